From an optimization exercise on the open Yosys and OpenROAD flow, aimed at small area; shortcuts taken in it are not production practice.
At most, simulation tests tie the RTL to the original design; equivalence was not proved.
Runs are listed by start time; runs that overlapped did not see each other's results, and the first one shown may already differ from the original design.
Some runs may be left out. An edit can pass the tests and still lose a function that they never use.
For run 2, only the layout was checked, not whether the RTL still works.
Power figures rest on the tool's default switching activity, not on a simulated workload.

==> flow/design.v <==
module pause_manager(
    input      clk_in,
    input      rst_in,
    input      pause_0_in,
    input      unpause_0_in,
    input      pause_unpause_0_in,
    output     inject_pause_out
);
    reg  pause_0_reg;
    reg  unpause_0_reg;
    wire set_pause_0;
    wire reset_pause_0;
    reg  pause_unpause_0_gen;
    reg  pause_unpause_0_reg;
    assign set_pause_0   = !pause_0_reg && pause_0_in;
    assign reset_pause_0 = !unpause_0_reg && unpause_0_in;
    always @(posedge clk_in) begin
        if(rst_in) begin
            pause_unpause_0_gen <= 1'b0;
            pause_0_reg         <= 1'b0;
            unpause_0_reg       <= 1'b0;
            pause_unpause_0_reg <= 1'b0;
        end
        else begin
            pause_0_reg   <= pause_0_in;
            unpause_0_reg <= unpause_0_in;
            case({set_pause_0,reset_pause_0})
                2'b00: pause_unpause_0_gen <= pause_unpause_0_gen;
                2'b01: pause_unpause_0_gen <= 1'b0;
                2'b10: pause_unpause_0_gen <= 1'b1;
                2'b11: pause_unpause_0_gen <= pause_unpause_0_gen;
            endcase
            pause_unpause_0_reg <= pause_unpause_0_in;
        end
    end
    assign inject_pause_out = pause_unpause_0_gen ||
                              pause_unpause_0_reg;
endmodule
module payload_encoder(
    input             clk_in,
    input             rst_in,
    input      [63:0] s_axis_tdata,
    input       [7:0] s_axis_tkeep,
    input       [7:0] s_axis_tuser,
    input       [7:0] s_axis_tdest,
    input             s_axis_tlast,
    input             s_axis_tvalid,
    output            s_axis_tready,
    input             inject_pause_in,
    input             pause_in,
    output reg [63:0] payload_out,
    output reg  [1:0] header_out
);
    localparam T_S1    = 8'h1e;
    localparam T_S2    = 8'h2d;
    localparam T_S3    = 8'h33;
    localparam T_S4    = 8'h4b;
    localparam T_S5    = 8'h55;
    localparam T_T0    = 8'h66;
    localparam T_T1    = 8'h78;
    localparam T_T2    = 8'h87;
    localparam T_T3    = 8'h99;
    localparam T_T4    = 8'haa;
    localparam T_T5    = 8'hb4;
    localparam T_T6    = 8'hcc;
    localparam T_T7    = 8'hd2;
    localparam T_IDLE  = 8'h00;
    localparam T_ERROR = 8'he1;
    localparam T_PAUSE = 8'hff;
    localparam H_DATA  = 2'b01;
    localparam H_CTRL  = 2'b10;
    wire [63:0] PAUSE   = {T_PAUSE,s_axis_tuser,{8{1'b0}},{32{1'b1}},{8{1'b0}}};
    wire [63:0] UNPAUSE = {T_PAUSE,s_axis_tuser,{8{1'b0}},{32{1'b0}},{8{1'b0}}};
    wire [63:0] IDLE    = {T_IDLE,{56{1'b0}}};
    wire       load_buf;
    wire       load_from_buf;
    reg [63:0] s_axis_tdata_reg;
    reg  [7:0] s_axis_tkeep_reg;
    reg  [7:0] s_axis_tuser_reg;
    reg  [7:0] s_axis_tdest_reg;
    reg        s_axis_tlast_reg;
    reg        s_axis_tvalid_reg;
    reg        s_axis_tready_reg;
    reg [63:0] s_axis_tdata_buf;
    reg  [7:0] s_axis_tkeep_buf;
    reg  [7:0] s_axis_tuser_buf;
    reg  [7:0] s_axis_tdest_buf;
    reg        s_axis_tlast_buf;
    reg        s_axis_tvalid_buf;
    reg        s_axis_tready_int;
    reg        inject_pause_reg;
    reg        pause_reg;
    wire       inject_pause;
    wire       inject_unpause;
    reg [23:0] tdata_temp;
    reg  [2:0] tkeep_temp;
    localparam START       = 3'b001;
    localparam SEND_MIDDLE = 3'b010;
    localparam SEND_LAST   = 3'b100;
    reg  [2:0] state;
    reg  [2:0] next_state;
    function [63:0] start_payload;
        input  [7:0] tkeep;
        input  [7:0] tuser;
        input  [7:0] tdest;
        input [63:0] tdata;
            case(tkeep)
                8'h80: start_payload = {T_S1,tuser,tdest,tdata[63:56],{32{1'b0}}};
                8'hc0: start_payload = {T_S2,tuser,tdest,tdata[63:48],{24{1'b0}}};
                8'he0: start_payload = {T_S3,tuser,tdest,tdata[63:40],{16{1'b0}}};
                8'hf0: start_payload = {T_S4,tuser,tdest,tdata[63:32],{8{1'b0}}};
                8'hf8: start_payload = {T_S5,tuser,tdest,tdata[63:24]};
                8'hfc: start_payload = {T_S5,tuser,tdest,tdata[63:24]};
                8'hfe: start_payload = {T_S5,tuser,tdest,tdata[63:24]};
                8'hff: start_payload = {T_S5,tuser,tdest,tdata[63:24]};
                default: start_payload = {T_ERROR,{56{1'b0}}};
            endcase
    endfunction
    function [63:0] end_payload;
        input  [7:0] tkeep;
        input [63:0] tdata;
            case(tkeep)
                8'h00: end_payload = {T_T0,{56{1'b0}}};
                8'h80: end_payload = {T_T1,tdata[63:56],{48{1'b0}}};
                8'hc0: end_payload = {T_T2,tdata[63:48],{40{1'b0}}};
                8'he0: end_payload = {T_T3,tdata[63:40],{32{1'b0}}};
                8'hf0: end_payload = {T_T4,tdata[63:32],{24{1'b0}}};
                8'hf8: end_payload = {T_T5,tdata[63:24],{16{1'b0}}};
                8'hfc: end_payload = {T_T6,tdata[63:16],{8{1'b0}}};
                8'hfe: end_payload = {T_T7,tdata[63:8]};
                default: end_payload = {T_ERROR,{56{1'b0}}};
            endcase
    endfunction
    assign s_axis_tready  = s_axis_tready_reg;
    assign inject_pause   = !inject_pause_reg && inject_pause_in;
    assign inject_unpause = inject_pause_reg && !inject_pause_in;
    assign load_buf       = s_axis_tready_reg && !s_axis_tready_int;
    assign load_from_buf  = !s_axis_tready_reg && s_axis_tready_int;
    always @(*) begin
        s_axis_tready_int = 1'b1;
        header_out        = H_CTRL;
        payload_out       = IDLE;
        next_state        = state;
        if(inject_pause || inject_unpause) begin
            s_axis_tready_int = 1'b0;
            header_out        = H_CTRL;
            payload_out       = inject_pause_in ? PAUSE : UNPAUSE;
        end
        else if(pause_in) begin
            s_axis_tready_int = 1'b0;
            header_out        = H_CTRL;
            payload_out       = IDLE;
        end
        else begin
            case(state)
                START: begin
                    if(s_axis_tvalid_reg) begin
                        header_out  = H_CTRL;
                        payload_out = start_payload(s_axis_tkeep_reg,s_axis_tuser_reg,s_axis_tdest_reg,s_axis_tdata_reg);
                        next_state  = s_axis_tkeep_reg[3] ? (s_axis_tlast_reg ? SEND_LAST : SEND_MIDDLE) : START;
                    end
                    else begin
                        header_out  = H_CTRL;
                        payload_out = IDLE;
                        next_state  = START;
                    end
                end
                SEND_MIDDLE: begin
                    if(s_axis_tvalid_reg) begin
                        if(s_axis_tlast_reg) begin
                            if(s_axis_tkeep_reg[3]) begin
                                header_out  = H_DATA;
                                payload_out = {tdata_temp,s_axis_tdata_reg[63:24]};
                                next_state  = SEND_LAST;
                            end
                            else begin
                                header_out  = H_CTRL;
                                payload_out = end_payload({tkeep_temp,s_axis_tkeep_reg[7:3]},{tdata_temp,s_axis_tdata_reg[63:24]});
                                next_state  = s_axis_tkeep_reg[4] ? SEND_LAST : START;
                            end
                        end
                        else begin
                            header_out  = H_DATA;
                            payload_out = {tdata_temp,s_axis_tdata_reg[63:24]};
                            next_state  = SEND_MIDDLE;
                        end
                    end
                    else begin
                        header_out  = H_CTRL;
                        payload_out = IDLE;
                        next_state  = SEND_MIDDLE;
                    end
                end
                SEND_LAST: begin
                    s_axis_tready_int = 1'b0;
                    header_out        = H_CTRL;
                    payload_out       = end_payload({tkeep_temp,{5{1'b0}}},{tdata_temp,{40{1'b0}}});
                    next_state        = START;
                end
            endcase
        end
    end
    always @(posedge clk_in) begin
        if(load_from_buf)begin
            s_axis_tdata_reg  <= s_axis_tdata_buf;
            s_axis_tkeep_reg  <= s_axis_tkeep_buf;
            s_axis_tuser_reg  <= s_axis_tuser_buf;
            s_axis_tdest_reg  <= s_axis_tdest_buf;
            s_axis_tlast_reg  <= s_axis_tlast_buf;
            s_axis_tvalid_reg <= s_axis_tvalid_buf;
        end
        else if(!s_axis_tready_int) begin
            s_axis_tdata_reg  <= s_axis_tdata_reg;
            s_axis_tkeep_reg  <= s_axis_tkeep_reg;
            s_axis_tuser_reg  <= s_axis_tuser_reg;
            s_axis_tdest_reg  <= s_axis_tdest_reg;
            s_axis_tlast_reg  <= s_axis_tlast_reg;
            s_axis_tvalid_reg <= s_axis_tvalid_reg;
        end
        else begin
            s_axis_tdata_reg  <= s_axis_tdata;
            s_axis_tkeep_reg  <= s_axis_tkeep;
            s_axis_tuser_reg  <= s_axis_tuser;
            s_axis_tdest_reg  <= s_axis_tdest;
            s_axis_tlast_reg  <= s_axis_tlast;
            s_axis_tvalid_reg <= s_axis_tvalid;
        end
        s_axis_tready_reg <= s_axis_tready_int;
    end
    always @(posedge clk_in) begin
        if(rst_in) begin
            s_axis_tdata_buf  <= {64{1'b0}};
            s_axis_tkeep_buf  <= {8{1'b0}};
            s_axis_tuser_buf  <= {8{1'b0}};
            s_axis_tdest_buf  <= {8{1'b0}};
            s_axis_tlast_buf  <= {8{1'b0}};
            s_axis_tvalid_buf <= 1'b0;
        end
        else if(load_buf)begin
            s_axis_tdata_buf  <= s_axis_tdata;
            s_axis_tkeep_buf  <= s_axis_tkeep;
            s_axis_tuser_buf  <= s_axis_tuser;
            s_axis_tdest_buf  <= s_axis_tdest;
            s_axis_tlast_buf  <= s_axis_tlast;
            s_axis_tvalid_buf <= s_axis_tvalid;
        end
    end
    always @(posedge clk_in) begin
        if(rst_in) begin
            inject_pause_reg <= 1'b0;
            pause_reg        <= 1'b0;
        end
        else begin
            inject_pause_reg <= inject_pause_in;
            pause_reg        <= pause_in;
        end
    end
    always @(posedge clk_in) begin
        if(rst_in) begin
            tdata_temp <= {24{1'b0}};
            tkeep_temp <= {3{1'b0}};
        end
        else if(s_axis_tvalid_reg) begin
            tdata_temp <= s_axis_tdata_reg[23:0];
            tkeep_temp <= s_axis_tkeep_reg[2:0];
        end
    end
    always @(posedge clk_in) begin
        if(rst_in) state <= START;
        else    state <= next_state;
    end
endmodule
module payload_manager(
    input  [63:0] payload_in,
    input   [1:0] header_in,
    output [63:0] payload_out,
    output  [1:0] header_out,
    output        valid_out
);
    localparam H_CTRL = 2'b10;
    localparam T_IDLE = 8'h00;
    assign valid_out = !(header_in == H_CTRL && payload_in[63:56] == T_IDLE);
    assign header_out = header_in;
    assign payload_out = payload_in;
endmodule
module payload_decoder(
    input             clk_in,
    input             rst_in,
    input      [63:0] payload_in,
    input       [1:0] header_in,
    input             valid_in,
    output     [63:0] m_axis_tdata,
    output      [7:0] m_axis_tkeep,
    output      [7:0] m_axis_tuser,
    output      [7:0] m_axis_tdest,
    output            m_axis_tlast,
    output            m_axis_tvalid,
    output            m_error,
    output            pause_out,
    output            unpause_out,
    output      [7:0] pause_src_out
);
    reg [63:0] payload_reg;
    reg  [1:0] header_reg;
    reg        valid_reg;
    reg [63:0] m_axis_tdata_reg;
    reg  [7:0] m_axis_tkeep_reg;
    reg  [7:0] m_axis_tuser_reg;
    reg  [7:0] m_axis_tdest_reg;
    reg        m_axis_tlast_reg;
    reg        m_axis_tvalid_reg;
    reg        m_error_reg;
    reg        pause_reg;
    reg        unpause_reg;
    reg  [7:0] pause_src_reg;
    reg [63:0] m_axis_tdata_int;
    reg  [7:0] m_axis_tkeep_int;
    reg  [7:0] m_axis_tuser_int;
    reg  [7:0] m_axis_tdest_int;
    reg        m_axis_tlast_int;
    reg        m_axis_tvalid_int;
    reg        m_error_int;
    reg        pause_int;
    reg        unpause_int;
    reg  [7:0] pause_src_int;
    reg        load_buf;
    localparam T_S1    = 8'h1e;
    localparam T_S2    = 8'h2d;
    localparam T_S3    = 8'h33;
    localparam T_S4    = 8'h4b;
    localparam T_S5    = 8'h55;
    localparam T_T0    = 8'h66;
    localparam T_T1    = 8'h78;
    localparam T_T2    = 8'h87;
    localparam T_T3    = 8'h99;
    localparam T_T4    = 8'haa;
    localparam T_T5    = 8'hb4;
    localparam T_T6    = 8'hcc;
    localparam T_T7    = 8'hd2;
    localparam T_IDLE  = 8'h00;
    localparam T_ERROR = 8'he1;
    localparam T_PAUSE = 8'hff;
    localparam H_DATA  = 2'b01;
    localparam H_CTRL  = 2'b10;
    localparam START       = 4'b0001;
    localparam SEND_MIDDLE = 4'b0010;
    localparam SEND_LAST   = 4'b0100;
    localparam END         = 4'b1000;
    reg  [3:0] state;
    reg  [3:0] next_state;
    assign m_axis_tdata  = m_axis_tdata_reg;
    assign m_axis_tkeep  = m_axis_tkeep_reg;
    assign m_axis_tuser  = m_axis_tuser_reg;
    assign m_axis_tdest  = m_axis_tdest_reg;
    assign m_axis_tlast  = m_axis_tlast_reg;
    assign m_axis_tvalid = m_axis_tvalid_reg;
    assign m_error       = m_error_reg;
    assign pause_out     = pause_reg;
    assign unpause_out   = unpause_reg;
    assign pause_src_out = pause_src_reg;
    always @(*) begin
        load_buf          = 1'b1;
        m_axis_tdata_int  = {64{1'b0}};
        m_axis_tkeep_int  = {8{1'b0}};
        m_axis_tuser_int  = m_axis_tuser_reg;
        m_axis_tdest_int  = m_axis_tdest_reg;
        m_axis_tlast_int  = 1'b0;
        m_axis_tvalid_int = 1'b0;
        m_error_int       = 1'b0;
        pause_int         = 1'b0;
        unpause_int       = 1'b0;
        pause_src_int     = {8{1'b0}};
        next_state        = state;
        if(valid_reg) begin
            if(header_reg == H_CTRL && (payload_reg[63:56] == T_PAUSE || payload_reg[63:56] == T_IDLE)) begin
                case(payload_reg[63:56])
                    T_PAUSE: begin
                        pause_int     = &payload_reg[39:8];
                        unpause_int   = !(&payload_reg[39:8]);
                        pause_src_int = payload_reg[55:48];
                    end
                    T_IDLE: begin
                        ;  
                    end
                endcase
            end
            else begin
                case(state)
                    START: begin
                        case({header_reg,payload_reg[63:56]})
                            {H_CTRL,T_ERROR}: begin
                                m_error_int       = 1'b1;
                                next_state        = START;
                            end
                            {H_CTRL,T_S1}: begin
                                m_axis_tdata_int  = {payload_reg[39:32],{56{1'b0}}};
                                m_axis_tkeep_int  = 8'h80;
                                m_axis_tuser_int  = payload_reg[55:48];
                                m_axis_tdest_int  = payload_reg[47:40];
                                m_axis_tlast_int  = 1'b1;
                                m_axis_tvalid_int = 1'b1;
                                next_state        = START;
                            end
                            {H_CTRL,T_S2}: begin
                                m_axis_tdata_int  = {payload_reg[39:24],{48{1'b0}}};
                                m_axis_tkeep_int  = 8'hc0;
                                m_axis_tuser_int  = payload_reg[55:48];
                                m_axis_tdest_int  = payload_reg[47:40];
                                m_axis_tlast_int  = 1'b1;
                                m_axis_tvalid_int = 1'b1;
                                next_state        = START;
                            end
                            {H_CTRL,T_S3}: begin
                                m_axis_tdata_int  = {payload_reg[39:16],{40{1'b0}}};
                                m_axis_tkeep_int  = 8'he0;
                                m_axis_tuser_int  = payload_reg[55:48];
                                m_axis_tdest_int  = payload_reg[47:40];
                                m_axis_tlast_int  = 1'b1;
                                m_axis_tvalid_int = 1'b1;
                                next_state        = START;
                            end
                            {H_CTRL,T_S4}: begin
                                m_axis_tdata_int  = {payload_reg[39:8],{32{1'b0}}};
                                m_axis_tkeep_int  = 8'hf0;
                                m_axis_tuser_int  = payload_reg[55:48];
                                m_axis_tdest_int  = payload_reg[47:40];
                                m_axis_tlast_int  = 1'b1;
                                m_axis_tvalid_int = 1'b1;
                                next_state        = START;
                            end
                            {H_CTRL,T_S5}: begin
                                if(valid_in) begin
                                    if(header_in == H_DATA) begin
                                        m_axis_tdata_int  = {payload_reg[39:0],payload_in[63:40]};
                                        m_axis_tkeep_int  = 8'hff;
                                        m_axis_tuser_int  = payload_reg[55:48];
                                        m_axis_tdest_int  = payload_reg[47:40];
                                        m_axis_tlast_int  = 1'b0;
                                        m_axis_tvalid_int = 1'b1;
                                        next_state        = SEND_MIDDLE;
                                    end
                                    else begin
                                        case({header_in,payload_in[63:56]})
                                            {H_CTRL,T_ERROR}: begin
                                                m_error_int       = 1'b1;
                                                next_state        = START;
                                            end
                                            {H_CTRL,T_PAUSE}: begin
                                                load_buf          = 1'b0;
                                                pause_int         = &payload_in[39:8];
                                                unpause_int       = !(&payload_in[39:8]);
                                                pause_src_int     = payload_in[55:48];
                                                next_state        = START;
                                            end
                                            {H_CTRL,T_IDLE}: begin
                                                load_buf          = 1'b0;
                                                next_state        = START;
                                            end
                                            {H_CTRL,T_T0}: begin
                                                m_axis_tdata_int  = {payload_reg[39:0],{24{1'b0}}};
                                                m_axis_tkeep_int  = 8'hf8;
                                                m_axis_tuser_int  = payload_reg[55:48];
                                                m_axis_tdest_int  = payload_reg[47:40];
                                                m_axis_tlast_int  = 1'b1;
                                                m_axis_tvalid_int = 1'b1;
                                                next_state        = END;
                                            end
                                            {H_CTRL,T_T1}: begin
                                                m_axis_tdata_int  = {payload_reg[39:0],payload_in[55:48],{16{1'b0}}};
                                                m_axis_tkeep_int  = 8'hfc;
                                                m_axis_tuser_int  = payload_reg[55:48];
                                                m_axis_tdest_int  = payload_reg[47:40];
                                                m_axis_tlast_int  = 1'b1;
                                                m_axis_tvalid_int = 1'b1;
                                                next_state        = END;
                                            end
                                            {H_CTRL,T_T2}: begin
                                                m_axis_tdata_int  = {payload_reg[39:0],payload_in[55:40],{8{1'b0}}};
                                                m_axis_tkeep_int  = 8'hfe;
                                                m_axis_tuser_int  = payload_reg[55:48];
                                                m_axis_tdest_int  = payload_reg[47:40];
                                                m_axis_tlast_int  = 1'b1;
                                                m_axis_tvalid_int = 1'b1;
                                                next_state        = END;
                                            end
                                            {H_CTRL,T_T3}: begin
                                                m_axis_tdata_int  = {payload_reg[39:0],payload_in[55:32]};
                                                m_axis_tkeep_int  = 8'hff;
                                                m_axis_tuser_int  = payload_reg[55:48];
                                                m_axis_tdest_int  = payload_reg[47:40];
                                                m_axis_tlast_int  = 1'b1;
                                                m_axis_tvalid_int = 1'b1;
                                                next_state        = END;
                                            end
                                            {H_CTRL,T_T4}: begin
                                                m_axis_tdata_int  = {payload_reg[39:0],payload_in[55:32]};
                                                m_axis_tkeep_int  = 8'hff;
                                                m_axis_tuser_int  = payload_reg[55:48];
                                                m_axis_tdest_int  = payload_reg[47:40];
                                                m_axis_tlast_int  = 1'b0;
                                                m_axis_tvalid_int = 1'b1;
                                                next_state        = SEND_LAST;
                                            end
                                            {H_CTRL,T_T5}: begin
                                                m_axis_tdata_int  = {payload_reg[39:0],payload_in[55:32]};
                                                m_axis_tkeep_int  = 8'hff;
                                                m_axis_tuser_int  = payload_reg[55:48];
                                                m_axis_tdest_int  = payload_reg[47:40];
                                                m_axis_tlast_int  = 1'b0;
                                                m_axis_tvalid_int = 1'b1;
                                                next_state        = SEND_LAST;
                                            end
                                            {H_CTRL,T_T6}: begin
                                                m_axis_tdata_int  = {payload_reg[39:0],payload_in[55:32]};
                                                m_axis_tkeep_int  = 8'hff;
                                                m_axis_tuser_int  = payload_reg[55:48];
                                                m_axis_tdest_int  = payload_reg[47:40];
                                                m_axis_tlast_int  = 1'b0;
                                                m_axis_tvalid_int = 1'b1;
                                                next_state        = SEND_LAST;
                                            end
                                            {H_CTRL,T_T7}: begin
                                                m_axis_tdata_int  = {payload_reg[39:0],payload_in[55:32]};
                                                m_axis_tkeep_int  = 8'hff;
                                                m_axis_tuser_int  = payload_reg[55:48];
                                                m_axis_tdest_int  = payload_reg[47:40];
                                                m_axis_tlast_int  = 1'b0;
                                                m_axis_tvalid_int = 1'b1;
                                                next_state        = SEND_LAST;
                                            end
                                            default: begin
                                                m_error_int = 1'b1;
                                                next_state  = START;
                                            end
                                        endcase
                                    end
                                end
                                else begin
                                    load_buf   = 1'b0;
                                    next_state = START;
                                end
                            end
                            default: begin
                                m_error_int = 1'b1;
                                next_state  = START;
                            end
                        endcase
                    end
                    SEND_MIDDLE: begin
                        if(valid_in) begin
                            if(header_in == H_DATA) begin
                                m_axis_tdata_int  = {payload_reg[39:0],payload_in[63:40]};
                                m_axis_tkeep_int  = 8'hff;
                                m_axis_tuser_int  = payload_reg[55:48];
                                m_axis_tdest_int  = payload_reg[47:40];
                                m_axis_tlast_int  = 1'b0;
                                m_axis_tvalid_int = 1'b1;
                                next_state        = SEND_MIDDLE;
                            end
                            else begin
                                case({header_in,payload_in[63:56]})
                                    {H_CTRL,T_ERROR}: begin
                                        m_error_int       = 1'b1;
                                        next_state        = START;
                                    end
                                    {H_CTRL,T_PAUSE}: begin
                                        load_buf          = 1'b0;
                                        pause_int         = &payload_in[39:8];
                                        unpause_int       = !(&payload_in[39:8]);
                                        pause_src_int     = payload_in[55:48];
                                        next_state        = SEND_MIDDLE;
                                    end
                                    {H_CTRL,T_IDLE}: begin
                                        load_buf          = 1'b0;
                                        next_state        = SEND_MIDDLE;
                                    end
                                    {H_CTRL,T_T0}: begin
                                        m_axis_tdata_int  = {payload_reg[39:0],{24{1'b0}}};
                                        m_axis_tkeep_int  = 8'hf8;
                                        m_axis_tlast_int  = 1'b1;
                                        m_axis_tvalid_int = 1'b1;
                                        next_state        = END;
                                    end
                                    {H_CTRL,T_T1}: begin
                                        m_axis_tdata_int  = {payload_reg[39:0],payload_in[55:48],{16{1'b0}}};
                                        m_axis_tkeep_int  = 8'hfc;
                                        m_axis_tlast_int  = 1'b1;
                                        m_axis_tvalid_int = 1'b1;
                                        next_state        = END;
                                    end
                                    {H_CTRL,T_T2}: begin
                                        m_axis_tdata_int  = {payload_reg[39:0],payload_in[55:40],{8{1'b0}}};
                                        m_axis_tkeep_int  = 8'hfe;
                                        m_axis_tlast_int  = 1'b1;
                                        m_axis_tvalid_int = 1'b1;
                                        next_state        = END;
                                    end
                                    {H_CTRL,T_T3}: begin
                                        m_axis_tdata_int  = {payload_reg[39:0],payload_in[55:32]};
                                        m_axis_tkeep_int  = 8'hff;
                                        m_axis_tlast_int  = 1'b1;
                                        m_axis_tvalid_int = 1'b1;
                                        next_state        = END;
                                    end
                                    {H_CTRL,T_T4}: begin
                                        m_axis_tdata_int  = {payload_reg[39:0],payload_in[55:32]};
                                        m_axis_tkeep_int  = 8'hff;
                                        m_axis_tlast_int  = 1'b0;
                                        m_axis_tvalid_int = 1'b1;
                                        next_state        = SEND_LAST;
                                    end
                                    {H_CTRL,T_T5}: begin
                                        m_axis_tdata_int  = {payload_reg[39:0],payload_in[55:32]};
                                        m_axis_tkeep_int  = 8'hff;
                                        m_axis_tlast_int  = 1'b0;
                                        m_axis_tvalid_int = 1'b1;
                                        next_state        = SEND_LAST;
                                    end
                                    {H_CTRL,T_T6}: begin
                                        m_axis_tdata_int  = {payload_reg[39:0],payload_in[55:32]};
                                        m_axis_tkeep_int  = 8'hff;
                                        m_axis_tlast_int  = 1'b0;
                                        m_axis_tvalid_int = 1'b1;
                                        next_state        = SEND_LAST;
                                    end
                                    {H_CTRL,T_T7}: begin
                                        m_axis_tdata_int  = {payload_reg[39:0],payload_in[55:32]};
                                        m_axis_tkeep_int  = 8'hff;
                                        m_axis_tlast_int  = 1'b0;
                                        m_axis_tvalid_int = 1'b1;
                                        next_state        = SEND_LAST;
                                    end
                                    default: begin
                                        m_error_int = 1'b1;
                                        next_state  = START;
                                    end
                                endcase
                            end
                        end
                        else begin
                            load_buf   = 1'b0;
                            next_state = SEND_MIDDLE;
                        end
                    end
                    SEND_LAST: begin
                        case({header_reg,payload_reg[63:56]})
                            {H_CTRL,T_T4}: begin
                                m_axis_tdata_int  = {payload_reg[31:24],{56{1'b0}}};
                                m_axis_tkeep_int  = 8'h80;
                                m_axis_tlast_int  = 1'b1;
                                m_axis_tvalid_int = 1'b1;
                                next_state        = START;
                            end
                            {H_CTRL,T_T5}: begin
                                m_axis_tdata_int  = {payload_reg[31:16],{48{1'b0}}};
                                m_axis_tkeep_int  = 8'hc0;
                                m_axis_tlast_int  = 1'b1;
                                m_axis_tvalid_int = 1'b1;
                                next_state        = START;
                            end
                            {H_CTRL,T_T6}: begin
                                m_axis_tdata_int  = {payload_reg[31:8],{40{1'b0}}};
                                m_axis_tkeep_int  = 8'he0;
                                m_axis_tlast_int  = 1'b1;
                                m_axis_tvalid_int = 1'b1;
                                next_state        = START;
                            end
                            {H_CTRL,T_T7}: begin
                                if(valid_in) begin
                                    case({header_in,payload_in[63:56]})
                                        {H_CTRL,T_ERROR}: begin
                                            m_error_int       = 1'b1;
                                            next_state        = START;
                                        end
                                        {H_CTRL,T_PAUSE}: begin
                                            load_buf          = 1'b0;
                                            pause_int         = &payload_in[39:8];
                                            unpause_int       = !(&payload_in[39:8]);
                                            pause_src_int     = payload_in[55:48];
                                            next_state        = SEND_LAST;
                                        end
                                        {H_CTRL,T_IDLE}: begin
                                            load_buf          = 1'b0;
                                            next_state        = SEND_LAST;
                                        end
                                        {H_CTRL,T_T0}: begin
                                            m_axis_tdata_int  = {payload_reg[31:0],{32{1'b0}}};
                                            m_axis_tkeep_int  = 8'hf0;
                                            m_axis_tlast_int  = 1'b1;
                                            m_axis_tvalid_int = 1'b1;
                                            next_state        = END;
                                        end
                                        default: begin
                                            m_error_int = 1'b1;
                                            next_state  = START;
                                        end
                                    endcase
                                end
                                else begin
                                    load_buf   = 1'b0;
                                    next_state = SEND_LAST;
                                end
                            end
                            default: begin
                                m_error_int = 1'b1;
                                next_state  = START;
                            end
                        endcase
                    end
                    END: begin
                        m_axis_tvalid_int = 1'b0;
                        next_state        = START;
                    end
                endcase
            end
        end
    end
    always @(posedge clk_in) begin
        if(rst_in) begin
            m_axis_tdata_reg  <= {64{1'b0}};
            m_axis_tkeep_reg  <= {8{1'b0}};
            m_axis_tuser_reg  <= {8{1'b0}};
            m_axis_tdest_reg  <= {8{1'b0}};
            m_axis_tlast_reg  <= {8{1'b0}};
            m_axis_tvalid_reg <= 1'b0;
            m_error_reg       <= 1'b0;
        end
        else begin
            m_axis_tdata_reg  <= m_axis_tdata_int;
            m_axis_tkeep_reg  <= m_axis_tkeep_int;
            m_axis_tuser_reg  <= m_axis_tuser_int;
            m_axis_tdest_reg  <= m_axis_tdest_int;
            m_axis_tlast_reg  <= m_axis_tlast_int;
            m_axis_tvalid_reg <= m_axis_tvalid_int;
            m_error_reg       <= m_error_int;
        end
    end
    always @(posedge clk_in) begin
        if(rst_in) begin
            payload_reg <= {64{1'b0}};
            header_reg  <= {2{1'b0}};
            valid_reg   <= 1'b0;
        end
        else if(load_buf) begin
            payload_reg <= payload_in;
            header_reg  <= header_in;
            valid_reg   <= valid_in;
        end
    end
    always @(posedge clk_in) begin
        if(rst_in) begin
            pause_reg     <= 1'b0;
            unpause_reg   <= 1'b0;
            pause_src_reg <= {8{1'b0}};
        end
        else begin
            pause_reg     <= pause_int;
            unpause_reg   <= unpause_int;
            pause_src_reg <= pause_src_int;
        end
    end
    always @(posedge clk_in) begin
        if(rst_in) state <= START;
        else       state <= next_state;
    end
endmodule
module aqueduct_codec(
    input         clk,
    input         rst,
    input  [63:0] s_axis_tdata,
    input   [7:0] s_axis_tkeep,
    input   [7:0] s_axis_tuser,
    input   [7:0] s_axis_tdest,
    input         s_axis_tlast,
    input         s_axis_tvalid,
    output        s_axis_tready,
    input         s_pause,
    input         s_send_pause,
    input         rx_almost_full,
    input         rx_almost_empty,
    output [63:0] tx_payload,
    output  [1:0] tx_header,
    input  [63:0] rx_payload,
    input   [1:0] rx_header,
    input         rx_valid,
    output [63:0] m_axis_tdata,
    output  [7:0] m_axis_tkeep,
    output  [7:0] m_axis_tuser,
    output  [7:0] m_axis_tdest,
    output        m_axis_tlast,
    output        m_axis_tvalid,
    output        m_error,
    output        m_pause,
    output        m_unpause,
    output  [7:0] m_pause_src
);
    wire        inject_pause;
    wire [63:0] rx_pm_payload;
    wire  [1:0] rx_pm_header;
    wire        rx_pm_valid;
    pause_manager pause_manager_inst(
        .clk_in(clk),
        .rst_in(rst),
        .pause_0_in(rx_almost_full),
        .unpause_0_in(rx_almost_empty),
        .pause_unpause_0_in(s_send_pause),
        .inject_pause_out(inject_pause)
    );
    payload_encoder payload_encoder_inst(
        .clk_in(clk),
        .rst_in(rst),
        .s_axis_tdata(s_axis_tdata),
        .s_axis_tkeep(s_axis_tkeep),
        .s_axis_tuser(s_axis_tuser),
        .s_axis_tdest(s_axis_tdest),
        .s_axis_tlast(s_axis_tlast),
        .s_axis_tvalid(s_axis_tvalid),
        .s_axis_tready(s_axis_tready),
        .inject_pause_in(inject_pause),
        .pause_in(s_pause),
        .payload_out(tx_payload),
        .header_out(tx_header)
    );
    payload_manager payload_manager_inst(
        .payload_in(rx_payload),
        .header_in(rx_header),
        .payload_out(rx_pm_payload),
        .header_out(rx_pm_header),
        .valid_out(rx_pm_valid)
    );
    payload_decoder payload_decoder_inst(
        .clk_in(clk),
        .rst_in(rst),
        .payload_in(rx_pm_payload),
        .header_in(rx_pm_header),
        .valid_in(rx_valid && rx_pm_valid),
        .m_axis_tdata(m_axis_tdata),
        .m_axis_tkeep(m_axis_tkeep),
        .m_axis_tuser(m_axis_tuser),
        .m_axis_tdest(m_axis_tdest),
        .m_axis_tlast(m_axis_tlast),
        .m_axis_tvalid(m_axis_tvalid),
        .m_error(m_error),
        .pause_out(m_pause),
        .unpause_out(m_unpause),
        .pause_src_out(m_pause_src)
    );
endmodule
==> flow/run.sh <==
#!/bin/bash
# synth_recipe.tcl (not shown) runs the flow's synth.tcl, then flattens the netlist and writes it again
# the make line also repeats each setting of config.mk as NAME=value (left out here)
make -C /OpenROAD-flow-scripts/flow DESIGN_CONFIG=/design/flow/config.mk WORK_HOME=/design/flow/orfs CLKGATE_MAP_FILE= SYNTH_SCRIPT=/design/flow/synth_recipe.tcl finish
==> flow/config.mk <==
export PLATFORM = sky130hd
export DESIGN_NAME = aqueduct_codec
export DESIGN_NICKNAME = aqueduct_codec
export VERILOG_FILES = /design/flow/design.v
export SDC_FILE = /design/flow/constraint.sdc
export NUM_CORES = 4
export LEC_CHECK = 0
export CAP_MARGIN = 20
export CORE_MARGIN = 2
export CORE_UTILIZATION = 40
export SLEW_MARGIN = 20
==> flow/constraint.sdc <==
create_clock -name core_clock -period 4.5 [get_ports {clk}]
set_input_delay 0.9000 -clock core_clock [delete_from_list [all_inputs] [get_ports {clk}]]
set_output_delay 0.9000 -clock core_clock [all_outputs]
set_load 0.01 [all_outputs]
==> impl_results.md, run 1 <==
* Cell Rows at 74
* Area Growth Syn to Fin at 32.3%
* CTS tree: built
* Number of global-route vias before repair at ~14000
* Arrival @ worst endpoint at between 3 and 4 ns
* Worst Max-Slew Pin Slew at between 1 and 1.5 ns
* Starting DRT DRC Count at 1248
* Io pins at 331
* Worst Clk Skew at about 0.022 ns
* Sink Count at between 300 and 400
* Leakage at roughly 8.1 nW
* Total negative slack at 0 ns
* H-tree depth at 2
* # Max-Cap Violations at 0
* Distinct cells, synth at 73
* Type of the tightest min-delay check: flip-flop to flip-flop
* Routed WL at ~57 mm
* Largest net degree at the start of global routing at ~210
* IO Port Bufs at 330
* Residual DRC count at 0
* Critical path peak fanout at 9
* Met1 WL at around 26 mm
* Global router's overall resource usage at between 20% and 30%
* Minimum clock period at roughly 4.4 ns
* Non-Filler Instances at 2656
* Power Density at about 400 mW/mm^2
* Startpoint types: flip-flop
* Placed insts at approximately 2600
* CP endpoint kind: primary output
* Vias at between 10000 and 15000
* Grt ovf at 0
* Register area share after synthesis at between 50% and 60%
* Final setup fails at 0
* Critical path type: flip-flop to primary output
* Final GP Congestion at 0.973
* Reg2Reg Depth at 6
* Ys flop type: dfxtp_1
* Reg-to-reg setup timing slack at 1.46 ns
* Initial antenna violation count at 3
* Die area at 0.0435 mm^2
* Final Hold Fails at 0
* Final worst path period share at a little over nine tenths
* Metal3 WL at 4.52 mm
* Die H at ~210 um
* Clk root buf: clkbuf_16
* Layout cell share with drive strength beyond 1 at between 10% and 20%
* Hold depth at 2
* Top layer in use: met5
* Via/cell ratio at around 5.6
* Total power at around 8.6 mW
* Worst-path clk slew at 0.06 ns
* Fmax at ~230 MHz
* FF-to-FF End: payload_decoder_inst.m_axis_tdest_reg[1]
* TritonCTS Buffers at 44
* EDFF count, synth at 90
* Synth Instances at between 1500 and 2000
* Crit Reg-Reg Startpoint: payload_decoder_inst.state[0]
* Slew HR at between 30% and 40%
* Starting Density at 40.7%
* Met2 WL at 25.0 mm
* Total core area at between 0.04 and 0.05 mm^2
* RSZ-0062 raised after global routing: no
* Slew Viols, Final at 0
* Status: no timing/DRC/antenna violations
* HP Start: payload_decoder_inst.payload_reg[44]
* FFs w/ async S/R, synth at 0%
* Yosys reg bits at 388
* Syn Area/Cell at about 9.4 um^2
* DRT Pass-1 Iters at 6
* Worst Path Required at ~3.6 ns
* Layout net count at around 2300
* Synth Net Count at 1948
* DPL Wire Length at between 30 and 40 mm
* Yosys warnings at 3
* Cts-stage hold buffer count at 0
* Die extent in x at ~210 um
* Cell area after synthesis at 0.0167 mm^2
* Worst IR drop on VDD at 250 uV
* First-pass GRT wire length at a little under 90 mm
* Remaining antenna violation count at 0
* WHS Endpoint: payload_decoder_inst.payload_reg[44]
* Bufs on Longest Clock Path at 3
* Wirelength per Cell at about 21 um
* Worst-skew pair later-pin latency at between 0.5 and 0.6 ns
-- power breakdown --
group | switching [mW] | internal [mW] | leakage, nW
Clock | 1.47 | 2.12 | 0.714
Combinational | 0.561 | 0.503 | 4.13
Sequential | 0.180 | 3.79 | 3.30
Total | 2.22 | 6.42 | 8.15
-- cells in the mapped netlist (3+ instances only) --
cell       instances  area (um^2)
nor3b_1            5         37.5
or3_1              6         37.5
nand3b_1           3         22.5
edfxtp_1          90         2700
nor3_1            12         60.1
a22oi_1           18          135
nand2_1          399         1500
o31ai_1            3         22.5
nor2b_1            9         56.3
o21ai_0           38          190
nor4_1            15         93.8
and3_1            14         87.6
dfxtp_1          298         5970
nor4bb_1           6         60.1
or4_1              6         45.0
nor2_1           113          424
mux2_2            90         1010
o211ai_1           3         22.5
or3b_2             4         35.0
o21a_1             4         30.0
buf_2             13         65.1
a32o_1             8         80.1
or4bb_1            6         67.6
a21oi_2            3         26.3
o21bai_1           5         37.5
a211oi_1           8         60.1
clkbuf_1          96          360
nand4_1           22          138
a22o_1            33          289
xor2_1             3         26.3
and2_1            17          106
nor4b_1            3         26.3
a221o_1           48          480
a31oi_1           15         93.8
mux2i_1           45          450
buf_1              3         11.3
a21oi_1          221         1110
inv_1             12         45.0
nand3_1           24          120
or2_2              6         37.5
buf_6              7         78.8
nand2b_1           9         56.3
o2111ai_1          3         26.3
-- worst max-delay path, stage by stage (launching register included) --
cell and delay [ns]:
edfxtp_1 0.60, and3_1 0.36, nand2_1 0.13, nor3b_1 0.50, nor3_1 0.11, or3_1 0.37
a31oi_1 0.23, clkdlybuf4s50_1 0.59
-- final cells by class --
class                           instances  area [um^2]
Timing Repair Buffer                  378         3700
Sequential cell                       388         8670
Antenna cell                            2         5.00
Clock buffer                           59         1240
Clock inverter                         21          218
Multi-Input combinational cell       1264         7600
Tap cell                              532          666
Fill cell                            3785        19000
Inverter                               12         46.3
-- cell families after synthesis --
| family | share of synthesized area (%) |
|---|---|
| simple gates | 18.9 |
| fa+ha+maj | 0.0747 |
| xor+xnor | 0.209 |
| flops | 51.8 |
| buf+inv | 3.38 |
| compound gates | 16.9 |
| mux | 8.74 |
-- per-stage QoR --
stage          setup WS [ns]  hold slack, ns  area (um^2)  utilization, %
3_5_place_dp           0.108           0.443        20500            49.9
4_1_cts              -0.0229           0.453        22000            53.5
6_report               0.129           0.450        22100            53.9
2_1_floorplan           1.13           0.431        16700               -
3_3_place_gp           0.244           0.438        20500            49.9
5_1_grt              0.00398           0.466        22100            53.9
-- placed cells by master (no fill, tap or decap), types with 14 or more instances in the layout --
cell               n
a22oi_1           17
nor4_1            14
mux2i_1           45
and2_1            16
and3_1            14
nor2_1           109
o21ai_0           37
mux2_2            90
a21oi_1          220
nand4_1           22
nand3_1           24
a31oi_1           14
nand2_1          398
edfxtp_1          90
clkbuf_16         45
clkdlybuf4s50_1  328
a22o_1            33
buf_4             45
dfxtp_1          298
a221o_1           48
-- metal layers --
layer / vias up / track usage (%)
li1: 7042 / -
met1: 7180 / 35.2
met2: 518 / 38.9
met3: 99 / 6.82
met4: 2 / 6.87
met5: - / 0
-- worst max path at each step --
stage                                             startpoint        endpoint  slack (ns)  cells after the start
floorplan                                            s_pause  tx_payload[10]        1.13                      7
global placement                                     s_pause  tx_payload[54]        0.24                      8
detailed placement                                   s_pause  tx_payload[54]        0.11                      8
CTS                 payload_encoder_inst.s_axis_tkeep_reg[2]  tx_payload[35]       -0.02                      7
global route                   payload_encoder_inst.state[1]   tx_payload[9]       0.004                      9
finish              payload_encoder_inst.s_axis_tkeep_reg[6]  tx_payload[60]        0.13                      7
-- repair_timing --
| item | 4_1_cts | 5_1_grt |
|---|---|---|
| setup endpoints to repair | 26 | 41 |
| setup buffers | 4 | 8 |
| endpoints found under the hold margin | 0 | 0 |
| pin swaps | 2 | 3 |
| resized for setup | 6 | 8 |
==> inputs of run 2 (changes only) <==
==> flow/design.v (replaced) <==
module pause_manager(
    input      clk_in,
    input      rst_in,
    input      pause_0_in,
    input      unpause_0_in,
    input      pause_unpause_0_in,
    output     inject_pause_out
);
    reg  pause_0_reg;
    reg  unpause_0_reg;
    wire set_pause_0;
    wire reset_pause_0;
    reg  pause_unpause_0_gen;
    reg  pause_unpause_0_reg;
    assign set_pause_0   = !pause_0_reg && pause_0_in;
    assign reset_pause_0 = !unpause_0_reg && unpause_0_in;
    always @(posedge clk_in) begin
        if(rst_in) begin
            pause_unpause_0_gen <= 1'b0;
            pause_0_reg         <= 1'b0;
            unpause_0_reg       <= 1'b0;
            pause_unpause_0_reg <= 1'b0;
        end
        else begin
            pause_0_reg   <= pause_0_in;
            unpause_0_reg <= unpause_0_in;
            case({set_pause_0,reset_pause_0})
                2'b00: pause_unpause_0_gen <= pause_unpause_0_gen;
                2'b01: pause_unpause_0_gen <= 1'b0;
                2'b10: pause_unpause_0_gen <= 1'b1;
                2'b11: pause_unpause_0_gen <= pause_unpause_0_gen;
            endcase
            pause_unpause_0_reg <= pause_unpause_0_in;
        end
    end
    assign inject_pause_out = pause_unpause_0_gen ||
                              pause_unpause_0_reg;
endmodule
module payload_encoder(
    input             clk_in,
    input             rst_in,
    input      [63:0] s_axis_tdata,
    input       [7:0] s_axis_tkeep,
    input       [7:0] s_axis_tuser,
    input       [7:0] s_axis_tdest,
    input             s_axis_tlast,
    input             s_axis_tvalid,
    output            s_axis_tready,
    input             inject_pause_in,
    input             pause_in,
    output reg [63:0] payload_out,
    output reg  [1:0] header_out
);
    localparam T_S1    = 8'h1e;
    localparam T_S2    = 8'h2d;
    localparam T_S3    = 8'h33;
    localparam T_S4    = 8'h4b;
    localparam T_S5    = 8'h55;
    localparam T_T0    = 8'h66;
    localparam T_T1    = 8'h78;
    localparam T_T2    = 8'h87;
    localparam T_T3    = 8'h99;
    localparam T_T4    = 8'haa;
    localparam T_T5    = 8'hb4;
    localparam T_T6    = 8'hcc;
    localparam T_T7    = 8'hd2;
    localparam T_IDLE  = 8'h00;
    localparam T_ERROR = 8'he1;
    localparam T_PAUSE = 8'hff;
    localparam H_DATA  = 2'b01;
    localparam H_CTRL  = 2'b10;
    localparam START       = 2'd0;
    localparam SEND_MIDDLE = 2'd1;
    localparam SEND_LAST   = 2'd2;
    reg        tready_reg;
    reg [63:0] b_data;
    reg  [7:0] b_keep;
    reg  [7:0] b_user;
    reg  [7:0] b_dest;
    reg        b_last;
    reg        b_valid;
    reg [63:0] h_data;
    reg  [7:0] h_keep;
    reg  [7:0] h_user;
    reg  [7:0] h_dest;
    reg        h_last;
    reg        h_valid;
    wire [63:0] c_data  = tready_reg ? b_data  : h_data;
    wire  [7:0] c_keep  = tready_reg ? b_keep  : h_keep;
    wire  [7:0] c_user  = tready_reg ? b_user  : h_user;
    wire  [7:0] c_dest  = tready_reg ? b_dest  : h_dest;
    wire        c_last  = tready_reg ? b_last  : h_last;
    wire        c_valid = tready_reg ? b_valid : h_valid;
    reg        inject_pause_reg;
    reg [23:0] tdata_temp;
    reg  [2:0] tkeep_temp;
    reg  [1:0] state;
    reg  [1:0] next_state;
    reg        tready_int;
    function [63:0] start_payload;
        input  [7:0] tkeep;
        input  [7:0] tuser;
        input  [7:0] tdest;
        input [63:0] tdata;
            case(tkeep)
                8'h80: start_payload = {T_S1,tuser,tdest,tdata[63:56],{32{1'b0}}};
                8'hc0: start_payload = {T_S2,tuser,tdest,tdata[63:48],{24{1'b0}}};
                8'he0: start_payload = {T_S3,tuser,tdest,tdata[63:40],{16{1'b0}}};
                8'hf0: start_payload = {T_S4,tuser,tdest,tdata[63:32],{8{1'b0}}};
                8'hf8: start_payload = {T_S5,tuser,tdest,tdata[63:24]};
                8'hfc: start_payload = {T_S5,tuser,tdest,tdata[63:24]};
                8'hfe: start_payload = {T_S5,tuser,tdest,tdata[63:24]};
                8'hff: start_payload = {T_S5,tuser,tdest,tdata[63:24]};
                default: start_payload = {T_ERROR,{56{1'b0}}};
            endcase
    endfunction
    function [63:0] end_payload;
        input  [7:0] tkeep;
        input [63:0] tdata;
            case(tkeep)
                8'h00: end_payload = {T_T0,{56{1'b0}}};
                8'h80: end_payload = {T_T1,tdata[63:56],{48{1'b0}}};
                8'hc0: end_payload = {T_T2,tdata[63:48],{40{1'b0}}};
                8'he0: end_payload = {T_T3,tdata[63:40],{32{1'b0}}};
                8'hf0: end_payload = {T_T4,tdata[63:32],{24{1'b0}}};
                8'hf8: end_payload = {T_T5,tdata[63:24],{16{1'b0}}};
                8'hfc: end_payload = {T_T6,tdata[63:16],{8{1'b0}}};
                8'hfe: end_payload = {T_T7,tdata[63:8]};
                default: end_payload = {T_ERROR,{56{1'b0}}};
            endcase
    endfunction
    assign s_axis_tready = tready_reg;
    wire inject = inject_pause_reg ^ inject_pause_in;
    always @(*) begin
        tready_int  = 1'b1;
        header_out  = H_CTRL;
        payload_out = {T_IDLE,{56{1'b0}}};
        next_state  = state;
        if(inject) begin
            tready_int  = 1'b0;
            payload_out = {T_PAUSE,s_axis_tuser,{8{1'b0}},{32{inject_pause_in}},{8{1'b0}}};
        end
        else if(pause_in) begin
            tready_int  = 1'b0;
        end
        else begin
            case(state)
                START: begin
                    if(c_valid) begin
                        payload_out = start_payload(c_keep,c_user,c_dest,c_data);
                        next_state  = c_keep[3] ? (c_last ? SEND_LAST : SEND_MIDDLE) : START;
                    end
                end
                SEND_MIDDLE: begin
                    if(c_valid) begin
                        if(c_last && !c_keep[3]) begin
                            payload_out = end_payload({tkeep_temp,c_keep[7:3]},{tdata_temp,c_data[63:24]});
                            next_state  = c_keep[4] ? SEND_LAST : START;
                        end
                        else begin
                            header_out  = H_DATA;
                            payload_out = {tdata_temp,c_data[63:24]};
                            next_state  = c_last ? SEND_LAST : SEND_MIDDLE;
                        end
                    end
                end
                default: begin
                    tready_int  = 1'b0;
                    payload_out = end_payload({tkeep_temp,{5{1'b0}}},{tdata_temp,{40{1'b0}}});
                    next_state  = START;
                end
            endcase
        end
    end
    always @(posedge clk_in) begin
        if(tready_reg) begin
            b_data <= s_axis_tdata;
            b_keep <= s_axis_tkeep;
            b_user <= s_axis_tuser;
            b_dest <= s_axis_tdest;
            b_last <= s_axis_tlast;
        end
        h_data  <= c_data;
        h_keep  <= c_keep;
        h_user  <= c_user;
        h_dest  <= c_dest;
        h_last  <= c_last;
        h_valid <= c_valid;
        if(c_valid) begin
            tdata_temp <= c_data[23:0];
            tkeep_temp <= c_keep[2:0];
        end
    end
    always @(posedge clk_in) begin
        if(rst_in) begin
            tready_reg       <= 1'b1;
            b_valid          <= 1'b0;
            inject_pause_reg <= 1'b0;
            state            <= START;
        end
        else begin
            tready_reg       <= tready_int;
            if(tready_reg)
                b_valid      <= s_axis_tvalid;
            inject_pause_reg <= inject_pause_in;
            state            <= next_state;
        end
    end
endmodule
module payload_manager(
    input  [63:0] payload_in,
    input   [1:0] header_in,
    output [63:0] payload_out,
    output  [1:0] header_out,
    output        valid_out
);
    localparam H_CTRL = 2'b10;
    localparam T_IDLE = 8'h00;
    assign valid_out = !(header_in == H_CTRL && payload_in[63:56] == T_IDLE);
    assign header_out = header_in;
    assign payload_out = payload_in;
endmodule
module payload_decoder(
    input             clk_in,
    input             rst_in,
    input      [63:0] payload_in,
    input       [1:0] header_in,
    input             valid_in,
    output reg [63:0] m_axis_tdata,
    output reg  [7:0] m_axis_tkeep,
    output      [7:0] m_axis_tuser,
    output      [7:0] m_axis_tdest,
    output reg        m_axis_tlast,
    output            m_axis_tvalid,
    output            m_error,
    output            pause_out,
    output            unpause_out,
    output      [7:0] pause_src_out
);
    localparam T_S1    = 8'h1e;
    localparam T_S2    = 8'h2d;
    localparam T_S3    = 8'h33;
    localparam T_S4    = 8'h4b;
    localparam T_S5    = 8'h55;
    localparam T_T0    = 8'h66;
    localparam T_T1    = 8'h78;
    localparam T_T2    = 8'h87;
    localparam T_T3    = 8'h99;
    localparam T_T4    = 8'haa;
    localparam T_T5    = 8'hb4;
    localparam T_T6    = 8'hcc;
    localparam T_T7    = 8'hd2;
    localparam T_IDLE  = 8'h00;
    localparam T_ERROR = 8'he1;
    localparam T_PAUSE = 8'hff;
    localparam H_DATA  = 2'b01;
    localparam H_CTRL  = 2'b10;
    localparam START       = 2'd0;
    localparam SEND_MIDDLE = 2'd1;
    localparam SEND_LAST   = 2'd2;
    localparam END         = 2'd3;
    localparam O_NONE = 4'd0;
    localparam O_ERR  = 4'd1;
    localparam O_S1   = 4'd2;
    localparam O_S2   = 4'd3;
    localparam O_S3   = 4'd4;
    localparam O_S4   = 4'd5;
    localparam O_DATA = 4'd6;
    localparam O_T0   = 4'd7;
    localparam O_T1   = 4'd8;
    localparam O_T2   = 4'd9;
    localparam O_T3   = 4'd10;
    localparam O_T47  = 4'd11;
    localparam O_L4   = 4'd12;
    localparam O_L5   = 4'd13;
    localparam O_L6   = 4'd14;
    localparam O_L70  = 4'd15;
    reg [63:0] payload_reg;
    reg        ctrl_reg;
    reg        valid_reg;
    reg [39:0] prev_data;
    reg  [3:0] out_code;
    reg  [7:0] m_axis_tuser_reg;
    reg  [7:0] m_axis_tdest_reg;
    reg        pause_reg;
    reg        unpause_reg;
    reg  [7:0] pause_src_reg;
    reg  [1:0] state;
    reg  [3:0] code_int;
    reg        load_buf;
    reg        load_ud;
    reg  [1:0] pause_sel;    
    reg  [1:0] next_state;
    wire [7:0] r_type = payload_reg[63:56];
    wire [7:0] i_type = payload_in[63:56];
    wire       i_data = header_in == H_DATA;
    wire       i_ctrl = header_in == H_CTRL;
    function [7:0] dec_in;
        input       ctrl;
        input [7:0] itype;
        input [1:0] stay;
            if(ctrl) begin
                case(itype)
                    T_PAUSE: dec_in = {O_NONE,stay,1'b0,1'b1};
                    T_IDLE:  dec_in = {O_NONE,stay,1'b0,1'b0};
                    T_T0:    dec_in = {O_T0,END,1'b1,1'b0};
                    T_T1:    dec_in = {O_T1,END,1'b1,1'b0};
                    T_T2:    dec_in = {O_T2,END,1'b1,1'b0};
                    T_T3:    dec_in = {O_T3,END,1'b1,1'b0};
                    T_T4, T_T5, T_T6, T_T7:
                             dec_in = {O_T47,SEND_LAST,1'b1,1'b0};
                    default: dec_in = {O_ERR,START,1'b1,1'b0};
                endcase
            end
            else dec_in = {O_ERR,START,1'b1,1'b0};
    endfunction
    wire [7:0] dec_start  = dec_in(i_ctrl,i_type,START);
    wire [7:0] dec_middle = dec_in(i_ctrl,i_type,SEND_MIDDLE);
    always @(*) begin
        code_int   = O_NONE;
        load_buf   = 1'b1;
        load_ud    = 1'b0;
        pause_sel  = 2'd0;
        next_state = state;
        if(valid_reg) begin
            if(ctrl_reg && r_type == T_PAUSE) begin
                pause_sel = 2'd1;
            end
            else if(ctrl_reg && r_type == T_IDLE) begin
                ;
            end
            else begin
                case(state)
                    START: begin
                        next_state = START;
                        if(ctrl_reg && r_type == T_S1) begin code_int = O_S1; load_ud = 1'b1; end
                        else if(ctrl_reg && r_type == T_S2) begin code_int = O_S2; load_ud = 1'b1; end
                        else if(ctrl_reg && r_type == T_S3) begin code_int = O_S3; load_ud = 1'b1; end
                        else if(ctrl_reg && r_type == T_S4) begin code_int = O_S4; load_ud = 1'b1; end
                        else if(ctrl_reg && r_type == T_S5) begin
                            if(valid_in) begin
                                if(i_data) begin
                                    code_int   = O_DATA;
                                    load_ud    = 1'b1;
                                    next_state = SEND_MIDDLE;
                                end
                                else begin
                                    {code_int,next_state,load_buf} = dec_start[7:1];
                                    pause_sel = {dec_start[0],1'b0};
                                    load_ud   = dec_start[7:4] != O_NONE && dec_start[7:4] != O_ERR;
                                end
                            end
                            else load_buf = 1'b0;
                        end
                        else code_int = O_ERR;
                    end
                    SEND_MIDDLE: begin
                        if(valid_in) begin
                            if(i_data) begin
                                code_int = O_DATA;
                                load_ud  = 1'b1;
                            end
                            else begin
                                {code_int,next_state,load_buf} = dec_middle[7:1];
                                pause_sel = {dec_middle[0],1'b0};
                            end
                        end
                        else load_buf = 1'b0;
                    end
                    SEND_LAST: begin
                        next_state = START;
                        if(ctrl_reg && r_type == T_T4) code_int = O_L4;
                        else if(ctrl_reg && r_type == T_T5) code_int = O_L5;
                        else if(ctrl_reg && r_type == T_T6) code_int = O_L6;
                        else if(ctrl_reg && r_type == T_T7) begin
                            next_state = SEND_LAST;
                            if(valid_in) begin
                                if(i_ctrl && i_type == T_PAUSE) begin
                                    load_buf = 1'b0; pause_sel = 2'd2;
                                end
                                else if(i_ctrl && i_type == T_IDLE) begin
                                    load_buf = 1'b0;
                                end
                                else if(i_ctrl && i_type == T_T0) begin
                                    code_int = O_L70; next_state = END;
                                end
                                else begin
                                    code_int = O_ERR; next_state = START;
                                end
                            end
                            else load_buf = 1'b0;
                        end
                        else code_int = O_ERR;
                    end
                    default: next_state = START;
                endcase
            end
        end
    end
    always @(posedge clk_in) begin
        if(load_buf) begin
            payload_reg <= payload_in;
            ctrl_reg    <= header_in == H_CTRL;
        end
        prev_data <= payload_reg[39:0];
    end
    always @(posedge clk_in) begin
        if(rst_in) begin
            valid_reg        <= 1'b0;
            out_code         <= O_NONE;
            m_axis_tuser_reg <= 8'd0;
            m_axis_tdest_reg <= 8'd0;
            pause_reg        <= 1'b0;
            unpause_reg      <= 1'b0;
            pause_src_reg    <= 8'd0;
            state            <= START;
        end
        else begin
            if(load_buf)
                valid_reg    <= valid_in;
            out_code         <= code_int;
            if(load_ud) begin
                m_axis_tuser_reg <= payload_reg[55:48];
                m_axis_tdest_reg <= payload_reg[47:40];
            end
            case(pause_sel)
                2'd1: begin
                    pause_reg     <= &payload_reg[39:8];
                    unpause_reg   <= !(&payload_reg[39:8]);
                    pause_src_reg <= payload_reg[55:48];
                end
                2'd2: begin
                    pause_reg     <= &payload_in[39:8];
                    unpause_reg   <= !(&payload_in[39:8]);
                    pause_src_reg <= payload_in[55:48];
                end
                default: begin
                    pause_reg     <= 1'b0;
                    unpause_reg   <= 1'b0;
                    pause_src_reg <= 8'd0;
                end
            endcase
            state            <= next_state;
        end
    end
    assign m_axis_tuser  = m_axis_tuser_reg;
    assign m_axis_tdest  = m_axis_tdest_reg;
    assign m_axis_tvalid = out_code[3:1] != 3'd0;
    assign m_error       = out_code == O_ERR;
    assign pause_out     = pause_reg;
    assign unpause_out   = unpause_reg;
    assign pause_src_out = pause_src_reg;
    always @(*) begin
        m_axis_tdata = {64{1'b0}};
        m_axis_tkeep = 8'h00;
        m_axis_tlast = 1'b1;
        case(out_code)
            O_NONE: m_axis_tlast = 1'b0;
            O_ERR:  m_axis_tlast = 1'b0;
            O_S1:   begin m_axis_tdata = {prev_data[39:32],{56{1'b0}}}; m_axis_tkeep = 8'h80; end
            O_S2:   begin m_axis_tdata = {prev_data[39:24],{48{1'b0}}}; m_axis_tkeep = 8'hc0; end
            O_S3:   begin m_axis_tdata = {prev_data[39:16],{40{1'b0}}}; m_axis_tkeep = 8'he0; end
            O_S4:   begin m_axis_tdata = {prev_data[39:8],{32{1'b0}}};  m_axis_tkeep = 8'hf0; end
            O_DATA: begin m_axis_tdata = {prev_data,payload_reg[63:40]}; m_axis_tkeep = 8'hff; m_axis_tlast = 1'b0; end
            O_T0:   begin m_axis_tdata = {prev_data,{24{1'b0}}}; m_axis_tkeep = 8'hf8; end
            O_T1:   begin m_axis_tdata = {prev_data,payload_reg[55:48],{16{1'b0}}}; m_axis_tkeep = 8'hfc; end
            O_T2:   begin m_axis_tdata = {prev_data,payload_reg[55:40],{8{1'b0}}}; m_axis_tkeep = 8'hfe; end
            O_T3:   begin m_axis_tdata = {prev_data,payload_reg[55:32]}; m_axis_tkeep = 8'hff; end
            O_T47:  begin m_axis_tdata = {prev_data,payload_reg[55:32]}; m_axis_tkeep = 8'hff; m_axis_tlast = 1'b0; end
            O_L4:   begin m_axis_tdata = {prev_data[31:24],{56{1'b0}}}; m_axis_tkeep = 8'h80; end
            O_L5:   begin m_axis_tdata = {prev_data[31:16],{48{1'b0}}}; m_axis_tkeep = 8'hc0; end
            O_L6:   begin m_axis_tdata = {prev_data[31:8],{40{1'b0}}};  m_axis_tkeep = 8'he0; end
            default: begin m_axis_tdata = {prev_data[31:0],{32{1'b0}}}; m_axis_tkeep = 8'hf0; end
        endcase
    end
endmodule
module aqueduct_codec(
    input         clk,
    input         rst,
    input  [63:0] s_axis_tdata,
    input   [7:0] s_axis_tkeep,
    input   [7:0] s_axis_tuser,
    input   [7:0] s_axis_tdest,
    input         s_axis_tlast,
    input         s_axis_tvalid,
    output        s_axis_tready,
    input         s_pause,
    input         s_send_pause,
    input         rx_almost_full,
    input         rx_almost_empty,
    output [63:0] tx_payload,
    output  [1:0] tx_header,
    input  [63:0] rx_payload,
    input   [1:0] rx_header,
    input         rx_valid,
    output [63:0] m_axis_tdata,
    output  [7:0] m_axis_tkeep,
    output  [7:0] m_axis_tuser,
    output  [7:0] m_axis_tdest,
    output        m_axis_tlast,
    output        m_axis_tvalid,
    output        m_error,
    output        m_pause,
    output        m_unpause,
    output  [7:0] m_pause_src
);
    wire        inject_pause;
    wire [63:0] rx_pm_payload;
    wire  [1:0] rx_pm_header;
    wire        rx_pm_valid;
    pause_manager pause_manager_inst(
        .clk_in(clk),
        .rst_in(rst),
        .pause_0_in(rx_almost_full),
        .unpause_0_in(rx_almost_empty),
        .pause_unpause_0_in(s_send_pause),
        .inject_pause_out(inject_pause)
    );
    payload_encoder payload_encoder_inst(
        .clk_in(clk),
        .rst_in(rst),
        .s_axis_tdata(s_axis_tdata),
        .s_axis_tkeep(s_axis_tkeep),
        .s_axis_tuser(s_axis_tuser),
        .s_axis_tdest(s_axis_tdest),
        .s_axis_tlast(s_axis_tlast),
        .s_axis_tvalid(s_axis_tvalid),
        .s_axis_tready(s_axis_tready),
        .inject_pause_in(inject_pause),
        .pause_in(s_pause),
        .payload_out(tx_payload),
        .header_out(tx_header)
    );
    payload_manager payload_manager_inst(
        .payload_in(rx_payload),
        .header_in(rx_header),
        .payload_out(rx_pm_payload),
        .header_out(rx_pm_header),
        .valid_out(rx_pm_valid)
    );
    payload_decoder payload_decoder_inst(
        .clk_in(clk),
        .rst_in(rst),
        .payload_in(rx_pm_payload),
        .header_in(rx_pm_header),
        .valid_in(rx_valid && rx_pm_valid),
        .m_axis_tdata(m_axis_tdata),
        .m_axis_tkeep(m_axis_tkeep),
        .m_axis_tuser(m_axis_tuser),
        .m_axis_tdest(m_axis_tdest),
        .m_axis_tlast(m_axis_tlast),
        .m_axis_tvalid(m_axis_tvalid),
        .m_error(m_error),
        .pause_out(m_pause),
        .unpause_out(m_unpause),
        .pause_src_out(m_pause_src)
    );
endmodule
==> impl_results.md, run 2 <==
* Vias at 12792 (-14%)
* Cell area after synthesis at 0.0156 mm^2 (-6.5%)
* Minimum clock period at 4.32 ns (-0.0509 ns)
* IO Port Bufs at 330 (unchanged)
* Arrival @ worst endpoint at 3.42 ns (-0.05 ns)
* Startpoint types: flip-flop
* TritonCTS Buffers at 40 (-9.1%)
* # Max-Cap Violations at 0 (unchanged)
* Layout net count at 1939 (-14%)
* CP startpoint: payload_encoder_inst.tready_reg
* Leading cell types in the layout, fill and taps excluded: clkdlybuf4s50_1, edfxtp_1, dfxtp_1
* Worst-skew pair later-pin latency at 0.55 ns (-0.03 ns)
* Clock power frac at 41.2% (-0.4 points)
* FFs w/ async S/R, synth at 0% (unchanged)
* Final GP Congestion at 0.918 (-5.6%)
* Worst Clk Skew at 0.0178 ns (-0.00377 ns)
* Top cells by count, synth: edfxtp_1, dfxtp_1, nor2_1, o21ai_0
* Critical path type: flip-flop to primary output
* Bufs on Longest Clock Path at 3 (unchanged)
* Total core area at 0.0386 mm^2 (-6.0%)
* Clk root buf: clkbuf_16
* Global router's overall resource usage at 22.9% (-2.4 points)
* Slew Viols, Final at 0 (unchanged)
* Top cells by area, synth: edfxtp_1, dfxtp_1, mux2_2
* Logic pwr share at 11.1% (-1.2 points)
* Area Growth Syn to Fin at 33.5%
* Crit Reg-Reg Startpoint: payload_decoder_inst.payload_reg[61]
* Worst-path clk slew at 0.06 ns (about the same)
* Final setup fails at 0 (unchanged)
* Routed WL at 48.3 mm (-15%)
* DPL Wire Length at 35.6 mm (-11%)
* Critical path peak fanout at 20 (+11)
* Cell with the most instances after synthesis: edfxtp_1
* Distinct cells, synth at 85 (+16%)
* RSZ-0062 raised after global routing: no
* Worst Path Required at 3.60 ns (about the same)
* Power Density at 382 mW/mm^2 (-1.9%)
* Starting DRT DRC Count at 1013 (-19%)
* Final-layout fill cell count at 3364 (-11%)
* Leakage at 7.95 nW (-2.4%)
* Synth Net Count at 1616 (-17%)
* Number of global-route vias before repair at 12386 (-14%)
* Die H at 202 um (-3.3%)
* Cell Rows at 72 (-2.7%)
* Type of the tightest min-delay check: flip-flop to flip-flop
* Reg2Reg Depth at 5 (-1)
* Final worst path period share at 96.0% (-1.1 points)
* Yosys reg bits at 353 (-9.0%)
* HP Start: payload_decoder_inst.payload_reg[2]
* Status: no timing/DRC/antenna violations
* Die area at 0.0407 mm^2 (-6.4%)
* Die extent in x at 202 um (-3.3%)
* Hold depth at 0 (-2)
* Starting Density at 40.5% (-0.23 points)
* Slew HR at 38.5% (+5.7 points)
* Worst Max-Slew Pin Slew at 0.923 ns (-0.0848 ns)
* Grt ovf at 0 (unchanged)
* Area of placed instances at 0.0195 mm^2 (-4.8%)
* EDFF count, synth at 181 (+100%)
* Syn Area/Cell at 10.8 um^2 (+15%)
* Dominant cell type by area after synthesis: edfxtp_1
* Most common cell after layout, fill and taps aside: clkdlybuf4s50_1
* Cell Int Power at 6.10 mW (-4.9%)
* CP endpoint kind: primary output
* Wirelength per Cell at 20.8 um (-2.4%)
* Cts-stage hold buffer count at 0 (unchanged)
* Largest net degree at the start of global routing at 110 (-48%)
* Fmax at 231 MHz (+1.2%)
* CTS tree: built
* Initial antenna violation count at 1 (-2)
* Sequential share of power at 47.7% (+1.7 points)
* Reg-to-reg setup timing slack at 1.64 ns (+0.18 ns)
* Final Hold Fails at 0 (unchanged)
* Sink Count at 353 (-9.0%)
* Yosys warnings at 3 (unchanged)
* Synth Instances at 1452 (-19%)
* Sw Pwr at 1.89 mW (-15%)
* Total negative slack at 0 ns (unchanged)
* Switching Share at 23.6% (-2.0 points)
* H-tree depth at 2 (unchanged)
* Via/cell ratio at 5.50 (-1.5%)
* DRT Pass-1 Iters at 5 (-1)
* Fin area at 0.0209 mm^2 (-5.6%)
* Area share of the largest cell type after synthesis at 34.7% (-0.90 points)
* Remaining antenna violation count at 0 (unchanged)
* Layout cell share with drive strength beyond 1 at 10.5% (-1.4 points)
* Register area share after synthesis at 56.7% (+5.0 points)
* Io pins at 331 (unchanged)
* Post-place setup slack at 0.179 ns (+0.0713 ns)
* Residual DRC count at 0 (unchanged)
* Ys flop type: edfxtp_1
* First-pass GRT wire length at 72.3 mm (-17%)
* PnR worst setup slack at 0.180 ns (+0.0509 ns)
* Worst IR drop on VDD at 259 uV (+3.6%)
-- run 2: changes by cell type in the layout (fill, tap and decap cells not counted), sizes merged, moves of 18 or more --
cell    before  now
edfxtp      90  181
nand2      399   91
dfxtp      298  172
o21ai       38  120
nand2b       9   28
a21oi      224   95
o221ai       1   19
inv         15   95
mux2        90   53
a221o       48    8
-- run 2: timing repair --
action / 4_1_cts / 5_1_grt
buffers inserted: 0 / 1
endpoints found under the setup margin: 0 / 53
gates resized for setup: 0 / 9
-- run 2: per-layer routing --
metal | wire (um) | vias up | GRT usage (%)
li1 | - | 6062 | -
met1 | 20700 | 6151 | 30.0
met2 | 23200 | 528 | 38.1
met3 | 3590 | 51 | 5.16
met4 | 849 | 0 | 6.43
met5 | 0 | - | 0
-- run 2: power groups by stage --
stage	Combinational, mW	Clock (mW)	Sequential, mW
2_1_floorplan	0.456	0	3.83
3_3_place_gp	0.865	0	3.87
3_5_place_dp	0.873	0	3.88
4_1_cts	0.880	3.38	3.81
5_1_grt	0.964	3.50	3.83
6_report	0.889	3.29	3.81
-- run 2: layout make-up --
class                           count  area (um^2)  share of cell area (%)
Inverter                           95          357                    1.71
Clock inverter                     20          231                    1.11
Multi-Input combinational cell    922         6090                    29.2
Timing Repair Buffer              363         3580                    17.1
Sequential cell                   353         8880                    42.5
Tap cell                          518          648                    3.10
Clock buffer                       52         1100                    5.25
Antenna cell                        1         2.50                  0.0120
-- run 2: worst paths after layout --
| check | end |
|---|---|
| setup / recovery | tx_payload[53] |
| hold / removal | payload_decoder_inst.prev_data[2] |
| setup reg to reg | payload_decoder_inst.m_axis_tdest_reg[3] |
| hold reg to reg | payload_decoder_inst.prev_data[2] |
-- run 2: cell families after synthesis --
group	count (synthesis)	synth area share, %
compound gates	439	19.3
xor+xnor	3	0.168
fa+ha+maj	1	0.0799
buf+inv	177	4.62
flops	353	56.7
mux	93	6.45
simple gates	386	12.7
-- run 2: worst max-delay path, stage by stage (launching register included) --
cell and delay [ns]:
dfxtp_4 0.53, mux2_2 0.41, mux2i_1 0.22, a32o_2 0.30, and2_1 0.41, a21o_4 0.22, a32o_1 0.23, clkdlybuf4s50_1 0.56
-- run 2: through the flow --
step	util, %	power [mW]	hold WS (ns)	cells
2_1_floorplan	-	4.28	0.323	1452
3_3_place_gp	50.5	4.73	0.324	2250
3_5_place_dp	50.5	4.75	0.327	2250
4_1_cts	53.9	8.07	0.340	2322
5_1_grt	54.1	8.30	0.346	2324
6_report	54.1	7.99	0.340	2324
==> inputs of run 3 (changes only) <==
--- a/flow/design.v
+++ b/flow/design.v
@@ -87,8 +87,11 @@
     reg        h_valid;
-    wire [63:0] c_data  = tready_reg ? b_data  : h_data;
-    wire  [7:0] c_keep  = tready_reg ? b_keep  : h_keep;
-    wire  [7:0] c_user  = tready_reg ? b_user  : h_user;
-    wire  [7:0] c_dest  = tready_reg ? b_dest  : h_dest;
-    wire        c_last  = tready_reg ? b_last  : h_last;
-    wire        c_valid = tready_reg ? b_valid : h_valid;
+    wire [89:0] b_beat = {b_data,b_keep,b_user,b_dest,b_last,b_valid};
+    wire [89:0] h_beat = {h_data,h_keep,h_user,h_dest,h_last,h_valid};
+    wire [89:0] c_beat = ({90{tready_reg}} & b_beat) | ({90{!tready_reg}} & h_beat);
+    wire [63:0] c_data  = c_beat[89:26];
+    wire  [7:0] c_keep  = c_beat[25:18];
+    wire  [7:0] c_user  = c_beat[17:10];
+    wire  [7:0] c_dest  = c_beat[9:2];
+    wire        c_last  = c_beat[1];
+    wire        c_valid = c_beat[0];
     reg        inject_pause_reg;
==> flow/flow/run.sh (new file) <==
#!/bin/bash
cp standard.sh standard_sh.log 2>/dev/null
export BUFFER_PORTS_ARGS="-buffer_cell sky130_fd_sc_hd__buf_1"
bash standard.sh > standard_run.log 2>&1
==> flow/standard.sh (new file) <==
#!/bin/bash
# synth_recipe.tcl (not shown) runs the flow's synth.tcl, then flattens the netlist and writes it again
# the make line also repeats each setting of config.mk as NAME=value (left out here)
make -C /OpenROAD-flow-scripts/flow DESIGN_CONFIG=/design/flow/config.mk WORK_HOME=/design/flow/orfs CLKGATE_MAP_FILE= SYNTH_SCRIPT=/design/flow/synth_recipe.tcl "${@:-finish}"
removed: flow/run.sh
==> impl_results.md, run 3 <==
* Die area at 0.0401 mm^2 (-1.6%)
* Bufs on Longest Clock Path at 3 (unchanged)
* DPL Wire Length at 33.6 mm (-5.5%)
* Total negative slack at 0 ns (unchanged)
* Die H at 200 um (-0.80%)
* Grt ovf at 0 (unchanged)
* Yosys reg bits at 353 (unchanged)
* Worst IR drop on VDD at 359 uV (+39%)
* First-pass GRT wire length at 69.6 mm (-3.8%)
* Area Growth Syn to Fin at 20.4%
* Sink Count at 353 (unchanged)
* CP endpoint kind: primary output
* # Max-Cap Violations at 0 (unchanged)
* Starting Density at 40.8% (+0.28 points)
* Number of global-route vias before repair at 11796 (-4.8%)
* TritonCTS Buffers at 40 (unchanged)
* Cell with the most instances after synthesis: edfxtp_1
* Critical path peak fanout at 33 (+65%)
* Area share of the largest cell type after synthesis at 35.3% (+0.58 points)
* Slew Viols, Final at 0 (unchanged)
* Remaining antenna violation count at 0 (unchanged)
* Global router's overall resource usage at 22.1% (-0.82 points)
* Worst-path cell chain: mux2i_1 -> nor2_1 -> o211ai_2 -> a21oi_2 -> a221oi_1 -> o31ai_1 -> buf_1
* Residual DRC count at 0 (unchanged)
* Starting DRT DRC Count at 792 (-22%)
* Critical path type: flip-flop to primary output
* Ys flop type: edfxtp_1
* Synth Net Count at 1555 (-3.8%)
* Wirelength per Cell at 20.3 um (-2.6%)
* Layout net count at 1887 (-2.7%)
* Crit path buffers/inverters at 1 (unchanged)
* Dominant cell type by area after synthesis: edfxtp_1
* Final worst path period share at 95.2% (-0.80 points)
* Worst-skew pair later-pin latency at 0.55 ns (about the same)
* Top cells by count, synth: edfxtp_1, dfxtp_1, nand2_1, o21ai_0, a21oi_1
* Vias at 12537 (-2.0%)
* IO Port Bufs at 330 (unchanged)
* CP peak stage delay at 0.58 ns (+0.02 ns)
* CP delay by family, top: compound AO/OA/AOI/OAI gates
* Via/cell ratio at 5.53 (+0.47%)
* Final Hold Fails at 0 (unchanged)
* Cts-stage hold buffer count at 0 (unchanged)
* Status: no timing/DRC/antenna violations
* Largest net degree at the start of global routing at 66 (-40%)
* Routed WL at 46.0 mm (-4.9%)
* Initial antenna violation count at 3 (+2)
* Register area share after synthesis at 57.7% (+0.94 points)
* Worst-path clk slew at 0.06 ns (about the same)
* EDFF count, synth at 181 (unchanged)
* Power Density at 417 mW/mm^2 (+9.0%)
* Clk root buf: clkbuf_16
* Worst Max-Slew Pin Slew at 0.987 ns (+0.0643 ns)
* H-tree depth at 2 (unchanged)
* CTS tree: built
* Top cells by area, synth: edfxtp_1, dfxtp_1, mux2_2
* Type of the tightest min-delay check: flip-flop to flip-flop
* Final setup fails at 0 (unchanged)
* Slew HR at 34.2% (-4.3 points)
* Cell area after synthesis at 0.0154 mm^2 (-1.6%)
* DRT Pass-1 Iters at 5 (unchanged)
* Syn Area/Cell at 11.1 um^2 (+2.7%)
* Synth Instances at 1391 (-4.2%)
* Die extent in x at 200 um (-0.80%)
* Startpoint types: flip-flop
* Yosys warnings at 3 (unchanged)
* Worst Path Required at 3.60 ns (about the same)
* Fmax at 233 MHz (+0.84%)
* Final GP Congestion at 0.973 (+6.0%)
* Worst Clk Skew at 0.0159 ns (-0.00188 ns)
* Distinct cells, synth at 81 (-4.7%)
* RSZ-0062 raised after global routing: no
* Total core area at 0.0378 mm^2 (-2.3%)
* Most common cell after layout, fill and taps aside: buf_1
* Final-layout fill cell count at 3516 (+4.5%)
* FFs w/ async S/R, synth at 0% (unchanged)
* Arrival @ worst endpoint at 3.38 ns (-0.04 ns)
* Leading cell types in the layout, fill and taps excluded: buf_1, edfxtp_1, dfxtp_1
* Leakage at 6.84 nW (-14%)
* Cell Rows at 71 (-1.4%)
* Critical Path Slowest Stage Cell: dfxtp_4
* Hold slack at 0.339 ns (-0.000915 ns)
* Layout cell share with drive strength beyond 1 at 10.9% (+0.42 points)
* Io pins at 331 (unchanged)
* Minimum clock period at 4.28 ns (-0.0360 ns)
-- run 3: cell count changes after synthesis, sizes merged, moves of 7 or more --
cell / before / now
o211a: 10 / 1
nand2b: 28 / 9
inv: 94 / 69
o21ai: 120 / 89
o31ai: 4 / 20
a32o: 18 / 10
a21o: 3 / 15
a211oi: 1 / 13
a21oi: 95 / 86
o32ai: 7 / 0
mux2: 53 / 62
nor2: 117 / 80
nand2: 91 / 126
nand3: 21 / 30
-- run 3: worst register-to-register path, stage by stage, from the launching register on --
cell and delay (ns):
edfxtp_1 0.51, and4bb_2 0.36, nand3_1 0.21, nor4_1 0.36, o311ai_1 0.26, a21oi_4 0.69
mux2i_1 0.28
-- run 3: power breakdown --
group	total [mW]	internal, mW	leakage [nW]	switching [mW]
Combinational	0.723	0.267	2.92	0.456
Clock	3.20	1.91	0.646	1.29
Sequential	3.80	3.66	3.27	0.139
Total	7.73	5.84	6.84	1.89
-- run 3: logic make-up (layout without fill, tap and decap cells) --
kind of cell	after synthesis	count (layout)	synth area share (%)
buffers and inverters	145	508	3.80
DFF	353	353	57.7
and+or+nand+nor	372	372	12.2
other	0	2	0
xor gates and xnor gates	1	1	0.0569
AOI/OAI and AO/OA	411	411	18.6
adders and majority gates	1	1	0.0813
muxes	108	108	7.53
-- run 3: repair_timing --
| action | CTS | global route |
|---|---|---|
| resized for setup | 0 | 2 |
| setup buffers | 0 | 1 |
| endpoints found under the setup margin | 0 | 6 |
-- run 3: path summary, 6_finish.rpt --
| path | startpoint | to | slack (ns) | depth (start not counted) |
|---|---|---|---|---|
| worst max-delay path | payload_encoder_inst.tready_reg | tx_payload[54] | 0.22 | 7 |
| worst min register to register | payload_decoder_inst.payload_reg[1] | payload_decoder_inst.prev_data[1] | 0.34 | 0 |
| worst min-delay path | payload_decoder_inst.payload_reg[1] | payload_decoder_inst.prev_data[1] | 0.34 | 0 |
| worst max register to register | payload_decoder_inst.payload_reg[59] | payload_decoder_inst.m_axis_tuser_reg[0] | 1.75 | 6 |
-- run 3: cell type report --
| type | instances | area (um^2) | area share [%] |
|---|---|---|---|
| clock buffers | 49 | 1100 | 5.92 |
| diodes | 2 | 5.00 | 0.0270 |
| flip-flops and latches | 353 | 8880 | 47.9 |
| clock inverters | 24 | 201 | 1.09 |
| inverters | 72 | 270 | 1.46 |
| repair buffers | 363 | 1510 | 8.13 |
| multi-input cells | 893 | 5930 | 32.0 |
| well taps | 511 | 639 | 3.45 |
-- run 3: per-layer routing --
metal | track usage [%] | routed length (um) | vias to the layer above
met5 | 0 | 13 | -
met4 | 6.93 | 1320 | 2
met3 | 4.70 | 2700 | 89
met2 | 34.7 | 21100 | 426
met1 | 30.5 | 20800 | 6115
li1 | - | - | 5905
-- run 3: through the flow --
stage | utilization, % | power, mW | cells | setup slack (ns) | instance area, um^2
global route | 49.1 | 8.03 | 2265 | 0.00480 | 18500
global placement | 45.6 | 4.57 | 2191 | 0.811 | 17200
finish | 49.1 | 7.73 | 2267 | 0.216 | 18500
floorplan | - | 4.27 | 1391 | 0.395 | 15400
CTS | 49.0 | 7.81 | 2264 | 0.178 | 18500
detailed placement | 45.6 | 4.58 | 2191 | 0.773 | 17200
==> inputs of run 4 (changes only) <==
--- a/flow/config.mk
+++ b/flow/config.mk
@@ -10,2 +10,4 @@
 export CORE_UTILIZATION = 40
+export CTS_BUF_LIST = sky130_fd_sc_hd__clkbuf_8
+export CTS_CLUSTER_SIZE = 30
 export SLEW_MARGIN = 20
==> impl_results.md, run 4 <==
* EDFF count, synth at 181 (unchanged)
* Syn Area/Cell at 11.1 um^2 (unchanged)
* Minimum clock period at 4.42 ns (+0.138 ns)
* Global router's overall resource usage at 22.3% (+0.23 points)
* Layout cell share with drive strength beyond 1 at 12.5% (+1.7 points)
* Wirelength per Cell at 20.1 um (-0.71%)
* Distinct cells, synth at 81 (unchanged)
* Cell Rows at 71 (unchanged)
* Cell Int Power at 5.62 mW (-3.8%)
* Sink Count at 353 (unchanged)
* Switching Share at 25.4% (+0.99 points)
* Starting Density at 40.8% (unchanged)
* Worst-path cell chain: or4_1 -> nor3_1 -> o21ai_1 -> buf_4 -> a21oi_1 -> o21ai_1 -> buf_4 -> o31ai_1 -> buf_1
* Arrival @ worst endpoint at 3.52 ns (+0.14 ns)
* Synth Net Count at 1555 (unchanged)
* Fmax at 226 MHz (-3.1%)
* Starting DRT DRC Count at 863 (+9.0%)
* Vias at 12559 (+0.18%)
* Top cells by count, synth: edfxtp_1, dfxtp_1, nand2_1, o21ai_0, a21oi_1
* Leading cell types in the layout, fill and taps excluded: buf_1, edfxtp_1, dfxtp_1
* Sequential share of power at 50.5% (+1.3 points)
* Via/cell ratio at 5.44 (-1.6%)
* Final core occ at 49.1% (unchanged)
* Die area at 0.0401 mm^2 (unchanged)
* Worst-skew pair later-pin latency at 0.66 ns (+0.11 ns)
* Critical Path Slowest Stage Cell: or4_1
* Synth Instances at 1391 (unchanged)
* Cell area after synthesis at 0.0154 mm^2 (unchanged)
* Critical path peak fanout at 14 (-58%)
* Yosys warnings at 3 (unchanged)
* Io pins at 331 (unchanged)
* Worst IR drop on VDD at 299 uV (-17%)
* Placed insts at 2191 (unchanged)
* IO Port Bufs at 330 (unchanged)
* Area Growth Syn to Fin at 20.4% (unchanged)
* Clk root buf: clkbuf_8
* Cell with the most instances after synthesis: edfxtp_1
* Critical path type: flip-flop to primary output
* Slew HR at 34.1% (-0.080 points)
* H-tree depth at 2 (unchanged)
* Grt ovf at 0 (unchanged)
* # Max-Cap Violations at 0 (unchanged)
* Status: no timing/DRC/antenna violations
* Die H at 200 um (unchanged)
* Area of placed instances at 0.0172 mm^2 (unchanged)
* Worst Path Required at 3.60 ns (about the same)
* Final Hold Fails at 0 (unchanged)
* Hold slack at 0.340 ns (+0.000752 ns)
* Cts-stage hold buffer count at 0 (unchanged)
* Worst Clk Skew at 0.0349 ns (+0.0190 ns)
* Final setup fails at 0 (unchanged)
* Area share of the largest cell type after synthesis at 35.3% (unchanged)
* Sw Pwr at 1.92 mW (+1.5%)
* Worst-path clk slew at 0.06 ns (about the same)
* Remaining antenna violation count at 0 (unchanged)
* Yosys reg bits at 353 (unchanged)
* Leakage at 6.93 nW (+1.3%)
* Startpoint types: flip-flop
* Non-Filler Instances at 2308 (+1.8%)
* First-pass GRT wire length at 70.4 mm (+1.1%)
* CP peak stage delay at 0.59 ns (about the same)
* DPL Wire Length at 33.6 mm (unchanged)
* Power Density at 406 mW/mm^2 (-2.5%)
* Total core area at 0.0378 mm^2 (unchanged)
* Final-layout fill cell count at 3564 (+1.4%)
* Largest net degree at the start of global routing at 66 (unchanged)
* Register area share after synthesis at 57.7% (unchanged)
* Initial antenna violation count at 3 (unchanged)
* Clock power frac at 39.9% (-1.5 points)
* DRT Pass-1 Iters at 5 (unchanged)
* FFs w/ async S/R, synth at 0% (unchanged)
* Final GP Congestion at 0.973 (unchanged)
* Routed WL at 46.5 mm (+1.1%)
* Total power at 7.53 mW (-2.5%)
* CTS tree: built
* Final worst path period share at 98.3% (+3.1 points)
* RSZ-0062 raised after global routing: yes
* CP endpoint kind: primary output
* Worst Max-Slew Pin Slew at 0.989 ns (+0.00120 ns)
* TritonCTS Buffers at 60 (+50%)
* Most common cell after layout, fill and taps aside: buf_1
* Bufs on Longest Clock Path at 3 (unchanged)
* Ys flop type: edfxtp_1
* Slew Viols, Final at 0 (unchanged)
* Dominant cell type by area after synthesis: edfxtp_1
* Layout net count at 1907 (+1.1%)
* Top cells by area, synth: edfxtp_1, dfxtp_1, mux2_2
* Fin area at 0.0185 mm^2 (unchanged)
* Type of the tightest min-delay check: flip-flop to flip-flop
* Logic pwr share at 9.6% (+0.2 points)
* Residual DRC count at 0 (unchanged)
* Die extent in x at 200 um (unchanged)
* Number of global-route vias before repair at 12006 (+1.8%)
-- run 4: changes by cell type in the layout (fill, tap and decap cells not counted), moves of 5 or more --
cell	change
clkinv_1	-6
inv_1	+18
clkbuf_16	-42
clkbuf_1	-5
clkbuf_8	+77
-- run 4: timing repair --
| action | CTS | global route |
|---|---|---|
| endpoints found under the setup margin | 0 | 27 |
| setup buffers | 0 | 1 |
| hold endpoints to repair | 0 | 0 |
| resized for setup | 0 | 3 |
-- run 4: per-stage QoR --
step                      setup slack [ns]  setup TNS, ns
after floorplan                      0.395              0
after global placement               0.811              0
after detailed placement             0.773              0
after CTS                           0.0629              0
after global routing               -0.0650         -0.203
final                               0.0782              0
-- run 4: cells by family (layout without fill, tap and decap cells) --
group,after synthesis,after routing,share of synthesized area [%]
compound gates,411,411,18.6
simple gates,372,372,12.2
flops,353,353,57.7
buf+inv,145,548,3.80
mux,108,108,7.53
fa+ha+maj,1,1,0.0813
xor+xnor,1,1,0.0569
other cells,0,3,0
-- run 4: power groups by stage --
| stage | Combinational [mW] | Clock [mW] | Sequential (mW) |
|---|---|---|---|
| final | 0.725 | 3.01 | 3.80 |
| after global routing | 0.793 | 3.23 | 3.83 |
| after CTS | 0.720 | 3.10 | 3.80 |
| after detailed placement | 0.716 | 0 | 3.87 |
| after global placement | 0.707 | 0 | 3.86 |
| after floorplan | 0.450 | 0 | 3.82 |
-- run 4: cell type report --
type                       instances  area, um^2  area share (%)
sequential                       353        8880            47.9
antenna                            3        7.51          0.0405
clock buffer                      79        1090            5.87
timing repair buffer             363        1510            8.13
tap                              511         639            3.45
clock inverter                    34         205            1.11
multi-input combinational        893        5940            32.0
inverter                          72         270            1.46
-- run 4: worst paths after layout --
path | start | to | slack, ns | depth (start not counted)
worst max-delay path | payload_encoder_inst.b_keep[3] | tx_payload[51] | 0.08 | 9
worst min-delay path | payload_decoder_inst.payload_reg[1] | payload_decoder_inst.prev_data[1] | 0.34 | 0
worst max register to register | payload_decoder_inst.payload_reg[59] | payload_decoder_inst.m_axis_tuser_reg[1] | 1.77 | 6
worst min register to register | payload_decoder_inst.payload_reg[1] | payload_decoder_inst.prev_data[1] | 0.34 | 0
-- run 4: worst max-delay path, delay by kind of cell, from the launching register on --
family,cells,cell delay (ns)
compound gates,4,0.83
buf+inv,3,0.66
flops,1,0.50
simple gates,2,0.91
-- run 4: layer usage --
layer | up-vias | track usage (%) | part of all wire, %
met2 | 425 | 35.0 | 46
met5 | - | 0 | 0
met4 | 0 | 8.64 | 2.8
li1 | 5970 | - | -
met3 | 81 | 4.13 | 6.1
met1 | 6083 | 30.6 | 45
==> inputs of run 5 (changes only) <==
--- a/flow/config.mk
+++ b/flow/config.mk
@@ -10,4 +10,3 @@
 export CORE_UTILIZATION = 40
-export CTS_BUF_LIST = sky130_fd_sc_hd__clkbuf_8
-export CTS_CLUSTER_SIZE = 30
+export CTS_BUF_LIST = sky130_fd_sc_hd__clkbuf_4
 export SLEW_MARGIN = 20
==> impl_results.md, run 5 <==
* Total power at 7.22 mW (-4.1%)
* Grt ovf at 0 (unchanged)
* Via/cell ratio at 5.41 (-0.59%)
* Initial antenna violation count at 4 (+1)
* TritonCTS Buffers at 92 (+53%)
* Io pins at 331 (unchanged)
* Worst Path Required at 3.60 ns (about the same)
* Routed WL at 46.2 mm (-0.51%)
* RSZ-0062 raised after global routing: yes
* Bufs on Longest Clock Path at 3 (unchanged)
* FFs w/ async S/R, synth at 0% (unchanged)
* Placed insts at 2191 (unchanged)
* Worst Clk Skew at 0.0492 ns (+0.0143 ns)
* Total core area at 0.0378 mm^2 (unchanged)
* Arrival @ worst endpoint at 3.48 ns (-0.04 ns)
* Cts-stage hold buffer count at 0 (unchanged)
* Leakage at 6.89 nW (-0.55%)
* Die H at 200 um (unchanged)
* Final GP Congestion at 0.973 (unchanged)
* Slew HR at 33.9% (-0.20 points)
* # Max-Cap Violations at 0 (unchanged)
* Vias at 12804 (+2.0%)
* DRT Pass-1 Iters at 7 (+2)
* Area of placed instances at 0.0172 mm^2 (unchanged)
* Register area share after synthesis at 57.7% (unchanged)
* Cell with the most instances after synthesis: edfxtp_1
* Worst Max-Slew Pin Slew at 0.992 ns (+0.00306 ns)
* HP Start: s_axis_tdest[5]
* Synth Instances at 1391 (unchanged)
* Minimum clock period at 4.38 ns (-0.0370 ns)
* Worst-path clk slew at 0.07 ns (about the same)
* Area occupied by multi-input gates at 0.00601 mm^2 (+1.3%)
* Critical Path Slowest Stage Cell: dfxtp_4
* Slew Viols, Final at 0 (unchanged)
* Cell area after synthesis at 0.0154 mm^2 (unchanged)
* CP endpoint kind: primary output
* Hold depth at 1 (+1)
* Startpoint types: flip-flop
* Final-layout fill cell count at 3599 (+0.98%)
* Starting Density at 40.8% (unchanged)
* Worst IR drop on VDD at 264 uV (-12%)
* Area Growth Syn to Fin at 20.2%
* Power Density at 390 mW/mm^2 (-3.9%)
* Top cells by area, synth: edfxtp_1, dfxtp_1, mux2_2
* Cell Rows at 71 (unchanged)
* Die extent in x at 200 um (unchanged)
* EDFF count, synth at 181 (unchanged)
* Final Hold Fails at 0 (unchanged)
* Yosys warnings at 3 (unchanged)
* Clk root buf: clkbuf_4
* H-tree depth at 3 (+1)
* Die area at 0.0401 mm^2 (unchanged)
* Worst-path cell chain: mux2i_1 -> inv_1 -> nor2_1 -> o211ai_4 -> a2111oi_4 -> buf_4 -> o31ai_1 -> a21oi_1 -> buf_1
* Reg area at 0.00888 mm^2 (unchanged)
* Synth Net Count at 1555 (unchanged)
* Reg2Reg Depth at 6 (unchanged)
* Layout net count at 1939 (+1.7%)
* Dominant cell type by area after synthesis: edfxtp_1
* Starting DRT DRC Count at 808 (-6.4%)
* Sink Count at 353 (unchanged)
* CP peak stage delay at 0.57 ns (-0.02 ns)
* Critical path peak fanout at 33 (+19)
* First-pass GRT wire length at 70.2 mm (-0.27%)
* Non-Filler Instances at 2367 (+2.6%)
* Largest net degree at the start of global routing at 66 (unchanged)
* Wirelength per Cell at 19.5 um (-3.0%)
* IO Port Bufs at 330 (unchanged)
* Residual DRC count at 0 (unchanged)
* Number of global-route vias before repair at 12279 (+2.3%)
* Status: no timing/DRC/antenna violations
* Distinct cells, synth at 81 (unchanged)
* Crit Reg-Reg Startpoint: payload_decoder_inst.payload_reg[59]
* Syn Area/Cell at 11.1 um^2 (unchanged)
* Critical path type: flip-flop to primary output
* Area share of the largest cell type after synthesis at 35.3% (unchanged)
* Final core occ at 49.0% (-0.096 points)
* CTS tree: built
* Yosys reg bits at 353 (unchanged)
* Fin area at 0.0185 mm^2 (-0.20%)
* Final worst path period share at 97.4% (-0.82 points)
* Layout cell share with drive strength beyond 1 at 15.3% (+2.8 points)
* Global router's overall resource usage at 22.3% (-0.049 points)
* Worst-skew pair later-pin latency at 0.77 ns (+0.11 ns)
* Fmax at 228 MHz (+0.84%)
* Leading cell types in the layout, fill and taps excluded: buf_1, edfxtp_1, dfxtp_1
* Final setup fails at 0 (unchanged)
* Type of the tightest min-delay check: input port to flip-flop
* Top cells by count, synth: edfxtp_1, dfxtp_1, nand2_1, o21ai_0, a21oi_1
* Remaining antenna violation count at 0 (unchanged)
* Most common cell after layout, fill and taps aside: buf_1
* CP startpoint: payload_encoder_inst.tready_reg
* DPL Wire Length at 33.6 mm (unchanged)
* Ys flop type: edfxtp_1
* Total negative slack at 0 ns (unchanged)
-- run 5: timing repair --
action | 4_1_cts | 5_1_grt
endpoints found under the hold margin | 0 | 0
setup buffers | 1 | 0
gates resized for setup | 7 | 11
pin swaps | 1 | 0
setup endpoints to repair | 22 | 40
-- run 5: power by group --
group	total, mW	switching [mW]	leakage (nW)	internal [mW]
sequential	3.80	0.139	3.27	3.66
combinational	0.733	0.463	2.93	0.270
clock	2.69	1.31	0.685	1.38
total	7.22	1.91	6.89	5.31
-- run 5: path summary, 6_finish.rpt --
path / to / slack [ns]
min: payload_encoder_inst.b_dest[5] / 0.29
min reg2reg: payload_decoder_inst.prev_data[2] / 0.34
max: tx_payload[46] / 0.12
max reg2reg: payload_decoder_inst.m_axis_tuser_reg[1] / 1.78
-- run 5: per-stage QoR --
stage / setup WS (ns) / hold WS [ns]
finish: 0.115 / 0.285
global route: -0.119 / 0.218
CTS: 0.0176 / 0.200
detailed placement: 0.773 / 0.328
global placement: 0.811 / 0.324
floorplan: 0.395 / 0.323
-- run 5: logic make-up (layout without fill, tap and decap cells) --
kind of cell,Yosys count,count (layout),synth area share (%)
fa+ha+maj,1,1,0.0813
simple gates,372,372,12.2
other cells,0,4,0
mux,108,108,7.53
flops,353,353,57.7
compound gates,411,411,18.6
xor+xnor,1,1,0.0569
buf+inv,145,606,3.80
-- run 5: cell type report --
class | count | area share [%]
Antenna cell | 4 | 0.0541
Clock buffer | 134 | 5.44
Clock inverter | 37 | 0.906
Inverter | 72 | 1.46
Multi-Input combinational cell | 893 | 32.5
Sequential cell | 353 | 48.0
Tap cell | 511 | 3.46
Timing Repair Buffer | 363 | 8.16
-- run 5: routing by layer --
metal,share of wire [%],vias up,GRT usage [%]
met4,3.1,0,8.66
met1,44,6132,30.2
li1,-,6079,-
met2,46,487,34.5
met5,0,-,0
met3,6.6,106,5.21
-- run 5: worst max-delay path, delay by kind of cell, from the launching register on --
| kind | cells | cell delay (ns) |
|---|---|---|
| simple gates | 1 | 0.22 |
| buf+inv | 3 | 0.61 |
| flops | 1 | 0.57 |
| mux | 1 | 0.35 |
| compound gates | 4 | 0.93 |
==> inputs of run 6 (changes only) <==
--- a/flow/config.mk
+++ b/flow/config.mk
@@ -9,4 +9,6 @@
 export CORE_MARGIN = 2
-export CORE_UTILIZATION = 40
-export CTS_BUF_LIST = sky130_fd_sc_hd__clkbuf_4
+export CORE_UTILIZATION = 65
+export CTS_BUF_LIST = sky130_fd_sc_hd__clkbuf_16
+export CTS_CLUSTER_DIAMETER = 150
+export CTS_CLUSTER_SIZE = 30
 export SLEW_MARGIN = 20
==> impl_results.md, run 6 <==
* Area share of the largest cell type after synthesis at 35.3% (unchanged)
* Grt ovf at 0 (unchanged)
* Cell with the most instances after synthesis: edfxtp_1
* FFs w/ async S/R, synth at 0% (unchanged)
* Slew Viols, Final at 0 (unchanged)
* Vias at 12704 (-0.78%)
* Type of the tightest min-delay check: flip-flop to flip-flop
* RSZ-0062 raised after global routing: no
* Synth Instances at 1391 (unchanged)
* Initial antenna violation count at 2 (-2)
* Area Growth Syn to Fin at 12.6%
* IO Port Bufs at 330 (unchanged)
* Bufs on Longest Clock Path at 3 (unchanged)
* Status: no timing/DRC/antenna violations
* Worst-skew pair later-pin latency at 0.51 ns (-0.26 ns)
* Yosys warnings at 3 (unchanged)
* Via/cell ratio at 6.30 (+17%)
* DPL Wire Length at 30.8 mm (-8.3%)
* Sink Count at 353 (unchanged)
* Distinct cells, synth at 81 (unchanged)
* Reg area at 0.00888 mm^2 (unchanged)
* Die extent in x at 158 um (-21%)
* Setup bufs post-CTS at 0 (-1)
* Wirelength per Cell at 20.9 um (+7.0%)
* Worst Max-Slew Pin Slew at 0.957 ns (-0.0344 ns)
* Worst IR drop on VDD at 349 uV (+32%)
* # Max-Cap Violations at 0 (unchanged)
* Total negative slack at 0 ns (unchanged)
* Post-place setup slack at 0.802 ns (+0.0293 ns)
* Slew HR at 36.2% (+2.3 points)
* Cell Rows at 56 (-21%)
* Final Hold Fails at 0 (unchanged)
* Register area share after synthesis at 57.7% (unchanged)
* Starting Density at 66.0% (+25 points)
* First-pass GRT wire length at 62.8 mm (-10%)
* Layout net count at 1851 (-4.5%)
* Critical path type: flip-flop to primary output
* Fmax at 234 MHz (+2.8%)
* Worst Path Required at 3.60 ns (about the same)
* Clk root buf: clkbuf_16
* Syn Area/Cell at 11.1 um^2 (unchanged)
* Die H at 158 um (-21%)
* Most common cell after layout, fill and taps aside: buf_1
* Ys flop type: edfxtp_1
* Arrival @ worst endpoint at 3.37 ns (-0.11 ns)
* EDFF count, synth at 181 (unchanged)
* DRT Pass-1 Iters at 6 (-1)
* Startpoint types: flip-flop
* Cell area after synthesis at 0.0154 mm^2 (unchanged)
* Final-layout fill cell count at 1684 (-53%)
* Layout cell share with drive strength beyond 1 at 7.97% (-7.4 points)
* Total core area at 0.0233 mm^2 (-38%)
* Top cells by area, synth: edfxtp_1, dfxtp_1, mux2_2
* Leading cell types in the layout, fill and taps excluded: buf_1, edfxtp_1, dfxtp_1
* Top cells by count, synth: edfxtp_1, dfxtp_1, nand2_1, o21ai_0, a21oi_1
* Power Density at 350 mW/mm^2 (-10%)
* Leakage at 6.37 nW (-7.5%)
* Remaining antenna violation count at 0 (unchanged)
* Worst Clk Skew at 0.0188 ns (-0.0305 ns)
* Dominant cell type by area after synthesis: edfxtp_1
* Critical path peak fanout at 14 (-58%)
* H-tree depth at 1 (-2)
* Die area at 0.0249 mm^2 (-38%)
* Synth Net Count at 1555 (unchanged)
* Cts-stage hold buffer count at 0 (unchanged)
* Routed WL at 42.1 mm (-8.9%)
* Final worst path period share at 94.8% (-2.6 points)
* PnR worst setup slack at 0.233 ns (+0.118 ns)
* Final setup fails at 0 (unchanged)
* Final GP Congestion at 0.984 (+1.1%)
* Io pins at 331 (unchanged)
* Number of global-route vias before repair at 11632 (-5.3%)
* Largest net degree at the start of global routing at 64 (-3.0%)
* Global router's overall resource usage at 32.3% (+10 points)
* CP endpoint kind: primary output
* Post_cts resized at 0 (-7)
* Worst-path clk slew at 0.11 ns (+0.04 ns)
* Minimum clock period at 4.27 ns (-0.118 ns)
* TritonCTS Buffers at 15 (-84%)
* Area occupied by multi-input gates at 0.00593 mm^2 (-1.3%)
* Yosys reg bits at 353 (unchanged)
* Residual DRC count at 0 (unchanged)
* CTS tree: built
* Starting DRT DRC Count at 1438 (+78%)
[run 6: cell counts after synthesis]
Identical to the previous run, type by type.
[run 6: cell type report]
type | instances | share of cell area [%]
Clock inverter | 9 | 0.224
Clock buffer | 15 | 2.17
Sequential cell | 353 | 51.2
Multi-Input combinational cell | 893 | 34.2
Timing Repair Buffer | 352 | 8.24
Tap cell | 319 | 2.30
Antenna cell | 2 | 0.0289
Inverter | 72 | 1.56
[run 6: report_power, final]
| part | switching (mW) | internal [mW] | total (mW) |
|---|---|---|---|
| clock network | 0.944 | 0.621 | 1.57 |
| logic | 0.443 | 0.259 | 0.702 |
| registers | 0.147 | 3.66 | 3.80 |
[run 6: critical path, stage by stage, from the launching register on]
cell      delay [ns]
edfxtp_1        0.52
or4_1           0.58
nor3_1          0.29
o21ai_1         0.13
buf_4           0.22
a21oi_1         0.14
o21ai_1         0.26
o31ai_1         0.49
buf_1           0.20
[run 6: worst paths after layout]
kind / from / endpoint / slack, ns / depth (start not counted)
worst max-delay path: payload_encoder_inst.b_keep[3] / tx_payload[49] / 0.23 / 8
worst min-delay path: payload_decoder_inst.payload_reg[7] / payload_decoder_inst.prev_data[7] / 0.35 / 0
worst max register to register: payload_decoder_inst.payload_reg[56] / payload_decoder_inst.payload_reg[7] / 1.63 / 6
worst min register to register: payload_decoder_inst.payload_reg[7] / payload_decoder_inst.prev_data[7] / 0.35 / 0
[run 6: cells by family (layout without fill, tap and decap cells)]
kind of cell	after synthesis	in the layout	share of synthesized area (%)
adder cells (fa/ha/maj)	1	1	0.0813
AND/OR/NAND/NOR	372	372	12.2
XOR/XNOR	1	1	0.0569
buffers and inverters	145	448	3.80
flip-flops	353	353	57.7
other	0	2	0
AO/OA/AOI/OAI	411	411	18.6
multiplexers	108	108	7.53
[run 6: stage by stage]
stage	utilization, %	cells	hold WS, ns	area [um^2]	total power, mW
global route	74.3	2015	0.359	17300	6.27
detailed placement	72.5	1989	0.329	16900	4.56
finish	74.3	2015	0.352	17300	6.07
CTS	74.3	2013	0.352	17300	6.08
floorplan	-	1391	0.323	15400	4.27
global placement	72.5	1989	0.324	16900	4.53
[run 6: metal layers]
metal  up-vias  GRT usage (%)  part of all wire, %
li1       5815              -                    -
met4         0           9.00                  2.5
met5         -              0                    0
met3        77           3.81                  8.7
met1      6106           46.7                   42
met2       706           51.8                   47
==> inputs of run 7 (changes only) <==
--- a/flow/config.mk
+++ b/flow/config.mk
@@ -12,3 +12,3 @@
 export CTS_CLUSTER_DIAMETER = 150
-export CTS_CLUSTER_SIZE = 30
+export CTS_CLUSTER_SIZE = 24
 export SLEW_MARGIN = 20
==> impl_results.md, run 7 <==
* Number of global-route vias before repair at 11688 (+0.48%)
* Final-layout fill cell count at 1675 (-0.53%)
* Critical path type: flip-flop to primary output
* Fmax at 230 MHz (-1.9%)
* Largest net degree at the start of global routing at 64 (unchanged)
* Leakage at 6.44 nW (+1.0%)
* Slew HR at 36.8% (+0.61 points)
* Io pins at 331 (unchanged)
* Area share of the largest cell type after synthesis at 35.3% (unchanged)
* Slew Viols, Final at 0 (unchanged)
* Remaining antenna violation count at 0 (unchanged)
* CP most frequent cell: o21ai_1
* Sequential share of power at 60.6% (-2.1 points)
* Die H at 158 um (unchanged)
* Final core occ at 74.8% (+0.49 points)
* Clock power frac at 28.2% (+2.4 points)
* Placed insts at 1989 (unchanged)
* Clk root buf: clkbuf_16
* Global router's overall resource usage at 32.4% (+0.12 points)
* Power Density at 360 mW/mm^2 (+2.6%)
* Reg area at 0.00888 mm^2 (unchanged)
* FFs w/ async S/R, synth at 0% (unchanged)
* Synth Area in Adders at 0.0813% (unchanged)
* Final GP Congestion at 0.984 (unchanged)
* Worst-skew pair later-pin latency at 0.52 ns (about the same)
* CP delay by family, top: compound AO/OA/AOI/OAI gates
* Sw Pwr at 1.58 mW (+3.2%)
* Status: no timing/DRC/antenna violations
* Leading cell types in the layout, fill and taps excluded: buf_1, edfxtp_1, dfxtp_1
* Cell area after synthesis at 0.0154 mm^2 (unchanged)
* Fin area at 0.0175 mm^2 (+0.66%)
* Top cells by count, synth: edfxtp_1, dfxtp_1, nand2_1, o21ai_0, a21oi_1
* Worst-path cell chain: or4_1 -> nor3_1 -> o21ai_1 -> buf_4 -> a21oi_1 -> o21ai_1 -> o31ai_1 -> buf_1
* CP peak stage delay at 0.59 ns (about the same)
* H-tree depth at 1 (unchanged)
* IO Port Bufs at 330 (unchanged)
* Largest family of logic cells by synthesized area: compound AO/OA/AOI/OAI gates
* Total negative slack at 0 ns (unchanged)
* Met2 Resource Use GR at 52.3% (+0.43 points)
* Final worst path period share at 96.6% (+1.8 points)
* Cell with the most instances after synthesis: edfxtp_1
* Non-Filler Instances at 2022 (+0.35%)
* Yosys warnings at 3 (unchanged)
* CTS tree: built
* Compound-Gate Fraction of Synth Area at 18.6% (unchanged)
* Residual DRC count at 0 (unchanged)
* Crit Reg-Reg Startpoint: payload_decoder_inst.payload_reg[56]
* Ys flop type: edfxtp_1
* Syn Area/Cell at 11.1 um^2 (unchanged)
* Critical Path Slowest Stage Cell: or4_1
* Starting Density at 66.0% (unchanged)
* Dominant cell type by area after synthesis: edfxtp_1
* Switching Share at 25.2% (-0.034 points)
* Critical path peak fanout at 14 (unchanged)
* Met1 usage in global routing at 46.2% (-0.55 points)
* Hold slack at 0.352 ns (+0.000255 ns)
* Minimum clock period at 4.35 ns (+0.0819 ns)
* Worst Path Required at 3.60 ns (about the same)
* Most common cell after layout, fill and taps aside: buf_1
* Arrival @ worst endpoint at 3.45 ns (+0.08 ns)
* Synth Net Count at 1555 (unchanged)
* Bufs on Longest Clock Path at 3 (unchanged)
* RSZ-0062 raised after global routing: no
* Setup bufs post-CTS at 0 (unchanged)
* Logic pwr share at 11.2% (-0.4 points)
* Routed WL at 42.2 mm (+0.29%)
* Worst IR drop on VDD at 331 uV (-5.2%)
* Post_cts resized at 0 (unchanged)
* Mux cell area share after synthesis at 7.53% (unchanged)
* Sink Count at 353 (unchanged)
* Layout cell share with drive strength beyond 1 at 8.17% (+0.20 points)
* CP endpoint kind: primary output
* Register area share after synthesis at 57.7% (unchanged)
* DPL Wire Length at 30.8 mm (unchanged)
* Worst-path clk slew at 0.10 ns (about the same)
* Grt ovf at 0 (unchanged)
* Wirelength per Cell at 20.9 um (about the same)
* Die area at 0.0249 mm^2 (unchanged)
* First-pass GRT wire length at 63.0 mm (+0.33%)
* Distinct cells, synth at 81 (unchanged)
* Die extent in x at 158 um (unchanged)
* Final setup fails at 0 (unchanged)
* EDFF count, synth at 181 (unchanged)
* Area of placed instances at 0.0169 mm^2 (unchanged)
* Starting DRT DRC Count at 1364 (-5.1%)
* Final Hold Fails at 0 (unchanged)
* Area Growth Syn to Fin at 13.4%
* Cts-stage hold buffer count at 0 (unchanged)
* Worst Clk Skew at 0.00964 ns (-0.00911 ns)
* Via/cell ratio at 6.27 (-0.50%)
* # Max-Cap Violations at 0 (unchanged)
* Simple-gate share of the synthesized area at 12.2% (unchanged)
* Met3 Track Usage GR at 4.49% (+0.68 points)
* Crit path buffers/inverters at 2 (unchanged)
* Busiest grt layer: met2
* Initial antenna violation count at 2 (unchanged)
* Top cells by area, synth: edfxtp_1, dfxtp_1, mux2_2
* TritonCTS Buffers at 18 (+3)
* Cell Rows at 56 (unchanged)
* Startpoint types: flip-flop
* Vias at 12684 (-0.16%)
* Type of the tightest min-delay check: flip-flop to flip-flop
* HP Start: payload_decoder_inst.payload_reg[7]
* Total core area at 0.0233 mm^2 (unchanged)
* CP startpoint: payload_encoder_inst.b_keep[3]
* Area occupied by multi-input gates at 0.00593 mm^2 (unchanged)
* Yosys reg bits at 353 (unchanged)
* Cell Int Power at 4.69 mW (+3.4%)
* DRT Pass-1 Iters at 6 (unchanged)
* Layout net count at 1854 (+0.16%)
* Synth Instances at 1391 (unchanged)
* Worst Max-Slew Pin Slew at 0.948 ns (-0.00915 ns)
* XOR/XNOR Fraction of Synth Area at 0.0569% (unchanged)
-- run 7: cell counts after synthesis --
Identical to the previous run, type by type.
-- run 7: kinds of logic (layout without fill, tap and decap cells) --
family | Yosys count | count (layout)
adder cells (fa/ha/maj) | 1 | 1
AO/OA/AOI/OAI | 411 | 411
XOR/XNOR | 1 | 1
AND/OR/NAND/NOR | 372 | 372
other | 0 | 2
flip-flops | 353 | 353
buffers and inverters | 145 | 455
multiplexers | 108 | 108
-- run 7: cell type report --
class                      count  area share (%)
sequential                   353            50.9
multi-input combinational    893            34.0
timing repair buffer         352            8.21
clock buffer                  19            2.72
tap                          319            2.29
inverter                      72            1.55
clock inverter                12           0.287
antenna                        2          0.0287
-- run 7: worst paths after layout --
kind                                    endpoint  slack [ns]  depth (start not counted)
max                               tx_payload[49]        0.15                          8
min            payload_decoder_inst.prev_data[7]        0.35                          0
max reg2reg  payload_decoder_inst.payload_reg[7]        1.63                          6
min reg2reg    payload_decoder_inst.prev_data[7]        0.35                          0
-- run 7: metrics by stage --
step / power (mW) / worst slack, ns
after floorplan: 4.27 / 0.395
after global placement: 4.53 / 0.815
after detailed placement: 4.56 / 0.802
after CTS: 6.28 / 0.199
after global routing: 6.47 / 0.0296
final: 6.27 / 0.151
-- run 7: per-layer routing --
metal	routed length, um	up-vias	share of wire [%]
li1	-	5817	-
met3	3730	86	8.8
met4	1110	0	2.6
met1	17500	6094	41
met5	0	-	0
met2	19900	687	47
-- run 7: power by group through the flow --
stage	logic, mW	clock network, mW	registers (mW)
6_report	0.703	1.77	3.80
2_1_floorplan	0.450	0	3.82
3_3_place_gp	0.669	0	3.86
5_1_grt	0.763	1.88	3.83
4_1_cts	0.695	1.79	3.80
3_5_place_dp	0.689	0	3.87
==> inputs of run 8 (changes only) <==
--- a/flow/config.mk
+++ b/flow/config.mk
@@ -7,2 +7,3 @@
 export LEC_CHECK = 0
+export ABC_AREA = 1
 export CAP_MARGIN = 20
==> impl_results.md, run 8 <==
* Status: no timing/DRC/antenna violations
* XOR/XNOR Fraction of Synth Area at 0.0572% (+0.00026 points)
* Area of placed instances at 0.0168 mm^2 (-0.58%)
* Initial antenna violation count at 0 (-2)
* Inserted Diodes at 0 (-2)
* Ys flop type: edfxtp_1
* Type of the tightest min-delay check: flip-flop to flip-flop
* Final-layout fill cell count at 1741 (+3.9%)
* FFs w/ async S/R, synth at 0% (unchanged)
* Critical path type: flip-flop to primary output
* Final core occ at 74.4% (-0.43 points)
* Syn Area/Cell at 8.61 um^2 (-22%)
* Layout net count at 2239 (+21%)
* EDFF count, synth at 181 (unchanged)
* Global router's overall resource usage at 33.4% (+1.0 points)
* Minimum clock period at 4.15 ns (-0.200 ns)
* CP endpoint kind: primary output
* Cell Rows at 56 (unchanged)
* Startpoint types: flip-flop
* CTS tree: built
* Leading cell types in the layout, fill and taps excluded: nand2_1, buf_1, inv_1
* RSZ-0062 raised after global routing: no
* Clk root buf: clkbuf_16
* Area Growth Syn to Fin at 13.2%
* Bufs on Longest Clock Path at 3 (unchanged)
* Routed WL at 43.2 mm (+2.3%)
* Mux cell area share after synthesis at 0% (-7.5 points)
* Starting DRT DRC Count at 1509 (+11%)
* Cts-stage hold buffer count at 0 (unchanged)
* Yosys warnings at 3 (unchanged)
* Crit Reg-Reg Startpoint: payload_decoder_inst.payload_reg[58]
* Via/cell ratio at 5.81 (-7.4%)
* Compound-Gate Fraction of Synth Area at 13.4% (-5.2 points)
* Number of global-route vias before repair at 12422 (+6.3%)
* Sink Count at 353 (unchanged)
* Synth Instances at 1780 (+28%)
* Top cells by count, synth: nand2_1, edfxtp_1, inv_1, dfxtp_1, o21ai_0
* Largest family of logic cells by synthesized area: simple AND/OR/NAND/NOR gates
* Fmax at 241 MHz (+4.8%)
* Reg-to-reg setup timing slack at 1.61 ns (-0.02 ns)
* End of the critical path: tx_payload[18]
* TritonCTS Buffers at 18 (unchanged)
* Final worst path period share at 92.2% (-4.4 points)
* Wirelength per Cell at 18.0 um (-14%)
* Area share of the largest cell type after synthesis at 35.5% (+0.16 points)
* DPL Wire Length at 31.6 mm (+2.5%)
* Worst IR drop on VDD at 423 uV (+28%)
* Die H at 158 um (-0.22%)
* Arrival @ worst endpoint at 3.25 ns (-0.20 ns)
* Slew HR at 29.0% (-7.8 points)
* Final GP Congestion at 0.979 (-0.49%)
* Total power at 6.50 mW (+3.6%)
* Cell with the most instances after synthesis: nand2_1
* Die area at 0.0248 mm^2 (-0.44%)
* Vias at 13971 (+10%)
* CP startpoint: payload_encoder_inst.tkeep_temp[1]
* DRT Pass-1 Iters at 6 (unchanged)
* Leakage at 7.05 nW (+9.5%)
* # Max-Cap Violations at 0 (unchanged)
* Die extent in x at 158 um (-0.22%)
* Synth Net Count at 1944 (+25%)
* Synth Area in Adders at 0.0816% (+0.00036 points)
* Power Density at 375 mW/mm^2 (+4.2%)
* Layout cell share with drive strength beyond 1 at 4.98% (-3.2 points)
* Io pins at 331 (unchanged)
* Sw Pwr at 1.78 mW (+13%)
* H-tree depth at 1 (unchanged)
* Remaining antenna violation count at 0 (unchanged)
* Fin area at 0.0174 mm^2 (-0.57%)
* Final Hold Fails at 0 (unchanged)
* IO Port Bufs at 330 (unchanged)
* Worst-path clk slew at 0.09 ns (about the same)
* Total negative slack at 0 ns (unchanged)
* First-pass GRT wire length at 65.1 mm (+3.3%)
* Setup bufs post-CTS at 0 (unchanged)
* Switching Share at 27.4% (+2.2 points)
* Sequential share of power at 58.7% (-1.9 points)
* FF-to-FF End: payload_decoder_inst.m_axis_tuser_reg[1]
* Worst-skew pair later-pin latency at 0.52 ns (about the same)
* Worst Path Required at 3.60 ns (about the same)
* Cell Int Power at 4.72 mW (+0.54%)
* Final setup fails at 0 (unchanged)
* Hold slack at 0.348 ns (-0.00408 ns)
* Critical path peak fanout at 11 (-3)
* Clock power frac at 26.8% (-1.4 points)
* Logic pwr share at 14.5% (+3.3 points)
* Total core area at 0.0233 mm^2 (unchanged)
* Worst Clk Skew at 0.0203 ns (+0.0106 ns)
* Distinct cells, synth at 46 (-43%)
* Worst Max-Slew Pin Slew at 1.06 ns (+0.115 ns)
* Cell area after synthesis at 0.0153 mm^2 (-0.45%)
* Largest net degree at the start of global routing at 66 (+3.1%)
* Top cells by area, synth: edfxtp_1, dfxtp_1, nand2_1
* Slew Viols, Final at 0 (unchanged)
* Residual DRC count at 0 (unchanged)
* Simple-gate share of the synthesized area at 21.9% (+9.7 points)
* Dominant cell type by area after synthesis: edfxtp_1
* Yosys reg bits at 353 (unchanged)
* Register area share after synthesis at 57.9% (+0.26 points)
* Starting Density at 65.7% (-0.29 points)
* Reg2Reg Depth at 13 (+7)
* Most common cell after layout, fill and taps aside: nand2_1
* Grt ovf at 0 (unchanged)
==> run 8: power by group through the flow <==
stage,Clock [mW],Sequential [mW],Combinational [mW]
after global routing,1.85,3.83,1.04
after floorplan,0,3.85,0.593
after CTS,1.76,3.81,0.923
after global placement,0,3.86,0.892
final,1.74,3.81,0.942
after detailed placement,0,3.88,0.915
==> run 8: worst min path at each step <==
stage / startpoint / to / slack (ns) / depth (start not counted)
after floorplan: payload_decoder_inst.payload_reg[0] / payload_decoder_inst.prev_data[0] / 0.32 / 0
after global placement: payload_decoder_inst.payload_reg[2] / payload_decoder_inst.prev_data[2] / 0.33 / 0
after detailed placement: payload_decoder_inst.payload_reg[0] / payload_decoder_inst.prev_data[0] / 0.33 / 0
after CTS: payload_decoder_inst.payload_reg[0] / payload_decoder_inst.prev_data[0] / 0.35 / 0
after global routing: payload_decoder_inst.payload_reg[5] / payload_decoder_inst.prev_data[5] / 0.36 / 0
final: payload_decoder_inst.payload_reg[0] / payload_decoder_inst.prev_data[0] / 0.35 / 0
==> run 8: cells by family after synthesis <==
logic type,after synthesis
fa+ha+maj,1
buf+inv,261
simple gates,783
xor+xnor,1
flops,353
compound gates,381
==> run 8: layer usage <==
metal	wire [um]	up-vias	global-route usage, %
met5	0	-	0
met4	1700	0	11.4
met3	3770	125	3.83
met2	20300	808	55.1
met1	17500	6483	46.3
li1	-	6555	-
==> run 8: worst max-delay path: stages (launching register included) <==
cell	delay [ns]
edfxtp_1	0.41
nand2_2	0.17
inv_1	0.31
nand2_1	0.22
nor2_2	0.23
nand3_2	0.19
nand2_2	0.18
inv_2	0.11
nand2_1	0.10
inv_2	0.08
o21ai_0	0.21
o211ai_1	0.12
o21ai_1	0.11
nand2_1	0.08
nand2_1	0.07
buf_1	0.15
==> run 8: cell type report <==
class	instances	area, um^2	area share [%]
Clock inverter	13	53.8	0.310
Inverter	188	708	4.08
Timing Repair Buffer	348	1390	7.99
Clock buffer	19	475	2.74
Multi-Input combinational cell	1166	5450	31.4
Sequential cell	353	8880	51.2
Tap cell	319	399	2.30
==> run 8: per-stage QoR <==
step / std cells / setup slack [ns]
2_1_floorplan: 1780 / 0.0978
3_3_place_gp: 2374 / 0.863
3_5_place_dp: 2374 / 0.843
4_1_cts: 2406 / 0.281
5_1_grt: 2406 / 0.0888
6_report: 2406 / 0.351
==> run 8: what timing repair did <==
action	CTS	global route
hold endpoints to repair	0	0
gates resized for setup	0	1
endpoints found under the setup margin	0	1
==> inputs of run 9 (changes only) <==
==> flow/flow/run.sh (replaced) <==
#!/bin/bash
# The standard layout with two changes:
#  - synthesis maps the logic with an area-oriented ABC script (flow/area.abc);
#    everything else in synthesis (registers, flattening, renaming) is the standard flow's own
#  - port buffers are made of the smallest buffer cell
set -euo pipefail
HERE=$(pwd)
FLOWDIR=$(cd "$(dirname "$0")" && pwd)
cp "$FLOWDIR/area.abc" "$HERE/area.abc"
{
  echo "proc abc {args} {"
  echo "  set i [lsearch -exact \$args -script]"
  echo "  if {\$i >= 0} { lset args [expr {\$i + 1}] $HERE/area.abc }"
  echo "  yosys abc {*}\$args"
  echo "}"
  cat "$HERE/synth_recipe.tcl"
} > "$HERE/area_synth.tcl"
sed "s#SYNTH_SCRIPT=[^ ]*#SYNTH_SCRIPT=$HERE/area_synth.tcl#" standard.sh > my_standard.sh
grep -q "SYNTH_SCRIPT=$HERE/area_synth.tcl" my_standard.sh
export BUFFER_PORTS_ARGS="-buffer_cell sky130_fd_sc_hd__buf_1"
bash my_standard.sh > flow_run.log 2>&1
==> flow/flow/area.abc (new file) <==
strash
&get -n
&fraig -x
&put
scorr
dc2
dretime
strash
&get -n
&dch -f
&nf -R 1000
&put
strash
&get -n
&dch -f
&nf -R 1000
&put
--- a/flow/config.mk
+++ b/flow/config.mk
@@ -7,3 +7,2 @@
 export LEC_CHECK = 0
-export ABC_AREA = 1
 export CAP_MARGIN = 20
==> impl_results.md, run 9 <==
* Io pins at 331 (unchanged)
* Startpoint types: flip-flop
* Cell Int Power at 4.73 mW (+0.35%)
* Largest net degree at the start of global routing at 51 (-23%)
* DRT Pass-1 Iters at 5 (-1)
* Final core occ at 78.6% (+4.2 points)
* Arrival @ worst endpoint at 3.48 ns (+0.23 ns)
* Synth Instances at 1154 (-35%)
* CP delay by family, top: simple AND/OR/NAND/NOR gates
* Worst IR drop on VDD at 406 uV (-4.1%)
* Sw Pwr at 1.63 mW (-8.5%)
* Slew Viols, Final at 0 (unchanged)
* Bufs on Longest Clock Path at 3 (unchanged)
* Register area share after synthesis at 63.9% (+5.9 points)
* Status: no timing/DRC/antenna violations
* Total power at 6.36 mW (-2.1%)
* Final setup fails at 0 (unchanged)
* H-tree depth at 1 (unchanged)
* Die extent in x at 150 um (-4.6%)
* Cell area after synthesis at 0.0139 mm^2 (-9.3%)
* Ys flop type: edfxtp_1
* RSZ-0062 raised after global routing: yes
* Vias at 11192 (-20%)
* Via/cell ratio at 6.16 (+6.1%)
* Sink Count at 353 (unchanged)
* Sequential share of power at 60.5% (+1.8 points)
* Synth Net Count at 1318 (-32%)
* DPL Wire Length at 27.7 mm (-12%)
* Final Hold Fails at 0 (unchanged)
* FFs w/ async S/R, synth at 0% (unchanged)
* Final GP Congestion at 0.939 (-4.1%)
* Top cells by area, synth: edfxtp_1, dfxtp_1, mux2_1
* Logic pwr share at 12.0% (-2.5 points)
* Dominant cell type by area after synthesis: edfxtp_1
* Top cells by count, synth: edfxtp_1, dfxtp_1, nand2_1, nor2_1, o21ai_0
* Worst-path clk slew at 0.09 ns (about the same)
* Remaining antenna violation count at 0 (unchanged)
* Minimum clock period at 4.38 ns (+0.232 ns)
* EDFF count, synth at 181 (unchanged)
* Worst Max-Slew Pin Slew at 0.942 ns (-0.121 ns)
* Initial antenna violation count at 2 (+2)
* Residual DRC count at 0 (unchanged)
* First-pass GRT wire length at 57.2 mm (-12%)
* Cell Rows at 53 (-5.4%)
* Area of placed instances at 0.0159 mm^2 (-5.5%)
* Syn Area/Cell at 12.0 um^2 (+40%)
* CTS tree: built
* Clk root buf: clkbuf_16
* Area share of the largest cell type after synthesis at 39.1% (+3.6 points)
* Yosys reg bits at 353 (unchanged)
* Final worst path period share at 97.4% (+5.2 points)
* Global router's overall resource usage at 32.8% (-0.60 points)
* Switching Share at 25.6% (-1.8 points)
* Leading cell types in the layout, fill and taps excluded: buf_1, edfxtp_1, dfxtp_1
* Clock power frac at 27.5% (+0.7 points)
* Total core area at 0.0210 mm^2 (-9.9%)
* CP endpoint kind: primary output
* Number of global-route vias before repair at 10560 (-15%)
* IO Port Bufs at 330 (unchanged)
* Die area at 0.0226 mm^2 (-9.1%)
* Routed WL at 38.4 mm (-11%)
* Yosys warnings at 3 (unchanged)
* Final-layout fill cell count at 1350 (-22%)
* Most common cell after layout, fill and taps aside: buf_1
* CP peak stage delay at 0.54 ns (+0.13 ns)
* Hold slack at 0.348 ns (+0.000679 ns)
* Die H at 150 um (-4.6%)
* Worst-skew pair later-pin latency at 0.52 ns (about the same)
* Cell with the most instances after synthesis: edfxtp_1
* Grt ovf at 0 (unchanged)
* Critical path type: flip-flop to primary output
* Layout cell share with drive strength beyond 1 at 5.84% (+0.86 points)
* Crit path buffers/inverters at 2 (-2)
* Layout net count at 1693 (-24%)
* Worst-path cell chain: mux2i_4 -> clkinv_1 -> nor3_1 -> nand3_1 -> nor2_2 -> nor2_1 -> nor2_4 -> a22o_1 -> a21oi_1 -> a2111oi_4 -> buf_1
* Starting DRT DRC Count at 1118 (-26%)
* Distinct cells, synth at 49 (+6.5%)
* Worst Clk Skew at 0.0147 ns (-0.00554 ns)
* Type of the tightest min-delay check: flip-flop to flip-flop
* TritonCTS Buffers at 18 (unchanged)
* Worst Path Required at 3.60 ns (about the same)
* Wirelength per Cell at 21.1 um (+17%)
* Starting Density at 66.1% (+0.44 points)
* Area Growth Syn to Fin at 18.8%
* # Max-Cap Violations at 0 (unchanged)
* Fin area at 0.0165 mm^2 (-4.8%)
* Power Density at 385 mW/mm^2 (+2.9%)
* Critical path peak fanout at 16 (+5)
* Leakage at 6.01 nW (-15%)
* Fmax at 228 MHz (-5.3%)
* Critical Path Slowest Stage Cell: dfxtp_4
* Slew HR at 36.6% (+7.6 points)
## run 9: changes by cell type after synthesis, sizes merged, moves of 29 or more
cell and change:
nand2 -376, inv -184, o21ai -111, a22o +65
mux2 +61, clkbuf -50, nand3 -49, a21oi -48
mux2i +47, clkinv +35, nor3 -31, nor2 -29
## run 9: worst register-to-register path: cells and delay by family, from the launching register on
family	cells	cell delay (ns)
buf+inv	3	1.07
flops	1	0.54
simple gates	3	0.23
mux	1	0.24
compound gates	1	0.47
## run 9: what timing repair did
action                     in CTS  in global routing
hold endpoints to repair        0                  0
setup endpoints to repair      10                 32
setup buffers                   0                  2
hold buffers                    0                  0
pin swaps                       0                  2
resized for setup               3                 10
## run 9: power by group through the flow
stage	registers (mW)	logic (mW)	clock network [mW]
floorplan	3.89	0.430	0
global placement	3.89	0.718	0
detailed placement	3.91	0.736	0
CTS	3.84	0.746	1.76
global route	3.87	0.828	1.88
finish	3.85	0.761	1.75
## run 9: layout make-up
cell class	count	area (um^2)	share of cell area (%)
tap	275	344	2.08
sequential	353	8880	53.8
clock buffer	19	475	2.88
inverter	39	154	0.932
timing repair buffer	355	1440	8.74
multi-input combinational	762	5160	31.3
antenna	2	5.00	0.0303
clock inverter	12	50.0	0.303
## run 9: worst paths after layout
check / startpoint / to / slack [ns] / cells past startpoint
min reg2reg: payload_decoder_inst.payload_reg[5] / payload_decoder_inst.prev_data[5] / 0.35 / 0
max reg2reg: payload_encoder_inst.tready_reg / payload_encoder_inst.state[0] / 1.81 / 8
min: payload_decoder_inst.payload_reg[5] / payload_decoder_inst.prev_data[5] / 0.35 / 0
max: payload_encoder_inst.tready_reg / tx_payload[41] / 0.12 / 11
## run 9: through the flow
step                      setup TNS (ns)  setup slack, ns  std cells
after floorplan                    -2.38           -0.101       1154
after global placement                 0            0.441       1782
after detailed placement               0            0.411       1782
after CTS                              0           0.0110       1813
after global routing              -0.172          -0.0743       1815
final                                  0            0.119       1817
## run 9: cells by family (layout without fill, tap and decap cells)
logic type / Yosys count / after routing / synth area share, %
buffers and inverters: 39 / 425 / 1.05
AND/OR/NAND/NOR: 344 / 344 / 11.6
other: 0 / 2 / 0
adder cells (fa/ha/maj): 1 / 1 / 0.0900
multiplexers: 108 / 108 / 8.33
flip-flops: 353 / 353 / 63.9
AO/OA/AOI/OAI: 309 / 309 / 15.0
## run 9: metal layers
layer / GRT usage, % / part of all wire [%] / vias up
met5: 0 / 0.037 / -
met2: 53.5 / 47 / 621
met4: 9.10 / 2.6 / 2
li1: - / - / 5154
met1: 45.9 / 41 / 5329
met3: 5.67 / 9.2 / 86
==> inputs of run 10 (changes only) <==
--- a/flow/design.v
+++ b/flow/design.v
@@ -198,3 +198,2 @@
         if(rst_in) begin
-            tready_reg       <= 1'b1;
             b_valid          <= 1'b0;
@@ -204,3 +203,2 @@
         else begin
-            tready_reg       <= tready_int;
             if(tready_reg)
@@ -211,2 +209,4 @@
     end
+    always @(posedge clk_in)
+        tready_reg <= tready_int;
 endmodule
@@ -412,8 +412,4 @@
             valid_reg        <= 1'b0;
-            out_code         <= O_NONE;
             m_axis_tuser_reg <= 8'd0;
             m_axis_tdest_reg <= 8'd0;
-            pause_reg        <= 1'b0;
-            unpause_reg      <= 1'b0;
-            pause_src_reg    <= 8'd0;
             state            <= START;
@@ -423,3 +419,2 @@
                 valid_reg    <= valid_in;
-            out_code         <= code_int;
             if(load_ud) begin
@@ -428,2 +423,7 @@
             end
+            state            <= next_state;
+        end
+    end
+    always @(posedge clk_in) begin
+            out_code         <= code_int;
             case(pause_sel)
@@ -445,4 +445,2 @@
             endcase
-            state            <= next_state;
-        end
     end
==> impl_results.md, run 10 <==
* Hold slack at 0.343 ns (-0.00565 ns)
* Top cells by count, synth: edfxtp_1, dfxtp_1, nor2_1, a21oi_1, mux2_1
* Residual DRC count at 0 (unchanged)
* Routed WL at 39.7 mm (+3.4%)
* Total negative slack at 0 ns (unchanged)
* Area share of the largest cell type after synthesis at 39.2% (+0.10 points)
* DPL Wire Length at 29.4 mm (+5.9%)
* Fin area at 0.0165 mm^2 (+0.11%)
* Worst IR drop on VDD at 331 uV (-19%)
* Reg area at 0.00888 mm^2 (unchanged)
* Wirelength per Cell at 21.8 um (+3.3%)
* Post-place setup slack at 0.617 ns (+0.205 ns)
* Worst Max-Slew Pin Slew at 1.06 ns (+0.116 ns)
* Area occupied by multi-input gates at 0.00515 mm^2 (-0.17%)
* Worst-skew pair later-pin latency at 0.52 ns (about the same)
* Type of the tightest min-delay check: flip-flop to flip-flop
* CP endpoint kind: primary output
* Total core area at 0.0210 mm^2 (-0.32%)
* Minimum clock period at 4.30 ns (-0.0859 ns)
* First-pass GRT wire length at 60.0 mm (+4.8%)
* Met2 Resource Use GR at 61.0% (+7.5 points)
* Worst-path clk slew at 0.10 ns (about the same)
* Area of placed instances at 0.0160 mm^2 (+0.59%)
* Vias at 11426 (+2.1%)
* Final GP Congestion at 0.958 (+2.0%)
* Critical path peak fanout at 15 (-1)
* Via/cell ratio at 6.28 (+2.0%)
* Register area share after synthesis at 64.0% (+0.17 points)
* Dominant cell type by area after synthesis: edfxtp_1
* Slew Viols, Final at 0 (unchanged)
* RSZ-0062 raised after global routing: no
* # Max-Cap Violations at 0 (unchanged)
* Worst Clk Skew at 0.0197 ns (+0.00497 ns)
* Leakage at 5.78 nW (-3.9%)
* Crit Reg-Reg Startpoint: payload_decoder_inst.payload_reg[61]
* Yosys warnings at 3 (unchanged)
* Starting DRT DRC Count at 1202 (+7.5%)
* Distinct cells, synth at 47 (-4.1%)
* Met3 Track Usage GR at 6.40% (+0.74 points)
* CP startpoint: payload_encoder_inst.tready_reg
* DRT Pass-1 Iters at 8 (+3)
* FFs w/ async S/R, synth at 0% (unchanged)
* Final setup fails at 0 (unchanged)
* Layout cell share with drive strength beyond 1 at 7.19% (+1.3 points)
* Cell with the most instances after synthesis: edfxtp_1
* Final Hold Fails at 0 (unchanged)
* Sink Count at 353 (unchanged)
* Final-layout fill cell count at 1298 (-3.9%)
* Startpoint types: flip-flop
* Die H at 150 um (-0.13%)
* Status: no timing/DRC/antenna violations
* Layout net count at 1699 (+0.35%)
* CTS tree: built
* Synth Net Count at 1312 (-0.46%)
* Slew HR at 28.7% (-7.8 points)
* Cell Rows at 53 (unchanged)
* HP Start: payload_decoder_inst.payload_reg[2]
* PnR worst setup slack at 0.204 ns (+0.0859 ns)
* Reg-to-reg setup timing slack at 1.76 ns (-0.05 ns)
* Die area at 0.0225 mm^2 (-0.25%)
* Worst Path Required at 3.60 ns (about the same)
* Power Density at 396 mW/mm^2 (+2.8%)
* Largest net degree at the start of global routing at 76 (+49%)
* EDFF count, synth at 181 (unchanged)
* Initial antenna violation count at 0 (-2)
* Fmax at 233 MHz (+2.0%)
* Cell area after synthesis at 0.0139 mm^2 (-0.26%)
* Area Growth Syn to Fin at 19.3%
* Hold depth at 0 (unchanged)
* Cts-stage hold buffer count at 0 (unchanged)
* Grt ovf at 0 (unchanged)
* Reg2Reg Depth at 6 (-2)
* Die extent in x at 150 um (-0.13%)
* Most common cell after layout, fill and taps aside: buf_1
* Number of global-route vias before repair at 11190 (+6.0%)
* Io pins at 331 (unchanged)
* Met1 usage in global routing at 41.8% (-4.1 points)
* Syn Area/Cell at 12.1 um^2 (+0.44%)
* WHS Endpoint: payload_decoder_inst.prev_data[2]
* Yosys reg bits at 353 (unchanged)
* Ys flop type: edfxtp_1
* Arrival @ worst endpoint at 3.40 ns (-0.08 ns)
* Top cells by area, synth: edfxtp_1, dfxtp_1, mux2_1
* Starting Density at 66.2% (about the same)
* Critical path type: flip-flop to primary output
* FF-to-FF End: payload_decoder_inst.payload_reg[12]
* Synth Instances at 1146 (-0.69%)
* H-tree depth at 1 (unchanged)
* Leading cell types in the layout, fill and taps excluded: buf_1, edfxtp_1, dfxtp_1
* TritonCTS Buffers at 18 (unchanged)
* Final worst path period share at 95.5% (-1.9 points)
* Clk root buf: clkbuf_16
* Global router's overall resource usage at 34.3% (+1.5 points)
* Remaining antenna violation count at 0 (unchanged)
* Busiest grt layer: met2
* Bufs on Longest Clock Path at 3 (unchanged)
* IO Port Bufs at 330 (unchanged)
## run 10: changes by cell type in the layout (fill, tap and decap cells not counted), moves of 25 or more
cell	change
o21ai_0	-35
o21ai_1	+25
nor2_1	+28
nand2_1	-29
## run 10: cell type report
type                            count  share of cell area [%]
Multi-Input combinational cell    769                    31.2
Timing Repair Buffer              367                    9.32
Tap cell                          275                    2.08
Sequential cell                   353                    53.7
Clock inverter                     12                   0.378
Inverter                           24                   0.598
Antenna cell                        1                  0.0151
Clock buffer                       18                    2.72
## run 10: worst max path at each step
stage	slack [ns]	to
global placement	0.71	tx_payload[11]
floorplan	-0.47	payload_decoder_inst.ctrl_reg
global route	0.004	tx_payload[12]
CTS	0.05	tx_payload[11]
detailed placement	0.62	tx_payload[11]
finish	0.20	tx_payload[28]
## run 10: critical path, stage by stage, from the launching register on
cell,delay [ns]
dfxtp_4,0.50
mux2_1,0.44
nor2_1,0.13
a21oi_1,0.05
or4_4,0.50
nand2b_4,0.18
nand2_4,0.20
a21oi_2,0.05
clkinv_2,0.17
a21oi_2,0.05
clkinv_2,0.15
a32oi_1,0.07
o21ai_1,0.16
buf_1,0.22
## run 10: timing repair
action,CTS,global route
endpoints found under the hold margin,0,0
setup endpoints to repair,0,25
gates resized for setup,0,3
buffers inserted,0,2
## run 10: where the power goes
part	internal, mW	switching, mW	total (mW)	leakage (nW)
combinational	0.330	0.600	0.929	2.27
clock	0.742	0.965	1.71	0.287
sequential	3.76	0.153	3.91	3.22
total	4.83	1.72	6.55	5.78
## run 10: logic make-up (layout without fill, tap and decap cells)
logic type      Yosys count  after routing  share of synthesized area, %
mux                     108            108                          8.50
flops                   353            353                          64.0
buf+inv                  24            421                         0.650
compound gates          306            306                          14.5
other cells               0              1                             0
simple gates            352            352                          12.1
fa+ha+maj                 3              3                         0.271
## run 10: routing by layer
metal	part of all wire, %	wire length [um]	vias to the layer above
li1	-	-	5158
met1	36	14500	5475
met2	51	20200	676
met3	8.8	3510	117
met4	3.8	1530	0
met5	0	0	-
## run 10: stage by stage
stage                     std cells  util (%)  total power, mW
after floorplan                1146         -             4.49
after global placement         1786      76.3             4.84
after detailed placement       1786      76.3             4.88
after CTS                      1816      78.7             6.54
after global routing           1818      78.9             6.78
final                          1819      78.9             6.55
==> inputs of run 11 (changes only) <==
--- a/flow/config.mk
+++ b/flow/config.mk
@@ -12,3 +12,3 @@
 export CTS_CLUSTER_DIAMETER = 150
-export CTS_CLUSTER_SIZE = 24
+export CTS_CLUSTER_SIZE = 28
 export SLEW_MARGIN = 20
==> impl_results.md, run 11 <==
* Final core occ at 78.7% (-0.22 points)
* TritonCTS Buffers at 16 (-2)
* XOR/XNOR Fraction of Synth Area at 0% (unchanged)
* DPL Wire Length at 29.4 mm (unchanged)
* Worst Path Required at 3.60 ns (about the same)
* Distinct cells, synth at 47 (unchanged)
* # Max-Cap Violations at 0 (unchanged)
* Synth Instances at 1146 (unchanged)
* Power Density at 393 mW/mm^2 (-0.70%)
* Final Hold Fails at 0 (unchanged)
* Synth Net Count at 1312 (unchanged)
* Via/cell ratio at 6.26 (-0.27%)
* CP endpoint kind: primary output
* Mux cell area share after synthesis at 8.50% (unchanged)
* Ys flop type: edfxtp_1
* Worst-skew pair later-pin latency at 0.53 ns (about the same)
* Number of global-route vias before repair at 11098 (-0.82%)
* Critical Path Slowest Stage Cell: dfxtp_4
* Total power at 6.49 mW (-0.98%)
* Minimum clock period at 4.29 ns (-0.00838 ns)
* EDFF count, synth at 181 (unchanged)
* Remaining antenna violation count at 0 (unchanged)
* Largest family of logic cells by synthesized area: compound AO/OA/AOI/OAI gates
* Clk root buf: clkbuf_16
* CP peak stage delay at 0.50 ns (about the same)
* Sink Count at 353 (unchanged)
* Starting DRT DRC Count at 1089 (-9.4%)
* Top cells by area, synth: edfxtp_1, dfxtp_1, mux2_1
* First-pass GRT wire length at 60.2 mm (+0.40%)
* Cell Rows at 53 (unchanged)
* Cts-stage hold buffer count at 0 (unchanged)
* IO Port Bufs at 330 (unchanged)
* CTS tree: built
* Cell with the most instances after synthesis: edfxtp_1
* Area Growth Syn to Fin at 19.0%
* Type of the tightest min-delay check: flip-flop to flip-flop
* Slew HR at 29.5% (+0.78 points)
* Compound-Gate Fraction of Synth Area at 14.5% (unchanged)
* Cell area after synthesis at 0.0139 mm^2 (unchanged)
* FFs w/ async S/R, synth at 0% (unchanged)
* Bufs on Longest Clock Path at 3 (unchanged)
* Worst Max-Slew Pin Slew at 1.05 ns (-0.0116 ns)
* Layout net count at 1696 (-0.18%)
* Yosys warnings at 3 (unchanged)
* Wirelength per Cell at 22.0 um (+0.73%)
* Simple-gate share of the synthesized area at 12.1% (unchanged)
* Top cells by count, synth: edfxtp_1, dfxtp_1, nor2_1, a21oi_1, mux2_1
* Vias at 11376 (-0.44%)
* Final worst path period share at 95.3% (-0.19 points)
* Total core area at 0.0210 mm^2 (unchanged)
* RSZ-0062 raised after global routing: no
* H-tree depth at 1 (unchanged)
* Area share of the largest cell type after synthesis at 39.2% (unchanged)
* Worst IR drop on VDD at 319 uV (-3.6%)
* Yosys reg bits at 353 (unchanged)
* Io pins at 331 (unchanged)
* Worst-path cell chain: mux2_1 -> nor2_1 -> a21oi_1 -> or4_4 -> nand2b_4 -> nand2_4 -> a21oi_2 -> clkinv_2 -> a21oi_2 -> clkinv_2 -> a32oi_1 -> o21ai_1 -> buf_1
* Final setup fails at 0 (unchanged)
* Initial antenna violation count at 1 (+1)
* Layout cell share with drive strength beyond 1 at 7.02% (-0.18 points)
* Leakage at 5.74 nW (-0.57%)
* Slew Viols, Final at 0 (unchanged)
* Syn Area/Cell at 12.1 um^2 (unchanged)
* Synth Area in Adders at 0.271% (unchanged)
* Fmax at 233 MHz (+0.20%)
* Die area at 0.0225 mm^2 (unchanged)
* Leading cell types in the layout, fill and taps excluded: buf_1, edfxtp_1, dfxtp_1
* Most common cell after layout, fill and taps aside: buf_1
* Final GP Congestion at 0.958 (unchanged)
* Register area share after synthesis at 64.0% (unchanged)
* Critical path peak fanout at 15 (unchanged)
* Fin area at 0.0165 mm^2 (-0.28%)
* Grt ovf at 0 (unchanged)
* Die H at 150 um (unchanged)
* Worst-path clk slew at 0.11 ns (about the same)
* DRT Pass-1 Iters at 7 (-1)
* Final-layout fill cell count at 1307 (+0.69%)
* Arrival @ worst endpoint at 3.39 ns (about the same)
* CP delay by family, top: simple AND/OR/NAND/NOR gates
* Status: no timing/DRC/antenna violations
* Global router's overall resource usage at 34.5% (+0.21 points)
* Largest net degree at the start of global routing at 76 (unchanged)
* Routed WL at 39.9 mm (+0.57%)
* Starting Density at 66.2% (unchanged)
* Total negative slack at 0 ns (unchanged)
* Critical path type: flip-flop to primary output
* Area of placed instances at 0.0160 mm^2 (unchanged)
* Startpoint types: flip-flop
* Dominant cell type by area after synthesis: edfxtp_1
* Worst Clk Skew at 0.0145 ns (-0.00521 ns)
* Residual DRC count at 0 (unchanged)
* Die extent in x at 150 um (unchanged)
* Crit path buffers/inverters at 3 (unchanged)
[run 11: cell counts after synthesis]
Identical to the previous run, type by type.
[run 11: kinds of logic after synthesis]
kind of cell               count (synthesis)
AOI/OAI and AO/OA                        306
adders and majority gates                  3
muxes                                    108
and+or+nand+nor                          352
DFF                                      353
buffers and inverters                     24
[run 11: timing repair]
action	4_1_cts	5_1_grt
buffers inserted	0	1
endpoints found under the hold margin	0	0
setup endpoints to repair	0	29
gates resized for setup	0	4
[run 11: final cells by class]
class	instances	area [um^2]	share of cell area, %
flip-flops and latches	353	8880	53.9
multi-input cells	769	5160	31.3
repair buffers	366	1530	9.30
clock buffers	16	400	2.43
well taps	275	344	2.09
inverters	24	98.8	0.599
clock inverters	11	66.3	0.402
diodes	2	5.00	0.0303
[run 11: metrics by stage]
step	instances	hold slack, ns	setup WS (ns)
finish	1816	0.351	0.213
global route	1815	0.356	0.0308
CTS	1813	0.350	0.0447
detailed placement	1786	0.328	0.617
global placement	1786	0.325	0.707
floorplan	1146	0.323	-0.472
[run 11: worst paths after layout]
kind                                        startpoint                                   end  slack [ns]  depth (start not counted)
setup reg to reg  payload_decoder_inst.payload_reg[60]  payload_decoder_inst.payload_reg[12]        1.76                          6
setup / recovery       payload_encoder_inst.tready_reg                        tx_payload[28]        0.21                         13
hold / removal     payload_decoder_inst.payload_reg[4]     payload_decoder_inst.prev_data[4]        0.35                          0
hold reg to reg    payload_decoder_inst.payload_reg[4]     payload_decoder_inst.prev_data[4]        0.35                          0
[run 11: per-layer routing]
layer	up-vias	routed length [um]	global-route usage, %
li1	5162	-	-
met1	5493	15000	42.9
met2	623	20200	60.6
met3	98	3280	6.22
met4	0	1420	12.5
met5	-	0	0
[run 11: power by group]
part | internal (mW) | switching [mW]
Combinational | 0.329 | 0.600
Sequential | 3.76 | 0.155
Clock | 0.669 | 0.971
==> inputs of run 12 (changes only) <==
--- a/flow/flow/area.abc
+++ b/flow/flow/area.abc
@@ -9,4 +9,3 @@
 &get -n
-&dch -f
-&nf -R 1000
+&deepsyn -T 60
 &put
==> impl_results.md, run 12 <==
* Status: no timing/DRC/antenna violations
* Worst-path clk slew at 0.10 ns (about the same)
* H-tree depth at 1 (unchanged)
* Area share of the largest cell type after synthesis at 41.9% (+2.7 points)
* Area Growth Syn to Fin at 17.7%
* Fmax at 233 MHz (-0.14%)
* Bufs on Longest Clock Path at 3 (unchanged)
* Layout net count at 1474 (-13%)
* Worst IR drop on VDD at 294 uV (-7.7%)
* Minimum clock period at 4.29 ns (+0.00580 ns)
* Global router's overall resource usage at 30.9% (-3.6 points)
* Cts-stage hold buffer count at 0 (unchanged)
* Layout cell share with drive strength beyond 1 at 4.63% (-2.4 points)
* Synth Net Count at 1111 (-15%)
* PnR worst setup slack at 0.207 ns (-0.00581 ns)
* Vias at 9531 (-16%)
* Dominant cell type by area after synthesis: edfxtp_1
* Final worst path period share at 95.4% (+0.13 points)
* Number of global-route vias before repair at 9505 (-14%)
* First-pass GRT wire length at 51.4 mm (-15%)
* XOR/XNOR Fraction of Synth Area at 0.0675% (+0.067 points)
* Starting Density at 66.5% (+0.31 points)
* Type of the tightest min-delay check: flip-flop to flip-flop
* Ys flop type: edfxtp_1
* Via/cell ratio at 6.02 (-3.9%)
* CP endpoint kind: primary output
* Syn Area/Cell at 13.7 um^2 (+14%)
* Reg2Reg Depth at 9 (+3)
* Total core area at 0.0195 mm^2 (-6.8%)
* Die area at 0.0211 mm^2 (-6.2%)
* Starting DRT DRC Count at 751 (-31%)
* Hold slack at 0.351 ns (+0.000739 ns)
* Final-layout fill cell count at 1307 (unchanged)
* Top cells by area, synth: edfxtp_1, dfxtp_1, mux2_1
* Placed insts at 1552 (-13%)
* Worst Max-Slew Pin Slew at 1.17 ns (+0.122 ns)
* Crit Reg-Reg Startpoint: payload_decoder_inst.payload_reg[56]
* Die H at 145 um (-3.2%)
* CTS tree: built
* Area of placed instances at 0.0147 mm^2 (-7.9%)
* Largest net degree at the start of global routing at 55 (-28%)
* Register area share after synthesis at 68.4% (+4.4 points)
* Clk root buf: clkbuf_16
* Grt ovf at 0 (unchanged)
* Distinct cells, synth at 41 (-13%)
* Cell area after synthesis at 0.0130 mm^2 (-6.4%)
* Final Hold Fails at 0 (unchanged)
* Simple-gate share of the synthesized area at 9.25% (-2.8 points)
* Power Density at 403 mW/mm^2 (+2.5%)
* Yosys warnings at 3 (unchanged)
* Top cells by count, synth: edfxtp_1, dfxtp_1, mux2_1, a22o_1, nand2_1
* Sink Count at 353 (unchanged)
* Slew HR at 21.8% (-7.7 points)
* Hold depth at 0 (unchanged)
* Die extent in x at 145 um (-3.2%)
* Leakage at 5.41 nW (-5.8%)
* Cell with the most instances after synthesis: edfxtp_1
* Io pins at 331 (unchanged)
* Initial antenna violation count at 1 (unchanged)
* FFs w/ async S/R, synth at 0% (unchanged)
* Worst-skew pair later-pin latency at 0.52 ns (about the same)
* Most common cell after layout, fill and taps aside: buf_1
* FF-to-FF End: payload_decoder_inst.payload_reg[49]
* Remaining antenna violation count at 0 (unchanged)
* Post-place setup slack at 0.352 ns (-0.265 ns)
* Final setup fails at 0 (unchanged)
* Worst Path Required at 3.60 ns (about the same)
* Final GP Congestion at 0.936 (-2.2%)
* Cell Rows at 51 (-3.8%)
* Fin area at 0.0153 mm^2 (-7.3%)
* Residual DRC count at 0 (unchanged)
* CP startpoint: pause_manager_inst.pause_unpause_0_gen
* Startpoint types: flip-flop
* Synth Instances at 945 (-18%)
* Leading cell types in the layout, fill and taps excluded: buf_1, edfxtp_1, dfxtp_1
* Largest family of logic cells by synthesized area: compound AO/OA/AOI/OAI gates
* DRT Pass-1 Iters at 7 (unchanged)
* DPL Wire Length at 24.6 mm (-16%)
* HP Start: payload_decoder_inst.payload_reg[7]
* Slew Viols, Final at 0 (unchanged)
* Compound-Gate Fraction of Synth Area at 13.1% (-1.4 points)
* Mux cell area share after synthesis at 8.05% (-0.45 points)
* WHS Endpoint: payload_decoder_inst.prev_data[7]
* Routed WL at 33.6 mm (-16%)
* Wirelength per Cell at 21.2 um (-3.6%)
* Non-Filler Instances at 1584 (-13%)
* Synth Area in Adders at 0.289% (+0.018 points)
* Worst Clk Skew at 0.0214 ns (+0.00693 ns)
* Critical path type: flip-flop to primary output
* RSZ-0062 raised after global routing: no
* Critical path peak fanout at 10 (-5)
* Reg-to-reg setup timing slack at 0.94 ns (-0.82 ns)
* Yosys reg bits at 353 (unchanged)
* IO Port Bufs at 330 (unchanged)
* TritonCTS Buffers at 16 (unchanged)
* EDFF count, synth at 181 (unchanged)
* Arrival @ worst endpoint at 3.39 ns (about the same)
* # Max-Cap Violations at 0 (unchanged)
-- run 12: cell types whose count changed in the layout (fill, tap and decap cells not counted), moves of 21 or more --
cell	change
a21oi_1	-58
a22oi_1	-24
nor2_1	-73
a221o_1	+21
o21ai_1	-34
a22o_1	+24
-- run 12: final cells by class --
cell class,count,area [um^2],area share [%]
sequential,353,8880,58.1
multi-input combinational,563,4120,27.0
timing repair buffer,345,1360,8.87
clock buffer,16,400,2.62
tap,265,332,2.17
inverter,29,116,0.761
clock inverter,12,70.1,0.458
antenna,1,2.50,0.0164
-- run 12: logic make-up (layout without fill, tap and decap cells) --
logic type | Yosys count | after routing
xor+xnor | 1 | 1
fa+ha+maj | 3 | 3
other cells | 0 | 1
flops | 353 | 353
compound gates | 220 | 220
mux | 94 | 94
simple gates | 245 | 245
buf+inv | 29 | 402
-- run 12: worst max-delay path by stage --
| stage | cells after the start | to |
|---|---|---|
| global placement | 8 | tx_payload[15] |
| CTS | 11 | tx_payload[47] |
| finish | 11 | tx_payload[19] |
| global route | 11 | tx_payload[17] |
| detailed placement | 8 | tx_payload[13] |
| floorplan | 8 | tx_payload[10] |
-- run 12: power by group --
group	total [mW]	internal, mW	switching, mW
Sequential	3.87	3.73	0.136
Clock	1.62	0.670	0.948
Combinational	0.674	0.249	0.425
Total	6.16	4.65	1.51
-- run 12: critical path, cell delays in order (launching register included) --
cell and delay [ns]:
dfxtp_1 0.33, nor2_1 0.20, or2_0 0.14, buf_4 0.19, nand2_1 0.28, nor3_1 0.24
buf_4 0.18, nand2_1 0.23, o21ai_4 0.39, o21bai_2 0.30, a221o_1 0.25, buf_1 0.15
-- run 12: timing repair --
action                                  4_1_cts  5_1_grt
pin swaps                                     1        0
endpoints found under the setup margin       16       48
gates resized for setup                       2       10
buffers inserted                              2        1
-- run 12: layer usage --
metal,up-vias,global-route usage [%],part of all wire (%)
met3,73,7.11,8.9
met2,486,54.3,50
met1,4575,38.4,38
met5,-,0,0
met4,0,9.17,2.9
li1,4397,-,-
-- run 12: metrics by stage --
stage,setup TNS [ns],power [mW],util [%]
2_1_floorplan,-0.947,4.30,-
3_3_place_gp,0,4.56,75.4
3_5_place_dp,0,4.60,75.4
4_1_cts,-0.0386,6.17,77.9
5_1_grt,0,6.38,78.3
6_report,0,6.16,78.3
==> inputs of run 13 (changes only) <==
--- a/flow/flow/area.abc
+++ b/flow/flow/area.abc
@@ -16 +16,9 @@
 &put
+&get -n
+&deepsyn -T 60
+&put
+strash
+&get -n
+&dch -f
+&nf -R 1000
+&put
--- a/flow/config.mk
+++ b/flow/config.mk
@@ -12,3 +12,3 @@
 export CTS_CLUSTER_DIAMETER = 150
-export CTS_CLUSTER_SIZE = 28
+export CTS_CLUSTER_SIZE = 32
 export SLEW_MARGIN = 20
==> impl_results.md, run 13 <==
* Status: no timing/DRC/antenna violations
* Worst Max-Slew Pin Slew at 1.10 ns (-0.0716 ns)
* Final Hold Fails at 0 (unchanged)
* XOR/XNOR Fraction of Synth Area at 0% (-0.067 points)
* Layout net count at 1484 (+0.68%)
* FFs w/ async S/R, synth at 0% (unchanged)
* Starting Density at 66.4% (-0.083 points)
* Yosys reg bits at 353 (unchanged)
* Slew HR at 26.6% (+4.8 points)
* Fmax at 229 MHz (-1.5%)
* Die extent in x at 145 um (about the same)
* Routed WL at 32.9 mm (-2.1%)
* Type of the tightest min-delay check: flip-flop to flip-flop
* Final worst path period share at 96.9% (+1.5 points)
* PnR worst setup slack at 0.141 ns (-0.0658 ns)
* Syn Area/Cell at 13.6 um^2 (-0.65%)
* Yosys warnings at 3 (unchanged)
* Sink Count at 353 (unchanged)
* Top cells by area, synth: edfxtp_1, dfxtp_1, mux2_1
* Residual DRC count at 0 (unchanged)
* Top cells by count, synth: edfxtp_1, dfxtp_1, a22o_1, nand2_1, mux2_1
* Grt ovf at 0 (unchanged)
* CP startpoint: payload_encoder_inst.tready_reg
* Critical path type: flip-flop to primary output
* Largest net degree at the start of global routing at 74 (+35%)
* FF-to-FF End: payload_decoder_inst.m_axis_tdest_reg[4]
* Mux cell area share after synthesis at 7.79% (-0.26 points)
* Remaining antenna violation count at 0 (unchanged)
* Compound-Gate Fraction of Synth Area at 12.7% (-0.38 points)
* HP Start: payload_decoder_inst.payload_reg[5]
* Initial antenna violation count at 2 (+1)
* Area Growth Syn to Fin at 18.0%
* Global router's overall resource usage at 30.3% (-0.60 points)
* Final setup fails at 0 (unchanged)
* CP endpoint kind: primary output
* Starting DRT DRC Count at 754 (+0.40%)
* CTS tree: built
* Reg area at 0.00888 mm^2 (unchanged)
* DPL Wire Length at 24.8 mm (+0.51%)
* Cell area after synthesis at 0.0130 mm^2 (-0.13%)
* Worst-path clk slew at 0.12 ns (+0.02 ns)
* Largest family of logic cells by synthesized area: compound AO/OA/AOI/OAI gates
* Minimum clock period at 4.36 ns (+0.0658 ns)
* Synth Instances at 950 (+0.53%)
* Register area share after synthesis at 68.5% (+0.086 points)
* Final-layout fill cell count at 1259 (-3.7%)
* Number of global-route vias before repair at 9456 (-0.52%)
* Most common cell after layout, fill and taps aside: buf_1
* Cts-stage hold buffer count at 0 (unchanged)
* Distinct cells, synth at 45 (+9.8%)
* Simple-gate share of the synthesized area at 9.55% (+0.30 points)
* Worst Clk Skew at 0.0510 ns (+0.0295 ns)
* H-tree depth at 1 (unchanged)
* Ys flop type: edfxtp_1
* Layout cell share with drive strength beyond 1 at 5.35% (+0.73 points)
* Die H at 145 um (about the same)
* Startpoint types: flip-flop
* Slew Viols, Final at 0 (unchanged)
* WHS Endpoint: payload_decoder_inst.prev_data[5]
* Synth Net Count at 1116 (+0.45%)
* Area occupied by multi-input gates at 0.00409 mm^2 (-0.88%)
* Cell Rows at 51 (unchanged)
* Crit Reg-Reg Startpoint: payload_decoder_inst.payload_reg[57]
* Area share of the largest cell type after synthesis at 41.9% (+0.053 points)
* Bufs on Longest Clock Path at 3 (unchanged)
* DRT Pass-1 Iters at 5 (-2)
* Final GP Congestion at 0.914 (-2.3%)
* Hold slack at 0.356 ns (+0.00508 ns)
* Leading cell types in the layout, fill and taps excluded: buf_1, edfxtp_1, dfxtp_1
* Die area at 0.0211 mm^2 (-0.12%)
* Via/cell ratio at 5.99 (-0.38%)
* IO Port Bufs at 330 (unchanged)
* Total core area at 0.0195 mm^2 (unchanged)
* Cell with the most instances after synthesis: edfxtp_1
* Io pins at 331 (unchanged)
* Worst IR drop on VDD at 409 uV (+39%)
* Vias at 9549 (+0.19%)
* Leakage at 5.52 nW (+2.0%)
* Reg-to-reg setup timing slack at 1.49 ns (+0.55 ns)
* # Max-Cap Violations at 0 (unchanged)
* Critical path peak fanout at 13 (+3)
* Worst-skew pair later-pin latency at 0.50 ns (-0.02 ns)
* Reg2Reg Depth at 13 (+4)
* Wirelength per Cell at 20.6 um (-2.6%)
* Hold depth at 0 (unchanged)
* Post-place setup slack at 0.389 ns (+0.0374 ns)
* Clk root buf: clkbuf_16
* RSZ-0062 raised after global routing: no
* First-pass GRT wire length at 50.6 mm (-1.5%)
* Arrival @ worst endpoint at 3.46 ns (+0.07 ns)
* Worst Path Required at 3.60 ns (about the same)
* TritonCTS Buffers at 15 (-1)
* EDFF count, synth at 181 (unchanged)
* Synth Area in Adders at 0.290% (+0.00036 points)
* Dominant cell type by area after synthesis: edfxtp_1
* Power Density at 397 mW/mm^2 (-1.4%)
[run 13: changes by cell type after synthesis, sizes merged, moves of 8 or more]
cell / before / now
mux2: 83 / 71
nor2: 46 / 56
mux2i: 11 / 21
clkinv: 29 / 40
o21ai: 30 / 21
a221o: 24 / 16
nand3: 9 / 17
[run 13: stage by stage]
step | std cells | setup TNS [ns] | area, um^2 | total power [mW] | utilization, %
final | 1593 | 0 | 15300 | 6.08 | 78.3
after global placement | 1562 | 0 | 14800 | 4.53 | 75.7
after CTS | 1587 | 0 | 15200 | 6.09 | 78.0
after floorplan | 950 | -4.97 | 13100 | 4.29 | -
after global routing | 1593 | 0 | 15300 | 6.30 | 78.3
after detailed placement | 1562 | 0 | 14800 | 4.57 | 75.7
[run 13: how the worst max path moves through the flow]
| stage | slack (ns) | cells after the start | end |
|---|---|---|---|
| 6_report | 0.14 | 11 | tx_payload[38] |
| 2_1_floorplan | -0.17 | 8 | tx_payload[19] |
| 4_1_cts | 0.02 | 11 | tx_payload[38] |
| 3_5_place_dp | 0.39 | 10 | tx_payload[50] |
| 3_3_place_gp | 0.54 | 10 | tx_payload[49] |
| 5_1_grt | 0.01 | 11 | tx_payload[38] |
[run 13: kinds of logic (layout without fill, tap and decap cells)]
family,after synthesis,after routing
flip-flops,353,353
adder cells (fa/ha/maj),3,3
other,0,2
AND/OR/NAND/NOR,255,255
AO/OA/AOI/OAI,207,207
buffers and inverters,40,416
multiplexers,92,92
[run 13: critical path: stages, from the launching register on]
cell      delay, ns
dfxtp_4        0.48
mux2i_2        0.32
clkinv_1       0.22
nand2_1        0.14
a21oi_2        0.09
or3_4          0.40
a21o_1         0.18
a31oi_1        0.27
nor2_1         0.16
and3_4         0.21
a221o_1        0.35
buf_1          0.14
[run 13: routing by layer]
metal  up-vias  share of wire [%]  GRT usage (%)
met2       433                 50           53.4
met3        69                8.3           4.94
met4         0                3.2           10.8
li1       4407                  -              -
met5         -                  0              0
met1      4640                 38           38.0
[run 13: final cells by class]
cell class / instances / area share (%)
flip-flops and latches: 353 / 58.1
inverters: 40 / 1.02
well taps: 265 / 2.17
clock inverters: 10 / 0.417
multi-input cells: 557 / 26.7
repair buffers: 351 / 9.13
diodes: 2 / 0.0327
clock buffers: 15 / 2.45
[run 13: report_power, final]
group          total, mW  internal, mW  switching (mW)
Sequential          3.86          3.73           0.132
Clock               1.56         0.631           0.930
Combinational      0.662         0.245           0.417
[run 13: timing repair]
| item | in CTS | in global routing |
|---|---|---|
| pin swaps | 0 | 1 |
| buffers inserted | 0 | 4 |
| endpoints found under the setup margin | 16 | 47 |
| resized for setup | 2 | 7 |
==> inputs of run 14 (changes only) <==
--- a/flow/design.v
+++ b/flow/design.v
@@ -97,4 +97,4 @@
     reg        inject_pause_reg;
-    reg [23:0] tdata_temp;
-    reg  [2:0] tkeep_temp;
+    wire [23:0] tdata_temp = h_data[23:0];
+    wire  [2:0] tkeep_temp = h_keep[2:0];
     reg  [1:0] state;
@@ -185,12 +185,12 @@
         end
-        h_data  <= c_data;
-        h_keep  <= c_keep;
-        h_user  <= c_user;
-        h_dest  <= c_dest;
-        h_last  <= c_last;
-        h_valid <= c_valid;
-        if(c_valid) begin
-            tdata_temp <= c_data[23:0];
-            tkeep_temp <= c_keep[2:0];
-        end
+        h_data[63:24] <= c_data[63:24];
+        h_keep[7:3]   <= c_keep[7:3];
+        h_user        <= c_user;
+        h_dest        <= c_dest;
+        h_last        <= c_last;
+        h_valid       <= c_valid;
+        if(c_valid && tready_reg)
+            h_data[23:0] <= b_data[23:0];
+        if(c_valid)
+            h_keep[2:0]  <= c_keep[2:0];
     end
==> flow/flow/area.abc (replaced) <==
strash
&get -n
&fraig -x
&put
scorr
dc2
dretime
strash
&get -n
&deepsyn -T 60
&put
strash
&get -n
&dch -f
&nf -R 1000
&put
--- a/flow/config.mk
+++ b/flow/config.mk
@@ -12,3 +12,3 @@
 export CTS_CLUSTER_DIAMETER = 150
-export CTS_CLUSTER_SIZE = 32
+export CTS_CLUSTER_SIZE = 28
 export SLEW_MARGIN = 20
==> impl_results.md, run 14 <==
* EDFF count, synth at 181 (unchanged)
* Dominant cell type by area after synthesis: edfxtp_1
* Largest net degree at the start of global routing at 66 (-11%)
* Vias at 9257 (-3.1%)
* Worst Max-Slew Pin Slew at 1.04 ns (-0.0541 ns)
* Status: no timing/DRC/antenna violations
* HP Start: payload_decoder_inst.payload_reg[3]
* Starting Density at 66.0% (-0.40 points)
* Final GP Congestion at 0.966 (+5.7%)
* Sink Count at 326 (-7.6%)
* Synth Instances at 923 (-2.8%)
* Yosys warnings at 3 (unchanged)
* Die H at 141 um (-2.7%)
* Layout net count at 1454 (-2.0%)
* Area of placed instances at 0.0140 mm^2 (-5.6%)
* Worst-path clk slew at 0.11 ns (about the same)
* Top cells by count, synth: edfxtp_1, dfxtp_1, a22o_1, nand2_1, clkinv_1
* Critical path type: flip-flop to primary output
* Worst Path Required at 3.60 ns (about the same)
* Reg2Reg Depth at 15 (+2)
* Post-place setup slack at 0.273 ns (-0.117 ns)
* Initial antenna violation count at 0 (-2)
* Leakage at 5.05 nW (-8.4%)
* Power Density at 385 mW/mm^2 (-3.0%)
* Slew Viols, Final at 0 (unchanged)
* Slew HR at 30.3% (+3.7 points)
* Bufs on Longest Clock Path at 3 (unchanged)
* WHS Endpoint: payload_decoder_inst.prev_data[3]
* Leading cell types in the layout, fill and taps excluded: buf_1, edfxtp_1, dfxtp_1
* DPL Wire Length at 23.8 mm (-3.8%)
* Startpoint types: flip-flop
* FF-to-FF End: payload_decoder_inst.pause_reg
* TritonCTS Buffers at 15 (unchanged)
* Final Hold Fails at 0 (unchanged)
* Worst Clk Skew at 0.0137 ns (-0.0373 ns)
* Hold slack at 0.350 ns (-0.00667 ns)
* Fmax at 230 MHz (+0.35%)
* Syn Area/Cell at 13.3 um^2 (-2.6%)
* Via/cell ratio at 6.05 (+0.87%)
* Minimum clock period at 4.34 ns (-0.0152 ns)
* FFs w/ async S/R, synth at 0% (unchanged)
* Critical path peak fanout at 11 (-2)
* Ys flop type: edfxtp_1
* # Max-Cap Violations at 0 (unchanged)
* Crit Reg-Reg Startpoint: payload_decoder_inst.payload_reg[61]
* Yosys reg bits at 326 (-7.6%)
* Inserted Diodes at 0 (-2)
* Total negative slack at 0 ns (unchanged)
* Remaining antenna violation count at 0 (unchanged)
* Distinct cells, synth at 51 (+13%)
* Grt ovf at 0 (unchanged)
* Global router's overall resource usage at 30.8% (+0.52 points)
* Final worst path period share at 96.5% (-0.34 points)
* Die area at 0.0200 mm^2 (-5.3%)
* Final setup fails at 0 (unchanged)
* Hold depth at 0 (unchanged)
* Layout cell share with drive strength beyond 1 at 4.09% (-1.3 points)
* Total core area at 0.0186 mm^2 (-4.8%)
* Fin area at 0.0144 mm^2 (-5.6%)
* Cell area after synthesis at 0.0123 mm^2 (-5.4%)
* DRT Pass-1 Iters at 7 (+2)
* Wirelength per Cell at 20.9 um (+1.2%)
* Type of the tightest min-delay check: flip-flop to flip-flop
* RSZ-0062 raised after global routing: no
* Top cells by area, synth: edfxtp_1, dfxtp_1, a22o_1
* Die extent in x at 141 um (-2.7%)
* Final-layout fill cell count at 1236 (-1.8%)
* Synth Net Count at 1089 (-2.4%)
* Io pins at 331 (unchanged)
* IO Port Bufs at 330 (unchanged)
* Most common cell after layout, fill and taps aside: buf_1
* Number of global-route vias before repair at 9029 (-4.5%)
* CTS tree: built
* Arrival @ worst endpoint at 3.44 ns (-0.02 ns)
* Cell Rows at 50 (-2.0%)
* Routed WL at 32.0 mm (-2.7%)
* First-pass GRT wire length at 48.2 mm (-4.8%)
* H-tree depth at 1 (unchanged)
* Reg-to-reg setup timing slack at 1.43 ns (-0.06 ns)
* Worst IR drop on VDD at 356 uV (-13%)
* PnR worst setup slack at 0.156 ns (+0.0152 ns)
* Area share of the largest cell type after synthesis at 44.3% (+2.4 points)
* Starting DRT DRC Count at 855 (+13%)
* Residual DRC count at 0 (unchanged)
* Clk root buf: clkbuf_16
* Register area share after synthesis at 68.0% (-0.49 points)
* Cell with the most instances after synthesis: edfxtp_1
* Worst-skew pair later-pin latency at 0.50 ns (about the same)
* CP endpoint kind: primary output
* Area Growth Syn to Fin at 17.8%
-- run 14: power by group --
part	switching, mW	internal [mW]	total, mW
clock	0.868	0.626	1.49
sequential	0.0990	3.40	3.50
combinational	0.369	0.209	0.578
-- run 14: kinds of logic after synthesis --
group	Yosys count	share of synthesized area (%)
muxes	66	5.87
DFF	326	68.0
and+or+nand+nor	245	9.87
AOI/OAI and AO/OA	231	14.3
xor gates and xnor gates	2	0.143
adders and majority gates	3	0.306
buffers and inverters	50	1.53
-- run 14: metal layers --
| metal | routed length [um] | up-vias | share of wire (%) | GRT usage, % |
|---|---|---|---|---|
| li1 | - | 4278 | - | - |
| met1 | 12000 | 4404 | 38 | 38.6 |
| met2 | 16300 | 499 | 51 | 55.5 |
| met3 | 2780 | 76 | 8.7 | 5.37 |
| met4 | 895 | 0 | 2.8 | 8.37 |
| met5 | 0 | - | 0 | 0 |
-- run 14: metrics by stage --
stage          total power, mW  instances  utilization, %
2_1_floorplan             3.87        923               -
3_3_place_gp              4.09       1503            75.1
3_5_place_dp              4.12       1503            75.1
4_1_cts                   5.59       1530            77.5
5_1_grt                   5.77       1531            77.7
6_report                  5.57       1531            77.7
-- run 14: area by class of cell --
type	instances	area, um^2	share of cell area (%)
Sequential cell	326	8340	57.8
Timing Repair Buffer	348	1390	9.59
Multi-Input combinational cell	547	3810	26.4
Inverter	50	189	1.31
Clock inverter	11	53.8	0.372
Tap cell	234	293	2.03
Clock buffer	15	375	2.60
-- run 14: critical path: stages (launching register included) --
cell and delay, ns:
dfxtp_4 0.46, buf_6 0.20, mux2_1 0.40, nor2b_1 0.17, and2_0 0.26, nor2_2 0.29
o21ai_0 0.16, buf_4 0.19, nand2b_1 0.32, o221ai_1 0.30, buf_1 0.19
-- run 14: worst max path at each step --
stage	start	to	slack, ns
CTS	payload_encoder_inst.tready_reg	tx_payload[39]	0.04
global route	payload_encoder_inst.tready_reg	tx_payload[13]	0.003
global placement	payload_encoder_inst.tready_reg	tx_payload[24]	0.41
detailed placement	rx_header[0]	payload_decoder_inst.m_axis_tuser_reg[5]	0.27
floorplan	payload_encoder_inst.tready_reg	tx_payload[10]	-0.17
finish	payload_encoder_inst.tready_reg	tx_payload[14]	0.16
-- run 14: repair_timing --
action                     in CTS  in global routing
hold buffers                    0                  0
buffers inserted                1                  1
setup endpoints to repair      32                 37
gates resized for setup         2                  9
==> inputs of run 15 (changes only) <==
--- a/flow/config.mk
+++ b/flow/config.mk
@@ -9,3 +9,3 @@
 export CORE_MARGIN = 2
-export CORE_UTILIZATION = 65
+export CORE_UTILIZATION = 70
 export CTS_BUF_LIST = sky130_fd_sc_hd__clkbuf_16
==> impl_results.md, run 15 <==
* Post-place setup slack at 0.335 ns (+0.0618 ns)
* Critical Path Slowest Stage Cell: dfxtp_4
* Global router's overall resource usage at 36.5% (+5.7 points)
* Final core occ at 84.5% (+6.7 points)
* Cts-stage hold buffer count at 0 (unchanged)
* RSZ-0062 raised after global routing: no
* Initial antenna violation count at 0 (unchanged)
* EDFF count, synth at 181 (unchanged)
* Final worst path period share at 96.6% (+0.11 points)
* Non-Filler Instances at 1533 (+0.13%)
* Met2 WL at 17.8 mm (+9.4%)
* Starting Density at 71.2% (+5.2 points)
* Status: no timing/DRC/antenna violations
* Dominant cell type by area after synthesis: edfxtp_1
* Residual DRC count at 0 (unchanged)
* Synth Instances at 929 (+0.65%)
* Worst-path clk slew at 0.10 ns (about the same)
* Sink Count at 326 (unchanged)
* Metal3 WL at 3.69 mm (+33%)
* Top layer in use: met4
* Layout net count at 1466 (+0.83%)
* CP most frequent cell: o21ai_2
* Routed WL at 35.0 mm (+9.4%)
* CP endpoint kind: primary output
* Area occupied by multi-input gates at 0.00384 mm^2 (+0.99%)
* Arrival @ worst endpoint at 3.45 ns (about the same)
* Fin area at 0.0145 mm^2 (+0.44%)
* Final setup fails at 0 (unchanged)
* Met1 WL at 12.0 mm (-0.56%)
* Critical path type: flip-flop to primary output
* CP peak stage delay at 0.46 ns (about the same)
* FFs w/ async S/R, synth at 0% (unchanged)
* Final GP Congestion at 0.991 (+2.6%)
* Syn Area/Cell at 13.2 um^2 (-0.96%)
* Minimum clock period at 4.35 ns (+0.00507 ns)
* Final-layout fill cell count at 873 (-29%)
* Top cells by area, synth: edfxtp_1, dfxtp_1, a22o_1
* # Max-Cap Violations at 0 (unchanged)
* DRT Pass-1 Iters at 8 (+1)
* IO Port Bufs at 330 (unchanged)
* Distinct cells, synth at 41 (-20%)
* PnR worst setup slack at 0.151 ns (-0.00507 ns)
* DPL Wire Length at 25.0 mm (+4.9%)
* Slew HR at 22.2% (-8.1 points)
* Ys flop type: edfxtp_1
* Slew Viols, Final at 0 (unchanged)
* Worst Max-Slew Pin Slew at 1.17 ns (+0.123 ns)
* Power Density at 387 mW/mm^2 (+0.46%)
* Die extent in x at 136 um (-3.7%)
* Worst-path cell chain: mux2i_2 -> clkinv_2 -> and2_0 -> o21ai_2 -> nor2b_1 -> nor2_1 -> o21ai_0 -> o21ai_2 -> and2_2 -> a221o_1 -> buf_1
* Yosys warnings at 3 (unchanged)
* Cell area after synthesis at 0.0122 mm^2 (-0.32%)
* Top cells by count, synth: edfxtp_1, dfxtp_1, a22o_1, nand2_1, nor2_1
* Type of the tightest min-delay check: flip-flop to flip-flop
* Io pins at 331 (unchanged)
* Leading cell types in the layout, fill and taps excluded: buf_1, edfxtp_1, dfxtp_1
* CTS tree: built
* Area Growth Syn to Fin at 18.7%
* Worst Clk Skew at 0.0173 ns (+0.00366 ns)
* Largest net degree at the start of global routing at 66 (unchanged)
* Vias at 9729 (+5.1%)
* Cell with the most instances after synthesis: edfxtp_1
* Total core area at 0.0172 mm^2 (-7.6%)
* TritonCTS Buffers at 15 (unchanged)
* Worst IR drop on VDD at 412 uV (+16%)
* Worst-skew pair later-pin latency at 0.50 ns (about the same)
* Clk root buf: clkbuf_16
* Most common cell after layout, fill and taps aside: buf_1
* Wirelength per Cell at 22.8 um (+9.3%)
* Grt ovf at 0 (unchanged)
* Remaining antenna violation count at 0 (unchanged)
* Reg area at 0.00834 mm^2 (unchanged)
* Final Hold Fails at 0 (unchanged)
* Cell Rows at 48 (-4.0%)
* Leakage at 5.14 nW (+1.7%)
* Layout cell share with drive strength beyond 1 at 5.43% (+1.3 points)
* Number of global-route vias before repair at 9507 (+5.3%)
* H-tree depth at 1 (unchanged)
* Placed insts at 1503 (unchanged)
* Inserted Diodes at 0 (unchanged)
* Via/cell ratio at 6.35 (+5.0%)
* Synth Net Count at 1095 (+0.55%)
* Startpoint types: flip-flop
* Fmax at 230 MHz (-0.12%)
* Starting DRT DRC Count at 896 (+4.8%)
* Die area at 0.0185 mm^2 (-7.2%)
* Die H at 136 um (-3.7%)
* Area of placed instances at 0.0140 mm^2 (+0.30%)
* Register area share after synthesis at 68.2% (+0.22 points)
* Yosys reg bits at 326 (unchanged)
* First-pass GRT wire length at 51.7 mm (+7.3%)
* Worst Path Required at 3.60 ns (about the same)
* Critical path peak fanout at 11 (unchanged)
* Area share of the largest cell type after synthesis at 44.5% (+0.14 points)
* Bufs on Longest Clock Path at 3 (unchanged)
==> run 15: stage by stage <==
step	total power [mW]	setup TNS [ns]	hold slack, ns
5_1_grt	5.78	0	0.342
3_5_place_dp	4.14	0	0.330
2_1_floorplan	3.88	-0.351	0.323
6_report	5.62	0	0.335
3_3_place_gp	4.10	0	0.324
4_1_cts	5.60	0	0.340
==> run 15: cells by family after synthesis <==
group / share of synthesized area (%)
DFF: 68.2
and+or+nand+nor: 10.3
AOI/OAI and AO/OA: 13.8
muxes: 5.94
buffers and inverters: 1.29
adders and majority gates: 0.307
xor gates and xnor gates: 0.0717
==> run 15: repair_timing <==
action,in CTS,in global routing
setup buffers,3,2
resized for setup,3,4
pin swaps,1,1
setup endpoints to repair,38,42
==> run 15: area by class of cell <==
type / instances / share of cell area [%]
Clock buffer: 15 / 2.59
Clock inverter: 10 / 0.345
Inverter: 42 / 1.19
Multi-Input combinational cell: 561 / 26.5
Sequential cell: 326 / 57.5
Tap cell: 225 / 1.94
Timing Repair Buffer: 354 / 9.94
==> run 15: metal layers <==
metal / GRT usage [%] / vias up
li1: - / 4307
met1: 43.9 / 4615
met2: 64.3 / 696
met3: 7.61 / 111
met4: 15.0 / 0
met5: 0 / -
==> run 15: worst max-delay path: cells and delay by family (launching register included) <==
kind            cells  cell delay, ns
flops               1            0.46
mux                 1            0.34
buf+inv             2            0.34
simple gates        4            0.82
compound gates      4            0.98
==> run 15: where the power goes <==
part	total [mW]	switching [mW]	internal, mW
Sequential	3.51	0.111	3.40
Combinational	0.605	0.389	0.216
Clock	1.50	0.879	0.625
==> run 15: path summary, 6_finish.rpt <==
kind / start / endpoint / slack [ns] / depth (start not counted)
setup / recovery: payload_encoder_inst.tready_reg / tx_payload[35] / 0.15 / 11
hold / removal: payload_decoder_inst.payload_reg[4] / payload_decoder_inst.prev_data[4] / 0.33 / 0
setup reg to reg: payload_decoder_inst.payload_reg[63] / payload_decoder_inst.pause_reg / 1.58 / 14
hold reg to reg: payload_decoder_inst.payload_reg[4] / payload_decoder_inst.prev_data[4] / 0.33 / 0

==> separate check: timing with driven ports <==
No port has a modelled driver above. Below, the same layouts with a new extraction and two added sets of constraints.
Step 1 (the two cells are an assumption about what drives the block):
set clk [get_ports {clk}]
set_driving_cell -lib_cell sky130_fd_sc_hd__clkbuf_16 $clk
set_driving_cell -lib_cell sky130_fd_sc_hd__buf_2 [delete_from_list [all_inputs] $clk]
Step 2 times the ports against the registers' clock, not the clock port: input delays grow and output delays shrink by t, the midpoint of the rising clock arrivals with the driver on.
Three values: ideal, step 1, step 2; two values: the first two.
| run | t, ns | setup WS [ns] | slew at the worst register clock pin (ns) |
|---|---|---|---|
| run 1 | 0.625 | 0.129 / 0.070 / 0.230 | 0.07 / 0.07 |
| run 2 | 0.593 | 0.180 / 0.125 / 0.201 | 0.06 / 0.06 |
| run 3 | 0.600 | 0.216 / 0.163 / 0.669 | 0.06 / 0.06 |
| run 4 | 0.686 | 0.078 / 0.031 / 0.670 | 0.07 / 0.07 |
| run 5 | 0.802 | 0.115 / 0.062 / 0.676 | 0.08 / 0.08 |
| run 6 | 0.555 | 0.233 / 0.182 / 0.737 | 0.11 / 0.11 |
| run 7 | 0.569 | 0.151 / 0.100 / 0.669 | 0.10 / 0.10 |
| run 8 | 0.561 | 0.351 / 0.302 / 0.753 | 0.10 / 0.10 |
| run 9 | 0.561 | 0.119 / 0.070 / 0.473 | 0.10 / 0.10 |
| run 10 | 0.563 | 0.204 / 0.157 / 0.663 | 0.10 / 0.10 |
| run 11 | 0.569 | 0.213 / 0.165 / 0.649 | 0.11 / 0.11 |
| run 12 | 0.556 | 0.207 / 0.158 / 0.349 | 0.10 / 0.10 |
| run 13 | 0.523 | 0.141 / 0.094 / 0.617 | 0.12 / 0.12 |
| run 14 | 0.538 | 0.156 / 0.108 / 0.257 | 0.11 / 0.11 |
| run 15 | 0.536 | 0.151 / 0.104 / 0.426 | 0.11 / 0.11 |
After both steps setup and hold are still met in every run listed.
